What follows belongs to an exercise in optimizing a design on an open flow for small area, a short achievable clock period and few clock cycles; a production flow would make more cautious choices. Function was checked by simulation only, so behaviour that the tests miss may differ from the original. Runs are listed by start time; runs that overlapped did not see each other's results, and the first one shown may already differ from the original design. The series may have gaps, and a smaller design here may also do less where the tests do not look.

File: config.mk
export PLATFORM = sky130hd
export DESIGN_NAME = PN
export DESIGN_NICKNAME = PN
export VERILOG_FILES = /design/flow/design.v
export SDC_FILE = /design/flow/constraint.sdc
export NUM_CORES = 8
export LEC_CHECK = 0
export CAP_MARGIN = 20
export CORE_MARGIN = 2
export CORE_UTILIZATION = 40
export SLEW_MARGIN = 20
File: constraint.sdc
create_clock -name core_clock -period 15.0 [get_ports {clk}]
set_input_delay 3.0000 -clock core_clock [delete_from_list [all_inputs] [get_ports {clk}]]
set_output_delay 3.0000 -clock core_clock [all_outputs]
set_load 0.01 [all_outputs]
File: design.v
module BE #(
    parameter N = 7
) (
    input  signed [N-1:0] a,
    input  signed [N-1:0] b,
    output signed [N-1:0] min,
    output signed [N-1:0] max
);
    assign {min, max} = (a > b) ? {b, a} : {a, b};
endmodule
module two_stages_bitonic_sorter #(
    parameter N = 7
) (
    rst_n,
    clk,
    a,
    b,
    c,
    d,
    e,
    f,
    g,
    h,
    i,
    j,
    k,
    l,
    m,
    n,
    o,
    p
);
    input rst_n, clk;
    input signed [N-1:0] a, b, c, d, e, f, g, h;
    output signed [N-1:0] i, j, k, l, m, n, o, p;
    reg signed  [N-1:0] bitonic_seq_reg[0:7];
    wire signed [N-1:0] lv1_1_min;
    wire signed [N-1:0] lv1_1_max;
    wire signed [N-1:0] lv1_2_min;
    wire signed [N-1:0] lv1_2_max;
    wire signed [N-1:0] lv1_3_min;
    wire signed [N-1:0] lv1_3_max;
    wire signed [N-1:0] lv1_4_min;
    wire signed [N-1:0] lv1_4_max;
    wire signed [N-1:0] lv2_1_min;
    wire signed [N-1:0] lv2_1_max;
    wire signed [N-1:0] lv2_2_min;
    wire signed [N-1:0] lv2_2_max;
    wire signed [N-1:0] lv2_3_min;
    wire signed [N-1:0] lv2_3_max;
    wire signed [N-1:0] lv2_4_min;
    wire signed [N-1:0] lv2_4_max;
    wire signed [N-1:0] lv3_1_min;
    wire signed [N-1:0] lv3_1_max;
    wire signed [N-1:0] lv3_2_min;
    wire signed [N-1:0] lv3_2_max;
    wire signed [N-1:0] lv3_3_min;
    wire signed [N-1:0] lv3_3_max;
    wire signed [N-1:0] lv3_4_min;
    wire signed [N-1:0] lv3_4_max;
    BE #(
        .N(N)
    ) lv1_1 (
        .a  (a),
        .b  (b),
        .min(lv1_1_min),
        .max(lv1_1_max)
    );
    BE #(
        .N(N)
    ) lv1_2 (
        .a  (c),
        .b  (d),
        .min(lv1_2_min),
        .max(lv1_2_max)
    );
    BE #(
        .N(N)
    ) lv1_3 (
        .a  (e),
        .b  (f),
        .min(lv1_3_min),
        .max(lv1_3_max)
    );
    BE #(
        .N(N)
    ) lv1_4 (
        .a  (g),
        .b  (h),
        .min(lv1_4_min),
        .max(lv1_4_max)
    );
    BE #(
        .N(N)
    ) lv2_1 (
        .a  (lv1_1_min),
        .b  (lv1_2_max),
        .min(lv2_1_min),
        .max(lv2_1_max)
    );
    BE #(
        .N(N)
    ) lv2_2 (
        .a  (lv1_1_max),
        .b  (lv1_2_min),
        .min(lv2_2_min),
        .max(lv2_2_max)
    );
    BE #(
        .N(N)
    ) lv2_3 (
        .a  (lv1_3_min),
        .b  (lv1_4_max),
        .min(lv2_3_min),
        .max(lv2_3_max)
    );
    BE #(
        .N(N)
    ) lv2_4 (
        .a  (lv1_3_max),
        .b  (lv1_4_min),
        .min(lv2_4_min),
        .max(lv2_4_max)
    );
    BE #(
        .N(N)
    ) lv3_1 (
        .a  (lv2_1_min),
        .b  (lv2_2_min),
        .min(lv3_1_min),
        .max(lv3_1_max)
    );
    BE #(
        .N(N)
    ) lv3_2 (
        .a  (lv2_1_max),
        .b  (lv2_2_max),
        .min(lv3_2_min),
        .max(lv3_2_max)
    );
    BE #(
        .N(N)
    ) lv3_3 (
        .a  (lv2_3_max),
        .b  (lv2_4_max),
        .min(lv3_3_min),
        .max(lv3_3_max)
    );
    BE #(
        .N(N)
    ) lv3_4 (
        .a  (lv2_3_min),
        .b  (lv2_4_min),
        .min(lv3_4_min),
        .max(lv3_4_max)
    );
    always @(*) begin
            bitonic_seq_reg[0] = lv3_1_min;
            bitonic_seq_reg[1] = lv3_1_max;
            bitonic_seq_reg[2] = lv3_2_min;
            bitonic_seq_reg[3] = lv3_2_max;
            bitonic_seq_reg[4] = lv3_3_max;
            bitonic_seq_reg[5] = lv3_3_min;
            bitonic_seq_reg[6] = lv3_4_max;
            bitonic_seq_reg[7] = lv3_4_min;
    end
    wire signed [N-1:0] sort_lv1_1_min;
    wire signed [N-1:0] sort_lv1_1_max;
    wire signed [N-1:0] sort_lv1_2_min;
    wire signed [N-1:0] sort_lv1_2_max;
    wire signed [N-1:0] sort_lv1_3_min;
    wire signed [N-1:0] sort_lv1_3_max;
    wire signed [N-1:0] sort_lv1_4_min;
    wire signed [N-1:0] sort_lv1_4_max;
    wire signed [N-1:0] sort_lv2_1_min;
    wire signed [N-1:0] sort_lv2_1_max;
    wire signed [N-1:0] sort_lv2_2_min;
    wire signed [N-1:0] sort_lv2_2_max;
    wire signed [N-1:0] sort_lv2_3_min;
    wire signed [N-1:0] sort_lv2_3_max;
    wire signed [N-1:0] sort_lv2_4_min;
    wire signed [N-1:0] sort_lv2_4_max;
    BE #(
        .N(N)
    ) sort_lv1_1 (
        .a  (bitonic_seq_reg[0]),
        .b  (bitonic_seq_reg[4]),
        .min(sort_lv1_1_min),
        .max(sort_lv1_1_max)
    );
    BE #(
        .N(N)
    ) sort_lv1_2 (
        .a  (bitonic_seq_reg[1]),
        .b  (bitonic_seq_reg[5]),
        .min(sort_lv1_2_min),
        .max(sort_lv1_2_max)
    );
    BE #(
        .N(N)
    ) sort_lv1_3 (
        .a  (bitonic_seq_reg[2]),
        .b  (bitonic_seq_reg[6]),
        .min(sort_lv1_3_min),
        .max(sort_lv1_3_max)
    );
    BE #(
        .N(N)
    ) sort_lv1_4 (
        .a  (bitonic_seq_reg[3]),
        .b  (bitonic_seq_reg[7]),
        .min(sort_lv1_4_min),
        .max(sort_lv1_4_max)
    );
    BE #(
        .N(N)
    ) sort_lv2_1 (
        .a  (sort_lv1_1_min),
        .b  (sort_lv1_3_min),
        .min(sort_lv2_1_min),
        .max(sort_lv2_1_max)
    );
    BE #(
        .N(N)
    ) sort_lv2_2 (
        .a  (sort_lv1_1_max),
        .b  (sort_lv1_3_max),
        .min(sort_lv2_2_min),
        .max(sort_lv2_2_max)
    );
    BE #(
        .N(N)
    ) sort_lv2_3 (
        .a  (sort_lv1_2_min),
        .b  (sort_lv1_4_min),
        .min(sort_lv2_3_min),
        .max(sort_lv2_3_max)
    );
    BE #(
        .N(N)
    ) sort_lv2_4 (
        .a  (sort_lv1_2_max),
        .b  (sort_lv1_4_max),
        .min(sort_lv2_4_min),
        .max(sort_lv2_4_max)
    );
    BE #(
        .N(N)
    ) sort_lv3_1 (
        .a  (sort_lv2_1_min),
        .b  (sort_lv2_3_min),
        .min(i),
        .max(j)
    );
    BE #(
        .N(N)
    ) sort_lv3_2 (
        .a  (sort_lv2_1_max),
        .b  (sort_lv2_3_max),
        .min(k),
        .max(l)
    );
    BE #(
        .N(N)
    ) sort_lv3_3 (
        .a  (sort_lv2_2_min),
        .b  (sort_lv2_4_min),
        .min(m),
        .max(n)
    );
    BE #(
        .N(N)
    ) sort_lv3_4 (
        .a  (sort_lv2_2_max),
        .b  (sort_lv2_4_max),
        .min(o),
        .max(p)
    );
endmodule
module LIFO (
    in,
    full,
    empty,
    clk,
    rst_n,
    wn,
    rn,
    out
);
    parameter DATA_WIDTH = 16;
    parameter STACK_DEPTH = 16;
    input [DATA_WIDTH-1:0] in;
    input clk, rst_n, wn, rn;
    output reg [DATA_WIDTH-1:0] out;
    output full, empty;
    reg [3:0] sp;
    reg [DATA_WIDTH-1:0] memory[0:STACK_DEPTH-1];
    integer i;
    assign full  = (sp == 4'b1111) ? 1 : 0;
    assign empty = (sp == 4'b0000) ? 1 : 0;
    always @(*) begin
            out = memory[sp];
    end
    always @(posedge clk or negedge rst_n) begin
        if (~rst_n) begin
            for (i = 0; i < STACK_DEPTH; i = i + 1) begin
                memory[i] <= 'd0;
            end
            sp <= 1;
        end else if (wn & !full) begin
            memory[sp] <= in;
            sp <= sp + 1;
        end else if (rn & !empty) begin
            sp <= sp - 1;
        end
    end
endmodule
module PN (
    input clk,
    input rst_n,
    input [1:0] mode,
    input operator,
    input [2:0] in,
    input in_valid,
    output reg out_valid,
    output reg signed [31:0] out
);
    integer i;
    parameter WORD = 16;
    parameter BUFFER_LEN = 16;
    localparam CNT_LEN = 4;
    localparam NUM_OF_RESULT = 4;
    localparam IDLE = 'd0;
    localparam RD_DATA = 'd1;
    localparam EVALUATION = 'd2;
    localparam SORT = 'd3;
    localparam DONE = 'd4;
    localparam POSTFIX_BURST = 'd0;
    localparam POSTFIX = 'd1;
    localparam PREFIX_BURST = 'd2;
    localparam PREFIX = 'd3;
    localparam DET_TYPE = 'd0;
    localparam PERFORM_OP_POP1 = 'd1;
    localparam PERFORM_OP_POP2 = 'd2;
    localparam PERFORM_OP_PUSH = 'd3;
    localparam PERFORM_CALCULATION = 'd4;
    localparam PUSH_MID_RESULT = 'd5;
    localparam ADD = 3'b000;
    localparam SUBTRACT = 3'b001;
    localparam MULT = 3'b010;
    localparam ABSOLUTE = 3'b011;
    reg signed [WORD-1:0] alu_out;
    reg signed [WORD-1:0] alu_buf1;
    reg signed [WORD-1:0] alu_buf2;
    reg [WORD-1:0] data_buf[0:BUFFER_LEN-1];
    reg signed [WORD-1:0] result_buf[0:NUM_OF_RESULT-1];   
    reg [CNT_LEN-1:0] strLen_cnt;
    reg [CNT_LEN-1:0] buf_index_cnt;
    reg [CNT_LEN-1:0] done_cnt;
    reg [CNT_LEN-1:0] result_reversed_cnt;
    reg [CNT_LEN-1:0] result_cnt;
    reg [2:0] currentState, nextState;
    reg [2:0] stackCTR, stackCTRnext;
    reg  [     2:0] modeState;
    wire            push;
    wire            pop;
    wire [WORD-1:0] stack_popped_value;
    wire [WORD-1:0] stack_pushed_value;
    wire            wn = push;
    wire            rn = pop;
    wire            state_IDLE = currentState == IDLE;
    wire            state_RD_DATA = currentState == RD_DATA;
    wire            state_EVALUATION = currentState == EVALUATION;
    wire            state_SORT = currentState == SORT;
    wire            state_DONE = currentState == DONE;
    wire            mode_POSTFIX_BURST = modeState == POSTFIX_BURST;
    wire            mode_POSTFIX = modeState == POSTFIX;
    wire            mode_PREFIX_BURST = modeState == PREFIX_BURST;
    wire            mode_PREFIX = modeState == PREFIX;
    wire            stack_DET_TYPE = stackCTR == DET_TYPE;
    wire            stack_POP1 = stackCTR == PERFORM_OP_POP1;
    wire            stack_POP2 = stackCTR == PERFORM_OP_POP2;
    wire            stack_PUSH = stackCTR == PERFORM_OP_PUSH;
    wire            stack_PUSH_MID_RESULT = stackCTR == PUSH_MID_RESULT;
    wire            stack_CALCULATION = stackCTR == PERFORM_CALCULATION;
    wire [WORD-1:0] buf_current_char = data_buf[buf_index_cnt];
    reg             evaluation_done_f;
    always @(*) begin
        if ((mode_POSTFIX || mode_POSTFIX_BURST) && stack_CALCULATION) begin
            evaluation_done_f = buf_index_cnt == strLen_cnt - 1;
        end else if ((mode_PREFIX || mode_PREFIX_BURST) && stack_CALCULATION) begin
            evaluation_done_f = buf_index_cnt == 0;
        end else begin
            evaluation_done_f = 1'b0;
        end
    end
    wire timed_out_f = done_cnt == 'd30;
    wire is_operand_f = buf_current_char[15] == 1'b0;
    wire is_operator_f = buf_current_char[15] == 1'b1;
    wire burst_done_f = stack_CALCULATION;
    always @(posedge clk or negedge rst_n) begin
        if (~rst_n) begin
            currentState <= IDLE;
        end else begin
            currentState <= nextState;
        end
    end
    wire output_done_f = result_cnt == 0;
    always @(*) begin
        case (currentState)
            IDLE: begin
                if (in_valid) begin
                    nextState = RD_DATA;
                end else begin
                    nextState = IDLE;
                end
            end
            RD_DATA: begin
                if (!in_valid) begin
                    nextState = EVALUATION;
                end else begin
                    nextState = RD_DATA;
                end
            end
            EVALUATION: begin
                if (evaluation_done_f && (mode_POSTFIX_BURST || mode_PREFIX_BURST)) begin
                    nextState = SORT;
                end else if (evaluation_done_f && (mode_PREFIX || mode_POSTFIX)) begin
                    nextState = DONE;
                end else begin
                    nextState = EVALUATION;
                end
            end
            SORT: begin
                nextState = DONE;
            end
            DONE: begin
                if (in_valid) begin
                    nextState = IDLE;
                end else if (mode_POSTFIX || mode_PREFIX) begin
                    nextState = IDLE;
                end else if (output_done_f) begin
                    nextState = IDLE;
                end else if (timed_out_f) begin
                    nextState = IDLE;
                end else begin
                    nextState = DONE;
                end
            end
            default: begin
                nextState = IDLE;
            end
        endcase
    end
    always @(posedge clk or negedge rst_n) begin
        if (~rst_n) begin
            modeState <= POSTFIX;
        end else if (state_IDLE && in_valid) begin
            case (mode)
                'd0: modeState <= PREFIX_BURST;
                'd1: modeState <= POSTFIX_BURST;
                'd2: modeState <= PREFIX;
                'd3: modeState <= POSTFIX;
                default: modeState <= PREFIX;
            endcase
        end else begin
            modeState <= modeState;
        end
    end
    always @(posedge clk or negedge rst_n) begin
        if (!rst_n) begin
            strLen_cnt <= 'd0;
            for (i = 0; i < BUFFER_LEN; i = i + 1) begin
                data_buf[i] <= 'd0;
            end
        end else if (state_DONE) begin
            strLen_cnt <= 0;
        end else if ((state_RD_DATA || state_IDLE) && in_valid) begin
            strLen_cnt <= strLen_cnt + 1;
            if (operator) begin
                data_buf[strLen_cnt] <= {1'b1, 12'b0, in};
            end else begin
                data_buf[strLen_cnt] <= {1'b0, 12'b0, in};
            end
        end else begin
            strLen_cnt <= strLen_cnt;
            for (i = 0; i < BUFFER_LEN; i = i + 1) begin
                data_buf[i] <= data_buf[i];
            end
        end
    end
    always @(posedge clk or negedge rst_n) begin
        if (~rst_n) begin
            stackCTR <= DET_TYPE;
        end else begin
            stackCTR <= stackCTRnext;
        end
    end
    always @(*) begin
        if (~rst_n) begin
            stackCTRnext = DET_TYPE;
        end else begin
            case (stackCTR)
                DET_TYPE: begin
                    if (state_EVALUATION) begin
                        case ({
                            is_operand_f, is_operator_f
                        })
                            2'b10: begin
                                stackCTRnext = PERFORM_OP_PUSH;
                            end
                            2'b01: begin
                                stackCTRnext = PERFORM_OP_POP1;
                            end
                            default: begin
                                stackCTRnext = DET_TYPE;
                            end
                        endcase
                    end else begin
                        stackCTRnext = DET_TYPE;
                    end
                end
                PERFORM_OP_PUSH: begin
                    stackCTRnext = DET_TYPE;
                end
                PERFORM_OP_POP1: begin
                    stackCTRnext = PERFORM_OP_POP2;
                end
                PERFORM_OP_POP2: begin
                    stackCTRnext = PERFORM_CALCULATION;
                end
                PUSH_MID_RESULT: begin
                    stackCTRnext = DET_TYPE;
                end
                PERFORM_CALCULATION: begin
                    if (mode_POSTFIX_BURST || mode_PREFIX_BURST) begin
                        stackCTRnext = DET_TYPE;
                    end else if (evaluation_done_f) begin
                        stackCTRnext = DET_TYPE;
                    end else begin
                        stackCTRnext = PUSH_MID_RESULT;  
                    end
                end
                default: begin
                    stackCTRnext = DET_TYPE;
                end
            endcase
        end
    end
    assign pop = stackCTRnext == PERFORM_OP_POP1 || stackCTRnext == PERFORM_OP_POP2;
    assign push = stack_PUSH || stack_PUSH_MID_RESULT;
    assign stack_pushed_value = stack_PUSH_MID_RESULT ? alu_out : buf_current_char;
    always @(posedge clk or negedge rst_n) begin
        if (~rst_n) begin
            buf_index_cnt <= 'd0;
        end else if (state_DONE) begin
            buf_index_cnt <= 0;
        end else if (currentState == RD_DATA && nextState == EVALUATION) begin
            case (modeState)
                PREFIX_BURST, PREFIX: buf_index_cnt <= strLen_cnt - 1;
                POSTFIX_BURST, POSTFIX: buf_index_cnt <= buf_index_cnt;
                default: buf_index_cnt <= buf_index_cnt;
            endcase
        end else if (stack_PUSH || stack_CALCULATION) begin
            case (modeState)
                PREFIX_BURST, PREFIX: buf_index_cnt <= buf_index_cnt - 1;
                POSTFIX_BURST, POSTFIX: buf_index_cnt <= buf_index_cnt + 1;
                default: buf_index_cnt <= buf_index_cnt;
            endcase
        end else begin
            buf_index_cnt <= buf_index_cnt;
        end
    end
    always @(posedge clk or negedge rst_n) begin
        if (~rst_n) begin
            result_reversed_cnt <= 0;
        end else if (state_RD_DATA) begin
            result_reversed_cnt <= 0;
        end else if (state_DONE) begin
            result_reversed_cnt <= result_reversed_cnt + 1;
        end else begin
            result_reversed_cnt <= result_reversed_cnt;
        end
    end
    always @(posedge clk or negedge rst_n) begin
        if (~rst_n) begin
            done_cnt  <= 'd0;
            out_valid <= 'd0;
            out       <= 'd0;
        end else if (timed_out_f) begin
            done_cnt  <= 'd0;
            out_valid <= 'd0;
            out       <= 'd0;
        end else if (state_DONE) begin
            done_cnt  <= done_cnt + 1;
            out_valid <= 1'b1;
            if (mode_PREFIX_BURST) begin
                out <= result_buf[result_cnt];
            end else if (mode_POSTFIX_BURST) begin
                out <= result_buf[result_reversed_cnt];
            end else if (mode_POSTFIX || mode_PREFIX) begin
                out <= alu_out;
            end else begin
                out <= out;
            end
        end else begin
            out_valid <= 'd0;
            out       <= 'd0;
            done_cnt  <= done_cnt;
        end
    end
    always @(posedge clk or negedge rst_n) begin
        if (!rst_n) begin
            alu_buf1 <= 'd0;
            alu_buf2 <= 'd0;
        end else if (stack_POP1) begin
            alu_buf1 <= stack_popped_value;
            alu_buf2 <= alu_buf2;
        end else if (stack_POP2) begin
            alu_buf1 <= alu_buf1;
            alu_buf2 <= stack_popped_value;
        end else begin
            alu_buf1 <= alu_buf1;
            alu_buf2 <= alu_buf2;
        end
    end
    reg signed [WORD-1:0] alu_calc;
    reg signed [WORD-1:0] alu_hold;
    always @(*) begin
        case (buf_current_char[2:0])
            ADD: begin
                alu_calc = alu_buf1 + alu_buf2;
            end
            SUBTRACT: begin
                if (mode_POSTFIX || mode_POSTFIX_BURST) begin
                    alu_calc = alu_buf2 - alu_buf1;
                end else begin
                    alu_calc = alu_buf1 - alu_buf2;
                end
            end
            MULT: begin
                alu_calc = alu_buf1 * alu_buf2;
            end
            ABSOLUTE: begin
                if ($signed(alu_buf1 + alu_buf2) < 0) begin
                    alu_calc = -(alu_buf1 + alu_buf2);
                end else begin
                    alu_calc = alu_buf1 + alu_buf2;
                end
            end
            default: begin
                alu_calc = alu_hold;
            end
        endcase
    end
    always @(posedge clk or negedge rst_n) begin
        if (!rst_n) begin
            alu_hold <= 'd0;
        end else if (stack_CALCULATION) begin
            alu_hold <= alu_calc;
        end
    end
    always @(*) begin
        if (!rst_n) begin
            alu_out = 'd0;
        end else if (stack_CALCULATION) begin
            alu_out = alu_calc;
        end else begin
            alu_out = alu_hold;
        end
    end
    wire signed [WORD-1:0] result_rd[0:3];
    wire signed [WORD-1:0] sorted_result_d[0:7];
    genvar idx;
    generate
        for (idx = 0; idx < 4; idx = idx + 1) begin
            assign result_rd[idx] = result_buf[idx];
        end
    endgenerate
    always @(posedge clk or negedge rst_n) begin
        if (!rst_n) begin
            result_cnt <= 'd0;
            for (i = 0; i < NUM_OF_RESULT; i = i + 1) begin
                result_buf[i] <= 16'h0fff;
            end
        end else if (state_RD_DATA) begin
            result_cnt <= 'd0;
            for (i = 0; i < NUM_OF_RESULT; i = i + 1) begin
                result_buf[i] <= 16'h0fff;
            end
        end else if (stack_CALCULATION && burst_done_f) begin
            result_cnt <= result_cnt + 1;
            result_buf[result_cnt] <= alu_out;
        end else if (state_SORT) begin
            for (i = 0; i < 4; i = i + 1) begin
                result_buf[i] <= sorted_result_d[i];
            end
            result_cnt <= result_cnt - 1;
        end else if (state_DONE) begin
            result_cnt <= result_cnt - 1;
        end else begin
            result_cnt <= result_cnt;
            for (i = 0; i < NUM_OF_RESULT; i = i + 1) begin
                result_buf[i] <= result_buf[i];
            end
        end
    end
    wire full;
    wire empty;
    LIFO stack (
        .in(stack_pushed_value),
        .clk(clk),
        .rst_n(rst_n),
        .wn(wn),
        .rn(rn),
        .out(stack_popped_value),
        .full(full),
        .empty(empty)
    );
    two_stages_bitonic_sorter #(
        .N(WORD)
    ) bitonics_sorter (
        .rst_n(rst_n),
        .clk(clk),
        .a(16'h0fff),
        .b(16'h0fff),
        .c(16'h0fff),
        .d(16'h0fff),
        .e(result_rd[0]),
        .f(result_rd[1]),
        .g(result_rd[2]),
        .h(result_rd[3]),
        .i(sorted_result_d[0]),
        .j(sorted_result_d[1]),
        .k(sorted_result_d[2]),
        .l(sorted_result_d[3]),
        .m(sorted_result_d[4]),
        .n(sorted_result_d[5]),
        .o(sorted_result_d[6]),
        .p(sorted_result_d[7])
    );
endmodule
File: run.sh
#!/bin/bash
# synth_recipe.tcl (not shown) runs the flow's synth.tcl, then flattens the netlist and writes it again
# the make line also repeats each setting of config.mk as NAME=value (left out here)
make -C /OpenROAD-flow-scripts/flow DESIGN_CONFIG=/design/flow/config.mk WORK_HOME=/design/flow/orfs CLKGATE_MAP_FILE= SYNTH_SCRIPT=/design/flow/synth_recipe.tcl finish
==> results.sh, run 1 <==
export IMPL_status="complete, no violations"
export IMPL_h_tree_depth=2
export IMPL_dp_cells=5223
export IMPL_port_buffers=41
export IMPL_reg2regPathDepth=60
export IMPL_critPathSlowestCell="dfstp_2"
export IMPL_cts_hold_buf=0
export IMPL_reg2reg_slack_ps=910
export IMPL_drtAntennaViolNets=0
export IMPL_layout_setup_ws_ps=905.6
export IMPL_vias=32034
export IMPL_tns_ps=0
export IMPL_vias_per_cell=6.012
export IMPL_place_worst_setup_slack_ps=869.8
export IMPL_critical_path_class="reg2reg"
export IMPL_maxCapViolations=0
export IMPL_hold_viol=0
export IMPL_grt_setup_unrepaired="false"
export IMPL_grt_pass1_vias=30797
export IMPL_cp_start_kind="flip-flop"
export IMPL_worst_r2r_endpoint="result_buf[2][13]"
export IMPL_io_pins=42
export IMPL_clkLatencyLatePin_ps=640
export IMPL_ys_ff_latch=475
export IMPL_root_buffer="clkbuf_16"
export IMPL_synth_cell_types=99
export IMPL_die_area_mm2=0.09372
export IMPL_critPathMaxFanout=34
export IMPL_end_kind="flip-flop"
export IMPL_whs_path_depth=0
export IMPL_cp_required_ps=15450
export IMPL_yosysWarningCount=10
export IMPL_finalCritPeriodShare_pct=93.96
export IMPL_min_path_type="reg2reg"
export IMPL_synthCells=4131
export IMPL_wl_um=130000
export IMPL_drtIter0Drc=3606
export IMPL_seq_area_mm2=0.01195
export IMPL_track_usage_pct=27.30
export IMPL_final_instance_count_excl_fill=5328
export IMPL_grt_pass1_wl_um=196000
export IMPL_drc=0
export IMPL_cts_buffers=53
export IMPL_synth_edf_count=0
export IMPL_min_from="stack.memory[15][1]"
export IMPL_grt_max_degree=79
export IMPL_r2r_start="result_buf[3][1]"
export IMPL_critPathBufInv=13
export IMPL_grt_ovfl_total=0
export IMPL_clk_pin_slew_ps=60
export IMPL_setup_violations=0
export IMPL_async_flop_share_pct=100.0
export IMPL_seq_area_frac_synth_pct=32.72
export IMPL_antenna_found_initial=5
export IMPL_skew_ps=62.17
export IMPL_drtPass1Iterations=6
export IMPL_layout_drive_gt1_share_pct=12.98
export IMPL_wl_per_cell_um=24.39
export IMPL_fin_crit_ps=14090
export IMPL_avgSynthCellArea_um2=8.839
export IMPL_dieHeight_um=306.1
export IMPL_slew_headroom_pct=26.50
export IMPL_cts_tree="yes"
export IMPL_hpwl_um=95940
export IMPL_area_growth_pct=10.66
export IMPL_max_freq_ghz=0.07095
export IMPL_max_slew_worst_pin_slew_ps=1093
export IMPL_clock_sinks=475
export IMPL_die_w_um=306.1
export IMPL_nNetsFinal=4491
export IMPL_diodes=0
export IMPL_core_area_mm2=0.09029
export IMPL_syn_cell_area_mm2=0.03651
export IMPL_n_fill_cell=8914
export IMPL_multi_input_area_mm2=0.02222
export IMPL_ys_flop_type="dfrtp_1"
export IMPL_finalWeightedCongestion=1.029
export IMPL_clockBufferDepth=3
export IMPL_cp_arrival_ps=14550
export IMPL_row_count=110
export IMPL_max_stage_delay_ps=580
export IMPL_path_delay_family="compound AO/OA/AOI/OAI gates"
export IMPL_initial_core_util_pct=40.44
export IMPL_min_to="stack.memory[15][1]"
export IMPL_maxSlewViolCount=0
[layout make-up]
type,count,share of cell area (%)
Sequential cell,475,29.57
Inverter,334,3.103
Clock buffer,75,3.784
Multi-Input combinational cell,3044,55.00
Clock inverter,24,0.6998
Tap cell,1176,3.641
Timing Repair Buffer,200,4.199
[state kept, by name, indices dropped and copies added (netlist names), 3 cells and up]
register       flops
result_cnt         4
result_buf        64
stack.sp           4
alu_buf2          16
buf_index_cnt      4
currentState       3
stack.memory     256
stackCTR           3
alu_hold          16
data_buf          64
out               16
strLen_cnt         4
alu_buf1          16
[Yosys cell counts, types with 81 or more instances]
library cell / count / area (µm²)
a21oi_1: 159 / 795.8
a22oi_1: 81 / 608.1
clkbuf_1: 226 / 848.3
dfrtp_1: 425 / 10640
fa_1: 83 / 1662
ha_1: 291 / 3641
inv_1: 326 / 1224
mux2_2: 137 / 1543
mux2i_1: 128 / 1281
nand2_1: 497 / 1866
nand3_1: 107 / 535.5
nor2_1: 320 / 1201
o21ai_0: 337 / 1687
[kinds of logic (layout without fill, tap and decap cells)]
family | count (synthesis) | after routing | synth area share [%]
simple gates | 1203 | 1203 | 14.76
compound gates | 1097 | 1098 | 20.47
buf+inv | 613 | 633 | 6.631
flops | 475 | 475 | 32.72
fa+ha+maj | 374 | 374 | 14.52
mux | 284 | 284 | 8.854
xor+xnor | 85 | 85 | 2.039
[layer usage]
metal	part of all wire [%]	track usage, %
met1	44	38.97
met5	0	0
met4	4.1	10.76
met2	43	41.32
met3	8.1	4.362
[metrics by stage]
stage | util (%) | cell area (µm²) | hold slack, ps
after detailed placement | 42.66 | 38510 | 366.8
after global routing | 44.75 | 40410 | 385.0
after CTS | 44.66 | 40320 | 381.5
after floorplan | - | 36510 | 429.0
after global placement | 42.66 | 38510 | 365.0
final | 44.75 | 40410 | 377.0
[worst register-to-register path: cells and delay by family (launching register included)]
family / cells / cell delay, ps
fa+ha+maj: 6 / 2110
flops: 1 / 580
mux: 1 / 400
simple gates: 19 / 4320
compound gates: 20 / 4330
buf+inv: 13 / 1990
xor+xnor: 1 / 160
[repair_timing]
item                       in CTS  in global routing
setup endpoints to repair       0                 28
gates resized for setup         0                  4
setup buffers                   0                  5
[layout by cell type, fill, tap and decap left out, drive strengths merged, types with 75 or more instances in the layout]
cell    count
fa         83
clkbuf     75
nand2     497
mux2      139
mux2i     128
ha        291
o21ai     361
nand3     110
a21oi     162
buf       160
nor2      321
a22oi      81
dfrtp     425
inv       330
[worst max-delay path by stage]
stage / start / cells past startpoint / to / slack, ps
floorplan: result_buf[1][15] / 61 / result_buf[1][1] / 1580
global placement: result_buf[1][15] / 60 / result_buf[1][3] / 970
detailed placement: result_buf[1][15] / 61 / result_buf[1][3] / 870
CTS: result_buf[1][15] / 61 / result_buf[1][3] / 810
global route: result_buf[3][1] / 59 / result_buf[1][1] / 30
finish: result_buf[3][1] / 60 / result_buf[2][13] / 910
Testbench counts, summed over its fixed seeds: cycles 118,660.
Power of run 1 is left out: the tool's default activity adds up to more than one toggle a clock period on the data nets, which glitch-free logic cannot reach.
==> run 2: changes to the inputs <==
==> design.v (replaced) <==
module BE #(
    parameter N = 7
) (
    input  signed [N-1:0] a,
    input  signed [N-1:0] b,
    output signed [N-1:0] min,
    output signed [N-1:0] max
);
    assign {min, max} = (a > b) ? {b, a} : {a, b};
endmodule
module two_stages_bitonic_sorter #(
    parameter N = 7
) (
    rst_n,
    clk,
    a,
    b,
    c,
    d,
    e,
    f,
    g,
    h,
    i,
    j,
    k,
    l,
    m,
    n,
    o,
    p
);
    input rst_n, clk;
    input signed [N-1:0] a, b, c, d, e, f, g, h;
    output signed [N-1:0] i, j, k, l, m, n, o, p;
    reg signed  [N-1:0] bitonic_seq_reg[0:7];
    wire signed [N-1:0] lv1_1_min;
    wire signed [N-1:0] lv1_1_max;
    wire signed [N-1:0] lv1_2_min;
    wire signed [N-1:0] lv1_2_max;
    wire signed [N-1:0] lv1_3_min;
    wire signed [N-1:0] lv1_3_max;
    wire signed [N-1:0] lv1_4_min;
    wire signed [N-1:0] lv1_4_max;
    wire signed [N-1:0] lv2_1_min;
    wire signed [N-1:0] lv2_1_max;
    wire signed [N-1:0] lv2_2_min;
    wire signed [N-1:0] lv2_2_max;
    wire signed [N-1:0] lv2_3_min;
    wire signed [N-1:0] lv2_3_max;
    wire signed [N-1:0] lv2_4_min;
    wire signed [N-1:0] lv2_4_max;
    wire signed [N-1:0] lv3_1_min;
    wire signed [N-1:0] lv3_1_max;
    wire signed [N-1:0] lv3_2_min;
    wire signed [N-1:0] lv3_2_max;
    wire signed [N-1:0] lv3_3_min;
    wire signed [N-1:0] lv3_3_max;
    wire signed [N-1:0] lv3_4_min;
    wire signed [N-1:0] lv3_4_max;
    BE #(
        .N(N)
    ) lv1_1 (
        .a  (a),
        .b  (b),
        .min(lv1_1_min),
        .max(lv1_1_max)
    );
    BE #(
        .N(N)
    ) lv1_2 (
        .a  (c),
        .b  (d),
        .min(lv1_2_min),
        .max(lv1_2_max)
    );
    BE #(
        .N(N)
    ) lv1_3 (
        .a  (e),
        .b  (f),
        .min(lv1_3_min),
        .max(lv1_3_max)
    );
    BE #(
        .N(N)
    ) lv1_4 (
        .a  (g),
        .b  (h),
        .min(lv1_4_min),
        .max(lv1_4_max)
    );
    BE #(
        .N(N)
    ) lv2_1 (
        .a  (lv1_1_min),
        .b  (lv1_2_max),
        .min(lv2_1_min),
        .max(lv2_1_max)
    );
    BE #(
        .N(N)
    ) lv2_2 (
        .a  (lv1_1_max),
        .b  (lv1_2_min),
        .min(lv2_2_min),
        .max(lv2_2_max)
    );
    BE #(
        .N(N)
    ) lv2_3 (
        .a  (lv1_3_min),
        .b  (lv1_4_max),
        .min(lv2_3_min),
        .max(lv2_3_max)
    );
    BE #(
        .N(N)
    ) lv2_4 (
        .a  (lv1_3_max),
        .b  (lv1_4_min),
        .min(lv2_4_min),
        .max(lv2_4_max)
    );
    BE #(
        .N(N)
    ) lv3_1 (
        .a  (lv2_1_min),
        .b  (lv2_2_min),
        .min(lv3_1_min),
        .max(lv3_1_max)
    );
    BE #(
        .N(N)
    ) lv3_2 (
        .a  (lv2_1_max),
        .b  (lv2_2_max),
        .min(lv3_2_min),
        .max(lv3_2_max)
    );
    BE #(
        .N(N)
    ) lv3_3 (
        .a  (lv2_3_max),
        .b  (lv2_4_max),
        .min(lv3_3_min),
        .max(lv3_3_max)
    );
    BE #(
        .N(N)
    ) lv3_4 (
        .a  (lv2_3_min),
        .b  (lv2_4_min),
        .min(lv3_4_min),
        .max(lv3_4_max)
    );
    always @(*) begin
            bitonic_seq_reg[0] = lv3_1_min;
            bitonic_seq_reg[1] = lv3_1_max;
            bitonic_seq_reg[2] = lv3_2_min;
            bitonic_seq_reg[3] = lv3_2_max;
            bitonic_seq_reg[4] = lv3_3_max;
            bitonic_seq_reg[5] = lv3_3_min;
            bitonic_seq_reg[6] = lv3_4_max;
            bitonic_seq_reg[7] = lv3_4_min;
    end
    wire signed [N-1:0] sort_lv1_1_min;
    wire signed [N-1:0] sort_lv1_1_max;
    wire signed [N-1:0] sort_lv1_2_min;
    wire signed [N-1:0] sort_lv1_2_max;
    wire signed [N-1:0] sort_lv1_3_min;
    wire signed [N-1:0] sort_lv1_3_max;
    wire signed [N-1:0] sort_lv1_4_min;
    wire signed [N-1:0] sort_lv1_4_max;
    wire signed [N-1:0] sort_lv2_1_min;
    wire signed [N-1:0] sort_lv2_1_max;
    wire signed [N-1:0] sort_lv2_2_min;
    wire signed [N-1:0] sort_lv2_2_max;
    wire signed [N-1:0] sort_lv2_3_min;
    wire signed [N-1:0] sort_lv2_3_max;
    wire signed [N-1:0] sort_lv2_4_min;
    wire signed [N-1:0] sort_lv2_4_max;
    BE #(
        .N(N)
    ) sort_lv1_1 (
        .a  (bitonic_seq_reg[0]),
        .b  (bitonic_seq_reg[4]),
        .min(sort_lv1_1_min),
        .max(sort_lv1_1_max)
    );
    BE #(
        .N(N)
    ) sort_lv1_2 (
        .a  (bitonic_seq_reg[1]),
        .b  (bitonic_seq_reg[5]),
        .min(sort_lv1_2_min),
        .max(sort_lv1_2_max)
    );
    BE #(
        .N(N)
    ) sort_lv1_3 (
        .a  (bitonic_seq_reg[2]),
        .b  (bitonic_seq_reg[6]),
        .min(sort_lv1_3_min),
        .max(sort_lv1_3_max)
    );
    BE #(
        .N(N)
    ) sort_lv1_4 (
        .a  (bitonic_seq_reg[3]),
        .b  (bitonic_seq_reg[7]),
        .min(sort_lv1_4_min),
        .max(sort_lv1_4_max)
    );
    BE #(
        .N(N)
    ) sort_lv2_1 (
        .a  (sort_lv1_1_min),
        .b  (sort_lv1_3_min),
        .min(sort_lv2_1_min),
        .max(sort_lv2_1_max)
    );
    BE #(
        .N(N)
    ) sort_lv2_2 (
        .a  (sort_lv1_1_max),
        .b  (sort_lv1_3_max),
        .min(sort_lv2_2_min),
        .max(sort_lv2_2_max)
    );
    BE #(
        .N(N)
    ) sort_lv2_3 (
        .a  (sort_lv1_2_min),
        .b  (sort_lv1_4_min),
        .min(sort_lv2_3_min),
        .max(sort_lv2_3_max)
    );
    BE #(
        .N(N)
    ) sort_lv2_4 (
        .a  (sort_lv1_2_max),
        .b  (sort_lv1_4_max),
        .min(sort_lv2_4_min),
        .max(sort_lv2_4_max)
    );
    BE #(
        .N(N)
    ) sort_lv3_1 (
        .a  (sort_lv2_1_min),
        .b  (sort_lv2_3_min),
        .min(i),
        .max(j)
    );
    BE #(
        .N(N)
    ) sort_lv3_2 (
        .a  (sort_lv2_1_max),
        .b  (sort_lv2_3_max),
        .min(k),
        .max(l)
    );
    BE #(
        .N(N)
    ) sort_lv3_3 (
        .a  (sort_lv2_2_min),
        .b  (sort_lv2_4_min),
        .min(m),
        .max(n)
    );
    BE #(
        .N(N)
    ) sort_lv3_4 (
        .a  (sort_lv2_2_max),
        .b  (sort_lv2_4_max),
        .min(o),
        .max(p)
    );
endmodule
module LIFO (
    in,
    full,
    empty,
    clk,
    rst_n,
    wn,
    rn,
    out
);
    parameter DATA_WIDTH = 16;
    parameter STACK_DEPTH = 16;
    input [DATA_WIDTH-1:0] in;
    input clk, rst_n, wn, rn;
    output reg [DATA_WIDTH-1:0] out;
    output full, empty;
    reg [3:0] sp;
    reg [DATA_WIDTH-1:0] memory[0:STACK_DEPTH-1];
    integer i;
    assign full  = (sp == 4'b1111) ? 1 : 0;
    assign empty = (sp == 4'b0000) ? 1 : 0;
    always @(*) begin
            out = memory[sp];
    end
    always @(posedge clk or negedge rst_n) begin
        if (~rst_n) begin
            for (i = 0; i < STACK_DEPTH; i = i + 1) begin
                memory[i] <= 'd0;
            end
            sp <= 1;
        end else if (wn & !full) begin
            memory[sp] <= in;
            sp <= sp + 1;
        end else if (rn & !empty) begin
            sp <= sp - 1;
        end
    end
endmodule
module PN (
    input clk,
    input rst_n,
    input [1:0] mode,
    input operator,
    input [2:0] in,
    input in_valid,
    output reg out_valid,
    output signed [31:0] out
);
    localparam S_IDLE = 2'd0, S_RUN = 2'd1, S_BOUT = 2'd2;
    reg [15:0] out_r;
    assign out = {{16{out_r[15]}}, out_r};
    reg [1:0] st;
    reg [1:0] md;
    reg [3:0] H;
    reg       hv;
    reg [3:0] Q [0:7];
    reg [2:0] qw, qr;
    wire      qempty = (qw == qr);
    wire      h_op = H[3];
    wire [2:0] h_val = H[2:0];
    wire      last_tok = qempty && !in_valid;
    reg [15:0] acc;
    reg        acc_big;
    reg        hasval;
    reg [6:0]  S [0:6];
    reg [2:0]  sd;
    reg [15:0] B [0:2];
    wire [6:0] S0 = S[0];
    wire [6:0] S1 = S[1];
    wire [6:0] S2 = S[2];
    reg        mulc, absn, absn_b, absn_o, casc, fin;
    reg [12:0] T;
    reg [1:0]  bpos;
    reg [2:0]  s1, s2;
    reg [6:0]  rsav;
    reg        rpend;
    wire busy = mulc | absn;
    wire run = (st == S_RUN);
    wire take = run && !busy && !casc && hv;
    wire single = md[1];
    wire post = md[0];
    wire p_red = take && single && !post && !h_op && S0[4];
    wire p_op  = take && single && !post && h_op;
    wire p_set = take && single && !post && !h_op && !S0[4];
    wire q_op  = take && single && post && h_op;
    wire q_val = take && single && post && !h_op;
    wire c_step = run && !busy && casc;
    wire alu_go = p_red || q_op || c_step;
    wire [1:0] aop = q_op ? h_val[1:0] : S0[6:5];
    wire [15:0] opA = S0[3] ? B[0] : {13'd0, S0[2:0]};
    wire [15:0] opB = p_red ? {13'd0, h_val} : acc;
    wire opB_big = !p_red && acc_big;
    wire swap = !S0[3] && opB_big;          
    wire [15:0] dsrc = swap ? opA : opB;
    wire mulf = alu_go && (aop == 2'd2);
    wire mul = mulf || mulc;
    wire [15:0] mc = mulc ? B[0] : (swap ? opB : opA);
    wire e0 = dsrc[0];
    wire e1 = mulc ? T[0] : dsrc[1];
    wire e2 = mulc ? T[1] : dsrc[2];
    wire inv = (alu_go && aop == 2'd1) || absn;
    wire [15:0] R0 = mulc ? acc : mulf ? (mc & {16{e0}}) : (alu_go ? opA : 16'd0);
    wire [15:0] bsel = (absn || !alu_go) ? acc : opB;
    wire [15:0] R1 = mul ? ((mc << 1) & {16{e1}}) : (bsel ^ {16{inv}});
    wire [15:0] R2 = mul ? ((mc << 2) & {16{e2}}) : 16'd0;
    wire [15:0] cs = R0 ^ R1 ^ R2;
    wire [15:0] cc = (R0 & R1) | (R0 & R2) | (R1 & R2);
    wire [15:0] res = cs + {cc[14:0], 1'b0} + {15'd0, inv};
    wire mul_more0 = (dsrc[15:3] != 13'd0);
    wire mul_more1 = (T[12:2] != 11'd0);
    wire start_mulc = mulf && mul_more0;
    wire abs_neg = alu_go && (aop == 2'd3) && res[15];
    wire op_done = (alu_go && !start_mulc) || (mulc && !mul_more1);
    wire c_pre = op_done && !post;
    wire c_post = op_done && post;
    wire c_last = (sd == 3'd1);
    wire c_casc = c_pre && !c_last && S1[4];
    wire c_setl = c_pre && !c_last && !S1[4];
    wire fin_now = q_op && last_tok;
    wire final_done = (c_pre && c_last) || (c_post && (fin_now || fin));
    wire s_emit = (final_done && !abs_neg) || (absn && absn_o);
    wire b_take = take && !single;
    wire b_third = b_take && (bpos == 2'd2);
    wire [1:0] b_op = md[0] ? h_val[1:0] : s1[1:0];
    wire [2:0] b_a = md[0] ? s1 : s2;
    wire [2:0] b_b = md[0] ? s2 : h_val;
    wire [6:0] b_sum = {4'd0, b_a} + {4'd0, b_b};
    wire [6:0] b_dif = {4'd0, b_a} - {4'd0, b_b};
    wire [6:0] b_mul = {4'd0, b_a} * {4'd0, b_b};
    wire [6:0] r = (b_op == 2'd1) ? b_dif : (b_op == 2'd2) ? b_mul : b_sum;
    wire desc = !md[0];
    function bef;
        input [6:0] x, y;
        input d;
        bef = d ? ($signed(x) > $signed(y)) : ($signed(x) < $signed(y));
    endfunction
    wire b_final = b_third && last_tok;
    wire b_push = b_third && !last_tok;
    wire bub0 = b_take && (bpos == 2'd0) && (sd >= 3'd2) && bef(S1, S0, desc);
    wire bub1 = b_take && (bpos == 2'd1) && (sd >= 3'd3) && bef(S2, S1, desc);
    wire bout = (st == S_BOUT);
    wire [6:0] X = b_third ? r : rsav;
    wire xpend = b_third || rpend;
    wire xwin = xpend && ((sd == 3'd0) || bef(X, S0, desc));
    wire b_emit = b_final || bout;
    wire b_spop = b_emit && !xwin;
    wire [6:0] bval = xwin ? X : S0;
    wire s_push = p_op || (q_val && hasval) || b_push;
    wire [6:0] s_new = b_push ? r : p_op ? {h_val[1:0], 5'd0} : {3'd0, acc_big, acc[2:0]};
    wire s_pop = (c_pre && !c_setl) || c_post || b_spop;
    wire b_pushv = (q_val && hasval && acc_big) || c_setl;
    wire b_popv = (c_pre || c_post) && S0[3];
    wire b_shift = start_mulc || (mulc && mul_more1);
    integer i;
    wire h_free = !hv || take;
    always @(posedge clk or negedge rst_n) begin
        if (!rst_n) begin
            st <= S_IDLE;
            hv <= 1'b0;
            qw <= 3'd0;
            qr <= 3'd0;
            hasval <= 1'b0;
            sd <= 3'd0;
            mulc <= 1'b0;
            absn <= 1'b0;
            casc <= 1'b0;
            fin <= 1'b0;
            bpos <= 2'd0;
            rpend <= 1'b0;
            out_valid <= 1'b0;
        end else begin
            if (st == S_IDLE) begin
                if (in_valid) st <= S_RUN;
            end else if (st == S_RUN) begin
                if (final_done) st <= S_IDLE;
                else if (b_final) st <= (sd == 3'd0) ? S_IDLE : S_BOUT;
            end else if (st == S_BOUT) begin
                if ({1'b0, sd} + {3'd0, rpend} == 4'd1) st <= S_IDLE;
            end
            if (h_free) begin
                if (!qempty) begin
                    hv <= 1'b1;
                    qr <= qr + 3'd1;
                end else begin
                    hv <= in_valid;
                end
            end
            if (in_valid && !(h_free && qempty)) qw <= qw + 3'd1;
            if (s_push) sd <= sd + 3'd1;
            else if (s_pop || c_setl) sd <= sd - 3'd1;
            if (q_val) hasval <= 1'b1;
            else if (final_done) hasval <= 1'b0;
            if (start_mulc) mulc <= 1'b1;
            else if (mulc && !mul_more1) mulc <= 1'b0;
            absn <= abs_neg;
            if (c_pre) casc <= c_casc;
            if (final_done) fin <= 1'b0;
            else if (fin_now) fin <= 1'b1;
            if (b_take) bpos <= (bpos == 2'd2) ? 2'd0 : bpos + 2'd1;
            if (b_final) rpend <= !xwin;
            else if (bout && xwin) rpend <= 1'b0;
            out_valid <= s_emit || b_emit;
        end
    end
    always @(posedge clk) begin
        if (h_free) H <= qempty ? {operator, in} : Q[qr];
        if (in_valid && !(h_free && qempty)) Q[qw] <= {operator, in};
        if (st == S_IDLE && in_valid) md <= mode;
        if (alu_go || mulc || absn) begin
            acc <= res;
            acc_big <= 1'b1;
        end else if (q_val) begin
            acc <= {13'd0, h_val};
            acc_big <= 1'b0;
        end
        absn_b <= abs_neg && c_setl;
        absn_o <= abs_neg && final_done;
        if (s_push) begin
            for (i = 6; i > 0; i = i - 1) S[i] <= S[i-1];
            S[0] <= s_new;
        end else if (s_pop || c_setl) begin
            for (i = 0; i < 6; i = i + 1) S[i] <= S[i+1];
            if (c_setl) S[0] <= {S1[6:5], 2'b11, S1[2:0]};
        end else if (p_set) begin
            S[0] <= {S0[6:5], 2'b10, h_val};
        end else if (bub0) begin
            S[0] <= S1;
            S[1] <= S0;
        end else if (bub1) begin
            S[1] <= S2;
            S[2] <= S1;
        end
        if (b_pushv && b_popv) begin
            B[0] <= res;
        end else if (b_pushv) begin
            B[2] <= B[1];
            B[1] <= B[0];
            B[0] <= res;
        end else if (b_popv) begin
            B[0] <= B[1];
            B[1] <= B[2];
        end else if (b_shift) begin
            B[0] <= B[0] << 2;
        end else if (absn && absn_b) begin
            B[0] <= res;
        end
        if (start_mulc) T <= dsrc[15:3];
        else if (mulc) T <= {2'd0, T[12:2]};
        if (b_take && bpos == 2'd0) s1 <= h_val;
        if (b_take && bpos == 2'd1) s2 <= h_val;
        if (b_final) rsav <= r;
        if (s_emit) out_r <= res;
        else if (b_emit) out_r <= {{9{bval[6]}}, bval};
        else out_r <= 16'd0;
    end
endmodule
==> run 2 against run 1 <==
Still clean. Die area is 64% lower. Via count is 72% lower. Hold slack better by 71 ps. Final cell count is 70% lower. Sequential share of layout area is 14 points higher. Cell area is 65% lower. Area after synthesis is 65% lower. Setup slack better by 6800 ps. Non-clock buffer count is 147 lower. Utilization is 0.69 points higher. Critical endpoint is now out_r[13]. Largest cell class is now sequential cells.
==> results.sh, run 2 <==
export IMPL_status="complete, no violations"
export IMPL_io_pins=42
export IMPL_wl_um=31860
export IMPL_root_buffer="clkbuf_16"
export IMPL_wl_met3_um=1551
export IMPL_grt_max_degree=39
export IMPL_drtAntennaViolNets=0
export IMPL_clock_sinks=217
export IMPL_maxSlewViolCount=0
export IMPL_cts_tree="yes"
export IMPL_synthCells=1155
export IMPL_layout_common_cells="177 x edfxtp_1, 103 x nand2_1, 83 x inv_1"
export IMPL_drtIter0Drc=825
export IMPL_hpwl_um=23200
export IMPL_async_flop_share_pct=9.677
export IMPL_core_area_mm2=0.03147
export IMPL_worst_r2r_endpoint="out_r[13]"
export IMPL_reg_largest_list="S (49), B (48), Q (32)"
export IMPL_die_w_um=182.7
export IMPL_vias_per_cell=5.679
export IMPL_min_path_type="reg2reg"
export IMPL_dp_cells=1546
export IMPL_skew_ps=24.95
export IMPL_fin_crit_ps=7276
export IMPL_grt_ovfl_total=0
export IMPL_tns_ps=0
export IMPL_seq_area_frac_synth_pct=48.68
export IMPL_yosysTopAreaCell="edfxtp_1"
export IMPL_ys_flop_type="edfxtp_1"
export IMPL_drtPass1Iterations=6
export IMPL_row_count=65
export IMPL_top_layer="met4"
export IMPL_hold_viol=0
export IMPL_clockBufferDepth=3
export IMPL_yosysWarningCount=3
export IMPL_critPathMaxFanout=27
export IMPL_clkLatencyLatePin_ps=550
export IMPL_ys_top_cells_by_count="177 x edfxtp_1, 103 x nand2_1, 83 x inv_1"
export IMPL_yosysMostFrequentCell="edfxtp_1"
export IMPL_maxCapViolations=0
export IMPL_end_kind="flip-flop"
export IMPL_min_to="B[2][14]"
export IMPL_synth_cell_types=79
export IMPL_critical_path_class="reg2reg"
export IMPL_track_usage_pct=19.09
export IMPL_finalWeightedCongestion=0.9140
export IMPL_avgSynthCellArea_um2=11.06
export IMPL_dr_wl_met2_um=14870
export IMPL_ys_ff_latch=217
export IMPL_largest_register_ffs=49
export IMPL_antenna_found_initial=0
export IMPL_post_cts_setup_buffers=0
export IMPL_whs_path_depth=0
export IMPL_area_growth_pct=11.92
export IMPL_reg2reg_slack_ps=7720
export IMPL_cts_resized_gates=0
export IMPL_die_area_mm2=0.03340
export IMPL_crit_start="mulc"
export IMPL_slew_headroom_pct=31.37
export IMPL_netlist_top_cells_area="edfxtp_1 42%, ha_1 6.4%, mux2_2 4.7%, dfrtp_1 4.1%, nand2_1 3.0%"
export IMPL_wl_per_cell_um=20.04
export IMPL_port_buffers=41
export IMPL_cp_start_kind="flip-flop"
export IMPL_met1_length_um=14450
export IMPL_clk_pin_slew_ps=60
export IMPL_grt_pass1_vias=8881
export IMPL_layout_drive_gt1_share_pct=10.86
export IMPL_cp_arrival_ps=7650
export IMPL_reg2regPathDepth=18
export IMPL_finalCritPeriodShare_pct=48.51
export IMPL_final_common_cell="edfxtp_1"
export IMPL_cp_required_ps=15380
export IMPL_max_freq_ghz=0.1374
export IMPL_setup_violations=0
export IMPL_grt_pass1_wl_um=50290
export IMPL_diodes=0
export IMPL_final_instance_count_excl_fill=1590
export IMPL_h_tree_depth=1
export IMPL_drc=0
export IMPL_regMostFlops="S"
export IMPL_syn_cell_area_mm2=0.01278
export IMPL_r2r_start="mulc"
export IMPL_max_slew_worst_pin_slew_ps=1025
export IMPL_vias=9029
export IMPL_initial_core_util_pct=40.60
export IMPL_n_fill_cell=2917
export IMPL_dieHeight_um=182.7
export IMPL_grt_setup_unrepaired="false"
export IMPL_cts_buffers=24
export IMPL_synth_edf_count=177
export IMPL_min_from="B[1][14]"
export IMPL_synth_top_area_share_pct=41.59
export IMPL_cts_hold_buf=0
export IMPL_nNetsFinal=1262
-- run 2: cells by family after synthesis --
kind of cell / synth area share [%]
AO/OA/AOI/OAI: 14.21
XOR/XNOR: 2.918
adder cells (fa/ha/maj): 9.184
buffers and inverters: 5.023
flip-flops: 48.68
multiplexers: 8.195
AND/OR/NAND/NOR: 11.80
-- run 2: per-stage QoR --
stage	utilization (%)	setup slack (ps)	hold WS, ps	cell area [µm²]
after global placement	42.79	8310	424.7	13470
after global routing	45.45	7205	461.7	14300
after detailed placement	42.79	7934	435.3	13470
final	45.45	7724	447.6	14300
after floorplan	-	9034	420.4	12780
after CTS	45.42	7902	450.4	14300
-- run 2: critical path, stage by stage, from the launching register on --
cell	delay [ps]
dfrtp_1	740
nor4b_4	580
nand3_1	780
mux2i_1	580
nor2_1	260
a31oi_1	430
o22ai_1	200
fa_1	460
ha_1	350
and2_1	180
a221oi_1	350
a21oi_1	170
o211ai_1	220
a21o_1	180
nand2_1	130
and4_4	210
a2111oi_4	770
or3_1	380
o31ai_1	140
-- run 2: worst max path at each step --
stage                            to  slack, ps  cells after the start
after global placement    out_r[13]       8310                     18
after CTS                 out_r[13]       7900                     18
after detailed placement  out_r[13]       7930                     18
after floorplan             S[3][0]       9030                     23
after global routing      out_r[13]       7210                     18
final                     out_r[13]       7720                     18
-- run 2: final cells by class --
cell class,instances,area [µm²],area share [%]
clock buffer,30,654.4,4.575
clock inverter,14,172.7,1.207
inverter,85,319.1,2.231
multi-input combinational,789,5933,41.48
sequential,217,6221,43.49
tap,402,503.0,3.516
timing repair buffer,53,500.5,3.499
-- run 2: per-layer routing --
layer  track usage [%]  vias to the layer above
li1                  -                     4288
met2             31.54                      286
met4             6.355                        0
met1             26.36                     4387
met3             2.085                       68
met5                 0                        -
Testbench counts for the RTL of run 2, summed over its fixed seeds: cycles 36,846.
Power of run 2 is not shown: the default activity estimate is doubtful for this run.
==> run 3: changes to the inputs <==
--- a/design.v
+++ b/design.v
@@ -333,7 +333,7 @@
     reg [3:0] H;
     reg       hv;
-    reg [3:0] Q [0:7];
-    reg [2:0] qw, qr;
-    wire      qempty = (qw == qr);
+    reg [3:0] Q [0:7];      
+    reg [3:0] bl;
+    wire      qempty = (bl == 4'd0);
     wire      h_op = H[3];
     wire [2:0] h_val = H[2:0];
@@ -347,11 +347,15 @@
     wire [6:0] S0 = S[0];
     wire [6:0] S1 = S[1];
-    wire [6:0] S2 = S[2];
     reg        mulc, absn, absn_b, absn_o, casc, fin;
     reg [12:0] T;
-    reg [1:0]  bpos;
-    reg [2:0]  s1, s2;
-    reg [6:0]  rsav;
-    reg        rpend;
+    reg [1:0]  bpos;        
+    reg [1:0]  nb;          
+    reg        rpend, hc;
+    reg [1:0]  aop;         
+    reg        opB_v;       
+    reg        dm_mul;      
+    reg        inv;         
+    reg        mrow;        
+    reg        swap;        
     wire busy = mulc | absn;
     wire run = (st == S_RUN);
@@ -359,34 +363,27 @@
     wire single = md[1];
     wire post = md[0];
-    wire p_red = take && single && !post && !h_op && S0[4];
-    wire p_op  = take && single && !post && h_op;
-    wire p_set = take && single && !post && !h_op && !S0[4];
-    wire q_op  = take && single && post && h_op;
-    wire q_val = take && single && post && !h_op;
+    wire p_red = take && !post && !h_op && S0[4];
+    wire p_op  = take && !post && h_op;
+    wire p_set = take && !post && !h_op && !S0[4];
+    wire q_op  = take && post && h_op;
+    wire q_val = take && post && !h_op;
     wire c_step = run && !busy && casc;
     wire alu_go = p_red || q_op || c_step;
-    wire [1:0] aop = q_op ? h_val[1:0] : S0[6:5];
     wire [15:0] opA = S0[3] ? B[0] : {13'd0, S0[2:0]};
-    wire [15:0] opB = p_red ? {13'd0, h_val} : acc;
-    wire opB_big = !p_red && acc_big;
-    wire swap = !S0[3] && opB_big;          
-    wire [15:0] dsrc = swap ? opA : opB;
-    wire mulf = alu_go && (aop == 2'd2);
-    wire mul = mulf || mulc;
-    wire [15:0] mc = mulc ? B[0] : (swap ? opB : opA);
-    wire e0 = dsrc[0];
-    wire e1 = mulc ? T[0] : dsrc[1];
-    wire e2 = mulc ? T[1] : dsrc[2];
-    wire inv = (alu_go && aop == 2'd1) || absn;
-    wire [15:0] R0 = mulc ? acc : mulf ? (mc & {16{e0}}) : (alu_go ? opA : 16'd0);
-    wire [15:0] bsel = (absn || !alu_go) ? acc : opB;
-    wire [15:0] R1 = mul ? ((mc << 1) & {16{e1}}) : (bsel ^ {16{inv}});
-    wire [15:0] R2 = mul ? ((mc << 2) & {16{e2}}) : 16'd0;
+    wire [15:0] opB = opB_v ? {13'd0, h_val} : acc;
+    wire [15:0] mc = swap ? acc : opA;
+    wire e0 = swap ? S0[0] : opB[0];
+    wire e1 = mulc ? T[0] : (swap ? S0[1] : opB[1]);
+    wire e2 = mulc ? T[1] : (swap ? S0[2] : opB[2]);
+    wire [15:0] R0 = mulc ? acc : dm_mul ? (mc & {16{e0}}) : (absn ? 16'd0 : opA);
+    wire [15:0] bsel = absn ? acc : opB;
+    wire [15:0] R1 = mrow ? ((mc << 1) & {16{e1}}) : (bsel ^ {16{inv}});
+    wire [15:0] R2 = mrow ? ((mc << 2) & {16{e2}}) : 16'd0;
     wire [15:0] cs = R0 ^ R1 ^ R2;
     wire [15:0] cc = (R0 & R1) | (R0 & R2) | (R1 & R2);
-    wire [15:0] res = cs + {cc[14:0], 1'b0} + {15'd0, inv};
-    wire mul_more0 = (dsrc[15:3] != 13'd0);
+    wire [15:0] res = cs + {cc[14:0], inv};
+    wire mul_more0 = !swap && !opB_v && (acc[15:3] != 13'd0);
     wire mul_more1 = (T[12:2] != 11'd0);
-    wire start_mulc = mulf && mul_more0;
+    wire start_mulc = alu_go && dm_mul && mul_more0;
     wire abs_neg = alu_go && (aop == 2'd3) && res[15];
     wire op_done = (alu_go && !start_mulc) || (mulc && !mul_more1);
@@ -396,47 +393,67 @@
     wire c_casc = c_pre && !c_last && S1[4];
     wire c_setl = c_pre && !c_last && !S1[4];
-    wire fin_now = q_op && last_tok;
-    wire final_done = (c_pre && c_last) || (c_post && (fin_now || fin));
+    wire fin_now = q_op && last_tok && single;
+    wire final_done = single && ((c_pre && c_last) || (c_post && (fin_now || fin)));
     wire s_emit = (final_done && !abs_neg) || (absn && absn_o);
-    wire b_take = take && !single;
-    wire b_third = b_take && (bpos == 2'd2);
-    wire [1:0] b_op = md[0] ? h_val[1:0] : s1[1:0];
-    wire [2:0] b_a = md[0] ? s1 : s2;
-    wire [2:0] b_b = md[0] ? s2 : h_val;
-    wire [6:0] b_sum = {4'd0, b_a} + {4'd0, b_b};
-    wire [6:0] b_dif = {4'd0, b_a} - {4'd0, b_b};
-    wire [6:0] b_mul = {4'd0, b_a} * {4'd0, b_b};
-    wire [6:0] r = (b_op == 2'd1) ? b_dif : (b_op == 2'd2) ? b_mul : b_sum;
     wire desc = !md[0];
     function bef;
         input [6:0] x, y;
         input d;
-        bef = d ? ($signed(x) > $signed(y)) : ($signed(x) < $signed(y));
+        reg [6:0] a, b;
+        reg lt;
+        integer k;
+        begin
+            a = {~x[6], x[5:0]};
+            b = {~y[6], y[5:0]};
+            lt = 1'b0;
+            for (k = 0; k < 7; k = k + 1)
+                lt = (!a[k] && b[k]) || (!(a[k] && !b[k]) && lt);
+            bef = lt ^ d;
+        end
     endfunction
+    wire b_take = take && !single;
+    wire b_third = b_take && (bpos == 2'd2);
     wire b_final = b_third && last_tok;
-    wire b_push = b_third && !last_tok;
-    wire bub0 = b_take && (bpos == 2'd0) && (sd >= 3'd2) && bef(S1, S0, desc);
-    wire bub1 = b_take && (bpos == 2'd1) && (sd >= 3'd3) && bef(S2, S1, desc);
+    wire b_ins = b_take && (bpos == 2'd0) && hasval;
+    wire bub0 = b_take && (bpos == 2'd1) && (nb >= 2'd2) && bef(B[1][6:0], B[0][6:0], desc);
+    wire bub1 = b_take && (bpos == 2'd2) && (nb == 2'd3) && bef(B[2][6:0], B[1][6:0], desc);
     wire bout = (st == S_BOUT);
-    wire [6:0] X = b_third ? r : rsav;
-    wire xpend = b_third || rpend;
-    wire xwin = xpend && ((sd == 3'd0) || bef(X, S0, desc));
-    wire b_emit = b_final || bout;
-    wire b_spop = b_emit && !xwin;
-    wire [6:0] bval = xwin ? X : S0;
-    wire s_push = p_op || (q_val && hasval) || b_push;
-    wire [6:0] s_new = b_push ? r : p_op ? {h_val[1:0], 5'd0} : {3'd0, acc_big, acc[2:0]};
-    wire s_pop = (c_pre && !c_setl) || c_post || b_spop;
-    wire b_pushv = (q_val && hasval && acc_big) || c_setl;
+    wire [6:0] bhead = hc ? B[1][6:0] : B[0][6:0];
+    wire [1:0] hn = nb - {1'b0, hc};
+    wire [6:0] cy = {cc[5:0], inv};
+    wire [6:0] nb0 = ~B[0][6:0];
+    wire [6:0] ds = cs[6:0] ^ cy ^ nb0;
+    wire [6:0] dc = (cs[6:0] & cy) | (cs[6:0] & nb0) | (cy & nb0);
+    wire [6:0] dif = ds + {dc[5:0], 1'b1};
+    wire fwin = (nb == 2'd0) || (dif[6] ^ desc);
+    wire owin = rpend && ((hn == 2'd0) || bef(acc[6:0], bhead, desc));
+    wire [6:0] oval = owin ? acc[6:0] : bhead;
+    wire bdone = bout && ({1'b0, hn} + {2'd0, rpend} == 3'd1);
+    wire s_push = p_op || (q_val && hasval && !b_ins);
+    wire [6:0] s_new = p_op ? {h_val[1:0], 5'd0} : {3'd0, acc_big, acc[2:0]};
+    wire s_pop = (c_pre && !c_setl && single) || (c_pre && !single) || c_post;
+    wire s_popset = c_setl && single;
+    wire b_pushv = (q_val && hasval && acc_big && single) || s_popset || b_ins;
     wire b_popv = (c_pre || c_post) && S0[3];
     wire b_shift = start_mulc || (mulc && mul_more1);
-    integer i;
     wire h_free = !hv || take;
+    wire [3:0] H_n = h_free ? (qempty ? {operator, in} : Q[bl[2:0] - 3'd1]) : H;
+    wire casc_n = c_pre ? (c_casc && single) : casc;
+    wire mulc_n = start_mulc || (mulc && mul_more1);
+    wire absn_n = abs_neg;
+    wire accbig_n = (alu_go || mulc || absn) ? 1'b1 : q_val ? 1'b0 : acc_big;
+    wire [6:0] S0_n = s_push ? s_new
+                    : s_popset ? {S1[6:5], 2'b11, S1[2:0]}
+                    : s_pop ? S1
+                    : p_set ? {S0[6:5], 2'b10, h_val}
+                    : S0;
+    wire [1:0] aop_n = post ? H_n[1:0] : S0_n[6:5];
+    wire opBv_n = !post && !casc_n;
+    integer i;
     always @(posedge clk or negedge rst_n) begin
         if (!rst_n) begin
             st <= S_IDLE;
             hv <= 1'b0;
-            qw <= 3'd0;
-            qr <= 3'd0;
+            bl <= 4'd0;
             hasval <= 1'b0;
             sd <= 3'd0;
@@ -446,5 +463,7 @@
             fin <= 1'b0;
             bpos <= 2'd0;
+            nb <= 2'd0;
             rpend <= 1'b0;
+            hc <= 1'b0;
             out_valid <= 1'b0;
         end else begin
@@ -453,36 +472,46 @@
             end else if (st == S_RUN) begin
                 if (final_done) st <= S_IDLE;
-                else if (b_final) st <= (sd == 3'd0) ? S_IDLE : S_BOUT;
+                else if (b_final) st <= (nb == 2'd0) ? S_IDLE : S_BOUT;
             end else if (st == S_BOUT) begin
-                if ({1'b0, sd} + {3'd0, rpend} == 4'd1) st <= S_IDLE;
-            end
-            if (h_free) begin
-                if (!qempty) begin
-                    hv <= 1'b1;
-                    qr <= qr + 3'd1;
-                end else begin
-                    hv <= in_valid;
-                end
+                if (bdone) st <= S_IDLE;
             end
-            if (in_valid && !(h_free && qempty)) qw <= qw + 3'd1;
+            if (h_free) hv <= !qempty || in_valid;
+            bl <= bl + {3'd0, in_valid && !(h_free && qempty)} - {3'd0, h_free && !qempty};
             if (s_push) sd <= sd + 3'd1;
-            else if (s_pop || c_setl) sd <= sd - 3'd1;
-            if (q_val) hasval <= 1'b1;
-            else if (final_done) hasval <= 1'b0;
+            else if (s_pop || s_popset) sd <= sd - 3'd1;
+            if (final_done || bdone || (b_final && nb == 2'd0) || (p_op && !single)) hasval <= 1'b0;
+            else if (q_val || (c_pre && !single)) hasval <= 1'b1;
             if (start_mulc) mulc <= 1'b1;
             else if (mulc && !mul_more1) mulc <= 1'b0;
             absn <= abs_neg;
-            if (c_pre) casc <= c_casc;
+            casc <= casc_n;
             if (final_done) fin <= 1'b0;
             else if (fin_now) fin <= 1'b1;
             if (b_take) bpos <= (bpos == 2'd2) ? 2'd0 : bpos + 2'd1;
-            if (b_final) rpend <= !xwin;
-            else if (bout && xwin) rpend <= 1'b0;
-            out_valid <= s_emit || b_emit;
+            if (bdone || (b_final && nb == 2'd0)) nb <= 2'd0;
+            else if (b_ins) nb <= nb + 2'd1;
+            else if (bout && hc) nb <= nb - 2'd1;
+            if (b_final) begin
+                rpend <= !fwin;
+                hc <= !fwin;
+            end else if (bout) begin
+                rpend <= rpend && !owin;
+                hc <= !owin;
+            end
+            out_valid <= s_emit || b_final || bout;
         end
     end
     always @(posedge clk) begin
-        if (h_free) H <= qempty ? {operator, in} : Q[qr];
-        if (in_valid && !(h_free && qempty)) Q[qw] <= {operator, in};
+        H <= H_n;
+        aop <= aop_n;
+        opB_v <= opBv_n;
+        dm_mul <= !mulc_n && !absn_n && (aop_n == 2'd2);
+        inv <= (!mulc_n && !absn_n && (aop_n == 2'd1)) || absn_n;
+        mrow <= mulc_n || (!absn_n && (aop_n == 2'd2));
+        swap <= !S0_n[3] && !opBv_n && accbig_n;
+        if (in_valid) begin
+            for (i = 7; i > 0; i = i - 1) Q[i] <= Q[i-1];
+            Q[0] <= {operator, in};
+        end
         if (st == S_IDLE && in_valid) md <= mode;
         if (alu_go || mulc || absn) begin
@@ -493,21 +522,12 @@
             acc_big <= 1'b0;
         end
-        absn_b <= abs_neg && c_setl;
+        absn_b <= abs_neg && s_popset;
         absn_o <= abs_neg && final_done;
         if (s_push) begin
             for (i = 6; i > 0; i = i - 1) S[i] <= S[i-1];
-            S[0] <= s_new;
-        end else if (s_pop || c_setl) begin
-            for (i = 0; i < 6; i = i + 1) S[i] <= S[i+1];
-            if (c_setl) S[0] <= {S1[6:5], 2'b11, S1[2:0]};
-        end else if (p_set) begin
-            S[0] <= {S0[6:5], 2'b10, h_val};
-        end else if (bub0) begin
-            S[0] <= S1;
-            S[1] <= S0;
-        end else if (bub1) begin
-            S[1] <= S2;
-            S[2] <= S1;
+        end else if (s_pop || s_popset) begin
+            for (i = 1; i < 6; i = i + 1) S[i] <= S[i+1];
         end
+        S[0] <= S0_n;
         if (b_pushv && b_popv) begin
             B[0] <= res;
@@ -515,6 +535,6 @@
             B[2] <= B[1];
             B[1] <= B[0];
-            B[0] <= res;
-        end else if (b_popv) begin
+            B[0] <= s_popset ? res : acc;
+        end else if (b_popv || (bout && hc)) begin
             B[0] <= B[1];
             B[1] <= B[2];
@@ -523,13 +543,17 @@
         end else if (absn && absn_b) begin
             B[0] <= res;
+        end else if (bub0) begin
+            B[0] <= B[1];
+            B[1] <= B[0];
+        end else if (bub1) begin
+            B[1] <= B[2];
+            B[2] <= B[1];
         end
-        if (start_mulc) T <= dsrc[15:3];
+        if (start_mulc) T <= acc[15:3];
         else if (mulc) T <= {2'd0, T[12:2]};
-        if (b_take && bpos == 2'd0) s1 <= h_val;
-        if (b_take && bpos == 2'd1) s2 <= h_val;
-        if (b_final) rsav <= r;
-        if (s_emit) out_r <= res;
-        else if (b_emit) out_r <= {{9{bval[6]}}, bval};
-        else out_r <= 16'd0;
+        if (bout || out_valid || (st == S_IDLE) || final_done || b_final)
+            out_r <= bout ? {{9{oval[6]}}, oval}
+                   : (out_valid || abs_neg || ((st == S_IDLE) && !absn)) ? 16'd0
+                   : (b_third && !fwin) ? B[0] : res;
     end
 endmodule
==> flow/run.sh (new file) <==
#!/bin/bash
set -euo pipefail
cd "$(dirname "${BASH_SOURCE[0]}")/.."
bash standard.sh SETUP_SLACK_MARGIN=10.5 finish > run_standard.log 2>&1
==> standard.sh (new file) <==
#!/bin/bash
# synth_recipe.tcl (not shown) runs the flow's synth.tcl, then flattens the netlist and writes it again
# the make line also repeats each setting of config.mk as NAME=value (left out here)
make -C /OpenROAD-flow-scripts/flow DESIGN_CONFIG=/design/flow/config.mk WORK_HOME=/design/flow/orfs CLKGATE_MAP_FILE= SYNTH_SCRIPT=/design/flow/synth_recipe.tcl "${@:-finish}"
--- a/config.mk
+++ b/config.mk
@@ -8,4 +8,4 @@
 export CAP_MARGIN = 20
 export CORE_MARGIN = 2
-export CORE_UTILIZATION = 40
+export CORE_UTILIZATION = 55
 export SLEW_MARGIN = 20
removed: run.sh
==> run 3 against run 2 <==
Still clean. Sequential share of layout area is 1.2 points lower. Hold slack worse by 3.1 ps. Global-route usage is 7.5 points higher. Area after synthesis is 0.57% lower. Fmax is 64% higher. Die area is 27% lower. Clock-buffer cell count is 5 higher. Utilization is 18 points higher. First-iteration DRC count is 6.2% higher. Critical endpoint is now out[5].
==> results.sh, run 3 <==
export IMPL_synth_top_area_share_pct=41.35
export IMPL_nNetsFinal=1245
export IMPL_area_growth_pct=13.86
export IMPL_ys_ff_latch=212
export IMPL_cp_arrival_ps=1440
export IMPL_r2r_start="H[2]"
export IMPL_maxCapViolations=0
export IMPL_root_buffer="clkbuf_16"
export IMPL_row_count=55
export IMPL_clock_sinks=212
export IMPL_clk_pin_slew_ps=60
export IMPL_finalCritPeriodShare_pct=29.57
export IMPL_drtIter0Drc=876
export IMPL_clockBufferDepth=3
export IMPL_clkLatencyLatePin_ps=530
export IMPL_layout_drive_gt1_share_pct=17.81
export IMPL_timing_hold_ws_ps=444.5
export IMPL_core_area_mm2=0.02264
export IMPL_regMostFlops="S"
export IMPL_max_freq_ghz=0.2254
export IMPL_skew_ps=6.548
export IMPL_ys_top_cells_by_count="175 x edfxtp_1, 95 x nor2_1, 84 x nand2_1"
export IMPL_hold_viol=0
export IMPL_ys_flop_type="edfxtp_1"
export IMPL_io_pins=42
export IMPL_utilization_pct=63.91
export IMPL_synth_edf_count=175
export IMPL_grt_ovfl_total=0
export IMPL_diodes=0
export IMPL_setup_violations=0
export IMPL_finalWeightedCongestion=0.8924
export IMPL_antenna_found_initial=0
export IMPL_die_area_mm2=0.02434
export IMPL_wl_per_cell_um=21.89
export IMPL_drtAntennaViolNets=0
export IMPL_grt_pass1_wl_um=50090
export IMPL_die_w_um=156
export IMPL_yosysTopAreaCell="edfxtp_1"
export IMPL_cp_required_ps=12000
export IMPL_port_buffers=41
export IMPL_crit_end="out[5]"
export IMPL_grt_max_degree=50
export IMPL_cp_cell_sequence="clkdlybuf4s50_1"
export IMPL_cts_tree="yes"
export IMPL_fin_crit_ps=4436
export IMPL_syn_cell_area_mm2=0.01271
export IMPL_seq_area_frac_synth_pct=48.05
export IMPL_track_usage_pct=26.62
export IMPL_initial_core_util_pct=56.13
export IMPL_hpwl_um=22200
export IMPL_critPathMaxFanout=1
export IMPL_critPathSlowestCell="clkdlybuf4s50_1"
export IMPL_reg2reg_slack_ps=10570
export IMPL_yosysWarningCount=4
export IMPL_reg2regPathDepth=15
export IMPL_netlist_top_cells_area="edfxtp_1 41%, mux2_2 5.6%, dfrtp_1 4.3%, ha_1 3.7%, fa_1 3.3%"
export IMPL_maxSlewViolCount=0
export IMPL_drc=0
export IMPL_wl_um=32420
export IMPL_dieHeight_um=156
export IMPL_min_path_type="reg2reg"
export IMPL_vias_per_cell=6.252
export IMPL_n_fill_cell=1848
export IMPL_worst_r2r_endpoint="out_r[14]"
export IMPL_synthCells=1141
export IMPL_cp_start_kind="flip-flop"
export IMPL_h_tree_depth=1
export IMPL_slew_headroom_pct=28.17
export IMPL_vias=9259
export IMPL_critical_path_class="reg2out"
export IMPL_end_kind="output pin"
export IMPL_layout_common_cells="175 x edfxtp_1, 95 x nor2_1, 84 x nand2_1"
export IMPL_tns_ps=0
export IMPL_grt_setup_unrepaired="true"
export IMPL_cts_buffers=25
export IMPL_async_flop_share_pct=10.38
export IMPL_largest_register_ffs=49
export IMPL_path_delay_family="buffers and inverters"
export IMPL_synth_cell_types=91
export IMPL_reg_largest_list="S (49), B (48), Q (32)"
export IMPL_grt_pass1_vias=8841
export IMPL_final_common_cell="edfxtp_1"
export IMPL_path_depth=1
export IMPL_drtPass1Iterations=6
export IMPL_yosysMostFrequentCell="edfxtp_1"
export IMPL_max_slew_worst_pin_slew_ps=1073
export IMPL_critPathBufInv=1
export IMPL_status="complete, no violations"
export IMPL_crit_start="out_r[5]"
export IMPL_max_stage_delay_ps=550
export IMPL_avgSynthCellArea_um2=11.14
==> run 3: what timing repair did <==
action,in CTS,in global routing
buffers inserted,16,18
hold buffers,0,0
resized for setup,44,24
cloned,2,0
pin swaps,4,4
endpoints found under the setup margin,83,42
hold endpoints to repair,0,0
==> run 3: layer usage <==
metal / wire, µm / GRT usage, % / up-vias
met2: 15230 / 43.66 / 365
met3: 2022 / 3.722 / 77
li1: - / - / 4337
met5: 0 / 0 / -
met4: 1278 / 10.05 / 0
met1: 13890 / 36.23 / 4480
==> run 3: cell families (layout without fill, tap and decap cells) <==
family	count (synthesis)	after routing	share of synthesized area (%)
compound gates	276	276	16.14
buf+inv	149	203	5.416
mux	95	96	8.291
simple gates	299	299	11.31
flops	212	212	48.05
xor+xnor	45	45	3.269
fa+ha+maj	65	65	7.523
==> run 3: through the flow <==
stage	area, µm²	setup slack (ps)	instances
final	14470	10560	1481
after global routing	14470	10480	1481
after CTS	14200	10530	1462
after detailed placement	13140	9094	1398
after global placement	13150	9198	1398
after floorplan	12710	10540	1141
==> run 3: final cells by class <==
cell class,instances,area (µm²),area share [%]
Sequential cell,212,6125,42.33
Multi-Input combinational cell,781,6101,42.17
Timing Repair Buffer,86,809.5,5.595
Clock buffer,35,714.4,4.938
Tap cell,285,356.6,2.465
Inverter,71,270.3,1.868
Clock inverter,11,92.59,0.6399
==> run 3: worst min-delay path by stage <==
| stage | start | endpoint | cells past startpoint |
|---|---|---|---|
| CTS | Q[6][3] | Q[7][3] | 0 |
| global route | S[5][2] | S[6][2] | 0 |
| floorplan | Q[2][2] | Q[3][2] | 0 |
| global placement | Q[0][2] | Q[1][2] | 0 |
| detailed placement | Q[2][3] | Q[3][3] | 0 |
| finish | Q[6][3] | Q[7][3] | 0 |
Testbench counts for the RTL of run 3, summed over its fixed seeds: cycles 36,846.
Power of run 3 is not shown: default switching activity piles up to over one toggle a cycle in this logic, so the estimate is an artifact.
==> run 4: changes to the inputs <==
--- a/design.v
+++ b/design.v
@@ -333,7 +333,7 @@
     reg [3:0] H;
     reg       hv;
-    reg [3:0] Q [0:7];      
-    reg [3:0] bl;
-    wire      qempty = (bl == 4'd0);
+    reg [3:0] Q [0:6];      
+    reg [2:0] bl;           
+    wire      qempty = (bl == 3'd0);
     wire      h_op = H[3];
     wire [2:0] h_val = H[2:0];
@@ -394,5 +394,9 @@
     wire c_setl = c_pre && !c_last && !S1[4];
     wire fin_now = q_op && last_tok && single;
+    wire fin_cand = (single && ((c_pre && c_last) || (c_post && (fin || (q_op && qempty)))))
+                  || (absn && absn_o) || (b_third && qempty);
     wire final_done = single && ((c_pre && c_last) || (c_post && (fin_now || fin)));
+    wire final_done_l = single && ((c_pre && c_last) || (c_post && ((q_op && qempty) || fin)));
+    wire final_done_n = single && ((c_pre && c_last) || (c_post && fin));
     wire s_emit = (final_done && !abs_neg) || (absn && absn_o);
     wire desc = !md[0];
@@ -438,5 +442,8 @@
     wire b_shift = start_mulc || (mulc && mul_more1);
     wire h_free = !hv || take;
-    wire [3:0] H_n = h_free ? (qempty ? {operator, in} : Q[bl[2:0] - 3'd1]) : H;
+    wire [3:0] H_n = h_free ? (qempty ? {operator, in} : Q[bl - 3'd1]) : H;
+    wire q_pop = h_free && !qempty;
+    wire [2:0] bl_up = q_pop ? bl : bl + 3'd1;      
+    wire [2:0] bl_st = q_pop ? bl - 3'd1 : bl;      
     wire casc_n = c_pre ? (c_casc && single) : casc;
     wire mulc_n = start_mulc || (mulc && mul_more1);
@@ -450,4 +457,22 @@
     wire [1:0] aop_n = post ? H_n[1:0] : S0_n[6:5];
     wire opBv_n = !post && !casc_n;
+    reg [1:0] st_tok, st_end;
+    always @(*) begin
+        st_tok = st;
+        st_end = st;
+        case (st)
+            S_IDLE: st_tok = S_RUN;
+            S_RUN: begin
+                if (final_done_n) st_tok = S_IDLE;
+                if (final_done_l) st_end = S_IDLE;
+                else if (b_third && qempty) st_end = (nb == 2'd0) ? S_IDLE : S_BOUT;
+            end
+            S_BOUT: if (bdone) begin
+                st_tok = S_IDLE;
+                st_end = S_IDLE;
+            end
+            default: ;
+        endcase
+    end
     integer i;
     always @(posedge clk or negedge rst_n) begin
@@ -455,5 +480,5 @@
             st <= S_IDLE;
             hv <= 1'b0;
-            bl <= 4'd0;
+            bl <= 3'd0;
             hasval <= 1'b0;
             sd <= 3'd0;
@@ -468,14 +493,7 @@
             out_valid <= 1'b0;
         end else begin
-            if (st == S_IDLE) begin
-                if (in_valid) st <= S_RUN;
-            end else if (st == S_RUN) begin
-                if (final_done) st <= S_IDLE;
-                else if (b_final) st <= (nb == 2'd0) ? S_IDLE : S_BOUT;
-            end else if (st == S_BOUT) begin
-                if (bdone) st <= S_IDLE;
-            end
+            st <= in_valid ? st_tok : st_end;
             if (h_free) hv <= !qempty || in_valid;
-            bl <= bl + {3'd0, in_valid && !(h_free && qempty)} - {3'd0, h_free && !qempty};
+            bl <= (in_valid && !(h_free && qempty)) ? bl_up : bl_st;
             if (s_push) sd <= sd + 3'd1;
             else if (s_pop || s_popset) sd <= sd - 3'd1;
@@ -499,5 +517,6 @@
                 hc <= !owin;
             end
-            out_valid <= s_emit || b_final || bout;
+            out_valid <= in_valid ? (((final_done_n && !abs_neg) || (absn && absn_o)) || bout)
+                                  : (((final_done_l && !abs_neg) || (absn && absn_o)) || (b_third && qempty) || bout);
         end
     end
@@ -511,5 +530,5 @@
         swap <= !S0_n[3] && !opBv_n && accbig_n;
         if (in_valid) begin
-            for (i = 7; i > 0; i = i - 1) Q[i] <= Q[i-1];
+            for (i = 6; i > 0; i = i - 1) Q[i] <= Q[i-1];
             Q[0] <= {operator, in};
         end
@@ -552,7 +571,7 @@
         if (start_mulc) T <= acc[15:3];
         else if (mulc) T <= {2'd0, T[12:2]};
-        if (bout || out_valid || (st == S_IDLE) || final_done || b_final)
+        if (!in_valid || bout || out_valid || (st == S_IDLE))
             out_r <= bout ? {{9{oval[6]}}, oval}
-                   : (out_valid || abs_neg || ((st == S_IDLE) && !absn)) ? 16'd0
+                   : (out_valid || abs_neg || ((st == S_IDLE) && !absn) || !fin_cand) ? 16'd0
                    : (b_third && !fwin) ? B[0] : res;
     end
==> flow/run.sh (replaced) <==
#!/bin/bash
# Own layout flow: the standard ORFS flow (standard.sh, unchanged synthesis),
# with two layout settings beyond the standard ones: ORFS's timing repair aims
# for a larger setup margin, and the port buffers are buf_4 cells. The clock
# period and constraints are the design's.
set -euo pipefail
cd "$(dirname "${BASH_SOURCE[0]}")/.."
bash standard.sh SETUP_SLACK_MARGIN=10.8 \
    "BUFFER_PORTS_ARGS=-buffer_cell sky130_fd_sc_hd__buf_4" finish > run_standard.log 2>&1
==> run 4 against run 3 <==
Still clean. First-iteration DRC count is 61% higher. Clock-buffer cell count is 6 lower. Setup slack better by 170 ps. Area after synthesis is 0.43% higher. Register-to-register slack better by 160 ps. Clock skew is 12 ps higher.
==> results.sh, run 4 <==
export IMPL_status="complete, no violations"
export IMPL_drc=0
export IMPL_row_count=55
export IMPL_max_slew_worst_pin_slew_ps=970.3
export IMPL_core_area_mm2=0.02271
export IMPL_root_buffer="clkbuf_16"
export IMPL_synthMuxAreaShare_pct=5.588
export IMPL_fin_crit_ps=4269
export IMPL_ys_top_cells_by_count="210 x nand2_1, 171 x edfxtp_1, 72 x nor2_1"
export IMPL_clockBufferDepth=3
export IMPL_critical_path_class="reg2reg"
export IMPL_synthCells=1255
export IMPL_synth_top_area_share_pct=40.24
export IMPL_end_kind="flip-flop"
export IMPL_grt_use_met2_pct=41.87
export IMPL_die_w_um=156.3
export IMPL_drtAntennaViolNets=0
export IMPL_clkLatencyLatePin_ps=530
export IMPL_grt_pass1_wl_um=56720
export IMPL_async_flop_share_pct=10.14
export IMPL_avgSynthCellArea_um2=10.17
export IMPL_yosysTopAreaCell="edfxtp_1"
export IMPL_drtIter0Drc=1413
export IMPL_drtPass1Iterations=8
export IMPL_synth_top_family_by_area="compound AO/OA/AOI/OAI gates"
export IMPL_ys_flop_type="edfxtp_1"
export IMPL_finalCritPeriodShare_pct=28.46
export IMPL_cts_buffers=24
export IMPL_synth_xor_area_share_pct=3.402
export IMPL_dieHeight_um=156.3
export IMPL_max_freq_ghz=0.2342
export IMPL_maxCapViolations=0
export IMPL_slew_headroom_pct=35.12
export IMPL_synth_edf_count=171
export IMPL_seq_area_frac_synth_pct=46.71
export IMPL_die_area_mm2=0.02444
export IMPL_top_usage_layer="met1"
export IMPL_met3_usage_pct=6.840
export IMPL_final_common_cell="nand2_1"
export IMPL_layout_drive_gt1_share_pct=20.79
export IMPL_track_usage_pct=30.24
export IMPL_vias=10264
export IMPL_nNetsFinal=1371
export IMPL_grt_max_degree=44
export IMPL_clk_pin_slew_ps=60
export IMPL_yosys_area_share_simple_pct=15.13
export IMPL_reg2regPathDepth=19
export IMPL_cts_hold_buf=0
export IMPL_ys_ff_latch=207
export IMPL_synth_cell_types=95
export IMPL_grt_pass1_vias=9686
export IMPL_critPathMaxFanout=7
export IMPL_synth_compound_area_share_pct=16.52
export IMPL_syn_cell_area_mm2=0.01276
export IMPL_layout_common_cells="209 x nand2_1, 171 x edfxtp_1, 92 x buf_4"
export IMPL_cp_start_kind="flip-flop"
export IMPL_area_growth_pct=16.11
export IMPL_reg_largest_list="S (49), B (48), Q (28)"
export IMPL_tns_ps=0
export IMPL_min_path_type="reg2reg"
export IMPL_finalWeightedCongestion=0.9859
export IMPL_antenna_found_initial=0
export IMPL_hold_viol=0
export IMPL_cp_required_ps=15220
export IMPL_netlist_top_cells_area="edfxtp_1 40%, nand2_1 6.2%, dfrtp_1 4.1%, ha_1 3.6%, fa_1 3.1%"
export IMPL_cts_tree="yes"
export IMPL_regMostFlops="S"
export IMPL_vias_per_cell=6.379
export IMPL_yosysWarningCount=4
export IMPL_met1_usage_pct=46.91
export IMPL_synth_adder_area_share_pct=7.167
export IMPL_clock_sinks=207
export IMPL_port_buffers=41
export IMPL_skew_ps=18.85
export IMPL_hpwl_um=25400
export IMPL_io_pins=42
export IMPL_grt_setup_unrepaired="true"
export IMPL_whs_path_depth=0
export IMPL_cp_arrival_ps=4480
export IMPL_h_tree_depth=1
export IMPL_initial_core_util_pct=56.20
export IMPL_grt_ovfl_total=0
export IMPL_yosysMostFrequentCell="nand2_1"
export IMPL_setup_violations=0
export IMPL_wl_per_cell_um=22.92
export IMPL_wl_um=36890
export IMPL_maxSlewViolCount=0
export IMPL_largest_register_ffs=49
-- run 4: stage by stage --
step	std cells	hold WS [ps]	util (%)	setup slack, ps	instance area [µm²]
after detailed placement	1514	435.3	57.80	9772	13130
after floorplan	1255	420.4	-	10830	12780
final	1609	450.7	65.25	10730	14820
after CTS	1596	449.3	63.75	10710	14480
after global placement	1514	426.9	57.80	9911	13130
after global routing	1608	463.4	65.24	10550	14820
-- run 4: worst paths after layout --
path / from / endpoint / slack [ps]
worst max-delay path: acc[0] / out_r[7] / 10730
worst min-delay path: Q[2][1] / Q[3][1] / 450
worst max register to register: acc[0] / out_r[7] / 10730
worst min register to register: Q[2][1] / Q[3][1] / 450
max in group asynchronous: rst_n / absn / 12380
min in group asynchronous: rst_n / sd[0] / 2350
-- run 4: logic make-up (layout without fill, tap and decap cells) --
group | Yosys count | after routing
xor+xnor | 47 | 47
simple gates | 417 | 417
flops | 207 | 207
buf+inv | 153 | 221
fa+ha+maj | 62 | 62
mux | 67 | 67
compound gates | 302 | 302
other cells | 0 | 1
-- run 4: critical path: stages, from the launching register on --
cell      delay [ps]
edfxtp_1         490
mux2i_4          200
o21ai_0           90
and2_4           200
buf_4            160
a22oi_1          160
nor2_1            60
a21oi_1          140
fa_1             460
inv_1             80
ha_2             310
a21oi_2          170
o221ai_1         130
a21oi_1          200
o31a_1           170
xnor3_2          370
o21ai_4          210
buf_6            120
buf_12           110
o21ai_0           90
-- run 4: timing repair --
item	4_1_cts	5_1_grt
gates cloned	4	0
resized for setup	55	66
pin swaps	22	31
setup buffers	34	12
hold endpoints to repair	0	0
setup endpoints to repair	96	69
-- run 4: area by class of cell --
class / count / area (µm²)
tap: 285 / 356.6
fill: 1814 / 7891
clock inverter: 15 / 168.9
multi-input combinational: 895 / 6465
sequential: 207 / 5984
antenna: 1 / 2.502
timing repair buffer: 106 / 954.7
inverter: 71 / 266.5
clock buffer: 29 / 619.3
-- run 4: per-layer routing --
layer / wire length [µm] / share of wire [%]
met5: 0 / 0
met4: 1197 / 3.2
met3: 4166 / 11
met2: 15200 / 41
met1: 16320 / 44
Testbench counts for the RTL of run 4, summed over its fixed seeds: cycles 36,846.
Power of run 4 is left out for the same reason.
==> run 5: changes to the inputs <==
--- a/flow/run.sh
+++ b/flow/run.sh
@@ -6,4 +6,4 @@
 set -euo pipefail
 cd "$(dirname "${BASH_SOURCE[0]}")/.."
-bash standard.sh SETUP_SLACK_MARGIN=10.8 \
+bash standard.sh SETUP_SLACK_MARGIN=10.6 \
     "BUFFER_PORTS_ARGS=-buffer_cell sky130_fd_sc_hd__buf_4" finish > run_standard.log 2>&1
==> run 5 against run 4 <==
Flip-flop and latch count is the same. Clock skew shrank 9.4 ps. Sequential share of layout area grew 0.82 points. Non-clock buffer count shrank 9. Highest routed layer unchanged. Setup slack lost 95 ps. Critical endpoint is now out_r[14]. Via count shrank 3.3%. Critical path depth is the same. Register-to-register slack lost 90 ps. Synthesized cell count is the same. Utilization shrank 1.4 points.
==> results.sh, run 5 <==
export IMPL_reg2reg_slack_ps=10640
export IMPL_min_to="Q[2][3]"
export IMPL_initial_core_util_pct=56.20
export IMPL_synthMuxAreaShare_pct=5.588
export IMPL_hold_viol=0
export IMPL_skew_ps=9.445
export IMPL_critPathSlowestCell="fa_1"
export IMPL_cp_arrival_ps=4600
export IMPL_finalWeightedCongestion=0.9372
export IMPL_cp_start_kind="flip-flop"
export IMPL_avgSynthCellArea_um2=10.17
export IMPL_area_growth_pct=13.68
export IMPL_n_fill_cell=1932
export IMPL_dieHeight_um=156.3
export IMPL_cts_hold_buf=0
export IMPL_synthCells=1255
export IMPL_max_freq_ghz=0.2291
export IMPL_ys_ff_latch=207
export IMPL_worst_r2r_endpoint="out_r[14]"
export IMPL_core_area_mm2=0.02271
export IMPL_maxCapViolations=0
export IMPL_grt_ovfl_total=0
export IMPL_synth_cell_types=95
export IMPL_seq_area_frac_synth_pct=46.71
export IMPL_clockBufferDepth=3
export IMPL_maxSlewViolCount=0
export IMPL_synth_edf_count=171
export IMPL_synth_compound_area_share_pct=16.52
export IMPL_synth_top_family_by_area="compound AO/OA/AOI/OAI gates"
export IMPL_clk_pin_slew_ps=60
export IMPL_max_slew_worst_pin_slew_ps=1041
export IMPL_cp_required_ps=15240
export IMPL_status="complete, no violations"
export IMPL_yosysWarningCount=4
export IMPL_regMostFlops="S"
export IMPL_final_common_cell="nand2_1"
export IMPL_wl_per_cell_um=22.08
export IMPL_multi_input_area_mm2=0.006375
export IMPL_reg2regPathDepth=19
export IMPL_netlist_top_cells_area="edfxtp_1 40%, nand2_1 6.2%, dfrtp_1 4.1%, ha_1 3.6%, fa_1 3.1%"
export IMPL_fin_crit_ps=4364
export IMPL_end_kind="flip-flop"
export IMPL_synth_adder_area_share_pct=7.167
export IMPL_grt_pass1_wl_um=53490
export IMPL_setup_violations=0
export IMPL_die_area_mm2=0.02444
export IMPL_max_stage_delay_ps=580
export IMPL_yosysMostFrequentCell="nand2_1"
export IMPL_critPathMaxFanout=7
export IMPL_whs_path_depth=0
export IMPL_yosys_area_share_simple_pct=15.13
export IMPL_async_flop_share_pct=10.14
export IMPL_min_path_type="reg2reg"
export IMPL_vias_per_cell=6.225
export IMPL_track_usage_pct=28.57
export IMPL_grt_setup_unrepaired="true"
export IMPL_drtAntennaViolNets=0
export IMPL_ys_flop_type="edfxtp_1"
export IMPL_nNetsFinal=1361
export IMPL_grt_pass1_vias=9129
export IMPL_drtIter0Drc=1211
export IMPL_drtPass1Iterations=6
export IMPL_clock_sinks=207
export IMPL_drc=0
export IMPL_reg_largest_list="S (49), B (48), Q (28)"
export IMPL_slew_headroom_pct=30.10
export IMPL_hpwl_um=25100
export IMPL_min_from="Q[1][3]"
export IMPL_wl_um=35210
export IMPL_ys_top_cells_by_count="210 x nand2_1, 171 x edfxtp_1, 72 x nor2_1"
export IMPL_die_w_um=156.3
export IMPL_critical_path_class="reg2reg"
export IMPL_finalCritPeriodShare_pct=29.09
export IMPL_clkLatencyLatePin_ps=530
export IMPL_synth_top_area_share_pct=40.24
export IMPL_largest_register_ffs=49
export IMPL_cts_tree="yes"
export IMPL_crit_start="mulc"
export IMPL_r2r_start="mulc"
export IMPL_syn_cell_area_mm2=0.01276
export IMPL_cp_cell_sequence="buf_12, nor2b_4, a211oi_4, buf_6, a31oi_4, fa_1, inv_2, fa_1, ha_1, a21o_1, a21oi_2, o21ai_2, xnor2_2, nor3_2, buf_4, buf_8, buf_6, mux2i_1, o21ai_1"
export IMPL_layout_common_cells="210 x nand2_1, 171 x edfxtp_1, 87 x buf_4"
export IMPL_antenna_found_initial=0
export IMPL_h_tree_depth=1
export IMPL_io_pins=42
export IMPL_port_buffers=41
export IMPL_vias=9929
export IMPL_root_buffer="clkbuf_16"
export IMPL_diodes=0
export IMPL_row_count=55
export IMPL_yosysTopAreaCell="edfxtp_1"
export IMPL_tns_ps=0
export IMPL_seq_area_mm2=0.005978
export IMPL_synth_xor_area_share_pct=3.402
export IMPL_layout_drive_gt1_share_pct=18.09
export IMPL_grt_max_degree=41
export IMPL_cts_buffers=23
## run 5: changes by cell type in the layout (fill, tap and decap cells not counted), sizes merged
cell,delta
clkinv,-4
diode,-1
clkinvlp,+2
bufinv,-1
clkbuf,+1
buf,-9
bufbuf,-2
## run 5: worst max-delay path: cells and delay by family (launching register included)
| kind | cells | cell delay (ps) |
|---|---|---|
| buffers and inverters | 6 | 790 |
| xor gates and xnor gates | 1 | 160 |
| DFF | 1 | 440 |
| AOI/OAI and AO/OA | 6 | 870 |
| and+or+nand+nor | 2 | 300 |
| muxes | 1 | 190 |
| adders and majority gates | 3 | 1330 |
## run 5: kinds of logic (layout without fill, tap and decap cells)
kind of cell             count (synthesis)  count (layout)
AND/OR/NAND/NOR                        417             417
multiplexers                            67              67
AO/OA/AOI/OAI                          302             302
flip-flops                             207             207
adder cells (fa/ha/maj)                 62              62
buffers and inverters                  153             208
XOR/XNOR                                47              47
## run 5: worst max-delay path by stage
stage	to	cells past startpoint
after global placement	out_r[7]	16
after CTS	out_r[6]	19
after global routing	out_r[14]	19
after detailed placement	out_r[15]	17
after floorplan	out_r[5]	17
final	out_r[14]	19
## run 5: what timing repair did
item | in CTS | in global routing
gates resized for setup | 28 | 54
setup endpoints to repair | 65 | 44
setup buffers | 21 | 16
cloned | 2 | 1
pin swaps | 4 | 23
## run 5: per-stage QoR
stage | hold WS [ps] | setup slack, ps | util, % | instances | instance area, µm²
2_1_floorplan | 420.4 | 10610 | - | 1255 | 12770
3_3_place_gp | 432.9 | 9211 | 57.80 | 1514 | 13130
3_5_place_dp | 432.4 | 9023 | 57.83 | 1514 | 13130
4_1_cts | 451.6 | 10560 | 62.32 | 1577 | 14150
5_1_grt | 454.4 | 10510 | 63.88 | 1595 | 14510
6_report | 451.7 | 10640 | 63.88 | 1595 | 14510
## run 5: per-layer routing
layer | wire length (µm) | global-route usage, % | vias to the layer above
met2 | 14880 | 41.37 | 481
met5 | 0 | 0 | -
met1 | 16590 | 45.00 | 4753
met3 | 3064 | 4.625 | 55
met4 | 684 | 6.378 | 0
li1 | - | - | 4640
## run 5: cell type report
| cell class | instances | area share [%] |
|---|---|---|
| multi-input cells | 895 | 43.94 |
| flip-flops and latches | 207 | 41.21 |
| repair buffers | 97 | 5.589 |
| clock buffers | 28 | 4.097 |
| well taps | 285 | 2.458 |
| inverters | 71 | 1.837 |
| clock inverters | 12 | 0.8711 |
Power of run 5 is left out for the same reason.
==> run 6: changes to the inputs <==
--- a/flow/run.sh
+++ b/flow/run.sh
@@ -6,4 +6,4 @@
 set -euo pipefail
 cd "$(dirname "${BASH_SOURCE[0]}")/.."
-bash standard.sh SETUP_SLACK_MARGIN=10.6 \
+bash standard.sh SETUP_SLACK_MARGIN=11.0 \
     "BUFFER_PORTS_ARGS=-buffer_cell sky130_fd_sc_hd__buf_4" finish > run_standard.log 2>&1
==> run 6 against run 5 <==
Flip-flop and latch count is the same. Non-clock buffer count grew 41. Fmax grew 1.0%. Clock skew grew 24 ps. Hold slack lost 6.9 ps. Setup slack gained 44 ps. Register-to-register slack gained 40 ps. Critical endpoint is now out_r[5].
==> results.sh, run 6 <==
export IMPL_status="complete, no violations"
export IMPL_layout_setup_ws_ps=10680
export IMPL_ys_ff_latch=207
export IMPL_clock_sinks=207
export IMPL_synthCells=1255
export IMPL_synth_cell_types=95
export IMPL_final_common_cell="nand2_1"
export IMPL_wl_per_cell_um=22.85
export IMPL_drtAntennaViolNets=0
export IMPL_async_flop_share_pct=10.14
export IMPL_cts_buffers=24
export IMPL_multi_input_area_mm2=0.006666
export IMPL_n_fill_cell=1781
export IMPL_drtIter0Drc=1347
export IMPL_antenna_found_initial=0
export IMPL_finalWeightedCongestion=0.9648
export IMPL_critical_path_class="reg2reg"
export IMPL_synth_edf_count=171
export IMPL_skew_ps=33.67
export IMPL_grt_pass1_vias=9948
export IMPL_clockBufferDepth=3
export IMPL_slew_headroom_pct=33.85
export IMPL_critPathMaxFanout=8
export IMPL_synth_top_area_share_pct=40.24
export IMPL_hpwl_um=25750
export IMPL_max_slew_worst_pin_slew_ps=992.3
export IMPL_wl_um=37450
export IMPL_cts_tree="yes"
export IMPL_seq_area_frac_synth_pct=46.71
export IMPL_layout_common_cells="209 x nand2_1, 171 x edfxtp_1, 101 x buf_4"
export IMPL_die_area_mm2=0.02444
export IMPL_place_worst_setup_slack_ps=9836
export IMPL_netlist_top_cells_area="edfxtp_1 40%, nand2_1 6.2%, dfrtp_1 4.1%, ha_1 3.6%, fa_1 3.1%"
export IMPL_cp_required_ps=15270
export IMPL_drc=0
export IMPL_maxSlewViolCount=0
export IMPL_core_area_mm2=0.02271
export IMPL_fin_crit_ps=4320
export IMPL_seq_area_mm2=0.005983
export IMPL_yosysTopAreaCell="edfxtp_1"
export IMPL_row_count=55
export IMPL_dieHeight_um=156.3
export IMPL_track_usage_pct=30.81
export IMPL_regMostFlops="S"
export IMPL_reg2reg_slack_ps=10680
export IMPL_layout_drive_gt1_share_pct=24.22
export IMPL_min_path_type="reg2reg"
export IMPL_io_pins=42
export IMPL_tns_ps=0
export IMPL_grt_pass1_wl_um=57530
export IMPL_met3_usage_pct=8.336
export IMPL_clk_pin_slew_ps=60
export IMPL_grt_max_degree=41
export IMPL_vias_per_cell=6.318
export IMPL_setup_violations=0
export IMPL_cp_arrival_ps=4590
export IMPL_ys_flop_type="edfxtp_1"
export IMPL_die_w_um=156.3
export IMPL_yosysMostFrequentCell="nand2_1"
export IMPL_final_instance_count_excl_fill=1639
export IMPL_top_usage_layer="met1"
export IMPL_ys_top_cells_by_count="210 x nand2_1, 171 x edfxtp_1, 72 x nor2_1"
export IMPL_finalCritPeriodShare_pct=28.80
export IMPL_initial_core_util_pct=56.20
export IMPL_met1_usage_pct=45.99
export IMPL_dp_cells=1517
export IMPL_largest_register_ffs=49
export IMPL_nNetsFinal=1403
export IMPL_clkLatencyLatePin_ps=550
export IMPL_grt_setup_unrepaired="true"
export IMPL_avgSynthCellArea_um2=10.17
export IMPL_port_buffers=41
export IMPL_area_growth_pct=20.04
export IMPL_max_freq_ghz=0.2315
export IMPL_reg_largest_list="S (49), B (48), Q (28)"
export IMPL_syn_cell_area_mm2=0.01276
export IMPL_h_tree_depth=1
export IMPL_end_kind="flip-flop"
export IMPL_vias=10356
export IMPL_cp_start_kind="flip-flop"
export IMPL_hold_viol=0
export IMPL_cts_hold_buf=0
export IMPL_maxCapViolations=0
export IMPL_grt_ovfl_total=0
export IMPL_diodes=0
export IMPL_yosysWarningCount=4
export IMPL_root_buffer="clkbuf_16"
export IMPL_grt_use_met2_pct=43.65
export IMPL_drtPass1Iterations=5
[run 6: cell counts after synthesis]
No cell type changed its count.
[run 6: critical path, stage by stage, from the launching register on]
cell and delay (ps):
dfrtp_2 420, buf_12 140, buf_4 140, nand2_1 70, o21ai_2 60, o21a_2 260, buf_4 190, and2_1 170
fa_1 550, ha_4 330, o21a_1 110, o2bb2ai_1 90, nor2_1 160, nand2_1 80, o31a_1 300, xnor3_2 340
buf_6 180, or2_4 230, a32o_1 260
[run 6: worst paths after layout]
path,startpoint,endpoint,cells after the start
setup / recovery,mulc,out_r[5],18
hold / removal,S[5][4],S[6][4],0
setup reg to reg,mulc,out_r[5],18
hold reg to reg,S[5][4],S[6][4],0
max in group asynchronous,rst_n,absn,1
min in group asynchronous,rst_n,sd[0],1
[run 6: what timing repair did]
action	4_1_cts	5_1_grt
pin swaps	34	29
gates resized for setup	113	49
cloned	4	1
buffers inserted	56	18
endpoints found under the setup margin	121	129
[run 6: metal layers]
layer  vias up  part of all wire, %
li1       4722                    -
met1      4965                   44
met2       570                   41
met3        99                   11
met4         0                  3.7
met5         -                    0
[run 6: final cells by class]
type,instances,share of cell area [%]
Clock buffer,26,3.969
Clock inverter,17,0.8902
Inverter,71,1.756
Multi-Input combinational cell,895,43.52
Sequential cell,207,39.06
Tap cell,285,2.328
Timing Repair Buffer,138,8.486
[run 6: stage by stage]
step	hold WS (ps)	utilization (%)	area (µm²)
after global placement	429.9	58.17	13210
after floorplan	420.4	-	12910
after global routing	452.6	67.46	15320
after detailed placement	438.0	58.20	13220
final	444.8	67.46	15320
after CTS	450.5	65.60	14900
[run 6: logic make-up after synthesis]
family | synth area share [%]
buffers and inverters | 5.490
flip-flops | 46.71
adder cells (fa/ha/maj) | 7.167
XOR/XNOR | 3.402
multiplexers | 5.588
AND/OR/NAND/NOR | 15.13
AO/OA/AOI/OAI | 16.52
Power of run 6 is left out for the same reason.
==> run 7: changes to the inputs <==
--- a/design.v
+++ b/design.v
@@ -349,4 +349,5 @@
     reg        mulc, absn, absn_b, absn_o, casc, fin;
     reg [12:0] T;
+    reg [2:0]  dg;          
     reg [1:0]  bpos;        
     reg [1:0]  nb;          
@@ -358,4 +359,8 @@
     reg        mrow;        
     reg        swap;        
+    reg        mc_b0;       
+    reg        mc_sm;       
+    reg        r0_pass;     
+    reg        b_acc;       
     wire busy = mulc | absn;
     wire run = (st == S_RUN);
@@ -372,10 +377,10 @@
     wire [15:0] opA = S0[3] ? B[0] : {13'd0, S0[2:0]};
     wire [15:0] opB = opB_v ? {13'd0, h_val} : acc;
-    wire [15:0] mc = swap ? acc : opA;
-    wire e0 = swap ? S0[0] : opB[0];
-    wire e1 = mulc ? T[0] : (swap ? S0[1] : opB[1]);
-    wire e2 = mulc ? T[1] : (swap ? S0[2] : opB[2]);
-    wire [15:0] R0 = mulc ? acc : dm_mul ? (mc & {16{e0}}) : (absn ? 16'd0 : opA);
-    wire [15:0] bsel = absn ? acc : opB;
+    wire [15:0] mc = ({16{swap}} & acc) | ({16{mc_b0}} & B[0]) | ({13'd0, {3{mc_sm}} & S0[2:0]});
+    wire e0 = dg[0];
+    wire e1 = dg[1];
+    wire e2 = dg[2];
+    wire [15:0] R0 = ({16{mulc}} & acc) | ({16{dm_mul && e0}} & mc) | ({16{r0_pass}} & opA);
+    wire [15:0] bsel = b_acc ? acc : {13'd0, h_val};
     wire [15:0] R1 = mrow ? ((mc << 1) & {16{e1}}) : (bsel ^ {16{inv}});
     wire [15:0] R2 = mrow ? ((mc << 2) & {16{e2}}) : 16'd0;
@@ -457,4 +462,8 @@
     wire [1:0] aop_n = post ? H_n[1:0] : S0_n[6:5];
     wire opBv_n = !post && !casc_n;
+    wire swap_n = !S0_n[3] && !opBv_n && accbig_n;
+    wire [2:0] acc_n = (alu_go || mulc || absn) ? res[2:0] : q_val ? h_val : acc[2:0];
+    wire [2:0] opB_n = opBv_n ? H_n[2:0] : acc_n;
+    wire [12:0] T_n = start_mulc ? acc[15:3] : mulc ? {2'd0, T[12:2]} : T;
     reg [1:0] st_tok, st_end;
     always @(*) begin
@@ -528,5 +537,9 @@
         inv <= (!mulc_n && !absn_n && (aop_n == 2'd1)) || absn_n;
         mrow <= mulc_n || (!absn_n && (aop_n == 2'd2));
-        swap <= !S0_n[3] && !opBv_n && accbig_n;
+        swap <= swap_n;
+        mc_b0 <= !swap_n && S0_n[3];
+        mc_sm <= !swap_n && !S0_n[3];
+        r0_pass <= !mulc_n && !absn_n && (aop_n != 2'd2);
+        b_acc <= absn_n || !opBv_n;
         if (in_valid) begin
             for (i = 6; i > 0; i = i - 1) Q[i] <= Q[i-1];
@@ -569,6 +582,8 @@
             B[2] <= B[1];
         end
-        if (start_mulc) T <= acc[15:3];
-        else if (mulc) T <= {2'd0, T[12:2]};
+        T <= T_n;
+        dg <= {mulc_n ? T_n[1] : (swap_n ? S0_n[2] : opB_n[2]),
+               mulc_n ? T_n[0] : (swap_n ? S0_n[1] : opB_n[1]),
+               swap_n ? S0_n[0] : opB_n[0]};
         if (!in_valid || bout || out_valid || (st == S_IDLE))
             out_r <= bout ? {{9{oval[6]}}, oval}
--- a/flow/run.sh
+++ b/flow/run.sh
@@ -6,4 +6,4 @@
 set -euo pipefail
 cd "$(dirname "${BASH_SOURCE[0]}")/.."
-bash standard.sh SETUP_SLACK_MARGIN=11.0 \
+bash standard.sh SETUP_SLACK_MARGIN=10.7 \
     "BUFFER_PORTS_ARGS=-buffer_cell sky130_fd_sc_hd__buf_4" finish > run_standard.log 2>&1
==> run 7 against run 6 <==
Critical path depth shrank 16. Clock skew shrank 3.9 ps. Final cell count shrank 2.4%. Flip-flop and latch count grew 7. Die area grew 0.10%. Critical endpoint is now out[29]. Clock-buffer cell count grew 4. Still clean. Via count shrank 2.2%. Non-clock buffer count shrank 46. Synthesized cell count grew 0.48%. Highest routed layer unchanged. Largest cell class unchanged.
==> results.sh, run 7 <==
export IMPL_cts_buffers=24
export IMPL_die_area_mm2=0.02446
export IMPL_yosysWarningCount=4
export IMPL_root_buffer="clkbuf_16"
export IMPL_cp_arrival_ps=1230
export IMPL_reg_largest_list="S (49), B (48), Q (28)"
export IMPL_layout_drive_gt1_share_pct=15.59
export IMPL_synth_edf_count=165
export IMPL_critPathMaxFanout=17
export IMPL_place_worst_setup_slack_ps=9610
export IMPL_drtIter0Drc=1161
export IMPL_initial_core_util_pct=56.26
export IMPL_crit_start="out_r[15]"
export IMPL_drtAntennaViolNets=0
export IMPL_synth_compound_area_share_pct=16.75
export IMPL_vias_per_cell=6.329
export IMPL_cp_required_ps=12000
export IMPL_synthCells=1261
export IMPL_tns_ps=0
export IMPL_clkLatencyLatePin_ps=540
export IMPL_skew_ps=29.79
export IMPL_synth_cell_types=83
export IMPL_syn_cell_area_mm2=0.01278
export IMPL_maxSlewViolCount=0
export IMPL_async_flop_share_pct=9.813
export IMPL_row_count=55
export IMPL_area_growth_pct=12.36
export IMPL_h_tree_depth=1
export IMPL_setup_violations=0
export IMPL_netlist_top_cells_area="edfxtp_1 39%, nand2_1 5.8%, dfxtp_1 4.4%, dfrtp_1 4.1%, ha_1 3.6%"
export IMPL_grt_max_degree=41
export IMPL_yosys_area_share_simple_pct=15.12
export IMPL_core_area_mm2=0.02271
export IMPL_avgSynthCellArea_um2=10.13
export IMPL_clk_pin_slew_ps=60
export IMPL_min_path_type="reg2reg"
export IMPL_synth_xor_area_share_pct=3.222
export IMPL_drc=0
export IMPL_ys_top_cells_by_count="197 x nand2_1, 165 x edfxtp_1, 81 x nor2_1"
export IMPL_wl_per_cell_um=22.53
export IMPL_yosysMostFrequentCell="nand2_1"
export IMPL_slew_headroom_pct=36.06
export IMPL_layout_common_cells="196 x nand2_1, 165 x edfxtp_1, 87 x buf_4"
export IMPL_stdcell_area_mm2=0.01436
export IMPL_grt_pass1_wl_um=54880
export IMPL_yosysTopAreaCell="edfxtp_1"
export IMPL_diodes=0
export IMPL_layout_setup_ws_ps=10770
export IMPL_synthMuxAreaShare_pct=5.396
export IMPL_max_freq_ghz=0.2364
export IMPL_cp_start_kind="flip-flop"
export IMPL_antenna_found_initial=0
export IMPL_cts_tree="yes"
export IMPL_timing_hold_ws_ps=446.7
export IMPL_clock_sinks=214
export IMPL_synth_top_family_by_area="compound AO/OA/AOI/OAI gates"
export IMPL_end_kind="output pin"
export IMPL_fin_crit_ps=4230
export IMPL_nNetsFinal=1365
export IMPL_r2r_start="acc[1]"
export IMPL_wl_um=36050
export IMPL_regMostFlops="S"
export IMPL_hold_viol=0
export IMPL_place_area_mm2=0.01314
export IMPL_maxCapViolations=0
export IMPL_status="complete, no violations"
export IMPL_finalWeightedCongestion=0.9783
export IMPL_clockBufferDepth=3
export IMPL_grt_setup_unrepaired="true"
export IMPL_synth_adder_area_share_pct=7.149
export IMPL_io_pins=42
export IMPL_die_w_um=156.4
export IMPL_seq_area_frac_synth_pct=47.28
export IMPL_grt_pass1_vias=9320
export IMPL_port_buffers=41
export IMPL_final_common_cell="nand2_1"
export IMPL_track_usage_pct=29.23
export IMPL_finalCritPeriodShare_pct=28.20
export IMPL_hpwl_um=25630
export IMPL_synth_top_area_share_pct=38.78
export IMPL_max_slew_worst_pin_slew_ps=956.0
export IMPL_critical_path_class="reg2out"
export IMPL_grt_ovfl_total=0
export IMPL_ys_flop_type="edfxtp_1"
export IMPL_vias=10126
export IMPL_ys_ff_latch=214
export IMPL_dieHeight_um=156.4
export IMPL_min_from="Q[1][3]"
export IMPL_drtPass1Iterations=6
export IMPL_largest_register_ffs=49
## run 7: worst max-delay path, stage by stage (launching register included)
cell and delay, ps:
edfxtp_1 410, buf_12 170, buf_4 140
## run 7: logic make-up after synthesis
group | after synthesis
compound gates | 307
xor+xnor | 47
mux | 65
fa+ha+maj | 62
simple gates | 416
flops | 214
buf+inv | 150
## run 7: final cells by class
class                   count  area [µm²]
fillers                  1910        8354
multi-input cells         898        6254
flip-flops and latches    214        6057
repair buffers             92       735.7
clock buffers              30       623.1
well taps                 285       356.6
inverters                  69       259.0
clock inverters            12       70.07
## run 7: through the flow
stage | std cells | utilization (%)
detailed placement | 1517 | 57.86
global placement | 1517 | 57.86
global route | 1600 | 63.21
CTS | 1581 | 62.16
floorplan | 1261 | -
finish | 1600 | 63.21
## run 7: timing repair
action / in CTS / in global routing
gates cloned: 0 / 1
hold buffers: 0 / 0
pin swaps: 6 / 9
gates resized for setup: 21 / 27
endpoints found under the setup margin: 71 / 28
setup buffers: 22 / 18
## run 7: worst paths after layout
| kind | endpoint | slack, ps | cells after the start |
|---|---|---|---|
| hold / removal | Q[2][3] | 450 | 0 |
| max in group asynchronous | mulc | 12360 | 1 |
| setup reg to reg | out_r[4] | 10840 | 17 |
| setup / recovery | out[29] | 10770 | 2 |
| min in group asynchronous | sd[0] | 2360 | 1 |
| hold reg to reg | Q[2][3] | 450 | 0 |
## run 7: per-layer routing
layer	GRT usage, %	share of wire [%]	vias up
li1	-	-	4665
met1	45.56	46	4915
met2	41.91	42	495
met3	5.788	9.5	51
met4	6.640	2.2	0
met5	0	0	-
Testbench counts for the RTL of run 7, summed over its fixed seeds: cycles 36,846.
Power of run 7 is not shown: the default activity estimate is doubtful for this run.
==> run 8: changes to the inputs <==
--- a/flow/run.sh
+++ b/flow/run.sh
@@ -6,4 +6,4 @@
 set -euo pipefail
 cd "$(dirname "${BASH_SOURCE[0]}")/.."
-bash standard.sh SETUP_SLACK_MARGIN=10.7 \
+bash standard.sh SETUP_SLACK_MARGIN=10.9 \
     "BUFFER_PORTS_ARGS=-buffer_cell sky130_fd_sc_hd__buf_4" finish > run_standard.log 2>&1
==> run 8 against run 7 <==
Final cell count increased by 0.38%. Global-route usage increased by 0.29 points. Wire length decreased by 0.26%. Non-clock buffer count grew 4. Clock skew fell by 17 ps. Clock-buffer cell count decreased by 4. First-iteration DRC count shrank 8.7%. Flip-flop and latch count did not move. Critical path depth unchanged. Setup slack worse by 2.1 ps. Cell area up 2.4%. Critical endpoint is now out[27]. Largest cell class unchanged.
==> results.sh, run 8 <==
export IMPL_finalCritPeriodShare_pct=28.22
export IMPL_drtIter0Drc=1060
export IMPL_reg2reg_slack_ps=10830
export IMPL_ys_flop_type="edfxtp_1"
export IMPL_cp_arrival_ps=1230
export IMPL_regMostFlops="S"
export IMPL_clk_pin_slew_ps=60
export IMPL_end_kind="output pin"
export IMPL_final_common_cell="nand2_1"
export IMPL_drc=0
export IMPL_max_slew_worst_pin_slew_ps=1060
export IMPL_core_area_mm2=0.02271
export IMPL_stdcell_area_mm2=0.01469
export IMPL_ys_top_cells_by_count="197 x nand2_1, 165 x edfxtp_1, 81 x nor2_1"
export IMPL_dp_cells=1519
export IMPL_track_usage_pct=29.52
export IMPL_yosysMostFrequentCell="nand2_1"
export IMPL_setup_violations=0
export IMPL_clock_sinks=214
export IMPL_diodes=0
export IMPL_status="complete, no violations"
export IMPL_finalWeightedCongestion=0.9251
export IMPL_area_growth_pct=15.00
export IMPL_die_w_um=156.4
export IMPL_cts_buffers=24
export IMPL_grt_pass1_vias=9521
export IMPL_h_tree_depth=1
export IMPL_vias=10077
export IMPL_cts_tree="yes"
export IMPL_cp_start_kind="flip-flop"
export IMPL_synthCells=1261
export IMPL_clkLatencyLatePin_ps=530
export IMPL_netlist_top_cells_area="edfxtp_1 39%, nand2_1 5.8%, dfxtp_1 4.4%, dfrtp_1 4.1%, ha_1 3.6%"
export IMPL_grt_pass1_wl_um=55260
export IMPL_grt_max_degree=48
export IMPL_hold_viol=0
export IMPL_initial_core_util_pct=56.26
export IMPL_max_freq_ghz=0.2363
export IMPL_wl_um=35960
export IMPL_async_flop_share_pct=9.813
export IMPL_yosysWarningCount=4
export IMPL_reg_largest_list="S (49), B (48), Q (28)"
export IMPL_antenna_found_initial=1
export IMPL_slew_headroom_pct=27.34
export IMPL_die_area_mm2=0.02446
export IMPL_maxCapViolations=0
export IMPL_tns_ps=0
export IMPL_place_area_mm2=0.01317
export IMPL_wl_per_cell_um=22.39
export IMPL_clockBufferDepth=3
export IMPL_ys_ff_latch=214
export IMPL_nNetsFinal=1369
export IMPL_critical_path_class="reg2out"
export IMPL_min_path_type="reg2reg"
export IMPL_row_count=55
export IMPL_grt_setup_unrepaired="true"
export IMPL_max_stage_delay_ps=410
export IMPL_cp_cell_sequence="buf_12, buf_4"
export IMPL_drtAntennaViolNets=0
export IMPL_layout_common_cells="196 x nand2_1, 165 x edfxtp_1, 87 x buf_4"
export IMPL_maxSlewViolCount=0
export IMPL_vias_per_cell=6.275
export IMPL_skew_ps=13.15
export IMPL_drtPass1Iterations=8
export IMPL_synth_edf_count=165
export IMPL_synth_top_area_share_pct=38.78
export IMPL_largest_register_ffs=49
export IMPL_final_instance_count_excl_fill=1606
export IMPL_fin_crit_ps=4232
export IMPL_seq_area_frac_synth_pct=47.28
export IMPL_utilization_pct=64.70
export IMPL_critPathMaxFanout=17
export IMPL_grt_ovfl_total=0
export IMPL_avgSynthCellArea_um2=10.13
export IMPL_yosysTopAreaCell="edfxtp_1"
export IMPL_io_pins=42
export IMPL_critPathSlowestCell="edfxtp_1"
export IMPL_dieHeight_um=156.4
export IMPL_cts_hold_buf=0
export IMPL_synth_cell_types=83
export IMPL_port_buffers=41
export IMPL_root_buffer="clkbuf_16"
export IMPL_hpwl_um=25350
export IMPL_cp_required_ps=12000
export IMPL_syn_cell_area_mm2=0.01278
export IMPL_n_fill_cell=1859
export IMPL_layout_drive_gt1_share_pct=18.55
run 8: cell type report:
cell class	instances	area, µm²	area share [%]
Clock inverter	18	201.4	1.371
Sequential cell	214	6060	41.24
Timing Repair Buffer	96	772.0	5.254
Tap cell	285	356.6	2.427
Multi-Input combinational cell	898	6426	43.74
Inverter	69	259.0	1.763
Clock buffer	26	618.1	4.207
run 8: logic make-up (layout without fill, tap and decap cells):
kind of cell	Yosys count	after routing	synth area share [%]
AND/OR/NAND/NOR	416	416	15.12
multiplexers	65	65	5.396
AO/OA/AOI/OAI	307	308	16.75
XOR/XNOR	47	47	3.222
buffers and inverters	150	209	5.083
adder cells (fa/ha/maj)	62	62	7.149
flip-flops	214	214	47.28
run 8: final timing paths:
path	startpoint	depth (start not counted)	end
max	out_r[15]	2	out[27]
min	Q[0][2]	0	Q[1][2]
max reg2reg	B[0][5]	14	out_r[8]
min reg2reg	Q[0][2]	0	Q[1][2]
max in group asynchronous	rst_n	1	mulc
min in group asynchronous	rst_n	1	sd[1]
run 8: worst max-delay path, delay by kind of cell (launching register included):
| family | cells | cell delay [ps] |
|---|---|---|
| buffers and inverters | 2 | 310 |
| flip-flops | 1 | 410 |
run 8: per-layer routing:
metal / GRT usage (%) / routed length [µm] / vias to the layer above
li1: - / - / 4677
met1: 45.02 / 16600 / 4857
met2: 42.35 / 14880 / 474
met3: 7.228 / 3616 / 67
met4: 6.946 / 843 / 2
met5: 0 / 13 / -
run 8: repair_timing:
item,in CTS,in global routing
buffers inserted,36,6
pin swaps,18,11
gates resized for setup,50,42
endpoints found under the setup margin,57,71
cloned,1,0
run 8: through the flow:
step / setup WS [ps] / hold slack, ps
floorplan: 10900 / 417.4
global placement: 9863 / 428.8
detailed placement: 9751 / 433.1
CTS: 10760 / 447.2
global route: 10610 / 455.5
finish: 10770 / 444.0
Power of run 8 is not shown: the default activity estimate is doubtful for this run.
==> run 9: changes to the inputs <==
--- a/flow/run.sh
+++ b/flow/run.sh
@@ -6,4 +6,4 @@
 set -euo pipefail
 cd "$(dirname "${BASH_SOURCE[0]}")/.."
-bash standard.sh SETUP_SLACK_MARGIN=10.9 \
+bash standard.sh SETUP_SLACK_MARGIN=10.7 \
     "BUFFER_PORTS_ARGS=-buffer_cell sky130_fd_sc_hd__buf_4" finish > run_standard.log 2>&1
--- a/config.mk
+++ b/config.mk
@@ -8,4 +8,4 @@
 export CAP_MARGIN = 20
 export CORE_MARGIN = 2
-export CORE_UTILIZATION = 55
+export CORE_UTILIZATION = 60
 export SLEW_MARGIN = 20
==> run 9 against run 8 <==
Wire length decreased by 2.2%. Area after synthesis is the same. Fmax hardly changed. Utilization grew 3.9 points. Final cell count shrank 1.5%. Still clean. Via count barely moved. Global-route usage is 1.3 points higher. Highest routed layer is now met4. Cell area decreased by 2.2%. First-iteration DRC count increased by 6.0%. Hold slack worse by 2.6 ps. Flip-flop and latch count is the same. Die area down 8.1%.
==> results.sh, run 9 <==
export IMPL_status="complete, no violations"
export IMPL_cp_cell_sequence="buf_12, buf_4"
export IMPL_largest_register_ffs=49
export IMPL_wl_per_cell_um=22.23
export IMPL_diodes=0
export IMPL_vias_per_cell=6.369
export IMPL_layout_drive_gt1_share_pct=15.53
export IMPL_met1_length_um=15850
export IMPL_cp_arrival_ps=1230
export IMPL_utilization_pct=68.59
export IMPL_maxCapViolations=0
export IMPL_cts_tree="yes"
export IMPL_worst_r2r_endpoint="out_r[12]"
export IMPL_hold_viol=0
export IMPL_skew_ps=19.43
export IMPL_ys_flop_type="edfxtp_1"
export IMPL_critical_path_class="reg2out"
export IMPL_h_tree_depth=1
export IMPL_synth_edf_count=165
export IMPL_hpwl_um=25050
export IMPL_vias=10076
export IMPL_seq_area_frac_synth_pct=47.28
export IMPL_reg2reg_slack_ps=10780
export IMPL_row_count=53
export IMPL_finalWeightedCongestion=0.9905
export IMPL_grt_pass1_wl_um=53490
export IMPL_track_usage_pct=30.87
export IMPL_clk_pin_slew_ps=60
export IMPL_cp_start_kind="flip-flop"
export IMPL_n_fill_cell=1636
export IMPL_dieHeight_um=149.9
export IMPL_reg_largest_list="S (49), B (48), Q (28)"
export IMPL_die_w_um=149.9
export IMPL_yosysTopAreaCell="edfxtp_1"
export IMPL_yosysWarningCount=4
export IMPL_grt_pass1_vias=9485
export IMPL_min_path_type="reg2reg"
export IMPL_nNetsFinal=1355
export IMPL_critPathMaxFanout=17
export IMPL_die_area_mm2=0.02248
export IMPL_syn_cell_area_mm2=0.01278
export IMPL_max_freq_ghz=0.2365
export IMPL_final_common_cell="nand2_1"
export IMPL_drtPass1Iterations=7
export IMPL_grt_ovfl_total=0
export IMPL_reg2regPathDepth=13
export IMPL_wl_um=35160
export IMPL_wl_met3_um=3731
export IMPL_ys_ff_latch=214
export IMPL_regMostFlops="S"
export IMPL_grt_max_degree=41
export IMPL_drc=0
export IMPL_initial_core_util_pct=60.97
export IMPL_async_flop_share_pct=9.813
export IMPL_place_area_mm2=0.01314
export IMPL_synthCells=1261
export IMPL_drtAntennaViolNets=0
export IMPL_r2r_start="acc[0]"
export IMPL_whs_path_depth=0
export IMPL_layout_common_cells="196 x nand2_1, 165 x edfxtp_1, 80 x buf_4"
export IMPL_stdcell_area_mm2=0.01437
export IMPL_antenna_found_initial=0
export IMPL_root_buffer="clkbuf_16"
export IMPL_fin_crit_ps=4228
export IMPL_min_to="Q[1][2]"
export IMPL_final_instance_count_excl_fill=1582
export IMPL_synth_cell_types=83
export IMPL_cts_buffers=24
export IMPL_tns_ps=0
export IMPL_core_area_mm2=0.02096
export IMPL_synth_top_area_share_pct=38.78
export IMPL_slew_headroom_pct=38.48
export IMPL_min_from="Q[0][2]"
export IMPL_setup_violations=0
export IMPL_maxSlewViolCount=0
export IMPL_drtIter0Drc=1124
export IMPL_critPathSlowestCell="edfxtp_1"
export IMPL_cp_required_ps=12000
export IMPL_dp_cells=1508
export IMPL_top_layer="met4"
export IMPL_max_stage_delay_ps=410
export IMPL_clock_sinks=214
export IMPL_ys_top_cells_by_count="197 x nand2_1, 165 x edfxtp_1, 81 x nor2_1"
export IMPL_finalCritPeriodShare_pct=28.19
export IMPL_area_growth_pct=12.51
export IMPL_end_kind="output pin"
export IMPL_grt_setup_unrepaired="false"
export IMPL_clkLatencyLatePin_ps=530
export IMPL_max_slew_worst_pin_slew_ps=919.8
export IMPL_yosysMostFrequentCell="nand2_1"
export IMPL_avgSynthCellArea_um2=10.13
export IMPL_io_pins=42
export IMPL_netlist_top_cells_area="edfxtp_1 39%, nand2_1 5.8%, dfxtp_1 4.4%, dfrtp_1 4.1%, ha_1 3.6%"
export IMPL_port_buffers=41
export IMPL_clockBufferDepth=3
export IMPL_dr_wl_met2_um=14950
-- run 9: changes by cell type in the layout (fill, tap and decap cells not counted), sizes merged --
| cell | delta |
|---|---|
| buf | -14 |
| clkbuf | +7 |
| clkinv | -4 |
| bufinv | -2 |
| clkinvlp | -1 |
-- run 9: final cells by class --
class | count | area, µm² | area share [%]
Timing Repair Buffer | 82 | 640.6 | 4.457
Tap cell | 275 | 344.1 | 2.394
Clock inverter | 11 | 115.1 | 0.8008
Clock buffer | 33 | 718.2 | 4.997
Multi-Input combinational cell | 898 | 6246 | 43.45
Sequential cell | 214 | 6051 | 42.10
Inverter | 69 | 259.0 | 1.802
-- run 9: cells by family (layout without fill, tap and decap cells) --
| family | after synthesis | count (layout) | share of synthesized area [%] |
|---|---|---|---|
| fa+ha+maj | 62 | 62 | 7.149 |
| flops | 214 | 214 | 47.28 |
| simple gates | 416 | 416 | 15.12 |
| xor+xnor | 47 | 47 | 3.222 |
| compound gates | 307 | 308 | 16.75 |
| mux | 65 | 65 | 5.396 |
| buf+inv | 150 | 195 | 5.083 |
-- run 9: how the worst max path moves through the flow --
stage                         start        end  slack (ps)  cells past startpoint
after global routing         acc[0]  out_r[12]       10610                     13
final                     out_r[15]    out[18]       10770                      2
after floorplan                swap   out_r[0]       10740                     16
after global placement         mrow  out_r[10]        9810                     13
after detailed placement       mrow   out_r[9]        9670                     13
after CTS                    acc[0]   out_r[9]       10710                     14
-- run 9: worst max-delay path: cells and delay by family (launching register included) --
| family | cells | cell delay, ps |
|---|---|---|
| buf+inv | 2 | 310 |
| flops | 1 | 410 |
-- run 9: stage by stage --
| stage | hold slack (ps) | setup WS (ps) |
|---|---|---|
| after floorplan | 417.4 | 10740 |
| after global placement | 426.3 | 9809 |
| after detailed placement | 428.9 | 9670 |
| after CTS | 444.3 | 10710 |
| after global routing | 460.6 | 10610 |
| final | 441.4 | 10770 |
-- run 9: layer usage --
metal	vias to the layer above	track usage, %
met5	-	0
met4	0	7.500
met3	46	7.348
met2	550	44.32
met1	4836	47.29
li1	4644	-
-- run 9: repair_timing --
item                       in CTS  in global routing
pin swaps                       6                 13
setup endpoints to repair      51                 32
gates cloned                    0                  1
buffers inserted               13                 16
hold buffers                    0                  0
resized for setup              19                 21
Power of run 9 is not shown: the default activity estimate is doubtful for this run.
==> run 10: changes to the inputs <==
--- a/flow/run.sh
+++ b/flow/run.sh
@@ -6,4 +6,4 @@
 set -euo pipefail
 cd "$(dirname "${BASH_SOURCE[0]}")/.."
-bash standard.sh SETUP_SLACK_MARGIN=10.7 \
+bash standard.sh SETUP_SLACK_MARGIN=10.5 \
     "BUFFER_PORTS_ARGS=-buffer_cell sky130_fd_sc_hd__buf_4" finish > run_standard.log 2>&1
--- a/config.mk
+++ b/config.mk
@@ -8,4 +8,4 @@
 export CAP_MARGIN = 20
 export CORE_MARGIN = 2
-export CORE_UTILIZATION = 60
+export CORE_UTILIZATION = 55
 export SLEW_MARGIN = 20
==> run 10 against run 9 <==
Register-to-register slack worse by 60 ps. Still clean on timing, DRC and antenna. Utilization is 6.3 points lower. Setup slack worse by 170 ps. First-iteration DRC count is 1.5% higher. Highest routed layer unchanged. Non-clock buffer count is 8 lower. Global-route usage is 1.6 points lower. Critical path type unchanged. Fmax is 3.8% lower.
==> results.sh, run 10 <==
export IMPL_status="complete, no violations"
export IMPL_ys_top_cells_by_count="197 x nand2_1, 165 x edfxtp_1, 81 x nor2_1"
export IMPL_synth_edf_count=165
export IMPL_tns_ps=0
export IMPL_die_w_um=156.4
export IMPL_drtAntennaViolNets=0
export IMPL_cp_cell_sequence="buf_4"
export IMPL_syn_cell_area_mm2=0.01278
export IMPL_seq_area_frac_synth_pct=47.28
export IMPL_vias=10047
export IMPL_antenna_found_initial=0
export IMPL_critPathSlowestCell="edfxtp_1"
export IMPL_track_usage_pct=29.24
export IMPL_initial_core_util_pct=56.26
export IMPL_grt_ovfl_total=0
export IMPL_wl_per_cell_um=22.59
export IMPL_end_kind="output pin"
export IMPL_netlist_top_cells_area="edfxtp_1 39%, nand2_1 5.8%, dfxtp_1 4.4%, dfrtp_1 4.1%, ha_1 3.6%"
export IMPL_nNetsFinal=1347
export IMPL_vias_per_cell=6.343
export IMPL_critical_path_class="reg2out"
export IMPL_synth_top_area_share_pct=38.78
export IMPL_cp_required_ps=12000
export IMPL_yosysMostFrequentCell="nand2_1"
export IMPL_diodes=0
export IMPL_ys_ff_latch=214
export IMPL_grt_max_degree=41
export IMPL_finalCritPeriodShare_pct=29.31
export IMPL_maxCapViolations=0
export IMPL_ys_flop_type="edfxtp_1"
export IMPL_dieHeight_um=156.4
export IMPL_fin_crit_ps=4396
export IMPL_maxSlewViolCount=0
export IMPL_cts_tree="yes"
export IMPL_clk_pin_slew_ps=60
export IMPL_reg_largest_list="S (49), B (48), Q (28)"
export IMPL_max_freq_ghz=0.2275
export IMPL_avgSynthCellArea_um2=10.13
export IMPL_die_area_mm2=0.02446
export IMPL_grt_pass1_wl_um=55100
export IMPL_cp_start_kind="flip-flop"
export IMPL_cts_hold_buf=0
export IMPL_wl_um=35790
export IMPL_yosysTopAreaCell="edfxtp_1"
export IMPL_clockBufferDepth=3
export IMPL_area_growth_pct=10.73
export IMPL_yosysWarningCount=4
export IMPL_synthCells=1261
export IMPL_path_delay_family="flip-flops"
export IMPL_drc=0
export IMPL_synth_cell_types=83
export IMPL_port_buffers=41
export IMPL_setup_violations=0
export IMPL_slew_headroom_pct=35.64
export IMPL_cp_arrival_ps=1400
export IMPL_hpwl_um=25560
export IMPL_grt_pass1_vias=9462
export IMPL_drtIter0Drc=1141
export IMPL_critPathBufInv=1
export IMPL_critPathMaxFanout=17
export IMPL_row_count=55
export IMPL_grt_setup_unrepaired="false"
export IMPL_h_tree_depth=1
export IMPL_min_path_type="reg2reg"
export IMPL_hold_viol=0
export IMPL_drtPass1Iterations=6
export IMPL_largest_register_ffs=49
export IMPL_async_flop_share_pct=9.813
export IMPL_clock_sinks=214
export IMPL_clkLatencyLatePin_ps=550
export IMPL_layout_common_cells="197 x nand2_1, 165 x edfxtp_1, 80 x nor2_1"
export IMPL_cts_buffers=25
export IMPL_finalWeightedCongestion=0.9491
export IMPL_layout_drive_gt1_share_pct=13.55
export IMPL_root_buffer="clkbuf_16"
export IMPL_skew_ps=27.41
export IMPL_final_common_cell="nand2_1"
export IMPL_regMostFlops="S"
export IMPL_max_slew_worst_pin_slew_ps=962.3
export IMPL_core_area_mm2=0.02271
export IMPL_max_stage_delay_ps=650
export IMPL_io_pins=42
-- run 10: final timing paths --
path,start,to,slack (ps),cells past startpoint
setup reg to reg,acc[1],out_r[14],10720,16
hold / removal,Q[2][1],Q[3][1],450,0
max in group asynchronous,rst_n,hc,12400,1
hold reg to reg,Q[2][1],Q[3][1],450,0
setup / recovery,out_r[15],out[23],10600,1
min in group asynchronous,rst_n,sd[0],2350,1
-- run 10: cell type report --
type | instances | area, µm²
Sequential cell | 214 | 6053
Clock inverter | 12 | 76.32
Fill cell | 1881 | 8562
Inverter | 69 | 259.0
Tap cell | 285 | 356.6
Timing Repair Buffer | 74 | 559.3
Clock buffer | 33 | 655.6
Multi-Input combinational cell | 897 | 6187
-- run 10: repair_timing --
action / 4_1_cts / 5_1_grt
setup buffers: 3 / 19
pin swaps: 2 / 6
gates resized for setup: 18 / 9
endpoints found under the setup margin: 31 / 30
-- run 10: layer usage --
metal | up-vias | global-route usage [%] | routed length, µm | share of wire [%]
met5 | - | 0 | 0 | 0
met4 | 0 | 6.029 | 586 | 1.6
met3 | 44 | 6.619 | 3614 | 10
met2 | 499 | 43.15 | 15110 | 42
met1 | 4879 | 44.23 | 16480 | 46
li1 | 4625 | - | - | -
-- run 10: cells by family (layout without fill, tap and decap cells) --
logic type | Yosys count | after routing | share of synthesized area [%]
xor+xnor | 47 | 47 | 3.222
simple gates | 416 | 416 | 15.12
flops | 214 | 214 | 47.28
compound gates | 307 | 307 | 16.75
fa+ha+maj | 62 | 62 | 7.149
mux | 65 | 65 | 5.396
buf+inv | 150 | 188 | 5.083
-- run 10: through the flow --
step	setup slack [ps]	hold WS (ps)	std cells	area (µm²)	utilization (%)
floorplan	10570	417.4	1261	12780	-
global placement	9628	429.8	1517	13140	57.86
detailed placement	9456	432.7	1517	13140	57.88
CTS	10510	447.5	1565	13980	61.58
global route	10500	465.9	1584	14150	62.30
finish	10600	447.0	1584	14150	62.30
Power of run 10 is not shown: the default activity estimate is doubtful for this run.
==> run 11: changes to the inputs <==
--- a/flow/run.sh
+++ b/flow/run.sh
@@ -6,4 +6,4 @@
 set -euo pipefail
 cd "$(dirname "${BASH_SOURCE[0]}")/.."
-bash standard.sh SETUP_SLACK_MARGIN=10.5 \
+bash standard.sh SETUP_SLACK_MARGIN=10.6 \
     "BUFFER_PORTS_ARGS=-buffer_cell sky130_fd_sc_hd__buf_4" finish > run_standard.log 2>&1
==> run 11 against run 10 <==
Still clean on timing, DRC and antenna. Sequential share of layout area is 0.60 points lower. Die area did not move. Setup slack improved by 94 ps. Critical endpoint is now out_r[1]. Highest routed layer unchanged.
==> results.sh, run 11 <==
export IMPL_status="complete, no violations"
export IMPL_grt_pass1_wl_um=54860
export IMPL_dp_cells=1517
export IMPL_place_worst_setup_slack_ps=9426
export IMPL_multi_input_area_mm2=0.006282
export IMPL_initial_core_util_pct=56.26
export IMPL_critPathSlowestCell="fa_1"
export IMPL_layout_common_cells="197 x nand2_1, 165 x edfxtp_1, 80 x nor2_1"
export IMPL_grt_setup_unrepaired="true"
export IMPL_wl_per_cell_um=22.33
export IMPL_dieHeight_um=156.4
export IMPL_core_area_mm2=0.02271
export IMPL_synth_edf_count=165
export IMPL_critPathMaxFanout=17
export IMPL_grt_ovfl_total=0
export IMPL_port_buffers=41
export IMPL_largest_register_ffs=49
export IMPL_seq_area_frac_synth_pct=47.28
export IMPL_reg2reg_slack_ps=10700
export IMPL_root_buffer="clkbuf_16"
export IMPL_final_instance_count_excl_fill=1592
export IMPL_ys_ff_latch=214
export IMPL_drc=0
export IMPL_clockBufferDepth=3
export IMPL_grt_max_degree=41
export IMPL_drtPass1Iterations=9
export IMPL_max_stage_delay_ps=640
export IMPL_hold_viol=0
export IMPL_die_area_mm2=0.02446
export IMPL_clk_pin_slew_ps=60
export IMPL_hpwl_um=25400
export IMPL_cp_cell_sequence="a222oi_1, buf_4, buf_4, o22ai_1, fa_1, inv_1, fa_2, inv_1, ha_1, or3_1, o21ai_0, a21oi_1, xnor2_2, nor2_4, buf_12, buf_12, mux2i_2, o2bb2ai_2"
export IMPL_maxSlewViolCount=0
export IMPL_fin_crit_ps=4302
export IMPL_syn_cell_area_mm2=0.01278
export IMPL_maxCapViolations=0
export IMPL_row_count=55
export IMPL_async_flop_share_pct=9.813
export IMPL_cp_required_ps=15270
export IMPL_layout_drive_gt1_share_pct=15.23
export IMPL_synth_cell_types=83
export IMPL_wl_um=35560
export IMPL_final_common_cell="nand2_1"
export IMPL_max_freq_ghz=0.2325
export IMPL_max_slew_worst_pin_slew_ps=924.1
export IMPL_vias_per_cell=6.301
export IMPL_layout_setup_ws_ps=10700
export IMPL_grt_pass1_vias=9381
export IMPL_n_fill_cell=1872
export IMPL_nNetsFinal=1354
export IMPL_slew_headroom_pct=38.20
export IMPL_critical_path_class="reg2reg"
export IMPL_synthCells=1261
export IMPL_end_kind="flip-flop"
export IMPL_yosysMostFrequentCell="nand2_1"
export IMPL_clock_sinks=214
export IMPL_cts_buffers=25
export IMPL_setup_violations=0
export IMPL_area_growth_pct=12.34
export IMPL_yosysWarningCount=4
export IMPL_path_delay_family="adder cells"
export IMPL_regMostFlops="S"
export IMPL_vias=10031
export IMPL_timing_hold_ws_ps=447.8
export IMPL_drtIter0Drc=1079
export IMPL_yosysTopAreaCell="edfxtp_1"
export IMPL_netlist_top_cells_area="edfxtp_1 39%, nand2_1 5.8%, dfxtp_1 4.4%, dfrtp_1 4.1%, ha_1 3.6%"
export IMPL_finalCritPeriodShare_pct=28.68
export IMPL_antenna_found_initial=0
export IMPL_reg_largest_list="S (49), B (48), Q (28)"
export IMPL_die_w_um=156.4
export IMPL_critPathBufInv=6
export IMPL_h_tree_depth=1
export IMPL_skew_ps=24.23
export IMPL_tns_ps=0
export IMPL_cts_hold_buf=0
export IMPL_avgSynthCellArea_um2=10.13
export IMPL_cp_start_kind="flip-flop"
export IMPL_seq_area_mm2=0.006055
export IMPL_diodes=0
export IMPL_track_usage_pct=29.14
export IMPL_synth_top_area_share_pct=38.78
export IMPL_min_path_type="reg2reg"
export IMPL_ys_flop_type="edfxtp_1"
export IMPL_io_pins=42
export IMPL_drtAntennaViolNets=0
export IMPL_cts_tree="yes"
export IMPL_clkLatencyLatePin_ps=540
export IMPL_finalWeightedCongestion=0.9450
export IMPL_cp_arrival_ps=4570
export IMPL_ys_top_cells_by_count="197 x nand2_1, 165 x edfxtp_1, 81 x nor2_1"
-- run 11: layout make-up --
type	instances	area share, %
Timing Repair Buffer	81	4.647
Clock buffer	34	4.594
Sequential cell	214	42.18
Inverter	69	1.805
Clock inverter	12	0.5143
Multi-Input combinational cell	897	43.77
Tap cell	285	2.485
-- run 11: per-stage QoR --
| stage | utilization, % | cell area [µm²] |
|---|---|---|
| finish | 63.20 | 14350 |
| global route | 63.20 | 14350 |
| CTS | 62.14 | 14110 |
| detailed placement | 57.86 | 13140 |
| global placement | 57.86 | 13140 |
| floorplan | - | 12780 |
-- run 11: worst paths after layout --
| kind | startpoint | cells past startpoint | end |
|---|---|---|---|
| hold reg to reg | Q[0][3] | 0 | Q[1][3] |
| setup / recovery | swap | 18 | out_r[1] |
| setup reg to reg | swap | 18 | out_r[1] |
| hold / removal | Q[0][3] | 0 | Q[1][3] |
| min in group asynchronous | rst_n | 1 | sd[0] |
| max in group asynchronous | rst_n | 1 | mulc |
-- run 11: logic make-up after synthesis --
logic type | after synthesis | synth area share [%]
and+or+nand+nor | 416 | 15.12
AOI/OAI and AO/OA | 307 | 16.75
DFF | 214 | 47.28
buffers and inverters | 150 | 5.083
muxes | 65 | 5.396
adders and majority gates | 62 | 7.149
xor gates and xnor gates | 47 | 3.222
-- run 11: what timing repair did --
action | CTS | global route
resized for setup | 20 | 29
setup buffers | 16 | 12
endpoints found under the hold margin | 0 | 0
gates cloned | 0 | 1
pin swaps | 6 | 7
setup endpoints to repair | 51 | 24
-- run 11: per-layer routing --
metal | share of wire (%) | track usage [%]
met3 | 9.9 | 7.034
met1 | 46 | 45.06
met2 | 42 | 41.47
met5 | 0 | 0
met4 | 2.0 | 6.291
Power of run 11 is not shown: the default activity estimate is doubtful for this run.
==> run 12: changes to the inputs <==
--- a/design.v
+++ b/design.v
@@ -465,5 +465,5 @@
     wire [2:0] acc_n = (alu_go || mulc || absn) ? res[2:0] : q_val ? h_val : acc[2:0];
     wire [2:0] opB_n = opBv_n ? H_n[2:0] : acc_n;
-    wire [12:0] T_n = start_mulc ? acc[15:3] : mulc ? {2'd0, T[12:2]} : T;
+    wire [12:0] T_n = start_mulc ? acc[15:3] : {2'd0, T[12:2]};   
     reg [1:0] st_tok, st_end;
     always @(*) begin
--- a/flow/run.sh
+++ b/flow/run.sh
@@ -6,4 +6,4 @@
 set -euo pipefail
 cd "$(dirname "${BASH_SOURCE[0]}")/.."
-bash standard.sh SETUP_SLACK_MARGIN=10.6 \
+bash standard.sh SETUP_SLACK_MARGIN=10.7 \
     "BUFFER_PORTS_ARGS=-buffer_cell sky130_fd_sc_hd__buf_4" finish > run_standard.log 2>&1
==> run 12 against run 11 <==
Cell area grew 0.79%. Via count shrank 1.3%. Non-clock buffer count rose by 20. Still clean. Die area shrank 2.5%. Area after synthesis down 2.5%. Setup slack improved by 31 ps. Final cell count down 0.82%. Clock-buffer cell count down 3.
==> results.sh, run 12 <==
export IMPL_status="complete, no violations"
export IMPL_cp_cell_sequence="a222oi_1, buf_4, nor2_1, fa_1, fa_1, ha_1, nor3_2, nor2_2, and3_4, nor4b_4, buf_12, buf_12, mux2i_1, o22ai_1"
export IMPL_tns_ps=0
export IMPL_synthMuxAreaShare_pct=6.029
export IMPL_cts_tree="yes"
export IMPL_vias=9900
export IMPL_reg2reg_slack_ps=10730
export IMPL_dieHeight_um=154.5
export IMPL_finalWeightedCongestion=0.9579
export IMPL_clock_sinks=212
export IMPL_synth_top_area_share_pct=37.14
export IMPL_r2r_start="acc[2]"
export IMPL_maxCapViolations=0
export IMPL_reg2regPathDepth=14
export IMPL_ys_ff_latch=212
export IMPL_synth_adder_area_share_pct=7.255
export IMPL_root_buffer="clkbuf_16"
export IMPL_area_growth_pct=16.18
export IMPL_worst_r2r_endpoint="out_r[3]"
export IMPL_end_kind="flip-flop"
export IMPL_min_path_type="reg2reg"
export IMPL_cts_buffers=25
export IMPL_die_area_mm2=0.02386
export IMPL_diodes=0
export IMPL_whs_path_depth=0
export IMPL_grt_ovfl_total=0
export IMPL_die_w_um=154.5
export IMPL_synth_edf_count=154
export IMPL_antenna_found_initial=2
export IMPL_max_freq_ghz=0.2341
export IMPL_cp_arrival_ps=4530
export IMPL_syn_cell_area_mm2=0.01245
export IMPL_async_flop_share_pct=9.906
export IMPL_grt_pass1_vias=9313
export IMPL_hold_viol=0
export IMPL_grt_setup_unrepaired="true"
export IMPL_port_buffers=41
export IMPL_regMostFlops="S"
export IMPL_yosysMostFrequentCell="nand2_1"
export IMPL_reg_largest_list="S (49), B (48), Q (28)"
export IMPL_largest_register_ffs=49
export IMPL_skew_ps=9.918
export IMPL_yosysWarningCount=4
export IMPL_final_common_cell="nand2_1"
export IMPL_avgSynthCellArea_um2=10.14
export IMPL_layout_drive_gt1_share_pct=17.93
export IMPL_drtPass1Iterations=9
export IMPL_h_tree_depth=1
export IMPL_min_from="Q[0][1]"
export IMPL_fin_crit_ps=4271
export IMPL_track_usage_pct=29.51
export IMPL_netlist_top_cells_area="edfxtp_1 37%, nand2_1 6.6%, dfxtp_1 5.9%, dfrtp_1 4.2%, ha_1 3.7%"
export IMPL_layout_common_cells="218 x nand2_1, 154 x edfxtp_1, 92 x buf_4"
export IMPL_ys_top_cells_by_count="219 x nand2_1, 154 x edfxtp_1, 74 x nor2_1"
export IMPL_drtIter0Drc=1177
export IMPL_min_to="Q[1][1]"
export IMPL_finalCritPeriodShare_pct=28.47
export IMPL_seq_area_frac_synth_pct=47.31
export IMPL_ys_flop_type="edfxtp_1"
export IMPL_drc=0
export IMPL_slew_headroom_pct=31.30
export IMPL_cp_required_ps=15260
export IMPL_hpwl_um=24830
export IMPL_maxSlewViolCount=0
export IMPL_row_count=55
export IMPL_critPathMaxFanout=9
export IMPL_synth_xor_area_share_pct=3.165
export IMPL_synth_compound_area_share_pct=16.14
export IMPL_timing_hold_ws_ps=445.7
export IMPL_yosysTopAreaCell="edfxtp_1"
export IMPL_cp_start_kind="flip-flop"
export IMPL_initial_core_util_pct=55.50
export IMPL_clockBufferDepth=3
export IMPL_drtAntennaViolNets=0
export IMPL_max_slew_worst_pin_slew_ps=1028
export IMPL_synth_top_family_by_area="compound AO/OA/AOI/OAI gates"
export IMPL_max_stage_delay_ps=620
export IMPL_io_pins=42
export IMPL_clkLatencyLatePin_ps=530
export IMPL_nNetsFinal=1342
export IMPL_critPathSlowestCell="fa_1"
export IMPL_cts_hold_buf=0
export IMPL_synth_cell_types=82
export IMPL_grt_max_degree=48
export IMPL_wl_per_cell_um=22.65
export IMPL_critical_path_class="reg2reg"
export IMPL_vias_per_cell=6.270
export IMPL_clk_pin_slew_ps=60
export IMPL_setup_violations=0
export IMPL_core_area_mm2=0.02243
export IMPL_grt_pass1_wl_um=54370
export IMPL_yosys_area_share_simple_pct=14.98
export IMPL_synthCells=1228
export IMPL_wl_um=35760
-- run 12: cell count changes in the layout (fill, tap and decap cells not counted), moves of 8 or more --
| cell | before | now |
|---|---|---|
| edfxtp_1 | 165 | 154 |
| dfxtp_1 | 22 | 31 |
| bufinv_16 | 0 | 8 |
| a22o_1 | 17 | 9 |
| nand3_1 | 29 | 9 |
| o211ai_1 | 1 | 10 |
| nor2_1 | 80 | 71 |
| buf_4 | 76 | 92 |
| nand2_1 | 197 | 218 |
| mux2_1 | 8 | 0 |
| a21oi_1 | 50 | 41 |
| mux2_2 | 21 | 32 |
-- run 12: worst max-delay path, delay by kind of cell (launching register included) --
family	cells	cell delay, ps
fa+ha+maj	3	1380
simple gates	5	810
compound gates	2	610
buf+inv	3	530
flops	1	440
mux	1	230
-- run 12: cell type report --
class / count / area, µm²
clock buffers: 31 / 668.1
fillers: 1828 / 7968
well taps: 285 / 356.6
repair buffers: 101 / 853.3
multi-input cells: 874 / 6173
inverters: 62 / 232.7
clock inverters: 14 / 270.3
flip-flops and latches: 212 / 5912
-- run 12: what timing repair did --
item	CTS	global route
gates cloned	0	2
pin swaps	8	11
endpoints found under the setup margin	58	39
buffers inserted	29	15
gates resized for setup	36	26
-- run 12: per-stage QoR --
step	cell area [µm²]	setup WS, ps	util [%]	cells
floorplan	12460	10720	-	1228
global placement	12830	9635	57.21	1487
detailed placement	12840	9559	57.26	1487
CTS	14150	10660	63.08	1561
global route	14470	10580	64.48	1579
finish	14470	10730	64.48	1579
-- run 12: worst max path at each step --
stage          startpoint   endpoint  slack, ps  cells past startpoint
2_1_floorplan         inv   out_r[2]      10720                     16
3_3_place_gp         mrow  out_r[10]       9630                     13
3_5_place_dp         mrow  out_r[14]       9560                     13
4_1_cts            acc[5]   out_r[2]      10660                     14
5_1_grt           B[0][2]   out_r[7]      10580                     14
6_report           acc[2]   out_r[3]      10730                     14
-- run 12: per-layer routing --
metal	GRT usage [%]	wire [µm]	up-vias
met4	7.407	895	0
met2	43.45	15250	483
met5	0	0	-
li1	-	-	4546
met1	43.27	15890	4805
met3	8.294	3732	66
-- run 12: cells by family after synthesis --
group,after synthesis
xor+xnor,45
simple gates,414
buf+inv,142
flops,212
compound gates,283
fa+ha+maj,61
mux,71
Testbench counts for the RTL of run 12, summed over its fixed seeds: cycles 36,846.
Power of run 12 is not shown: the default activity estimate is doubtful for this run.
==> run 13: changes to the inputs <==
--- a/flow/run.sh
+++ b/flow/run.sh
@@ -6,4 +6,4 @@
 set -euo pipefail
 cd "$(dirname "${BASH_SOURCE[0]}")/.."
-bash standard.sh SETUP_SLACK_MARGIN=10.7 \
+bash standard.sh SETUP_SLACK_MARGIN=10.8 \
     "BUFFER_PORTS_ARGS=-buffer_cell sky130_fd_sc_hd__buf_4" finish > run_standard.log 2>&1
==> run 13 against run 12 <==
Sequential share of layout area down 0.61 points. Non-clock buffer count up 14. First-iteration DRC count down 5.4%. Hold slack worse by 5.8 ps. Fmax down 3.5%. Synthesized cell count unchanged. Clock skew up 2.2 ps. Setup slack worse by 160 ps. Die area unchanged. Critical endpoint unchanged. Largest cell class unchanged. Critical path depth up 3. Area after synthesis unchanged. Via count up 2.0%.
==> results.sh, run 13 <==
export IMPL_worst_r2r_endpoint="out_r[3]"
export IMPL_cp_start_kind="flip-flop"
export IMPL_syn_cell_area_mm2=0.01245
export IMPL_cts_tree="yes"
export IMPL_hpwl_um=25350
export IMPL_maxSlewViolCount=0
export IMPL_diodes=0
export IMPL_vias_per_cell=6.333
export IMPL_netlist_top_cells_area="edfxtp_1 37%, nand2_1 6.6%, dfxtp_1 5.9%, dfrtp_1 4.2%, ha_1 3.7%"
export IMPL_finalWeightedCongestion=0.9770
export IMPL_tns_ps=0
export IMPL_wl_per_cell_um=23.24
export IMPL_synthCells=1228
export IMPL_vias=10095
export IMPL_yosysMostFrequentCell="nand2_1"
export IMPL_clockBufferDepth=3
export IMPL_timing_hold_ws_ps=439.9
export IMPL_clock_sinks=212
export IMPL_grt_max_degree=47
export IMPL_nNetsFinal=1356
export IMPL_cts_buffers=25
export IMPL_port_buffers=41
export IMPL_layout_common_cells="218 x nand2_1, 154 x edfxtp_1, 103 x buf_4"
export IMPL_largest_register_ffs=49
export IMPL_critPathMaxFanout=6
export IMPL_min_path_type="reg2reg"
export IMPL_drtIter0Drc=1113
export IMPL_max_freq_ghz=0.2259
export IMPL_reg2reg_slack_ps=10570
export IMPL_finalCritPeriodShare_pct=29.52
export IMPL_r2r_start="B[0][1]"
export IMPL_synth_top_area_share_pct=37.14
export IMPL_die_area_mm2=0.02386
export IMPL_synth_edf_count=154
export IMPL_area_growth_pct=17.93
export IMPL_max_slew_worst_pin_slew_ps=965.0
export IMPL_clk_pin_slew_ps=60
export IMPL_crit_end="out_r[3]"
export IMPL_multi_input_area_mm2=0.006401
export IMPL_core_area_mm2=0.02243
export IMPL_seq_area_mm2=0.005912
export IMPL_h_tree_depth=1
export IMPL_critical_path_class="reg2reg"
export IMPL_status="complete, no violations"
export IMPL_ys_ff_latch=212
export IMPL_grt_pass1_vias=9414
export IMPL_cp_arrival_ps=4710
export IMPL_cp_required_ps=15280
export IMPL_antenna_found_initial=2
export IMPL_seq_area_frac_synth_pct=47.31
export IMPL_dieHeight_um=154.5
export IMPL_end_kind="flip-flop"
export IMPL_place_area_mm2=0.01284
export IMPL_setup_violations=0
export IMPL_drtPass1Iterations=8
export IMPL_cts_hold_buf=0
export IMPL_clkLatencyLatePin_ps=540
export IMPL_track_usage_pct=30.29
export IMPL_yosysTopAreaCell="edfxtp_1"
export IMPL_grt_ovfl_total=0
export IMPL_fin_crit_ps=4428
export IMPL_stdcell_area_mm2=0.01468
export IMPL_avgSynthCellArea_um2=10.14
export IMPL_regMostFlops="S"
export IMPL_io_pins=42
export IMPL_initial_core_util_pct=55.50
export IMPL_root_buffer="clkbuf_16"
export IMPL_n_fill_cell=1837
export IMPL_grt_pass1_wl_um=55660
export IMPL_skew_ps=12.14
export IMPL_synth_cell_types=82
export IMPL_async_flop_share_pct=9.906
export IMPL_wl_um=37040
export IMPL_crit_start="B[0][1]"
export IMPL_maxCapViolations=0
export IMPL_drc=0
export IMPL_final_common_cell="nand2_1"
export IMPL_hold_viol=0
export IMPL_layout_drive_gt1_share_pct=21.39
export IMPL_die_w_um=154.5
export IMPL_reg_largest_list="S (49), B (48), Q (28)"
export IMPL_yosysWarningCount=4
export IMPL_grt_setup_unrepaired="true"
export IMPL_ys_top_cells_by_count="219 x nand2_1, 154 x edfxtp_1, 74 x nor2_1"
export IMPL_row_count=55
export IMPL_reg2regPathDepth=17
export IMPL_slew_headroom_pct=35.60
export IMPL_ys_flop_type="edfxtp_1"
export IMPL_drtAntennaViolNets=0
==> run 13: how the worst min path moves through the flow <==
stage	depth (start not counted)	startpoint	to
global route	0	Q[4][3]	Q[5][3]
global placement	0	Q[2][1]	Q[3][1]
CTS	2	T[5]	T[3]
floorplan	0	B[1][9]	B[2][9]
detailed placement	0	S[5][5]	S[6][5]
finish	0	Q[0][3]	Q[1][3]
==> run 13: area by class of cell <==
class | count | share of cell area (%)
repair buffers | 115 | 6.663
inverters | 62 | 1.585
well taps | 285 | 2.428
multi-input cells | 874 | 43.59
clock inverters | 13 | 0.8010
clock buffers | 33 | 4.669
flip-flops and latches | 212 | 40.26
==> run 13: layer usage <==
metal	GRT usage [%]	up-vias	wire [µm]
met1	45.47	4876	16380
met4	8.686	2	1049
met5	0	-	13
met3	7.985	77	4183
met2	43.30	544	15420
li1	-	4596	-
==> run 13: metrics by stage <==
step	setup WS, ps	utilization, %	instances
6_report	10570	65.45	1594
5_1_grt	10440	65.45	1594
4_1_cts	10730	62.86	1566
3_5_place_dp	9751	57.24	1487
3_3_place_gp	9926	57.24	1487
2_1_floorplan	10800	-	1228
==> run 13: cells by family after synthesis <==
kind of cell    synth area share, %
compound gates                16.14
xor+xnor                      3.165
fa+ha+maj                     7.255
buf+inv                       5.125
flops                         47.31
mux                           6.029
simple gates                  14.98
==> run 13: critical path: stages, from the launching register on <==
cell,delay (ps)
edfxtp_1,500
a222oi_1,560
buf_4,240
buf_6,100
nor2_4,30
fa_2,600
inv_2,50
fa_1,350
inv_1,80
ha_1,230
nor3_1,180
nor2_1,90
and3_4,160
nor4b_4,270
buf_6,180
clkbuf_16,170
mux2i_4,260
o22ai_1,110
==> run 13: repair_timing <==
action / CTS / global route
pin swaps: 15 / 31
cloned: 1 / 2
hold endpoints to repair: 0 / 0
setup buffers: 32 / 26
resized for setup: 42 / 74
setup endpoints to repair: 70 / 77
Power of run 13 is not shown: the default activity estimate is doubtful for this run.
==> run 14: changes to the inputs <==
--- a/design.v
+++ b/design.v
@@ -465,5 +465,5 @@
     wire [2:0] acc_n = (alu_go || mulc || absn) ? res[2:0] : q_val ? h_val : acc[2:0];
     wire [2:0] opB_n = opBv_n ? H_n[2:0] : acc_n;
-    wire [12:0] T_n = start_mulc ? acc[15:3] : {2'd0, T[12:2]};   
+    wire [12:0] T_n = start_mulc ? acc[15:3] : mulc ? {2'd0, T[12:2]} : T;
     reg [1:0] st_tok, st_end;
     always @(*) begin
--- a/flow/run.sh
+++ b/flow/run.sh
@@ -6,4 +6,4 @@
 set -euo pipefail
 cd "$(dirname "${BASH_SOURCE[0]}")/.."
-bash standard.sh SETUP_SLACK_MARGIN=10.8 \
+bash standard.sh SETUP_SLACK_MARGIN=10.7 REMOVE_ABC_BUFFERS=1 \
     "BUFFER_PORTS_ARGS=-buffer_cell sky130_fd_sc_hd__buf_4" finish > run_standard.log 2>&1
==> run 14 against run 13 <==
Still clean on timing, DRC and antenna. Via count up 0.71%. Synthesized cell count up 2.7%. Flip-flop and latch count up 2. Fmax up 4.7%. Die area up 2.5%. Sequential share of layout area up 1.5 points. Clock skew up 6.3 ps. Hold slack better by 5.1 ps. Clock-buffer cell count up 1. Cell area down 1.2%. Wire length down 3.1%. Final cell count up 0.56%. Critical path type is now reg2out. Critical endpoint is now out[25]. Largest cell class unchanged. Highest routed layer is now met4.
==> results.sh, run 14 <==
export IMPL_wl_um=35880
export IMPL_grt_ovfl_total=0
export IMPL_antenna_found_initial=0
export IMPL_timing_hold_ws_ps=445.0
export IMPL_layout_common_cells="195 x nand2_1, 165 x edfxtp_1, 89 x buf_4"
export IMPL_ys_top_cells_by_count="197 x nand2_1, 165 x edfxtp_1, 81 x nor2_1"
export IMPL_vias=10167
export IMPL_synth_top_area_share_pct=38.78
export IMPL_async_flop_share_pct=9.813
export IMPL_ys_flop_type="edfxtp_1"
export IMPL_cp_arrival_ps=1230
export IMPL_slew_headroom_pct=35.81
export IMPL_grt_max_degree=47
export IMPL_netlist_top_cells_area="edfxtp_1 39%, nand2_1 5.8%, dfxtp_1 4.4%, dfrtp_1 4.1%, ha_1 3.6%"
export IMPL_core_area_mm2=0.02271
export IMPL_die_area_mm2=0.02446
export IMPL_root_buffer="clkbuf_16"
export IMPL_max_freq_ghz=0.2365
export IMPL_wl_per_cell_um=22.39
export IMPL_min_path_type="reg2reg"
export IMPL_setup_violations=0
export IMPL_grt_pass1_wl_um=54960
export IMPL_grt_setup_unrepaired="false"
export IMPL_r2r_start="S[0][3]"
export IMPL_max_slew_worst_pin_slew_ps=936.0
export IMPL_tns_ps=0
export IMPL_end_kind="output pin"
export IMPL_drtIter0Drc=1100
export IMPL_hold_viol=0
export IMPL_critPathMaxFanout=17
export IMPL_place_area_mm2=0.01316
export IMPL_yosysMostFrequentCell="nand2_1"
export IMPL_whs_path_depth=0
export IMPL_clkLatencyLatePin_ps=530
export IMPL_maxSlewViolCount=0
export IMPL_yosysTopAreaCell="edfxtp_1"
export IMPL_h_tree_depth=1
export IMPL_initial_core_util_pct=56.26
export IMPL_largest_register_ffs=49
export IMPL_drtAntennaViolNets=0
export IMPL_finalWeightedCongestion=0.9163
export IMPL_clk_pin_slew_ps=60
export IMPL_nNetsFinal=1366
export IMPL_grt_pass1_vias=9443
export IMPL_clockBufferDepth=3
export IMPL_track_usage_pct=29.13
export IMPL_min_from="Q[0][2]"
export IMPL_dieHeight_um=156.4
export IMPL_reg_largest_list="S (49), B (48), Q (28)"
export IMPL_status="complete, no violations"
export IMPL_synthCells=1261
export IMPL_port_buffers=41
export IMPL_drc=0
export IMPL_critical_path_class="reg2out"
export IMPL_cts_tree="yes"
export IMPL_seq_area_mm2=0.006057
export IMPL_synth_edf_count=165
export IMPL_skew_ps=18.47
export IMPL_seq_area_frac_synth_pct=47.28
export IMPL_io_pins=42
export IMPL_finalCritPeriodShare_pct=28.19
export IMPL_row_count=55
export IMPL_ys_ff_latch=214
export IMPL_multi_input_area_mm2=0.006296
export IMPL_cp_start_kind="flip-flop"
export IMPL_yosysWarningCount=4
export IMPL_regMostFlops="S"
export IMPL_min_to="Q[1][2]"
export IMPL_fin_crit_ps=4228
export IMPL_maxCapViolations=0
export IMPL_hpwl_um=25370
export IMPL_final_common_cell="nand2_1"
export IMPL_clock_sinks=214
export IMPL_die_w_um=156.4
export IMPL_stdcell_area_mm2=0.01451
export IMPL_diodes=0
export IMPL_syn_cell_area_mm2=0.01278
export IMPL_layout_drive_gt1_share_pct=16.69
export IMPL_avgSynthCellArea_um2=10.13
export IMPL_reg2regPathDepth=14
export IMPL_drtPass1Iterations=7
export IMPL_vias_per_cell=6.342
export IMPL_n_fill_cell=1827
export IMPL_worst_r2r_endpoint="out_r[14]"
export IMPL_reg2reg_slack_ps=10850
export IMPL_synth_cell_types=83
export IMPL_cts_buffers=24
export IMPL_cp_required_ps=12000
export IMPL_area_growth_pct=13.55
==> run 14: cell count changes after synthesis, sizes merged, moves of 11 or more <==
cell,delta
nand2,-21
o21ai,+12
nand3,+20
edfxtp,+11
==> run 14: critical path, cell delays in order, from the launching register on <==
cell and delay, ps:
edfxtp_1 410, buf_12 170, buf_4 140
==> run 14: how the worst max path moves through the flow <==
stage | to | from | slack (ps)
after floorplan | dg[1] | mulc | 9990
after global placement | out_r[9] | mrow | 9780
after detailed placement | out_r[6] | mrow | 9620
after CTS | out_r[11] | B[0][5] | 10710
after global routing | out_r[14] | S[0][3] | 10620
final | out[25] | out_r[15] | 10770
==> run 14: cell families (layout without fill, tap and decap cells) <==
family          count (synthesis)  in the layout  share of synthesized area [%]
fa+ha+maj                      62             62                          7.149
mux                            65             65                          5.396
compound gates                307            308                          16.75
buf+inv                       150            206                          5.083
xor+xnor                       47             47                          3.222
flops                         214            214                          47.28
simple gates                  416            416                          15.12
==> run 14: stage by stage <==
step,worst slack (ps),util [%],std cells
finish,10770,63.88,1603
global route,10620,63.88,1603
CTS,10710,62.46,1584
detailed placement,9618,57.96,1520
global placement,9783,57.96,1520
floorplan,9987,-,1180
==> run 14: area by class of cell <==
type                       instances  share of cell area [%]
clock buffer                      34                   4.674
sequential                       214                   41.75
timing repair buffer              93                   5.132
inverter                          69                   1.785
tap                              285                   2.458
clock inverter                    10                  0.8021
multi-input combinational        898                   43.40
==> run 14: metal layers <==
| metal | global-route usage (%) | part of all wire, % | vias up |
|---|---|---|---|
| met5 | 0 | 0 | - |
| met4 | 7.208 | 2.4 | 0 |
| met3 | 6.065 | 10 | 56 |
| met2 | 41.85 | 42 | 516 |
| met1 | 44.96 | 45 | 4933 |
| li1 | - | - | 4662 |
==> run 14: timing repair <==
item | in CTS | in global routing
pin swaps | 6 | 10
endpoints found under the hold margin | 0 | 0
cloned | 1 | 1
setup endpoints to repair | 50 | 28
gates resized for setup | 20 | 39
hold buffers | 0 | 0
setup buffers | 19 | 18
Testbench counts for the RTL of run 14, summed over its fixed seeds: cycles 36,846.
Power of run 14 is not shown: the default activity estimate is doubtful for this run.
==> run 15: changes to the inputs <==
--- a/flow/run.sh
+++ b/flow/run.sh
@@ -6,4 +6,4 @@
 set -euo pipefail
 cd "$(dirname "${BASH_SOURCE[0]}")/.."
-bash standard.sh SETUP_SLACK_MARGIN=10.7 REMOVE_ABC_BUFFERS=1 \
+bash standard.sh SETUP_SLACK_MARGIN=10.7 SKIP_GATE_CLONING=1 \
     "BUFFER_PORTS_ARGS=-buffer_cell sky130_fd_sc_hd__buf_4" finish > run_standard.log 2>&1
==> run 15 against run 14 <==
Non-clock buffer count up 5. Clock-buffer cell count fell by 4. Hold slack improved by 1.8 ps. Clock skew increased by 4.6 ps. Wire length up 0.34%. Register-to-register slack worse by 40 ps.
==> results.sh, run 15 <==
export IMPL_hold_viol=0
export IMPL_async_flop_share_pct=9.813
export IMPL_drc=0
export IMPL_ys_top_cells_by_count="197 x nand2_1, 165 x edfxtp_1, 81 x nor2_1"
export IMPL_clock_sinks=214
export IMPL_track_usage_pct=29.23
export IMPL_synth_edf_count=165
export IMPL_grt_pass1_wl_um=54880
export IMPL_seq_area_frac_synth_pct=47.28
export IMPL_reg_largest_list="S (49), B (48), Q (28)"
export IMPL_finalCritPeriodShare_pct=28.23
export IMPL_yosysMostFrequentCell="nand2_1"
export IMPL_row_count=55
export IMPL_ys_flop_type="edfxtp_1"
export IMPL_cp_arrival_ps=1230
export IMPL_grt_setup_unrepaired="true"
export IMPL_io_pins=42
export IMPL_clockBufferDepth=3
export IMPL_grt_ovfl_total=0
export IMPL_slew_headroom_pct=37.12
export IMPL_diodes=0
export IMPL_fin_crit_ps=4234
export IMPL_cts_buffers=24
export IMPL_wl_per_cell_um=22.43
export IMPL_largest_register_ffs=49
export IMPL_synthCells=1261
export IMPL_synth_cell_types=83
export IMPL_final_common_cell="nand2_1"
export IMPL_syn_cell_area_mm2=0.01278
export IMPL_min_to="Q[2][3]"
export IMPL_cts_hold_buf=0
export IMPL_dieHeight_um=156.4
export IMPL_vias=10169
export IMPL_core_area_mm2=0.02271
export IMPL_vias_per_cell=6.336
export IMPL_yosysTopAreaCell="edfxtp_1"
export IMPL_clkLatencyLatePin_ps=530
export IMPL_min_from="Q[1][3]"
export IMPL_status="complete, no violations"
export IMPL_wl_um=36010
export IMPL_yosysWarningCount=4
export IMPL_h_tree_depth=1
export IMPL_reg2reg_slack_ps=10810
export IMPL_maxSlewViolCount=0
export IMPL_finalWeightedCongestion=0.9783
export IMPL_end_kind="output pin"
export IMPL_max_slew_worst_pin_slew_ps=940.2
export IMPL_die_w_um=156.4
export IMPL_layout_common_cells="196 x nand2_1, 165 x edfxtp_1, 92 x buf_4"
export IMPL_critical_path_class="reg2out"
export IMPL_whs_path_depth=0
export IMPL_cts_tree="yes"
export IMPL_netlist_top_cells_area="edfxtp_1 39%, nand2_1 5.8%, dfxtp_1 4.4%, dfrtp_1 4.1%, ha_1 3.6%"
export IMPL_r2r_start="acc[2]"
export IMPL_port_buffers=41
export IMPL_cp_start_kind="flip-flop"
export IMPL_min_path_type="reg2reg"
export IMPL_max_freq_ghz=0.2362
export IMPL_critPathMaxFanout=17
export IMPL_avgSynthCellArea_um2=10.13
export IMPL_drtPass1Iterations=6
export IMPL_grt_pass1_vias=9320
export IMPL_grt_max_degree=41
export IMPL_worst_r2r_endpoint="out_r[0]"
export IMPL_antenna_found_initial=0
export IMPL_ys_ff_latch=214
export IMPL_drtIter0Drc=1189
export IMPL_initial_core_util_pct=56.26
export IMPL_skew_ps=23.04
export IMPL_die_area_mm2=0.02446
export IMPL_maxCapViolations=0
export IMPL_reg2regPathDepth=15
export IMPL_root_buffer="clkbuf_16"
export IMPL_cp_required_ps=12000
export IMPL_nNetsFinal=1370
export IMPL_tns_ps=0
export IMPL_clk_pin_slew_ps=60
export IMPL_hpwl_um=25630
export IMPL_area_growth_pct=12.86
export IMPL_synth_top_area_share_pct=38.78
export IMPL_setup_violations=0
export IMPL_layout_drive_gt1_share_pct=16.14
export IMPL_drtAntennaViolNets=0
export IMPL_regMostFlops="S"
-- run 15: worst max-delay path by stage --
stage | slack (ps) | end | depth (start not counted) | from
finish | 10770 | out[29] | 2 | out_r[15]
global route | 10640 | out_r[0] | 18 | S[0][3]
CTS | 10700 | out_r[1] | 14 | S[0][3]
detailed placement | 9610 | out_r[6] | 13 | mrow
global placement | 9690 | out_r[1] | 13 | mrow
floorplan | 10740 | out_r[0] | 16 | swap
-- run 15: repair_timing --
| action | CTS | global route |
|---|---|---|
| endpoints found under the hold margin | 0 | 0 |
| endpoints found under the setup margin | 71 | 28 |
| gates resized for setup | 21 | 32 |
| buffers inserted | 22 | 24 |
| pin swaps | 6 | 11 |
-- run 15: worst max-delay path, stage by stage (launching register included) --
cell	delay [ps]
edfxtp_1	410
buf_12	170
buf_4	140
-- run 15: cell type report --
class | count | area (µm²)
inverter | 69 | 259.0
tap | 285 | 356.6
multi-input combinational | 897 | 6257
fill | 1903 | 8290
timing repair buffer | 98 | 793.3
sequential | 214 | 6060
clock inverter | 12 | 70.07
clock buffer | 30 | 623.1
-- run 15: per-stage QoR --
| stage | worst slack, ps | std cells | area [µm²] | util, % | hold slack, ps |
|---|---|---|---|---|---|
| 2_1_floorplan | 10740 | 1261 | 12780 | - | 417.4 |
| 3_3_place_gp | 9692 | 1517 | 13140 | 57.86 | 428.3 |
| 3_5_place_dp | 9610 | 1517 | 13140 | 57.86 | 435.5 |
| 4_1_cts | 10700 | 1581 | 14120 | 62.16 | 449.2 |
| 5_1_grt | 10640 | 1605 | 14420 | 63.49 | 463.2 |
| 6_report | 10770 | 1605 | 14420 | 63.49 | 446.8 |
-- run 15: routing by layer --
layer | part of all wire [%] | wire (µm) | vias to the layer above | track usage [%]
met2 | 42 | 15070 | 496 | 41.91
met5 | 0 | 0 | - | 0
li1 | - | - | 4668 | -
met3 | 9.1 | 3280 | 62 | 5.788
met4 | 2.3 | 844 | 0 | 6.640
met1 | 47 | 16820 | 4943 | 45.56
-- run 15: cells by family (layout without fill, tap and decap cells) --
| family | count (synthesis) | count (layout) | synth area share, % |
|---|---|---|---|
| AO/OA/AOI/OAI | 307 | 307 | 16.75 |
| XOR/XNOR | 47 | 47 | 3.222 |
| adder cells (fa/ha/maj) | 62 | 62 | 7.149 |
| buffers and inverters | 150 | 209 | 5.083 |
| flip-flops | 214 | 214 | 47.28 |
| multiplexers | 65 | 65 | 5.396 |
| AND/OR/NAND/NOR | 416 | 416 | 15.12 |
Power of run 15 is not shown: the default activity estimate is doubtful for this run.

## static timing again, ports no longer ideal
No port has a modelled driver above. Below, the same layouts with a new extraction and two added sets of constraints.
Step 1, drivers: a clkbuf_16 drives clk and a buf_2 each remaining input, both assumed.
Step 2 times the ports against the registers' clock, not the clock port: input delays grow and output delays shrink by t, the midpoint of the rising clock arrivals with the driver on.
a / b / c = ideal ports / drivers / drivers and shift; a / b = the first two.
| run | t, ns | setup slack, ns | cell pins on the clock port's net |
|---|---|---|---|
| run 1 | 0.676 | 0.906 / 0.906 / 0.906 | 1 |
| run 2 | 0.591 | 7.724 / 7.724 / 7.724 | 1 |
| run 3 | 0.571 | 10.564 / 10.516 / 10.192 | 1 |
| run 4 | 0.575 | 10.731 / 10.699 / 10.514 | 1 |
| run 5 | 0.577 | 10.636 / 10.636 / 10.320 | 1 |
| run 6 | 0.578 | 10.680 / 10.680 / 10.564 | 1 |
| run 7 | 0.573 | 10.770 / 10.720 / 10.301 | 1 |
| run 8 | 0.568 | 10.768 / 10.721 / 10.509 | 1 |
| run 9 | 0.564 | 10.772 / 10.724 / 10.346 | 1 |
| run 10 | 0.580 | 10.604 / 10.555 / 10.336 | 1 |
| run 11 | 0.578 | 10.698 / 10.698 / 10.359 | 1 |
| run 12 | 0.574 | 10.729 / 10.715 / 10.483 | 1 |
| run 13 | 0.585 | 10.572 / 10.572 / 10.515 | 1 |
| run 14 | 0.566 | 10.772 / 10.726 / 10.400 | 1 |
| run 15 | 0.573 | 10.766 / 10.715 / 10.307 | 1 |
After both steps setup and hold are still met in every run listed. The setup slack of run 7, which loses most, moves by -0.050 ns with the drivers and by -0.469 ns with both steps.
